Background: an optimization exercise with open tools, aiming at small area, a short achievable clock period and few clock cycles. Do not read the settings as production practice. Where RTL was checked, it was by simulation tests only, not by an equivalence proof against the original. The runs stand in the order in which they began. Some may have run side by side, so a run need not build on the results above it, and the first need not be the original design. Not every run is shown, and edits may drop behaviour that the tests do not exercise. For runs 2 to 10, 15, 16, 24 and 25, only the layout was checked, not whether the RTL still works. Power and IR drop assume default switching activity.

[flow/config.mk]
export PLATFORM = sky130hd
export DESIGN_NAME = med_filter
export DESIGN_NICKNAME = med_filter
export VERILOG_FILES = /design/flow/design.v
export SDC_FILE = /design/flow/constraint.sdc
export NUM_CORES = 4
export LEC_CHECK = 0
export CAP_MARGIN = 20
export CORE_MARGIN = 2
export CORE_UTILIZATION = 40
export SLEW_MARGIN = 20
[flow/constraint.sdc]
create_clock -name core_clock -period 4.5 [get_ports {clk}]
set_input_delay 0.9000 -clock core_clock [delete_from_list [all_inputs] [get_ports {clk}]]
set_output_delay 0.9000 -clock core_clock [all_outputs]
set_load 0.01 [all_outputs]
[flow/design.v]
`timescale 1ns / 1ps
module arrange(
    output reg [7:0] max,
    output reg [7:0] med,
    output reg [7:0] min,
    input [7:0] a,
    input [7:0] b,
    input [7:0] c,
    input clk
    );
	 always @(posedge clk) begin
	       if ( a<=b && b<=c ) begin  
			     min<=a;
				  med<=b;
			     max<=c;
			 end
	       if ( a>=b && b<=c && a<=c ) begin  
			     min<=b;
			     med<=a;
			     max<=c;
			 end
	       if ( a<=b && b>=c && a>=c ) begin   
			    min<=c;
				 med<=a;
			    max<=b;
			 end
	       if ( a>=b && b>=c ) begin   
			     min<=c;
				  med<=b;
				  max<=a;
			 end
	       if ( a>=b && b<=c && a>=c ) begin   
              min<=b;
              med<=c;
              max<=a;
			 end
	       if ( a<=b && b>=c && a<=c ) begin  
			     min<=a;
			     med<=c;
			     max<=b;
			 end
	 end
endmodule
`timescale 1ns / 1ps
module med_filter(
    output  [7:0] out,
    output reg out_valid,
    output reg [15:0] addr_med,
    output reg finished,
    output reg [15:0] addr_im,
    input  [7:0] dout_im,
    input start,
    input rst,
    input clk
    );
	reg [7:0] matrix [0:2][0:2];
	reg [1:0] row_matrix;
	reg [1:0] row_matrix1;
	reg [1:0] row_matrix2;
	reg [7:0] col1, col2;
	reg rd1, rd2;
	reg [7:0] row,col;
	reg start_flag;
	reg win_valid, a_valid, s1_valid, s2_valid;
	reg [7:0] a11,a12,a13,a21,a22,a23,a31,a32,a33;
	wire [7:0] maxr1,maxr2,maxr3,medr1,medr2,medr3,minr1,minr2,minr3;
   wire [7:0] maxc1,maxc2,maxc3,medc1,medc2,medc3,minc1,minc2,minc3;
   always @(posedge clk) begin
     if ( rst ) begin
        start_flag<=0;
        addr_im<=0;
        finished<=0;
        rd1<=0;
        rd2<=0;
        win_valid<=0;
        a_valid<=0;
        s1_valid<=0;
        s2_valid<=0;
        out_valid<=0;
     end
     else begin
       if ( start && !start_flag ) begin
          start_flag<=1;
          finished<=0;
          row<=0;
          col<=0;
          row_matrix<=0;
          addr_med<=16'hFFFF;
       end
       rd1<=0;
       if( start_flag==1 ) begin
	    row_matrix<=row_matrix+1;
		 row_matrix1<=row_matrix;
		 col1<=col;
		 rd1<=1;
		 addr_im<=224*(row+row_matrix)+col;
		 if( row_matrix==2 ) begin 
		     row_matrix<=0;
		     col<=col+1;
			  if ( col==223) begin 
		     row<=row+1;
			  col<=0;
			  if ( row==221 ) start_flag<=0;
		     end
		 end
       end
       rd2<=rd1;
       row_matrix2<=row_matrix1;
       col2<=col1;
       if ( rd2 ) begin
	    matrix[row_matrix2][2]<=dout_im;
		 matrix[row_matrix2][1]<=matrix[row_matrix2][2];
	    matrix[row_matrix2][0]<=matrix[row_matrix2][1];
       end
       win_valid<= rd2 && row_matrix2==2 && col2>=2;
       a_valid<=win_valid;
       if ( win_valid ) begin
         a11<=matrix[0][0];
         a12<=matrix[0][1];
			a13<=matrix[0][2];
			a21<=matrix[1][0];
			a22<=matrix[1][1];
			a23<=matrix[1][2];
			a31<=matrix[2][0];
			a32<=matrix[2][1];
			a33<=matrix[2][2];
       end
       s1_valid<=a_valid;
       s2_valid<=s1_valid;
       out_valid<=s2_valid;
       if ( s2_valid ) addr_med<=addr_med+1;
       if ( out_valid && addr_med==16'd49283 ) finished<=1;
     end
   end
arrange r1(maxr1,medr1,minr1,a11,a12,a13,clk);
arrange r2(maxr2,medr2,minr2,a21,a22,a23,clk);
arrange r3(maxr3,medr3,minr3,a31,a32,a33,clk);
arrange c1(maxc1,medc1,minc1,minr1,minr2,minr3,clk);
arrange c2(maxc2,medc2,minc2,medr1,medr2,medr3,clk);
arrange c3(maxc3,medc3,minc3,maxr1,maxr2,maxr3,clk);
arrange total(,out,,minc3,medc2,maxc1,clk);
endmodule
[flow/run.sh]
#!/bin/bash
# synth_recipe.tcl (not shown) runs the flow's synth.tcl, then flattens the netlist and writes it again
# the make line also repeats each setting of config.mk as NAME=value (left out here)
make -C /OpenROAD-flow-scripts/flow DESIGN_CONFIG=/design/flow/config.mk WORK_HOME=/design/flow/orfs CLKGATE_MAP_FILE= SYNTH_SCRIPT=/design/flow/synth_recipe.tcl finish
==> results.tsv, run 1 <==
metric	value	unit
hold depth	0	
Mapped Area	0.0244	mm2
element type at the critical path end	flop	
startpoint types	flop	
worst setup slack after layout	405	ps
# diodes	0	
largest net degree at the start of global routing	73	
root buffer cell	clkbuf_16	
io pins	53	
FF-to-FF End	addr_im[14]	
post-CTS setup buffer count	0	
Clock Power Share	0.384	
area leader, netlist	edfxtp_1	
Resized cells post-CTS	0	
Worst-Margin Slew	1010	ps
combinational share of power	0.159	
RSZ-0062 raised after global routing	false	
worst-skew pair later-pin latency	590	ps
PortBufs	52	
Die ar.	0.0630	mm2
share of cells above drive strength 1	0.104	
register bit total from synthesis	381	
storage element area	0.0112	mm2
Max Clock Freq	244	MHz
drt initial violations	1666	
vias in the first global route	17900	
Critical Path AT	4530	ps
P per Cell Area	325	mW/mm2
DR vias/cell	5.71	
Final Critical Period	4090	ps
core area	0.0604	mm2
placed wire-length estimate	50.3	mm
Remaining DRCs	0	
CP most frequent cell	fa_1	
nets	2570	
initial antenna violation count	0	
Via Count	18100	
dpl ws	427	ps
Top reg by flops	matrix	
fin util	0.457	
Worst EP required	4940	ps
Synth area leaders	edfxtp_1 44%, ha_1 10%, mux4_2 6.1%, mux2i_1 5.0%, nand2_1 3.4%	
Die Wd	251	um
switching portion of total power	0.266	
Post-Place Cells	3088	
share of the synthesized area in the top cell type	0.438	
multi-input combinational cell area	0.0126	mm2
skew final	39.6	ps
Mapped Cells	2204	
setup_tns	0	ps
Max Slew Vio Count	0	
Remaining Overflow, GRT	0	
post-synthesis sequential area ratio	0.459	
gpl congestion	0.930	
ys flop type	edfxtp_1	
R2R Setup Slk	410	ps
Largest register FFs	128	
Area growth, synth to finish	13.0	%
Setup-failing EPs final	0	
Worst Path Max Fanout	6	
Psw	2.38	mW
CTS clk-pin slew, worst paths	60	ps
slowest stage delay, CP	480	ps
worst-case clock buffer depth	3	
max_cap viols	0	
Worst Reg2Reg Path Length in Cells	15	
worst hold path type	flop to flop	
worst r2r src	row[0]	
Post-CTS Hold Buffers	0	
H-tree levels	2	
Finished Layout Cells	3167	
Internal	6.58	mW
number of fill cells in the layout	5633	
Hold Startpoint	col1[5]	
run status	no timing/DRC/antenna violations	
Peak VDD IR	0.000234	V
global-route wire length before repair	105	mm
Worst slew margin	0.325	
Final Hold Fails	0	
crit-path cells	ha_1 -> fa_1 -> xor2_1 -> buf_4 -> fa_1 -> ha_1 -> fa_1 -> a211oi_1 -> o21bai_1 -> a21oi_1 -> xor2_1 -> nor3_1 -> xnor2_1 -> mux2i_1 -> nor2_1	
Leak	11.4	nW
DR pass1 iterations	7	
Syn Area/Cell	11.1	um2
Routed Antenna Nets	0	
Flop pwr share	0.457	
final wirelength	67.3	mm
CP max-delay cell	edfxtp_1	
Initial Utilization	0.404	
Final period util	0.910	
GRT Util Overall	0.213	
DIE HEIGHT	251	um
Netlist cell types	76	
total CTS buffers	44	
crit path kind	flop to flop	
Top Registers	matrix x128, addr_im x16, addr_med x16	
Worst Hold End	col2[5]	
number of synthesized flops with an enable pin	356	
cell row count	90	
clk sinks	381	
async set-reset flop share out of synthesis	0	
Synth warnings	2	
CTS tree	yes	
WL per Instance	21.2	um
-- worst max-delay path: cells and delay by family (launching register included) --
| kind | cells | cell delay, ps |
|---|---|---|
| fa+ha+maj | 5 | 1790 |
| xor+xnor | 3 | 630 |
| compound gates | 3 | 590 |
| flops | 1 | 480 |
| buf+inv | 1 | 170 |
| simple gates | 2 | 160 |
| mux | 1 | 140 |
-- cell type report --
class / count / area share
Sequential cell: 381 / 0.406
Inverter: 167 / 0.0227
Timing Repair Buffer: 89 / 0.0294
Multi-Input combinational cell: 1669 / 0.457
Clock buffer: 49 / 0.0414
Tap cell: 782 / 0.0355
Clock inverter: 30 / 0.00812
-- worst max-delay path by stage --
stage | startpoint | cells past startpoint | slack [ps] | to
2_1_floorplan | row[0] | 15 | 680 | addr_im[14]
4_1_cts | row[0] | 15 | 380 | addr_im[15]
5_1_grt | row[0] | 15 | 40 | addr_im[15]
3_3_place_gp | row[0] | 15 | 430 | addr_im[15]
3_5_place_dp | row[0] | 15 | 430 | addr_im[14]
6_report | row[0] | 15 | 410 | addr_im[14]
-- layout by cell type (no fill, tap or decap), drive strengths merged, types with 18 or more instances in the layout --
master,netlist,layout
a211oi,18,18
edfxtp,356,356
dfxtp,25,25
nor2b,35,35
nand4,41,41
xor2,20,20
clkdlybuf4s50,0,52
nor2,158,158
o21a,18,18
clkbuf,64,49
nand2,223,223
conb,1,104
a21oi,121,121
mux2,45,45
xnor2,25,25
mux4,66,66
buf,26,37
o31ai,24,24
o21ai,138,138
a31oi,22,22
ha,199,199
inv,167,171
mux2i,123,123
nand3,49,49
a22oi,31,31
a21o,32,32
clkinv,0,18
-- stage by stage --
step           area, um2  hold WS (ps)  power (mW)
5_1_grt            27600           425        9.35
6_report           27600           418        8.96
4_1_cts            27600           420        9.04
3_3_place_gp       26200           401        5.56
3_5_place_dp       26200           406        5.59
2_1_floorplan      24800           400        5.17
-- cell usage after synthesis, drive strengths merged, types with 31 or more instances --
cell    count
a21o       32
a21oi     121
a22oi      31
clkbuf     64
edfxtp    356
ha        199
inv       167
mux2       45
mux2i     123
mux4       66
nand2     223
nand3      49
nand4      41
nor2      158
nor2b      35
o21ai     138
-- logic make-up (layout without fill, tap and decap cells) --
kind of cell	count (synthesis)	after routing	synth area share
simple gates	592	592	0.111
flops	381	381	0.459
mux	234	234	0.132
buf+inv	257	335	0.0414
xor+xnor	45	45	0.0162
compound gates	487	487	0.132
fa+ha+maj	207	207	0.109
other cells	1	104	0.000154
-- per-layer routing --
metal / share of wire / vias up / GRT usage
met5: 0 / - / 0
met4: 0.045 / 0 / 0.0932
met3: 0.067 / 150 / 0.0347
met2: 0.48 / 725 / 0.361
met1: 0.41 / 8739 / 0.270
li1: - / 8465 / -
-- power groups by stage --
stage / sequential [mW] / combinational [mW] / clock (mW)
finish: 4.10 / 1.42 / 3.44
global route: 4.11 / 1.59 / 3.65
detailed placement: 4.17 / 1.41 / 0
global placement: 4.17 / 1.39 / 0
CTS: 4.10 / 1.42 / 3.52
floorplan: 4.15 / 1.02 / 0
Testbench counts, summed over its fixed seeds: cycles 1,790,304.
==> run 2, diff against run 1 <==
==> flow/design.v (replaced) <==
`timescale 1ns / 1ps
module arrange(
    output [7:0] max,
    output [7:0] med,
    output [7:0] min,
    input [7:0] a,
    input [7:0] b,
    input [7:0] c
    );
    wire x = a < b;
    wire y = a < c;
    wire z = b < c;
    assign max = (!x && !y) ? a : (!z ? b : c);
    assign min = ( x &&  y) ? a : ( z ? b : c);
    assign med = (x ^ y) ? a : ((x ^ z) ? c : b);
endmodule
`timescale 1ns / 1ps
module med_filter(
    output reg [7:0] out,
    output reg out_valid,
    output reg [15:0] addr_med,
    output reg finished,
    output reg [15:0] addr_im,
    input  [7:0] dout_im,
    input start,
    input rst,
    input clk
    );
   reg        running;
   reg [2:0]  ri;       
   reg [7:0]  rc;       
   reg [5:0]  rb;       
   wire col_end  = (ri == 3'd7);
   wire row_end  = (rc == 8'd223);
   wire band_end = (rb == 6'd36);
   always @(posedge clk) begin
      if (rst || (start && !running)) begin
         running <= !rst;
         ri <= 0;
         rc <= 0;
         rb <= 0;
         addr_im <= 0;
      end else if (running) begin
         ri <= ri + 3'd1;
         if (!col_end) begin
            addr_im <= addr_im + 16'd224;
         end else if (!row_end) begin
            rc <= rc + 8'd1;
            addr_im <= addr_im - 16'd1567;    
         end else begin
            rc <= 0;
            rb <= rb + 6'd1;
            addr_im <= addr_im - 16'd447;     
            if (band_end) running <= 0;
         end
      end
   end
   wire       rv = running && (ri[2] || ri[1]) && (rc[7:1] != 0);
   wire [1:0] rf = !rv ? 2'd0 : (ri != 3'd2) ? 2'd1 : (rc != 8'd2) ? 2'd2 : 2'd3;
   reg  [1:0] f1, f2, f3, f4;
   always @(posedge clk) begin
      if (rst) begin
         f1 <= 0; f2 <= 0; f3 <= 0; f4 <= 0;
      end else begin
         f1 <= rf; f2 <= f1; f3 <= f2; f4 <= f3;
      end
   end
   reg [7:0] p [0:16];
   integer k;
   always @(posedge clk) begin
      p[0] <= dout_im;
      for (k = 1; k <= 16; k = k + 1) p[k] <= p[k-1];
   end
   wire [7:0] smax, smed, smin;
   arrange srow(.max(smax), .med(smed), .min(smin), .a(p[0]), .b(p[8]), .c(p[16]));
   reg [7:0] lo1, lo2, lo3, md1, md2, md3, hi1, hi2, hi3;
   always @(posedge clk) begin
      lo1 <= smin; lo2 <= lo1; lo3 <= lo2;
      md1 <= smed; md2 <= md1; md3 <= md2;
      hi1 <= smax; hi2 <= hi1; hi3 <= hi2;
   end
   wire lx = lo1 < lo2, ly = lo1 < lo3;
   wire mx = md1 < md2, my = md1 < md3;
   wire hx = hi1 < hi2, hy = hi1 < hi3;
   reg  lz, mz, hz;
   reg [7:0] lmax, mmed, hmin;
   always @(posedge clk) begin
      lz <= lx; mz <= mx; hz <= hx;
      lmax <= (!lx && !ly) ? lo1 : (!lz ? lo2 : lo3);
      hmin <= ( hx &&  hy) ? hi1 : ( hz ? hi2 : hi3);
      mmed <= (mx ^ my) ? md1 : ((mx ^ mz) ? md3 : md2);
   end
   wire [7:0] fmed;
   arrange sfin(.max(), .med(fmed), .min(), .a(lmax), .b(mmed), .c(hmin));
   always @(posedge clk) begin
      out <= fmed;
   end
   always @(posedge clk) begin
      if (rst) begin
         out_valid <= 0;
         finished <= 0;
      end else begin
         out_valid <= (f4 != 0);
         if (start && !running) begin
            finished <= 0;
            addr_med <= 16'hFFFF;
         end else if (f4 != 0) begin
            addr_med <= addr_med + ((f4 == 2'd3) ? 16'd1 :
                                    (f4 == 2'd2) ? 16'hFBAB : 16'd222);   
            if (addr_med == 16'd49061) finished <= 1;
         end
      end
   end
endmodule
==> run 2 against run 1 <==
  * Utilization increased by 2.3 points
  * Area after synthesis down 51%
  * Maximum frequency is 37% higher
  * Worst hold slack lost 94 ps
  * Highest routed layer unchanged
  * Combinational power rose by 61%
  * Largest power group unchanged
==> results.tsv, run 2 <==
metric	value	unit
initial antenna violation count	0	
crit-path cells	ha_1 -> nand2_1 -> or3_1 -> ha_1 -> nand4_1 -> o21ai_0 -> a21oi_1 -> o31ai_1 -> o21ai_0 -> a21oi_1	
Synth warnings	3	
Die ar.	0.0310	mm2
Worst Path Max Fanout	7	
slowest stage delay, CP	490	ps
Worst slew margin	0.473	
Peak VDD IR	0.000333	V
Netlist cell types	69	
Final period util	0.664	
design area	0.0139	mm2
fin util	0.480	
PortBufs	52	
Fin Hold WS	323	ps
Top Registers	p x136, addr_im x16, addr_med x16	
top cells by count, synth	287 x dfxtp_1, 114 x ha_1, 91 x inv_1	
Worst EP required	4930	ps
DIE HEIGHT	176	um
final wirelength	22.5	mm
Flop pwr share	0.409	
element type at the critical path end	flop	
DR vias/cell	4.89	
number of synthesized flops with an enable pin	16	
post-CTS setup buffer count	0	
Remaining Overflow, GRT	0	
skew final	27.0	ps
Final Critical Period	2990	ps
crit path kind	flop to flop	
Syn Area/Cell	10.5	um2
worst-case clock buffer depth	3	
switching portion of total power	0.302	
Post-CTS Hold Buffers	0	
# diodes	0	
share of the synthesized area in the top cell type	0.485	
drt initial violations	379	
Power, Total	8.37	mW
DR pass1 iterations	5	
Max Slew Vio Count	0	
Max Clock Freq	335	MHz
startpoint types	flop	
Remaining DRCs	0	
core area	0.0289	mm2
Critical Path AT	3410	ps
async set-reset flop share out of synthesis	0	
RSZ-0062 raised after global routing	false	
setup_tns	0	ps
Setup-failing EPs final	0	
register bit total from synthesis	303	
multi-input combinational cell area	0.00518	mm2
post-synthesis sequential area ratio	0.526	
Clock Power Share	0.319	
total CTS buffers	34	
largest net degree at the start of global routing	27	
Initial Utilization	0.409	
most frequent cells in the layout	287 x dfxtp_1, 114 x ha_1, 91 x inv_1	
Placed Area	0.0128	mm2
io pins	53	
max_cap viols	0	
CTS tree	yes	
commonest non-fill, non-tap cell in the layout	dfxtp_1	
ys flop type	dfxtp_1	
CP max-delay cell	or3_1	
Crit path buffers/inverters	0	
GRT Util Overall	0.148	
run status	no timing/DRC/antenna violations	
placed wire-length estimate	15.9	mm
WL per Instance	14.0	um
Synth area leaders	dfxtp_1 49%, ha_1 12%, edfxtp_1 4.1%, inv_1 2.9%, nand2_1 2.8%	
combinational share of power	0.272	
Area growth, synth to finish	17.3	%
H-tree levels	2	
worst-skew pair later-pin latency	520	ps
nets	1321	
share of cells above drive strength 1	0.0893	
Final Hold Fails	0	
Internal	5.85	mW
cell row count	62	
Worst-Margin Slew	785	ps
cell with the most instances after synthesis	dfxtp_1	
Top reg by flops	p	
number of fill cells in the layout	2613	
Mapped Cells	1126	
Mapped Area	0.0118	mm2
Routed Antenna Nets	0	
worst hold path type	flop to flop	
Psw	2.52	mW
clk sinks	303	
Resized cells post-CTS	0	
crit-path leading delay family	compound AO/OA/AOI/OAI gates	
Die Wd	176	um
P per Cell Area	603	mW/mm2
root buffer cell	clkbuf_16	
Via Count	7851	
gpl congestion	0.838	
global-route wire length before repair	37.8	mm
vias in the first global route	7588	
storage element area	0.00623	mm2
area leader, netlist	dfxtp_1	
Leak	5.98	nW
CTS clk-pin slew, worst paths	60	ps
Largest register FFs	136	
[run 2: worst paths after layout]
kind / startpoint / end / slack, ps / cells after the start
setup / recovery: rc[1] / addr_im[15] / 1510 / 10
hold / removal: p[10][3] / p[11][3] / 320 / 0
setup reg to reg: rc[1] / addr_im[15] / 1510 / 10
hold reg to reg: p[10][3] / p[11][3] / 320 / 0
[run 2: metal layers]
layer,GRT usage,vias up,routed length (um)
met4,0.0503,0,506
met1,0.210,3609,11400
met2,0.230,104,9900
met3,0.0248,49,695
li1,-,4089,-
met5,0,-,0
[run 2: power by group through the flow]
stage,sequential (mW),clock [mW],combinational [mW]
after floorplan,3.37,0,1.79
after global placement,3.48,0,2.25
after detailed placement,3.49,0,2.28
after CTS,3.43,2.76,2.29
after global routing,3.48,2.87,2.57
final,3.42,2.67,2.28
[run 2: final cells by class]
class	count	share of cell area
Sequential cell	303	0.448
Multi-Input combinational cell	708	0.373
Clock buffer	47	0.0685
Timing Repair Buffer	57	0.0402
Tap cell	384	0.0346
Inverter	91	0.0246
Clock inverter	14	0.0110
[run 2: cell families after synthesis]
| kind of cell | after synthesis | share of synthesized area |
|---|---|---|
| buf+inv | 115 | 0.0372 |
| compound gates | 243 | 0.143 |
| flops | 303 | 0.526 |
| mux | 38 | 0.0347 |
| simple gates | 283 | 0.114 |
| fa+ha+maj | 115 | 0.122 |
| xor+xnor | 29 | 0.0230 |
[run 2: stage by stage]
stage / setup slack [ps] / std cells
2_1_floorplan: 1940 / 1126
3_3_place_gp: 1690 / 1543
3_5_place_dp: 1560 / 1543
4_1_cts: 1540 / 1604
5_1_grt: 1250 / 1604
6_report: 1510 / 1604
==> run 3, diff against run 2 <==
--- a/flow/config.mk
+++ b/flow/config.mk
@@ -8,4 +8,5 @@
 export CAP_MARGIN = 20
 export CORE_MARGIN = 2
 export CORE_UTILIZATION = 40
+export SETUP_SLACK_MARGIN = 2.0
 export SLEW_MARGIN = 20
==> run 3 against run 2 <==
  * Still clean on timing, DRC and antenna
  * Clock-buffer cell count decreased by 12
  * Total power increased by 0.86%
  * Via count grew 1.8%
  * Area after synthesis stayed put
  * Clock power about the same
  * First-iteration DRC count increased by 6.9%
  * Non-clock buffer count is 18 higher
  * Clock skew fell by 10 ps
  * Routed wire length up 0.72%
  * Worst hold slack better by 1.0 ps
  * Cell count rose by 0.94%
  * Flip-flop and latch count unchanged
  * Largest power group unchanged
  * Highest routed layer unchanged
==> results.tsv, run 3 <==
metric	value	unit
run status	no timing/DRC/antenna violations	
Mapped Area	0.0118	mm2
Worst Path Max Fanout	5	
area leader, netlist	dfxtp_1	
Adder-Cell Fraction of Synth Area	0.122	
setup_tns	0	ps
share of the synthesized area in the top cell type	0.485	
Worst Reg2Reg Path Length in Cells	11	
Netlist cell types	69	
PortBufs	52	
Synth warnings	3	
CTS clk-pin slew, worst paths	60	ps
Max Clock Freq	400	MHz
Internal	5.89	mW
skew final	16.9	ps
async set-reset flop share out of synthesis	0	
crit path kind	flop to flop	
initial antenna violation count	0	
Die ar.	0.0310	mm2
ys flop type	dfxtp_1	
global-route wire length before repair	38.1	mm
multi-input combinational cell area	0.00536	mm2
Flop pwr share	0.406	
Clock Power Share	0.317	
register bit total from synthesis	303	
io pins	53	
WL per Instance	14.0	um
number of synthesized flops with an enable pin	16	
Worst Setup SP	rc[1]	
largest net degree at the start of global routing	28	
core area	0.0289	mm2
Peak VDD IR	0.000371	V
worst hold path type	flop to flop	
DR pass1 iterations	5	
switching portion of total power	0.303	
worst-case clock buffer depth	3	
multiplexer share of the synthesized area	0.0347	
RSZ-0062 raised after global routing	true	
nets	1336	
Remaining Overflow, GRT	0	
post-synthesis sequential area ratio	0.526	
storage element area	0.00625	mm2
Final Hold Fails	0	
commonest non-fill, non-tap cell in the layout	dfxtp_1	
Synth area leaders	dfxtp_1 49%, ha_1 12%, edfxtp_1 4.1%, inv_1 2.9%, nand2_1 2.8%	
number of fill cells in the layout	2630	
share of cells above drive strength 1	0.146	
P per Cell Area	593	mW/mm2
element type at the critical path end	flop	
Power, Total	8.44	mW
vias in the first global route	7744	
drt initial violations	405	
combinational share of power	0.278	
Post-CTS Hold Buffers	0	
Psw	2.56	mW
simple-gate share of the synthesized area	0.114	
root buffer cell	clkbuf_16	
total CTS buffers	31	
Setup-failing EPs final	0	
Final Critical Period	2500	ps
largest family of logic cells by synthesized area	compound AO/OA/AOI/OAI gates	
Final period util	0.555	
Syn Area/Cell	10.5	um2
GRT Util Overall	0.147	
placed wire-length estimate	15.9	mm
Post-Place Cells	1541	
DR vias/cell	4.94	
startpoint types	flop	
Worst slew margin	0.462	
Largest register FFs	136	
Die Wd	176	um
worst-skew pair later-pin latency	560	ps
Setup crit end	addr_im[11]	
most frequent cells in the layout	271 x dfxtp_1, 105 x ha_1, 90 x inv_1	
final wirelength	22.7	mm
CTS tree	yes	
DIE HEIGHT	176	um
Mapped Cells	1126	
Via Count	7990	
FF-to-FF End	addr_im[11]	
Remaining DRCs	0	
clk sinks	303	
Routed Antenna Nets	0	
cell row count	62	
worst r2r src	rc[1]	
Initial Utilization	0.409	
post-synthesis compound-gate area fraction	0.143	
Worst EP required	4990	ps
Finished Layout Cells	1619	
Top Registers	p x136, addr_im x16, addr_med x16	
Leak	6.10	nW
max_cap viols	0	
cell with the most instances after synthesis	dfxtp_1	
top cells by count, synth	287 x dfxtp_1, 114 x ha_1, 91 x inv_1	
Fin Hold WS	324	ps
Worst-Margin Slew	808	ps
fin util	0.492	
Top reg by flops	p	
gpl congestion	0.811	
Area growth, synth to finish	20.3	%
H-tree levels	1	
Critical Path AT	2990	ps
# diodes	0	
R2R Setup Slk	2000	ps
Post-Synth XOR/XNOR Area	0.0230	
Max Slew Vio Count	0	
[run 3: cell types whose count changed in the layout (fill, tap and decap cells not counted), moves of 5 or more]
cell and change:
dfxtp_2 +15, clkbuf_1 -9, ha_1 -9, o21ai_1 +6, ha_2 +5, buf_4 +16
dfxtp_1 -16, o21ai_0 -7
[run 3: critical path: stages, from the launching register on]
cell     delay, ps
dfxtp_4        380
ha_4           140
nand2_2         40
or3_4          430
inv_4           90
ha_4           200
a21o_1         170
a21o_1         220
nand2_2        110
o31ai_4         80
or4_1          520
nand2_1         60
[run 3: worst min-delay path by stage]
| stage | start | cells past startpoint | slack [ps] | endpoint |
|---|---|---|---|---|
| detailed placement | p[12][0] | 0 | 310 | p[13][0] |
| finish | p[13][2] | 0 | 320 | p[14][2] |
| CTS | p[13][2] | 0 | 330 | p[14][2] |
| global placement | p[14][3] | 0 | 310 | p[15][3] |
| floorplan | p[9][0] | 0 | 310 | p[10][0] |
| global route | p[12][0] | 0 | 330 | p[13][0] |
[run 3: kinds of logic (layout without fill, tap and decap cells)]
logic type | Yosys count | after routing
AOI/OAI and AO/OA | 243 | 243
DFF | 303 | 303
and+or+nand+nor | 283 | 283
adders and majority gates | 115 | 115
xor gates and xnor gates | 29 | 29
buffers and inverters | 115 | 224
muxes | 38 | 38
[run 3: final cells by class]
| cell class | instances | area share |
|---|---|---|
| Clock buffer | 35 | 0.0591 |
| Clock inverter | 23 | 0.0184 |
| Inverter | 91 | 0.0242 |
| Multi-Input combinational cell | 708 | 0.376 |
| Sequential cell | 303 | 0.439 |
| Tap cell | 384 | 0.0337 |
| Timing Repair Buffer | 75 | 0.0498 |
[run 3: what timing repair did]
item	in CTS	in global routing
pin swaps	7	21
gates resized for setup	23	41
setup endpoints to repair	47	77
buffers inserted	5	15
[run 3: per-layer routing]
layer	global-route usage	wire length, um	share of wire
met4	0.0427	444	0.020
met1	0.202	11000	0.49
met5	0	0	0
met2	0.241	10400	0.46
met3	0.0224	822	0.036
[run 3: power by group through the flow]
stage          clock (mW)  sequential (mW)  combinational [mW]
2_1_floorplan           0             3.37                1.79
5_1_grt              2.86             3.48                2.66
3_5_place_dp            0             3.49                2.28
3_3_place_gp            0             3.48                2.24
6_report             2.67             3.42                2.34
4_1_cts              2.75             3.43                2.31
[run 3: metrics by stage]
stage	setup slack (ps)	instance area, um2
CTS	1990	14000
global placement	1460	12800
floorplan	2020	11900
global route	1900	14200
finish	2000	14200
detailed placement	1430	12800
==> run 4, diff against run 3 <==
--- a/flow/design.v
+++ b/flow/design.v
@@ -29,29 +29,25 @@
    reg        running;
    reg [2:0]  ri;       
    reg [7:0]  rc;       
-   reg [5:0]  rb;       
+   reg        lastc;    
    wire col_end  = (ri == 3'd7);
-   wire row_end  = (rc == 8'd223);
-   wire band_end = (rb == 6'd36);
+   wire last_rd  = (addr_im == 16'd50175);    
    always @(posedge clk) begin
       if (rst || (start && !running)) begin
          running <= !rst;
          ri <= 0;
          rc <= 0;
-         rb <= 0;
+         lastc <= 0;
          addr_im <= 0;
       end else if (running) begin
          ri <= ri + 3'd1;
-         if (!col_end) begin
-            addr_im <= addr_im + 16'd224;
-         end else if (!row_end) begin
-            rc <= rc + 8'd1;
-            addr_im <= addr_im - 16'd1567;    
-         end else begin
-            rc <= 0;
-            rb <= rb + 6'd1;
-            addr_im <= addr_im - 16'd447;     
-            if (band_end) running <= 0;
+         addr_im <= addr_im + (!col_end ? 16'd224 :           
+                               !lastc   ? 16'hF9E1 :         
+                                          16'hFE41);         
+         if (col_end) begin
+            rc <= lastc ? 8'd0 : rc + 8'd1;
+            lastc <= (rc == 8'd222);
+            if (last_rd) running <= 0;
          end
       end
    end
--- a/flow/config.mk
+++ b/flow/config.mk
@@ -7,6 +7,7 @@
 export LEC_CHECK = 0
 export CAP_MARGIN = 20
 export CORE_MARGIN = 2
-export CORE_UTILIZATION = 40
-export SETUP_SLACK_MARGIN = 2.0
+export CORE_UTILIZATION = 60
+export CTS_BUF_LIST = sky130_fd_sc_hd__clkbuf_4 sky130_fd_sc_hd__clkbuf_8
+export SETUP_SLACK_MARGIN = 2.5
 export SLEW_MARGIN = 20
==> run 4 against run 3 <==
  * Via count increased by 7.6%
  * Worst setup slack got worse by 42 ps
  * Worst hold slack got worse by 20 ps
  * Total power increased by 8.6%
  * Area after synthesis decreased by 2.7%
  * Critical path type unchanged
==> results.tsv, run 4 <==
metric	value	unit
run status	no timing/DRC/antenna violations	
Die Wd	143	um
Placed Area	0.0125	mm2
Via Count	8599	
CTS clk-pin slew, worst paths	70	ps
crit path kind	flop to flop	
ys flop type	dfxtp_1	
Synth warnings	3	
post-synthesis sequential area ratio	0.532	
Final Hold Fails	0	
Mapped Area	0.0115	mm2
Setup-failing EPs final	0	
dpl ws	1240	ps
clk sinks	298	
worst setup slack after layout	1960	ps
core area	0.0188	mm2
top cells by count, synth	282 x dfxtp_1, 110 x ha_1, 88 x nor2_1	
Leak	6.84	nW
worst-skew pair later-pin latency	580	ps
P per Cell Area	590	mW/mm2
Fin Hold WS	304	ps
CP most frequent cell	ha_4	
final wirelength	26.5	mm
Initial Utilization	0.614	
DR pass1 iterations	5	
gpl congestion	0.846	
design area	0.0155	mm2
Max Clock Freq	394	MHz
Crit path buffers/inverters	1	
setup_tns	0	ps
placed wire-length estimate	14.7	mm
Remaining Overflow, GRT	0	
cell row count	50	
share of the synthesized area in the top cell type	0.490	
number of fill cells in the layout	1098	
# diodes	0	
worst-case clock buffer depth	3	
crit-path cells	ha_4 -> ha_4 -> and2_4 -> inv_8 -> ha_4 -> nand4_1 -> a311oi_2 -> nand4_1 -> a211oi_2 -> mux2_4	
share of cells above drive strength 1	0.395	
CTS tree	yes	
async set-reset flop share out of synthesis	0	
number of synthesized flops with an enable pin	16	
Final period util	0.565	
Syn Area/Cell	10.5	um2
drt initial violations	515	
Critical Path AT	2990	ps
most frequent cells in the layout	221 x dfxtp_1, 81 x ha_1, 77 x nor2_1, 77 x buf_4, 66 x nand2_1	
commonest non-fill, non-tap cell in the layout	dfxtp_1	
area leader, netlist	dfxtp_1	
Peak VDD IR	0.000379	V
Worst slew margin	0.615	
total CTS buffers	46	
worst hold path type	flop to flop	
PortBufs	52	
Post-Place Cells	1363	
Die ar.	0.0203	mm2
Routed Antenna Nets	0	
DR vias/cell	5.51	
Worst EP required	4950	ps
crit-path leading delay family	compound AO/OA/AOI/OAI gates	
Final Critical Period	2540	ps
DIE HEIGHT	143	um
slowest stage delay, CP	350	ps
Finished Layout Cells	1561	
initial antenna violation count	0	
skew final	32.5	ps
Largest register FFs	136	
RSZ-0062 raised after global routing	true	
global-route wire length before repair	40.0	mm
Max Slew Vio Count	0	
Mapped Cells	1102	
Remaining DRCs	0	
startpoint types	flop	
fin util	0.828	
register bit total from synthesis	298	
Top Registers	p x136, addr_im x16, addr_med x16	
element type at the critical path end	flop	
nets	1411	
io pins	53	
Worst-Margin Slew	571	ps
CP max-delay cell	dfxtp_2	
Synth area leaders	dfxtp_1 49%, ha_1 12%, edfxtp_1 4.2%, nor2_1 2.9%, o21ai_0 2.7%	
GRT Util Overall	0.244	
Power, Total	9.17	mW
Worst Path Max Fanout	5	
max_cap viols	0	
Area growth, synth to finish	34.9	%
Netlist cell types	60	
WL per Instance	17.0	um
H-tree levels	2	
vias in the first global route	8417	
root buffer cell	clkbuf_8	
cell with the most instances after synthesis	dfxtp_1	
largest net degree at the start of global routing	28	
Top reg by flops	p	
-- run 4: cell families after synthesis --
kind of cell,synth area share
muxes,0.0342
DFF,0.532
adders and majority gates,0.119
buffers and inverters,0.0356
AOI/OAI and AO/OA,0.129
and+or+nand+nor,0.117
xor gates and xnor gates,0.0328
-- run 4: layout make-up --
type                    instances  area (um2)  share of cell area
inverters                      80         315              0.0203
clock buffers                  69         887              0.0571
flip-flops and latches        298        6250               0.402
well taps                     234         293              0.0188
clock inverters                16         181              0.0117
multi-input cells             698        6160               0.397
repair buffers                166        1450              0.0933
-- run 4: timing repair --
action / in CTS / in global routing
buffers inserted: 86 / 24
endpoints found under the setup margin: 155 / 100
pin swaps: 67 / 53
gates cloned: 1 / 2
hold buffers: 0 / 0
gates resized for setup: 357 / 142
-- run 4: layer usage --
metal / vias to the layer above / routed length [um] / global-route usage
li1: 4197 / - / -
met1: 4108 / 11900 / 0.316
met2: 227 / 12700 / 0.411
met3: 67 / 1160 / 0.0454
met4: 0 / 723 / 0.0881
met5: - / 0 / 0
-- run 4: power by group --
| group | total (mW) | switching (mW) | internal [mW] | leakage [nW] |
|---|---|---|---|---|
| Clock | 2.51 | 1.06 | 1.45 | 0.558 |
| Combinational | 3.21 | 1.52 | 1.69 | 3.76 |
| Sequential | 3.44 | 0.347 | 3.10 | 2.53 |
| Total | 9.17 | 2.93 | 6.24 | 6.84 |
-- run 4: path summary, 6_finish.rpt --
kind         startpoint          end  slack (ps)  cells after the start
max               ri[0]  addr_im[15]        1960                     10
min             p[7][1]      p[8][1]         300                      0
max reg2reg       ri[0]  addr_im[15]        1960                     10
min reg2reg     p[7][1]      p[8][1]         300                      0
==> run 5, diff against run 4 <==
--- a/flow/config.mk
+++ b/flow/config.mk
@@ -7,7 +7,6 @@
 export LEC_CHECK = 0
 export CAP_MARGIN = 20
 export CORE_MARGIN = 2
-export CORE_UTILIZATION = 60
-export CTS_BUF_LIST = sky130_fd_sc_hd__clkbuf_4 sky130_fd_sc_hd__clkbuf_8
+export CORE_UTILIZATION = 40
 export SETUP_SLACK_MARGIN = 2.5
 export SLEW_MARGIN = 20
==> run 5 against run 4 <==
  * Clock-buffer cell count is 25 lower
  * Die area is 48% higher
  * Utilization is 28 points lower
  * Largest power group unchanged
  * Synthesized cell count stayed put
  * Sequential share of layout area is 0.48 points lower
  * Cell count is 8.2% higher
  * Via count is 2.5% lower
  * Critical path type unchanged
  * Routed wire length is 5.2% lower
==> results.tsv, run 5 <==
metric	value	unit
Mapped Cells	1102	
placed wire-length estimate	15.4	mm
cell with the most instances after synthesis	dfxtp_1	
startpoint types	flop	
Final Hold Fails	0	
clk sinks	298	
async set-reset flop share out of synthesis	0	
drt initial violations	523	
vias in the first global route	8151	
register bit total from synthesis	298	
Top reg by flops	p	
worst-case clock buffer depth	3	
most frequent cells in the layout	223 x dfxtp_1, 89 x buf_4, 83 x ha_1	
Post-CTS Hold Buffers	0	
Max Slew Vio Count	0	
DR pass1 iterations	5	
cell row count	62	
Mapped Area	0.0115	mm2
initial antenna violation count	0	
Initial Utilization	0.403	
PortBufs	52	
Top Registers	p x136, addr_im x16, addr_med x16	
Post-Place Cells	1513	
Remaining DRCs	0	
CTS tree	yes	
Die Wd	174	um
# diodes	0	
Peak VDD IR	0.000404	V
Final period util	0.552	
Fin Hold WS	318	ps
post-synthesis sequential area ratio	0.532	
worst hold path type	flop to flop	
setup_tns	0	ps
share of the synthesized area in the top cell type	0.490	
total CTS buffers	30	
Leak	6.81	nW
Final Critical Period	2490	ps
Routed Antenna Nets	0	
top cells by count, synth	282 x dfxtp_1, 110 x ha_1, 88 x nor2_1	
worst-skew pair later-pin latency	540	ps
run status	no timing/DRC/antenna violations	
final wirelength	25.1	mm
area leader, netlist	dfxtp_1	
Area growth, synth to finish	36.6	%
io pins	53	
largest net degree at the start of global routing	28	
H-tree levels	1	
GRT Util Overall	0.161	
ys flop type	dfxtp_1	
element type at the critical path end	flop	
share of cells above drive strength 1	0.369	
RSZ-0062 raised after global routing	true	
Setup-failing EPs final	0	
Critical Path AT	2910	ps
nets	1403	
Worst Path Max Fanout	5	
Max Clock Freq	402	MHz
P per Cell Area	597	mW/mm2
Worst slew margin	0.644	
Via Count	8388	
Netlist cell types	60	
Synth warnings	3	
fin util	0.551	
DR vias/cell	4.97	
WL per Instance	14.9	um
Finished Layout Cells	1689	
global-route wire length before repair	40.4	mm
Largest register FFs	136	
DIE HEIGHT	174	um
Worst EP required	4920	ps
Worst-Margin Slew	532	ps
commonest non-fill, non-tap cell in the layout	dfxtp_1	
skew final	17.8	ps
crit path kind	flop to flop	
Synth area leaders	dfxtp_1 49%, ha_1 12%, edfxtp_1 4.2%, nor2_1 2.9%, o21ai_0 2.7%	
CTS clk-pin slew, worst paths	60	ps
root buffer cell	clkbuf_16	
number of synthesized flops with an enable pin	16	
gpl congestion	0.824	
core area	0.0285	mm2
max_cap viols	0	
Syn Area/Cell	10.5	um2
Die ar.	0.0302	mm2
Remaining Overflow, GRT	0	
[run 5: final cells by class]
type | count | area, um2
inverter | 80 | 308
clock buffer | 44 | 917
clock inverter | 11 | 129
sequential | 298 | 6250
fill | 2535 | 12800
multi-input combinational | 698 | 6180
timing repair buffer | 174 | 1470
tap | 384 | 480
[run 5: what timing repair did]
| item | CTS | global route |
|---|---|---|
| pin swaps | 81 | 71 |
| resized for setup | 361 | 116 |
| cloned | 1 | 3 |
| endpoints found under the setup margin | 155 | 108 |
| endpoints found under the hold margin | 0 | 0 |
| setup buffers | 88 | 29 |
[run 5: kinds of logic (layout without fill, tap and decap cells)]
group	Yosys count	after routing	synth area share
compound gates	222	222	0.129
flops	298	298	0.532
fa+ha+maj	110	110	0.119
mux	37	37	0.0342
buf+inv	107	309	0.0356
xor+xnor	41	41	0.0328
simple gates	287	288	0.117
[run 5: critical path, cell delays in order, from the launching register on]
cell and delay (ps):
dfxtp_4 360, ha_4 140, ha_4 150, and2_4 170
inv_6 40, ha_4 260, nand4_1 140, a311oi_4 330
nand4_1 200, a211oi_2 250, mux2_4 310
[run 5: worst paths after layout]
path / from / endpoint / slack, ps / cells past startpoint
max: ri[0] / addr_im[15] / 2010 / 10
min reg2reg: p[12][4] / p[13][4] / 320 / 0
min: p[12][4] / p[13][4] / 320 / 0
max reg2reg: ri[0] / addr_im[15] / 2010 / 10
[run 5: report_power, final]
part / leakage (nW) / internal, mW / total (mW) / switching, mW
combinational: 3.77 / 1.79 / 3.40 / 1.61
clock: 0.512 / 1.53 / 2.55 / 1.02
sequential: 2.53 / 3.09 / 3.45 / 0.356
[run 5: per-layer routing]
metal | vias up | routed length (um) | global-route usage
met5 | - | 0 | 0
met3 | 49 | 896 | 0.0248
met4 | 0 | 577 | 0.0431
li1 | 4186 | - | -
met1 | 4005 | 11500 | 0.213
met2 | 148 | 12100 | 0.276
[run 5: per-stage QoR]
stage                     setup slack, ps  area [um2]  total power [mW]
after detailed placement             1260       12700              5.67
final                                2010       15700              9.40
after global routing                 1890       15700              9.95
after floorplan                      2010       11800              5.03
after CTS                            2000       15100              8.96
after global placement               1300       12700              5.62
==> run 6, diff against run 5 <==
--- a/flow/design.v
+++ b/flow/design.v
@@ -30,7 +30,7 @@
    reg [2:0]  ri;       
    reg [7:0]  rc;       
    reg        lastc;    
-   wire col_end  = (ri == 3'd7);
+   reg        col_end;  
    wire last_rd  = (addr_im == 16'd50175);    
    always @(posedge clk) begin
       if (rst || (start && !running)) begin
@@ -38,9 +38,11 @@
          ri <= 0;
          rc <= 0;
          lastc <= 0;
+         col_end <= 0;
          addr_im <= 0;
       end else if (running) begin
          ri <= ri + 3'd1;
+         col_end <= (ri == 3'd6);
          addr_im <= addr_im + (!col_end ? 16'd224 :           
                                !lastc   ? 16'hF9E1 :         
                                           16'hFE41);         
--- a/flow/config.mk
+++ b/flow/config.mk
@@ -8,5 +8,5 @@
 export CAP_MARGIN = 20
 export CORE_MARGIN = 2
 export CORE_UTILIZATION = 40
-export SETUP_SLACK_MARGIN = 2.5
+export SETUP_SLACK_MARGIN = 2.3
 export SLEW_MARGIN = 20
==> run 6 against run 5 <==
  * Still clean
  * Sequential power down 1%
  * Clock skew down 8.5 ps
  * Worst setup slack better by 200 ps
  * Area after synthesis up 1.5%
  * Non-clock buffer count down 54
  * Clock-buffer cell count down 10
  * Combinational power down about 20%
  * Worst hold slack worse by 2.5 ps
  * Maximum frequency up 8.6%
  * Flip-flop and latch count up 1
  * Register-to-register slack better by 200 ps
  * Critical endpoint is now addr_med[14]
  * Largest cell class unchanged
==> results.tsv, run 6 <==
metric	value	unit
run status	no timing/DRC/antenna violations	
register bit total from synthesis	299	
element type at the critical path end	flop	
hold depth	0	
async set-reset flop share out of synthesis	0	
share of cells above drive strength 1	0.224	
setup_tns	0	ps
Worst slew margin	0.625	
Remaining Overflow, GRT	0	
slowest stage delay, CP	400	ps
PortBufs	52	
GRT Util Overall	0.151	
gpl congestion	0.833	
post-synthesis sequential area ratio	0.526	
drt initial violations	430	
area leader, netlist	dfxtp_1	
final wirelength	23.2	mm
Final Hold Fails	0	
Worst Hold End	p[8][1]	
Leak	6.46	nW
WL per Instance	13.8	um
max_cap viols	0	
nets	1382	
worst hold path type	flop to flop	
number of fill cells in the layout	2532	
largest net degree at the start of global routing	32	
Final period util	0.508	
Top Registers	p x136, addr_im x16, addr_med x16	
Via Count	8139	
most frequent cells in the layout	239 x dfxtp_1, 106 x nand2_1, 87 x inv_1, 87 x ha_1, 69 x nor2_1	
clk sinks	299	
Final Critical Period	2290	ps
Worst-Margin Slew	561	ps
top cells by count, synth	283 x dfxtp_1, 107 x nand2_1, 105 x ha_1	
initial antenna violation count	0	
Finished Layout Cells	1675	
GR Util met3	0.0255	
Die ar.	0.0306	mm2
core area	0.0288	mm2
CP max-delay cell	edfxtp_1	
CTS clk-pin slew, worst paths	60	ps
# diodes	0	
io pins	53	
commonest non-fill, non-tap cell in the layout	dfxtp_1	
share of the synthesized area in the top cell type	0.485	
CTS tree	yes	
ys flop type	dfxtp_1	
Netlist cell types	71	
busiest grt layer	met2	
H-tree levels	1	
Max Slew Vio Count	0	
crit-path leading delay family	simple AND/OR/NAND/NOR gates	
cell with the most instances after synthesis	dfxtp_1	
Worst Reg2Reg Path Length in Cells	10	
DIE HEIGHT	175	um
Top reg by flops	p	
Peak VDD IR	0.000339	V
R2R Setup Slk	2210	ps
Syn Area/Cell	10.2	um2
Setup-failing EPs final	0	
Synth warnings	3	
Max Clock Freq	437	MHz
Initial Utilization	0.406	
Worst EP required	4920	ps
Critical Path AT	2710	ps
Mapped Area	0.0117	mm2
Mapped Cells	1143	
worst-case clock buffer depth	3	
worst-skew pair later-pin latency	560	ps
Worst Path Max Fanout	5	
RSZ-0062 raised after global routing	true	
placed wire-length estimate	15.5	mm
FF-to-FF End	addr_med[14]	
skew final	9.31	ps
cell row count	62	
Post-Place Cells	1550	
number of synthesized flops with an enable pin	16	
P per Cell Area	598	mW/mm2
DR pass1 iterations	6	
vias in the first global route	7848	
Crit path buffers/inverters	1	
Post-CTS Hold Buffers	0	
crit path kind	flop to flop	
global routing met2 resource utilization	0.249	
met1 usage	0.206	
Hold Startpoint	p[7][1]	
DR vias/cell	4.86	
total CTS buffers	31	
startpoint types	flop	
Die Wd	175	um
global-route wire length before repair	38.4	mm
root buffer cell	clkbuf_16	
worst r2r src	addr_med[1]	
Synth area leaders	dfxtp_1 48%, ha_1 11%, edfxtp_1 4.1%, nand2_1 3.4%, inv_1 3.1%	
Area growth, synth to finish	27.0	%
Remaining DRCs	0	
Routed Antenna Nets	0	
crit-path cells	buf_6 -> xor2_2 -> ha_4 -> nor3_4 -> o221ai_2 -> a311oi_2 -> nor3b_2 -> o2bb2ai_4 -> or3b_1 -> nand4_1	
Largest register FFs	136	
==> run 6: worst register-to-register path, delay by kind of cell, from the launching register on <==
family	cells	cell delay, ps
flops	1	400
xor+xnor	1	180
compound gates	3	570
buf+inv	1	150
fa+ha+maj	1	180
simple gates	4	670
==> run 6: repair_timing <==
action / CTS / global route
setup endpoints to repair: 135 / 86
hold endpoints to repair: 0 / 0
resized for setup: 140 / 73
pin swaps: 28 / 49
buffers inserted: 39 / 27
cloned: 1 / 0
==> run 6: worst max-delay path by stage <==
stage,start,to,slack (ps),cells past startpoint
6_report,addr_med[1],addr_med[14],2210,10
3_3_place_gp,start,addr_med[12],1380,3
5_1_grt,addr_med[1],addr_med[14],2050,10
3_5_place_dp,start,addr_med[6],1300,3
2_1_floorplan,f4[1],addr_med[14],2140,12
4_1_cts,addr_med[1],addr_med[14],2130,10
==> run 6: power by group <==
part | switching (mW) | internal, mW | leakage, nW
clock | 1.07 | 1.66 | 0.547
combinational | 1.36 | 1.37 | 3.39
sequential | 0.312 | 3.10 | 2.53
==> run 6: cells by family after synthesis <==
logic type      Yosys count  share of synthesized area
flops                   299                      0.526
simple gates            294                      0.120
compound gates          229                      0.124
buf+inv                 127                     0.0415
fa+ha+maj               108                      0.115
xor+xnor                 46                     0.0361
mux                      40                     0.0372
==> run 6: stage by stage <==
stage	util	hold WS (ps)	total power [mW]	area (um2)	setup WS, ps
global route	0.516	320	9.45	14800	2050
finish	0.516	316	8.88	14800	2210
detailed placement	0.440	312	5.46	12700	1300
floorplan	-	310	4.85	11800	2140
CTS	0.499	317	8.67	14400	2130
global placement	0.440	310	5.44	12700	1380
==> run 6: layout make-up <==
cell class                 count  area (um2)  area share
inverter                      96         368      0.0248
timing repair buffer         120        1030      0.0693
sequential                   299        6230       0.419
multi-input combinational    718        5610       0.378
tap                          384         480      0.0324
clock buffer                  34         807      0.0544
clock inverter                24         327      0.0220
==> run 6: layer usage <==
metal	vias up	share of wire	wire length, um
met5	-	0	0
met4	0	0.016	380
met3	36	0.036	838
met2	109	0.47	10800
met1	3800	0.48	11100
li1	4194	-	-
==> run 7, diff against run 6 <==
--- a/flow/design.v
+++ b/flow/design.v
@@ -1,4 +1,13 @@
 `timescale 1ns / 1ps
+module lt8(output y, input [7:0] a, input [7:0] b);
+    wire [7:0] g = ~a & b;
+    wire [7:0] l = ~a | b;
+    wire [3:0] g2 = {g[7] | l[7] & g[6], g[5] | l[5] & g[4], g[3] | l[3] & g[2], g[1] | l[1] & g[0]};
+    wire [3:0] l2 = {l[7] & l[6], l[5] & l[4], l[3] & l[2], l[1] & l[0]};
+    wire [1:0] g4 = {g2[3] | l2[3] & g2[2], g2[1] | l2[1] & g2[0]};
+    wire       l4 = l2[3] & l2[2];
+    assign y = g4[1] | l4 & g4[0];
+endmodule
 module arrange(
     output [7:0] max,
     output [7:0] med,
@@ -7,9 +16,10 @@
     input [7:0] b,
     input [7:0] c
     );
-    wire x = a < b;
-    wire y = a < c;
-    wire z = b < c;
+    wire x, y, z;
+    lt8 cx(x, a, b);
+    lt8 cy(y, a, c);
+    lt8 cz(z, b, c);
     assign max = (!x && !y) ? a : (!z ? b : c);
     assign min = ( x &&  y) ? a : ( z ? b : c);
     assign med = (x ^ y) ? a : ((x ^ z) ? c : b);
@@ -77,9 +87,10 @@
       md1 <= smed; md2 <= md1; md3 <= md2;
       hi1 <= smax; hi2 <= hi1; hi3 <= hi2;
    end
-   wire lx = lo1 < lo2, ly = lo1 < lo3;
-   wire mx = md1 < md2, my = md1 < md3;
-   wire hx = hi1 < hi2, hy = hi1 < hi3;
+   wire lx, ly, mx, my, hx, hy;
+   lt8 clx(lx, lo1, lo2), cly(ly, lo1, lo3);
+   lt8 cmx(mx, md1, md2), cmy(my, md1, md3);
+   lt8 chx(hx, hi1, hi2), chy(hy, hi1, hi3);
    reg  lz, mz, hz;
    reg [7:0] lmax, mmed, hmin;
    always @(posedge clk) begin
@@ -99,14 +110,12 @@
          finished <= 0;
       end else begin
          out_valid <= (f4 != 0);
-         if (start && !running) begin
-            finished <= 0;
-            addr_med <= 16'hFFFF;
-         end else if (f4 != 0) begin
-            addr_med <= addr_med + ((f4 == 2'd3) ? 16'd1 :
-                                    (f4 == 2'd2) ? 16'hFBAB : 16'd222);   
-            if (addr_med == 16'd49061) finished <= 1;
-         end
+         if (start && !running) finished <= 0;
+         else if (f4 != 0 && addr_med == 16'd49061) finished <= 1;
       end
+      if (start && !running) addr_med <= 16'hFFFF;
+      else addr_med <= addr_med + ((f4 == 2'd0) ? 16'd0 :
+                                   (f4 == 2'd3) ? 16'd1 :
+                                   (f4 == 2'd2) ? 16'hFBAB : 16'd222);   
    end
 endmodule
==> run 7 against run 6 <==
  * Via count fell by 3.6%
  * Register-to-register slack got worse by 760 ps
  * Clock power fell by 8.4%
  * Cell count fell by 6.1%
  * Worst setup slack got worse by 760 ps
  * Combinational power rose by 3%
  * Total power fell by 2.0%
  * Synthesized cell count fell by 6.8%
  * Maximum frequency fell by 25%
  * Clock-buffer cell count rose by 1
  * Critical path type unchanged
  * Critical endpoint is now md1[1]
  * Largest power group unchanged
==> results.tsv, run 7 <==
metric	value	unit
commonest non-fill, non-tap cell in the layout	dfxtp_1	
largest net degree at the start of global routing	28	
cell row count	60	
max_cap viols	0	
worst hold path type	flop to flop	
element type at the critical path end	flop	
CTS tree	yes	
placed wire-length estimate	14.6	mm
DR vias/cell	4.99	
Netlist cell types	76	
Worst EP required	4990	ps
worst-skew pair later-pin latency	560	ps
worst-case clock buffer depth	3	
Synth warnings	3	
clk sinks	299	
Largest register FFs	136	
Via Count	7849	
Leak	6.07	nW
core area	0.0270	mm2
crit path kind	flop to flop	
Worst-Margin Slew	662	ps
skew final	14.6	ps
Final Hold Fails	0	
Critical Path AT	3540	ps
Final period util	0.678	
Routed Antenna Nets	0	
Peak VDD IR	0.000334	V
Syn Area/Cell	10.4	um2
Remaining Overflow, GRT	0	
io pins	53	
number of synthesized flops with an enable pin	0	
ys flop type	dfxtp_1	
DIE HEIGHT	170	um
register bit total from synthesis	299	
Mapped Cells	1065	
Max Clock Freq	328	MHz
Area growth, synth to finish	32.9	%
drt initial violations	314	
setup_tns	0	ps
Final Critical Period	3050	ps
startpoint types	flop	
Worst Path Max Fanout	8	
fin util	0.544	
gpl congestion	0.829	
Worst slew margin	0.558	
total CTS buffers	30	
top cells by count, synth	299 x dfxtp_1, 79 x nor2_1, 77 x nand2_1	
Top reg by flops	p	
initial antenna violation count	0	
root buffer cell	clkbuf_16	
GRT Util Overall	0.152	
Synth area leaders	dfxtp_1 54%, mux2i_1 5.0%, maj3_1 3.1%, ha_1 2.9%, nor2_1 2.7%	
Die Wd	170	um
DR pass1 iterations	7	
Initial Utilization	0.409	
run status	no timing/DRC/antenna violations	
Die ar.	0.0290	mm2
PortBufs	52	
vias in the first global route	7503	
Max Slew Vio Count	0	
H-tree levels	1	
P per Cell Area	592	mW/mm2
share of cells above drive strength 1	0.290	
Mapped Area	0.0111	mm2
WL per Instance	14.3	um
post-synthesis sequential area ratio	0.542	
global-route wire length before repair	36.5	mm
nets	1246	
area leader, netlist	dfxtp_1	
CTS clk-pin slew, worst paths	60	ps
RSZ-0062 raised after global routing	true	
async set-reset flop share out of synthesis	0	
Top Registers	p x136, addr_im x16, addr_med x16	
Remaining DRCs	0	
final wirelength	22.5	mm
# diodes	0	
share of the synthesized area in the top cell type	0.542	
Setup-failing EPs final	0	
most frequent cells in the layout	255 x dfxtp_1, 68 x nor2_1, 67 x inv_1	
cell with the most instances after synthesis	dfxtp_1	
## run 7: changes by cell type in the layout (fill, tap and decap cells not counted), moves of 14 or more
| cell | delta |
|---|---|
| mux2i_1 | +29 |
| a21o_1 | -15 |
| nand2_1 | -42 |
| maj3_2 | +25 |
| dfxtp_4 | +14 |
| dfxtp_2 | -14 |
| maj3_1 | +17 |
| inv_1 | -20 |
| o21ai_0 | -30 |
| ha_1 | -74 |
| edfxtp_1 | -16 |
| a21oi_1 | -21 |
| dfxtp_1 | +16 |
| mux2_2 | -15 |
## run 7: cell type report
type / instances / area [um2]
timing repair buffer: 139 / 1300
tap: 341 / 427
clock inverter: 19 / 209
multi-input combinational: 667 / 5550
fill: 2411 / 12300
clock buffer: 35 / 820
inverter: 72 / 279
sequential: 299 / 6100
## run 7: worst max-delay path, cell delays in order, from the launching register on
cell	delay, ps
dfxtp_2	320
nor2b_4	120
maj3_2	290
maj3_2	300
maj3_2	300
maj3_2	290
maj3_2	300
a21o_1	160
maj3_2	310
ha_4	330
buf_8	140
nand2_1	50
o21ai_1	70
## run 7: per-stage QoR
| step | hold slack (ps) | worst slack [ps] | cell area (um2) | instances | power, mW |
|---|---|---|---|---|---|
| final | 324 | 1450 | 14700 | 1572 | 8.70 |
| after global routing | 330 | 1340 | 14700 | 1572 | 9.15 |
| after CTS | 327 | 1460 | 14000 | 1537 | 8.34 |
| after detailed placement | 312 | 1150 | 12100 | 1435 | 5.27 |
| after global placement | 310 | 1340 | 12100 | 1435 | 5.25 |
| after floorplan | 310 | 1530 | 11300 | 1065 | 4.78 |
## run 7: worst paths after layout
kind	startpoint	end	slack, ps	depth (start not counted)
worst min-delay path	p[2][5]	p[3][5]	320	0
worst min register to register	p[2][5]	p[3][5]	320	0
worst max-delay path	p[16][0]	md1[1]	1450	12
worst max register to register	p[16][0]	md1[1]	1450	12
## run 7: routing by layer
| layer | share of wire | track usage | wire (um) |
|---|---|---|---|
| met5 | 0 | 0 | 0 |
| met4 | 0.014 | 0.0379 | 324 |
| met3 | 0.036 | 0.0263 | 805 |
| met2 | 0.47 | 0.258 | 10600 |
| met1 | 0.48 | 0.202 | 10800 |
## run 7: what timing repair did
action	in CTS	in global routing
hold buffers	0	0
resized for setup	177	107
gates cloned	0	0
pin swaps	39	51
endpoints found under the setup margin	130	94
setup buffers	48	35
## run 7: where the power goes
group | switching (mW) | internal [mW] | leakage (nW)
clock network | 1.07 | 1.44 | 0.501
registers | 0.331 | 3.04 | 2.51
logic | 1.26 | 1.55 | 3.06
total | 2.67 | 6.03 | 6.07
## run 7: cell families (layout without fill, tap and decap cells)
group	after synthesis	in the layout	synth area share
AND/OR/NAND/NOR	281	281	0.124
XOR/XNOR	49	49	0.0429
adder cells (fa/ha/maj)	71	71	0.0714
buffers and inverters	99	265	0.0338
AO/OA/AOI/OAI	198	198	0.122
flip-flops	299	299	0.542
multiplexers	68	68	0.0641
==> run 8, diff against run 7 <==
==> flow/flow/run.sh (new file) <==
#!/bin/bash
# Standard ORFS layout, with unrestricted resizing and plain buffers on the ports.
set -euo pipefail
bash standard.sh MATCH_CELL_FOOTPRINT=0 "BUFFER_PORTS_ARGS=-buffer_cell sky130_fd_sc_hd__buf_2" finish > standard.log 2>&1
==> flow/standard.sh (new file) <==
#!/bin/bash
# synth_recipe.tcl (not shown) runs the flow's synth.tcl, then flattens the netlist and writes it again
# the make line also repeats each setting of config.mk as NAME=value (left out here)
make -C /OpenROAD-flow-scripts/flow DESIGN_CONFIG=/design/flow/config.mk WORK_HOME=/design/flow/orfs CLKGATE_MAP_FILE= SYNTH_SCRIPT=/design/flow/synth_recipe.tcl "${@:-finish}"
removed: flow/run.sh
==> run 8 against run 7 <==
  * Die area did not move
  * First-iteration DRC count increased by 33%
  * Clock skew grew 3.0 ps
  * Sequential power about the same
  * Combinational power is 6% lower
  * Utilization is 2.0 points lower
  * Critical path type unchanged
  * Critical endpoint is now md1[0]
==> results.tsv, run 8 <==
metric	value	unit
run status	no timing/DRC/antenna violations	
area leader, netlist	dfxtp_1	
CTS clk-pin slew, worst paths	60	ps
DR vias/cell	4.99	
root buffer cell	clkbuf_16	
async set-reset flop share out of synthesis	0	
P per Cell Area	600	mW/mm2
Via Count	7763	
Worst slew margin	0.571	
Netlist cell types	76	
WL per Instance	14.3	um
number of fill cells in the layout	2369	
Setup-failing EPs final	0	
worst-case clock buffer depth	3	
Syn Area/Cell	10.4	um2
FF-to-FF End	md1[0]	
Worst Hold End	p[16][1]	
cell row count	60	
drt initial violations	417	
GRT Util Overall	0.149	
Remaining Overflow, GRT	0	
global routing met2 resource utilization	0.241	
global-route wire length before repair	35.7	mm
largest net degree at the start of global routing	28	
clk sinks	299	
gpl congestion	0.831	
Power, Total	8.49	mW
crit path kind	flop to flop	
skew final	17.5	ps
io pins	53	
design area	0.0142	mm2
top cells by count, synth	299 x dfxtp_1, 79 x nor2_1, 77 x nand2_1	
R2R Setup Slk	1450	ps
vias in the first global route	7208	
Max Clock Freq	327	MHz
Initial Utilization	0.409	
Synth area leaders	dfxtp_1 54%, mux2i_1 5.0%, maj3_1 3.1%, ha_1 2.9%, nor2_1 2.7%	
Worst Path Max Fanout	8	
Largest register FFs	136	
Routed Antenna Nets	0	
element type at the critical path end	flop	
Placed Area	0.0118	mm2
post-synthesis sequential area ratio	0.542	
core area	0.0270	mm2
Mapped Cells	1065	
Mapped Area	0.0111	mm2
worst-skew pair later-pin latency	570	ps
met1 usage	0.205	
placed wire-length estimate	14.3	mm
Peak VDD IR	0.000383	V
share of cells above drive strength 1	0.295	
worst r2r src	p[16][0]	
H-tree levels	1	
cell with the most instances after synthesis	dfxtp_1	
GR Util met3	0.0263	
most frequent cells in the layout	271 x dfxtp_1, 77 x nor2_1, 68 x nand2_1	
DR pass1 iterations	5	
ys flop type	dfxtp_1	
storage element area	0.00604	mm2
Top reg by flops	p	
Remaining DRCs	0	
share of the synthesized area in the top cell type	0.542	
setup_tns	0	ps
number of synthesized flops with an enable pin	0	
max_cap viols	0	
Hold Startpoint	p[15][1]	
busiest grt layer	met2	
Synth warnings	3	
Area growth, synth to finish	28.0	%
commonest non-fill, non-tap cell in the layout	dfxtp_1	
CTS tree	yes	
Worst EP required	4950	ps
worst hold path type	flop to flop	
Die ar.	0.0290	mm2
Final Hold Fails	0	
Top Registers	p x136, addr_im x16, addr_med x16	
Final period util	0.679	
hold depth	0	
Critical Path AT	3500	ps
Die Wd	170	um
Leak	5.86	nW
total CTS buffers	30	
RSZ-0062 raised after global routing	true	
Final Critical Period	3050	ps
Worst-Margin Slew	642	ps
Post-CTS Hold Buffers	0	
Max Slew Vio Count	0	
final wirelength	22.3	mm
startpoint types	flop	
PortBufs	52	
DIE HEIGHT	170	um
initial antenna violation count	0	
Worst Reg2Reg Path Length in Cells	12	
register bit total from synthesis	299	
# diodes	0	
nets	1229	
multi-input combinational cell area	0.00546	mm2
fin util	0.524	
[run 8: layer usage]
| metal | part of all wire | vias to the layer above |
|---|---|---|
| met5 | 0 | - |
| met4 | 0.016 | 0 |
| met3 | 0.041 | 31 |
| met2 | 0.46 | 135 |
| met1 | 0.48 | 3638 |
| li1 | - | 3959 |
[run 8: per-stage QoR]
stage | setup WS (ps) | hold slack [ps] | cells
6_report | 1450 | 317 | 1556
5_1_grt | 1320 | 325 | 1556
4_1_cts | 1430 | 321 | 1537
3_5_place_dp | 1240 | 312 | 1434
3_3_place_gp | 1350 | 310 | 1434
2_1_floorplan | 1540 | 310 | 1065
[run 8: cell type report]
cell class                      instances  share of cell area
Inverter                               72              0.0199
Multi-Input combinational cell        667               0.386
Timing Repair Buffer                  122              0.0648
Sequential cell                       299               0.427
Clock buffer                           45              0.0663
Tap cell                              341              0.0301
Clock inverter                         10             0.00628
[run 8: what timing repair did]
action	4_1_cts	5_1_grt
endpoints found under the setup margin	103	79
pin swaps	34	51
resized for setup	105	88
buffers inserted	48	19
[run 8: cells by family (layout without fill, tap and decap cells)]
logic type               after synthesis  count (layout)  share of synthesized area
XOR/XNOR                              49              49                     0.0429
multiplexers                          68              68                     0.0641
AND/OR/NAND/NOR                      281             281                      0.124
buffers and inverters                 99             249                     0.0338
AO/OA/AOI/OAI                        198             198                      0.122
flip-flops                           299             299                      0.542
adder cells (fa/ha/maj)               71              71                     0.0714
[run 8: worst max path at each step]
stage                  start      endpoint  cells past startpoint
CTS                 p[16][0]        md1[0]                     12
finish              p[16][0]        md1[0]                     12
floorplan              f4[0]  addr_med[12]                     16
global placement       f4[1]  addr_med[12]                     12
detailed placement     f4[1]  addr_med[12]                     12
global route        p[16][0]        md1[2]                     12
[run 8: where the power goes]
group | switching, mW | internal [mW]
combinational | 1.22 | 1.44
clock | 1.03 | 1.45
sequential | 0.324 | 3.04
total | 2.57 | 5.92
[run 8: critical path, cell delays in order, from the launching register on]
cell,delay [ps]
dfxtp_2,320
nor2b_4,110
maj3_2,290
maj3_2,300
maj3_2,300
maj3_2,290
maj3_2,310
a21o_1,170
maj3_2,320
ha_4,290
buf_8,150
nand2_1,60
o21ai_1,50
==> run 9, diff against run 8 <==
--- a/flow/design.v
+++ b/flow/design.v
@@ -65,12 +65,17 @@
    end
    wire       rv = running && (ri[2] || ri[1]) && (rc[7:1] != 0);
    wire [1:0] rf = !rv ? 2'd0 : (ri != 3'd2) ? 2'd1 : (rc != 8'd2) ? 2'd2 : 2'd3;
-   reg  [1:0] f1, f2, f3, f4;
+   reg  [1:0] f1, f2, f3;
+   reg        n_row, n_col, n_band;    
    always @(posedge clk) begin
       if (rst) begin
-         f1 <= 0; f2 <= 0; f3 <= 0; f4 <= 0;
+         f1 <= 0; f2 <= 0; f3 <= 0;
+         n_row <= 0; n_col <= 0; n_band <= 0;
       end else begin
-         f1 <= rf; f2 <= f1; f3 <= f2; f4 <= f3;
+         f1 <= rf; f2 <= f1; f3 <= f2;
+         n_row  <= (f3 == 2'd1);
+         n_col  <= (f3 == 2'd2);
+         n_band <= (f3 == 2'd3);
       end
    end
    reg [7:0] p [0:16];
@@ -109,13 +114,13 @@
          out_valid <= 0;
          finished <= 0;
       end else begin
-         out_valid <= (f4 != 0);
+         out_valid <= n_row || n_col || n_band;
          if (start && !running) finished <= 0;
-         else if (f4 != 0 && addr_med == 16'd49061) finished <= 1;
+         else if (n_row && addr_med == 16'd49061) finished <= 1;    
       end
       if (start && !running) addr_med <= 16'hFFFF;
-      else addr_med <= addr_med + ((f4 == 2'd0) ? 16'd0 :
-                                   (f4 == 2'd3) ? 16'd1 :
-                                   (f4 == 2'd2) ? 16'hFBAB : 16'd222);   
+      else addr_med <= addr_med + (({16{n_row}}  & 16'd222)  |
+                                   ({16{n_col}}  & 16'hFBAB) |     
+                                   ({16{n_band}} & 16'd1));
    end
 endmodule
==> flow/flow/run.sh (replaced) <==
#!/bin/bash
# Standard ORFS layout, except: no full/half-adder cell extraction in synthesis
# (ABC maps the comparators freely), unrestricted resizing, plain port buffers.
set -euo pipefail
bash standard.sh ADDER_MAP_FILE= MATCH_CELL_FOOTPRINT=0 "BUFFER_PORTS_ARGS=-buffer_cell sky130_fd_sc_hd__buf_2" finish > standard.log 2>&1
--- a/flow/config.mk
+++ b/flow/config.mk
@@ -8,5 +8,5 @@
 export CAP_MARGIN = 20
 export CORE_MARGIN = 2
 export CORE_UTILIZATION = 40
-export SETUP_SLACK_MARGIN = 2.3
+export SETUP_SLACK_MARGIN = 2.6
 export SLEW_MARGIN = 20
==> run 9 against run 8 <==
  * Synthesized cell count up 7.5%
  * Sequential share of layout area down 3.5 points
  * Flip-flop and latch count is 1 higher
  * Global-route usage increased by 3.7 points
  * Cell count increased by 12%
  * Clock skew up 3.3 ps
  * Maximum frequency up 14%
  * Routed wire length increased by 26%
  * Total power fell by 2.0%
  * Worst hold slack is essentially flat
  * Worst setup slack improved by 380 ps
  * Register-to-register slack better by 380 ps
  * Critical path type unchanged
==> results.tsv, run 9 <==
metric	value	unit
run status	no timing/DRC/antenna violations	
crit path kind	flop to flop	
Worst slew margin	0.671	
Worst Path Max Fanout	7	
Largest register FFs	136	
global-route wire length before repair	44.3	mm
slowest stage delay, CP	360	ps
Psw	2.51	mW
async set-reset flop share out of synthesis	0	
P per Cell Area	524	mW/mm2
CP max-delay cell	maj3_2	
largest net degree at the start of global routing	25	
Final Critical Period	2670	ps
crit-path cells	nand2b_4 -> maj3_2 -> maj3_2 -> a32oi_4 -> a21oi_4 -> buf_6 -> o21ai_4 -> buf_6 -> mux2i_4 -> a222oi_1	
Top Registers	p x136, addr_im x16, addr_med x16	
number of synthesized flops with an enable pin	0	
R2R Setup Slk	1830	ps
max_cap viols	0	
worst-case clock buffer depth	3	
H-tree levels	1	
design area	0.0159	mm2
Post-Place Cells	1535	
crit-path leading delay family	compound AO/OA/AOI/OAI gates	
Critical Path AT	3100	ps
register bit total from synthesis	300	
Worst EP required	4920	ps
Setup-failing EPs final	0	
Remaining DRCs	0	
cell row count	61	
combinational share of power	0.297	
ys flop type	dfxtp_1	
Final Hold Fails	0	
Power, Total	8.32	mW
Post-CTS Hold Buffers	0	
Mapped Cells	1145	
skew final	20.8	ps
# diodes	0	
nets	1354	
final wirelength	28.0	mm
Clock Power Share	0.304	
Die ar.	0.0293	mm2
gpl congestion	0.930	
Synth warnings	3	
Routed Antenna Nets	0	
Netlist cell types	81	
DIE HEIGHT	171	um
post-synthesis sequential area ratio	0.537	
commonest non-fill, non-tap cell in the layout	dfxtp_1	
vias in the first global route	8767	
DR vias/cell	5.18	
CTS tree	yes	
Finished Layout Cells	1745	
worst hold path type	flop to flop	
share of the synthesized area in the top cell type	0.537	
CTS clk-pin slew, worst paths	70	ps
total CTS buffers	30	
element type at the critical path end	flop	
Top reg by flops	p	
Remaining Overflow, GRT	0	
top cells by count, synth	300 x dfxtp_1, 91 x inv_1, 84 x nor2_1	
Initial Utilization	0.405	
core area	0.0276	mm2
Final period util	0.594	
share of cells above drive strength 1	0.413	
switching portion of total power	0.302	
setup_tns	0	ps
initial antenna violation count	0	
Max Clock Freq	374	MHz
RSZ-0062 raised after global routing	true	
clk sinks	300	
drt initial violations	702	
worst-skew pair later-pin latency	560	ps
Peak VDD IR	0.000362	V
area leader, netlist	dfxtp_1	
cell with the most instances after synthesis	dfxtp_1	
PortBufs	52	
Internal	5.81	mW
most frequent cells in the layout	225 x dfxtp_1, 109 x buf_4, 82 x inv_1	
Area growth, synth to finish	42.0	%
DR pass1 iterations	6	
Die Wd	171	um
WL per Instance	16.1	um
GRT Util Overall	0.186	
Synth area leaders	dfxtp_1 54%, maj3_1 3.4%, a21oi_1 3.1%, inv_1 3.1%, nor2_1 2.8%	
io pins	53	
placed wire-length estimate	16.0	mm
startpoint types	flop	
Mapped Area	0.0112	mm2
Crit path buffers/inverters	2	
fin util	0.575	
root buffer cell	clkbuf_16	
Max Slew Vio Count	0	
Placed Area	0.0120	mm2
Syn Area/Cell	9.77	um2
Worst-Margin Slew	491	ps
Flop pwr share	0.399	
number of fill cells in the layout	2302	
Leak	6.47	nW
Via Count	9044	
run 9: cell count changes in the layout (fill, tap and decap cells not counted), moves of 11 or more:
cell	before	now
buf_2	52	17
nor3_1	16	32
nand3_1	9	20
a21oi_2	11	26
buf_6	19	77
dfxtp_1	271	225
buf_4	45	109
xor2_1	10	23
mux2i_1	43	20
ha_1	12	0
inv_1	67	82
dfxtp_4	8	49
run 9: logic make-up after synthesis:
logic type,count (synthesis),synth area share
compound gates,250,0.152
flops,300,0.537
simple gates,322,0.143
buf+inv,138,0.0482
fa+ha+maj,51,0.0471
mux,34,0.0311
xor+xnor,50,0.0412
run 9: worst register-to-register path: stages, from the launching register on:
cell and delay (ps):
dfxtp_4 350, nand2b_4 130, maj3_2 290, maj3_2 360, a32oi_4 330, a21oi_4 120
buf_6 140, o21ai_4 240, buf_6 160, mux2i_4 100, a222oi_1 320
run 9: power by group through the flow:
stage | Sequential, mW | Clock, mW | Combinational (mW)
floorplan | 3.27 | 0 | 1.36
global placement | 3.36 | 0 | 1.64
detailed placement | 3.36 | 0 | 1.66
CTS | 3.31 | 2.60 | 2.17
global route | 3.37 | 2.72 | 2.65
finish | 3.32 | 2.53 | 2.47
run 9: stage by stage:
stage	setup WS, ps	hold slack (ps)
global route	1740	325
CTS	1890	319
finish	1830	317
floorplan	2080	310
detailed placement	1690	312
global placement	1800	310
run 9: final timing paths:
| path | from | to | cells past startpoint |
|---|---|---|---|
| worst max-delay path | p[0][0] | md1[1] | 10 |
| worst min-delay path | p[7][0] | p[8][0] | 0 |
| worst max register to register | p[0][0] | md1[1] | 10 |
| worst min register to register | p[7][0] | p[8][0] | 0 |
run 9: per-layer routing:
metal | part of all wire | global-route usage | vias up
met2 | 0.48 | 0.305 | 248
met3 | 0.043 | 0.0281 | 73
met5 | 0 | 0 | -
met1 | 0.45 | 0.248 | 4312
met4 | 0.032 | 0.0700 | 0
li1 | - | - | 4411
run 9: timing repair:
action / 4_1_cts / 5_1_grt
gates resized for setup: 314 / 134
hold endpoints to repair: 0 / 0
setup endpoints to repair: 121 / 126
pin swaps: 90 / 79
buffers inserted: 119 / 35
run 9: layout make-up:
type                    count  area (um2)  area share
flip-flops and latches    300        6220       0.392
multi-input cells         707        5860       0.369
repair buffers            213        1960       0.123
clock buffers              40         808      0.0509
well taps                 378         473      0.0298
inverters                  91         353      0.0222
clock inverters            16         211      0.0133
==> run 10, diff against run 9 <==
--- a/flow/config.mk
+++ b/flow/config.mk
@@ -8,5 +8,5 @@
 export CAP_MARGIN = 20
 export CORE_MARGIN = 2
 export CORE_UTILIZATION = 40
-export SETUP_SLACK_MARGIN = 2.6
+export SETUP_SLACK_MARGIN = 2.3
 export SLEW_MARGIN = 20
==> run 10 against run 9 <==
  * Synthesized cell count unchanged
  * Worst hold slack lost 4.1 ps
  * Sequential power hardly changed
  * Critical endpoint is now md1[0]
  * Largest power group unchanged
  * Worst setup slack got worse by 29 ps
  * Total power fell by 0.87%
==> results.tsv, run 10 <==
metric	value	unit
run status	no timing/DRC/antenna violations	
element type at the critical path end	flop	
P per Cell Area	581	mW/mm2
Largest register FFs	136	
switching portion of total power	0.295	
drt initial violations	472	
dpl ws	1510	ps
DR pass1 iterations	6	
largest net degree at the start of global routing	25	
Mapped Cells	1145	
# diodes	0	
clk sinks	300	
CTS clk-pin slew, worst paths	70	ps
Placed Area	0.0119	mm2
cell row count	61	
max_cap viols	0	
combinational share of power	0.265	
Internal	5.82	mW
root buffer cell	clkbuf_16	
Worst EP required	4910	ps
Setup-failing EPs final	0	
Die Wd	171	um
share of the synthesized area in the top cell type	0.537	
Final Critical Period	2700	ps
setup_tns	0	ps
GRT Util Overall	0.162	
DIE HEIGHT	171	um
placed wire-length estimate	15.5	mm
register bit total from synthesis	300	
Routed Antenna Nets	0	
worst setup slack after layout	1800	ps
Psw	2.43	mW
Power, Total	8.25	mW
worst-skew pair later-pin latency	560	ps
Synth area leaders	dfxtp_1 54%, maj3_1 3.4%, a21oi_1 3.1%, inv_1 3.1%, nor2_1 2.8%	
Area growth, synth to finish	27.0	%
Syn Area/Cell	9.77	um2
share of cells above drive strength 1	0.278	
startpoint types	flop	
most frequent cells in the layout	258 x dfxtp_1, 87 x inv_1, 81 x nor2_1	
design area	0.0142	mm2
Top Registers	p x136, addr_im x16, addr_med x16	
Max Clock Freq	370	MHz
Via Count	8395	
Remaining Overflow, GRT	0	
io pins	53	
WL per Instance	14.5	um
crit path kind	flop to flop	
Top reg by flops	p	
Initial Utilization	0.405	
Remaining DRCs	0	
area leader, netlist	dfxtp_1	
nets	1258	
gpl congestion	0.873	
CTS tree	yes	
ys flop type	dfxtp_1	
Post-Place Cells	1535	
H-tree levels	1	
Clock Power Share	0.334	
Mapped Area	0.0112	mm2
Peak VDD IR	0.000361	V
PortBufs	52	
Finished Layout Cells	1650	
initial antenna violation count	0	
Post-CTS Hold Buffers	0	
post-synthesis sequential area ratio	0.537	
cell with the most instances after synthesis	dfxtp_1	
Worst-Margin Slew	690	ps
number of fill cells in the layout	2497	
Die ar.	0.0293	mm2
core area	0.0276	mm2
Leak	5.76	nW
Max Slew Vio Count	0	
Fin Hold WS	313	ps
Netlist cell types	81	
vias in the first global route	7857	
skew final	21.4	ps
worst hold path type	flop to flop	
fin util	0.514	
worst-case clock buffer depth	3	
async set-reset flop share out of synthesis	0	
Flop pwr share	0.401	
commonest non-fill, non-tap cell in the layout	dfxtp_1	
RSZ-0062 raised after global routing	true	
Worst slew margin	0.540	
Critical Path AT	3120	ps
global-route wire length before repair	39.2	mm
final wirelength	24.0	mm
DR vias/cell	5.09	
number of synthesized flops with an enable pin	0	
top cells by count, synth	300 x dfxtp_1, 91 x inv_1, 84 x nor2_1	
Worst Path Max Fanout	6	
Final period util	0.600	
Synth warnings	3	
total CTS buffers	31	
Final Hold Fails	0	
run 10: cell count changes in the layout (fill, tap and decap cells not counted), moves of 8 or more:
| cell | change |
|---|---|
| a21oi_2 | -14 |
| dfxtp_1 | +33 |
| nor2_1 | +8 |
| a21oi_1 | +20 |
| buf_6 | -68 |
| buf_2 | +35 |
| o21ai_0 | +16 |
| buf_4 | -59 |
| o21ai_2 | -12 |
| dfxtp_4 | -33 |
run 10: cell type report:
cell class	count	area, um2	area share
Tap cell	378	473	0.0333
Inverter	91	345	0.0243
Sequential cell	300	6100	0.429
Multi-Input combinational cell	707	5320	0.375
Timing Repair Buffer	116	827	0.0582
Clock inverter	20	307	0.0216
Clock buffer	38	832	0.0586
run 10: kinds of logic (layout without fill, tap and decap cells):
kind of cell               after synthesis  count (layout)  synth area share
muxes                                   34              34            0.0311
and+or+nand+nor                        322             322             0.143
AOI/OAI and AO/OA                      250             250             0.152
adders and majority gates               51              51            0.0471
buffers and inverters                  138             265            0.0482
xor gates and xnor gates                50              50            0.0412
DFF                                    300             300             0.537
run 10: path summary, 6_finish.rpt:
check / start / end / slack, ps / cells after the start
hold reg to reg: p[4][7] / p[5][7] / 310 / 0
setup / recovery: p[0][0] / md1[0] / 1800 / 9
setup reg to reg: p[0][0] / md1[0] / 1800 / 9
hold / removal: p[4][7] / p[5][7] / 310 / 0
run 10: worst max-delay path: stages (launching register included):
cell      delay, ps
dfxtp_4         340
nand2b_4        130
maj3_2          300
maj3_2          380
a32oi_4         310
buf_6           150
a31oi_4         130
o21ai_4         250
mux2i_4         120
a222oi_1        430
run 10: metal layers:
layer  vias up  global-route usage  wire (um)
li1       4216                   -          -
met1      3940               0.229      11700
met2       198               0.257      10800
met3        41              0.0242        994
met4         0              0.0479        457
met5         -                   0          0
run 10: power groups by stage:
stage / logic [mW] / registers [mW] / clock network [mW]
global placement: 1.62 / 3.36 / 0
detailed placement: 1.64 / 3.36 / 0
CTS: 2.00 / 3.31 / 2.82
floorplan: 1.34 / 3.27 / 0
finish: 2.18 / 3.31 / 2.75
global route: 2.36 / 3.36 / 2.94
run 10: timing repair:
item                       4_1_cts  5_1_grt
buffers inserted                39       17
resized for setup              115       84
pin swaps                       34       30
cloned                           0        1
setup endpoints to repair       85       72
==> run 11, diff against run 10 <==
--- a/flow/design.v
+++ b/flow/design.v
@@ -1,13 +1,4 @@
 `timescale 1ns / 1ps
-module lt8(output y, input [7:0] a, input [7:0] b);
-    wire [7:0] g = ~a & b;
-    wire [7:0] l = ~a | b;
-    wire [3:0] g2 = {g[7] | l[7] & g[6], g[5] | l[5] & g[4], g[3] | l[3] & g[2], g[1] | l[1] & g[0]};
-    wire [3:0] l2 = {l[7] & l[6], l[5] & l[4], l[3] & l[2], l[1] & l[0]};
-    wire [1:0] g4 = {g2[3] | l2[3] & g2[2], g2[1] | l2[1] & g2[0]};
-    wire       l4 = l2[3] & l2[2];
-    assign y = g4[1] | l4 & g4[0];
-endmodule
 module arrange(
     output [7:0] max,
     output [7:0] med,
@@ -16,10 +7,9 @@
     input [7:0] b,
     input [7:0] c
     );
-    wire x, y, z;
-    lt8 cx(x, a, b);
-    lt8 cy(y, a, c);
-    lt8 cz(z, b, c);
+    wire x = a < b;
+    wire y = a < c;
+    wire z = b < c;
     assign max = (!x && !y) ? a : (!z ? b : c);
     assign min = ( x &&  y) ? a : ( z ? b : c);
     assign med = (x ^ y) ? a : ((x ^ z) ? c : b);
@@ -92,10 +82,9 @@
       md1 <= smed; md2 <= md1; md3 <= md2;
       hi1 <= smax; hi2 <= hi1; hi3 <= hi2;
    end
-   wire lx, ly, mx, my, hx, hy;
-   lt8 clx(lx, lo1, lo2), cly(ly, lo1, lo3);
-   lt8 cmx(mx, md1, md2), cmy(my, md1, md3);
-   lt8 chx(hx, hi1, hi2), chy(hy, hi1, hi3);
+   wire lx = lo1 < lo2, ly = lo1 < lo3;
+   wire mx = md1 < md2, my = md1 < md3;
+   wire hx = hi1 < hi2, hy = hi1 < hi3;
    reg  lz, mz, hz;
    reg [7:0] lmax, mmed, hmin;
    always @(posedge clk) begin
==> run 11 against run 10 <==
  * Area after synthesis fell by 1.9%
  * Synthesized cell count fell by 4.5%
  * Sequential share of layout area rose by 1.1 points
  * Clock-buffer cell count rose by 1
  * Largest power group unchanged
  * Non-clock buffer count fell by 8
  * First-iteration DRC count rose by 5.3%
  * Global-route usage fell by 0.93 points
  * Clock power fell by 11%
  * Via count fell by 5.4%
  * Combinational power fell by 12%
  * Flip-flop and latch count did not move
==> results.tsv, run 11 <==
metric	value	unit
cell with the most instances after synthesis	dfxtp_1	
final wirelength	22.2	mm
nets	1206	
largest net degree at the start of global routing	22	
startpoint types	flop	
Top Registers	p x136, addr_im x16, addr_med x16	
ys flop type	dfxtp_1	
Remaining DRCs	0	
global-route wire length before repair	36.7	mm
PortBufs	52	
Largest register FFs	136	
Netlist cell types	74	
placed wire-length estimate	14.5	mm
Critical Path AT	3150	ps
Placed Area	0.0117	mm2
Remaining Overflow, GRT	0	
top cells by count, synth	300 x dfxtp_1, 84 x nor2_1, 78 x inv_1	
Worst-Margin Slew	757	ps
Die ar.	0.0288	mm2
root buffer cell	clkbuf_16	
Worst Path Max Fanout	7	
Worst slew margin	0.495	
Fin Hold WS	324	ps
run status	no timing/DRC/antenna violations	
element type at the critical path end	flop	
Synth area leaders	dfxtp_1 55%, mux2i_1 3.6%, nor2_1 2.9%, inv_1 2.7%, nand2_1 2.6%	
Syn Area/Cell	10.0	um2
Synth warnings	3	
Mapped Cells	1094	
worst hold path type	flop to flop	
Top reg by flops	p	
setup_tns	0	ps
cell row count	60	
clk sinks	300	
gpl congestion	0.826	
DIE HEIGHT	170	um
Initial Utilization	0.407	
H-tree levels	1	
Area growth, synth to finish	25.7	%
# diodes	0	
WL per Instance	14.3	um
share of cells above drive strength 1	0.275	
crit path kind	flop to flop	
Peak VDD IR	0.000384	V
share of the synthesized area in the top cell type	0.547	
initial antenna violation count	0	
Max Clock Freq	376	MHz
vias in the first global route	7389	
Via Count	7942	
post-synthesis sequential area ratio	0.547	
Post-CTS Hold Buffers	0	
design area	0.0138	mm2
skew final	6.15	ps
most frequent cells in the layout	265 x dfxtp_1, 78 x nor2_1, 75 x inv_1	
Leak	5.66	nW
Max Slew Vio Count	0	
drt initial violations	497	
RSZ-0062 raised after global routing	true	
area leader, netlist	dfxtp_1	
Final Hold Fails	0	
max_cap viols	0	
register bit total from synthesis	300	
CTS clk-pin slew, worst paths	60	ps
commonest non-fill, non-tap cell in the layout	dfxtp_1	
async set-reset flop share out of synthesis	0	
Die Wd	170	um
Setup-failing EPs final	0	
worst-case clock buffer depth	3	
io pins	53	
Mapped Area	0.0110	mm2
worst-skew pair later-pin latency	560	ps
GRT Util Overall	0.153	
Final Critical Period	2660	ps
core area	0.0270	mm2
Power, Total	7.67	mW
Routed Antenna Nets	0	
Final period util	0.591	
number of synthesized flops with an enable pin	0	
total CTS buffers	30	
CTS tree	yes	
DR pass1 iterations	8	
P per Cell Area	556	mW/mm2
Worst EP required	5000	ps
DR vias/cell	5.10	
run 11: cell count changes in the layout (fill, tap and decap cells not counted), sizes merged, moves of 7 or more:
cell,before,now
a21oi,71,57
buf,116,108
inv,94,78
maj3,51,36
mux2i,28,43
nor2b,34,27
nor3,38,15
run 11: area by class of cell:
cell class	count	area, um2
repair buffers	108	777
clock buffers	39	805
inverters	79	303
multi-input cells	675	5210
clock inverters	14	185
repair inverters	1	5.00
flip-flops and latches	300	6080
fillers	2397	13200
well taps	341	427
run 11: cell families (layout without fill, tap and decap cells):
logic type,after synthesis,after routing,share of synthesized area
buffers and inverters,119,241,0.0408
AND/OR/NAND/NOR,301,301,0.135
AO/OA/AOI/OAI,230,230,0.145
multiplexers,51,51,0.0509
adder cells (fa/ha/maj),36,36,0.0347
XOR/XNOR,57,57,0.0462
flip-flops,300,300,0.547
run 11: worst max-delay path, stage by stage, from the launching register on:
cell     delay, ps
dfxtp_2        330
nor2b_4        120
maj3_2         300
maj3_2         310
maj3_2         310
maj3_2         330
a31o_4         260
and2_4         170
mux2i_4        240
o221a_1        230
run 11: layer usage:
| metal | track usage | part of all wire | vias up |
|---|---|---|---|
| met3 | 0.0240 | 0.041 | 35 |
| li1 | - | - | 4022 |
| met4 | 0.0442 | 0.022 | 0 |
| met2 | 0.239 | 0.44 | 155 |
| met5 | 0 | 0 | - |
| met1 | 0.219 | 0.49 | 3730 |
run 11: timing repair:
item                                    in CTS  in global routing
pin swaps                                   29                 30
endpoints found under the setup margin      83                 87
buffers inserted                            35                 18
gates cloned                                 0                  1
resized for setup                           98                 82
run 11: path summary, 6_finish.rpt:
check / startpoint / end / slack (ps) / cells past startpoint
setup / recovery: hmin[0] / out[1] / 1840 / 9
hold / removal: p[4][6] / p[5][6] / 320 / 0
setup reg to reg: hmin[0] / out[1] / 1840 / 9
hold reg to reg: p[4][6] / p[5][6] / 320 / 0
run 11: where the power goes:
group | leakage [nW] | switching, mW | total [mW] | internal (mW)
Combinational | 2.66 | 0.923 | 1.92 | 0.997
Clock | 0.480 | 1.02 | 2.46 | 1.44
Sequential | 2.51 | 0.280 | 3.29 | 3.01
Total | 5.66 | 2.22 | 7.67 | 5.45
run 11: stage by stage:
| step | util | setup WS (ps) | cells |
|---|---|---|---|
| 2_1_floorplan | - | 1950 | 1094 |
| 3_3_place_gp | 0.435 | 1590 | 1450 |
| 3_5_place_dp | 0.435 | 1490 | 1450 |
| 4_1_cts | 0.493 | 1810 | 1538 |
| 5_1_grt | 0.512 | 1750 | 1557 |
| 6_report | 0.512 | 1840 | 1557 |
Testbench counts for the RTL of run 11, summed over its fixed seeds: cycles 795,708.
==> run 12, diff against run 11 <==
==> flow/flow/run.sh (replaced) <==
#!/bin/bash
# Standard ORFS layout, with unrestricted resizing and plain buffers on the ports.
set -euo pipefail
bash standard.sh MATCH_CELL_FOOTPRINT=0 "BUFFER_PORTS_ARGS=-buffer_cell sky130_fd_sc_hd__buf_2" finish > standard.log 2>&1
==> run 12 against run 11 <==
  * Critical path depth grew 1
  * Global-route usage shrank 0.46 points
  * First-iteration DRC count shrank 27%
  * Clock power grew 5%
  * Flip-flop and latch count is the same
  * Critical endpoint is now addr_im[15]
  * Clock-buffer cell count shrank 5
  * Synthesized cell count shrank 0.91%
  * Worst hold slack gained 1.6 ps
  * Register-to-register slack gained 400 ps
  * Critical path type unchanged
  * Die area grew 3.6%
  * Cell count grew 2.4%
  * Combinational power grew 35%
==> results.tsv, run 12 <==
metric	value	unit
root buffer cell	clkbuf_16	
post-synthesis sequential area ratio	0.528	
clk sinks	300	
share of cells above drive strength 1	0.248	
Top Registers	p x136, addr_im x16, addr_med x16	
H-tree levels	1	
Peak VDD IR	0.000373	V
GRT Util Overall	0.148	
Leak	6.33	nW
Hold Startpoint	p[2][1]	
worst-skew pair later-pin latency	560	ps
dpl ws	1940	ps
Area growth, synth to finish	23.9	%
Worst Hold End	p[3][1]	
final wirelength	22.4	mm
Syn Area/Cell	10.5	um2
drt initial violations	365	
Via Count	7736	
element type at the critical path end	flop	
fin util	0.505	
Synth warnings	3	
DIE HEIGHT	173	um
placed wire-length estimate	15.0	mm
register bit total from synthesis	300	
CTS tree	yes	
vias in the first global route	7546	
Placed Area	0.0121	mm2
io pins	53	
run status	no timing/DRC/antenna violations	
design area	0.0141	mm2
Largest register FFs	136	
Final Critical Period	2260	ps
Worst Reg2Reg Path Length in Cells	10	
total CTS buffers	30	
P per Cell Area	607	mW/mm2
worst setup slack after layout	2240	ps
Max Slew Vio Count	0	
CP max-delay cell	dfxtp_4	
share of the synthesized area in the top cell type	0.528	
Synth area leaders	dfxtp_1 53%, ha_1 12%, inv_1 2.8%, nor2_1 2.6%, a21o_1 2.6%	
Worst Path Max Fanout	5	
startpoint types	flop	
Worst EP required	4950	ps
max_cap viols	0	
Mapped Area	0.0114	mm2
Die Wd	173	um
Post-CTS Hold Buffers	0	
hold depth	0	
ys flop type	dfxtp_1	
PortBufs	52	
cell with the most instances after synthesis	dfxtp_1	
Power, Total	8.55	mW
Critical Path AT	2700	ps
CTS clk-pin slew, worst paths	70	ps
FF-to-FF End	addr_im[15]	
DR vias/cell	4.85	
initial antenna violation count	0	
Initial Utilization	0.407	
Worst Setup SP	col_end	
# diodes	0	
area leader, netlist	dfxtp_1	
Setup-failing EPs final	0	
Worst slew margin	0.664	
Routed Antenna Nets	0	
Max Clock Freq	443	MHz
crit-path cells	and2_4 -> inv_6 -> ha_4 -> and4_1 -> a221o_1 -> o211a_1 -> o21ai_2 -> nor2_1 -> a31oi_1 -> mux2_2	
skew final	8.87	ps
number of synthesized flops with an enable pin	0	
DR pass1 iterations	5	
global-route wire length before repair	37.2	mm
nets	1318	
most frequent cells in the layout	267 x dfxtp_1, 96 x ha_1, 79 x inv_1	
commonest non-fill, non-tap cell in the layout	dfxtp_1	
largest net degree at the start of global routing	31	
Netlist cell types	68	
RSZ-0062 raised after global routing	true	
crit path kind	flop to flop	
Remaining DRCs	0	
Final Hold Fails	0	
Worst-Margin Slew	504	ps
Top reg by flops	p	
worst-case clock buffer depth	3	
top cells by count, synth	300 x dfxtp_1, 113 x ha_1, 85 x inv_1	
R2R Setup Slk	2240	ps
async set-reset flop share out of synthesis	0	
Die ar.	0.0298	mm2
gpl congestion	0.828	
setup_tns	0	ps
WL per Instance	14.0	um
worst r2r src	col_end	
Mapped Cells	1084	
worst hold path type	flop to flop	
cell row count	61	
Final period util	0.501	
core area	0.0279	mm2
Remaining Overflow, GRT	0	
slowest stage delay, CP	360	ps
-- run 12: cell types whose count changed after synthesis, sizes merged, moves of 9 or more --
cell and change:
ha +113, maj3 -36, a21o +32, mux2i -26
clkbuf -22, nor2b -18, o21ai +17, xnor2 -14
mux2 +11, nand3 -10, a222oi -9, xor2 -9
-- run 12: kinds of logic after synthesis --
kind of cell / Yosys count / synth area share
AO/OA/AOI/OAI: 222 / 0.129
XOR/XNOR: 34 / 0.0291
adder cells (fa/ha/maj): 114 / 0.126
buffers and inverters: 107 / 0.0361
flip-flops: 300 / 0.528
multiplexers: 36 / 0.0349
AND/OR/NAND/NOR: 271 / 0.117
-- run 12: where the power goes --
| part | internal (mW) | switching (mW) | leakage (nW) | total, mW |
|---|---|---|---|---|
| clock network | 1.53 | 1.07 | 0.516 | 2.59 |
| logic | 1.30 | 1.29 | 3.30 | 2.59 |
| registers | 3.07 | 0.301 | 2.52 | 3.37 |
| total | 5.90 | 2.65 | 6.33 | 8.55 |
-- run 12: layer usage --
metal,part of all wire,global-route usage,vias to the layer above
li1,-,-,3985
met1,0.50,0.203,3601
met2,0.45,0.246,111
met3,0.030,0.0204,39
met4,0.025,0.0410,0
met5,0,0,-
-- run 12: repair_timing --
item                       in CTS  in global routing
setup endpoints to repair      60                 72
gates cloned                    1                  0
pin swaps                      26                 44
resized for setup              49                 85
setup buffers                  28                 15
-- run 12: worst max-delay path: cells and delay by family, from the launching register on --
family / cells / cell delay (ps)
buf+inv: 1 / 40
mux: 1 / 340
compound gates: 4 / 770
fa+ha+maj: 1 / 230
simple gates: 3 / 400
flops: 1 / 360
-- run 12: final cells by class --
type | instances | area, um2
inverters | 85 | 324
repair buffers | 98 | 649
well taps | 378 | 473
fillers | 2516 | 13800
multi-input cells | 678 | 5520
flip-flops and latches | 300 | 6060
clock buffers | 34 | 796
clock inverters | 21 | 274
-- run 12: worst max-delay path by stage --
stage                  endpoint  slack, ps  depth (start not counted)
floorplan           addr_im[15]       2210                         11
global placement         md1[6]       2070                          9
detailed placement       md1[2]       1940                          9
CTS                 addr_im[15]       2240                         10
global route        addr_im[15]       2120                         10
finish              addr_im[15]       2240                         10
-- run 12: through the flow --
stage,hold slack [ps],cells
detailed placement,312,1495
global placement,310,1495
global route,328,1594
floorplan,310,1084
CTS,325,1579
finish,325,1594
==> run 13, diff against run 12 <==
--- a/flow/config.mk
+++ b/flow/config.mk
@@ -8,5 +8,8 @@
 export CAP_MARGIN = 20
 export CORE_MARGIN = 2
 export CORE_UTILIZATION = 40
+export CTS_BUF_LIST = sky130_fd_sc_hd__clkbuf_16
+export CTS_CLUSTER_DIAMETER = 80
+export CTS_CLUSTER_SIZE = 25
 export SETUP_SLACK_MARGIN = 2.3
 export SLEW_MARGIN = 20
==> run 13 against run 12 <==
  * Worst hold slack lost 7.7 ps
  * Cell count shrank 1.9%
  * Sequential share of layout area grew 2.1 points
  * Design area shrank 4.7%
  * Utilization shrank 2.4 points
  * Clock power shrank 39%
  * Via count shrank 1.8%
  * Routed wire length shrank 1.9%
  * Flip-flop and latch count is the same
  * Area after synthesis is the same
  * Sequential power is essentially flat
  * Critical path type unchanged
  * Critical endpoint unchanged
==> results.tsv, run 13 <==
metric	value	unit
share of the synthesized area in the top cell type	0.528	
gpl congestion	0.828	
post-synthesis sequential area ratio	0.528	
core area	0.0279	mm2
async set-reset flop share out of synthesis	0	
Via Count	7600	
Max Clock Freq	440	MHz
crit path kind	flop to flop	
drt initial violations	407	
register bit total from synthesis	300	
clk sinks	300	
WL per Instance	14.0	um
Critical Path AT	2660	ps
ys flop type	dfxtp_1	
Mapped Cells	1084	
Netlist cell types	68	
Top Registers	p x136, addr_im x16, addr_med x16	
commonest non-fill, non-tap cell in the layout	dfxtp_1	
global routing met2 resource utilization	0.234	
Largest register FFs	136	
max_cap viols	0	
Setup-failing EPs final	0	
global-route wire length before repair	36.2	mm
DR vias/cell	4.86	
initial antenna violation count	0	
Peak VDD IR	0.000346	V
H-tree levels	1	
Worst EP required	4890	ps
Area growth, synth to finish	18.1	%
largest net degree at the start of global routing	31	
Synth area leaders	dfxtp_1 53%, ha_1 12%, inv_1 2.8%, nor2_1 2.6%, a21o_1 2.6%	
cell with the most instances after synthesis	dfxtp_1	
busiest grt layer	met2	
R2R Setup Slk	2230	ps
Top reg by flops	p	
vias in the first global route	7291	
PortBufs	52	
DR pass1 iterations	5	
number of fill cells in the layout	2610	
area leader, netlist	dfxtp_1	
Mapped Area	0.0114	mm2
nets	1305	
CTS tree	yes	
crit-path cells	and2_4 -> inv_6 -> ha_4 -> and4_1 -> a221o_1 -> o211a_1 -> o21ai_2 -> nor2_1 -> a31oi_1 -> mux2_2	
Worst-Margin Slew	488	ps
startpoint types	flop	
Final period util	0.505	
worst hold path type	flop to flop	
Die ar.	0.0298	mm2
CTS clk-pin slew, worst paths	90	ps
io pins	53	
worst-skew pair later-pin latency	510	ps
Initial Utilization	0.407	
P per Cell Area	562	mW/mm2
run status	no timing/DRC/antenna violations	
Remaining Overflow, GRT	0	
cell row count	61	
Worst slew margin	0.674	
Worst Path Max Fanout	5	
GR Util met3	0.0185	
CP max-delay cell	dfxtp_4	
# diodes	0	
root buffer cell	clkbuf_16	
fin util	0.481	
Leak	6.05	nW
share of cells above drive strength 1	0.217	
DIE HEIGHT	173	um
Routed Antenna Nets	0	
placed wire-length estimate	15.0	mm
Final Critical Period	2270	ps
number of synthesized flops with an enable pin	0	
Synth warnings	3	
element type at the critical path end	flop	
GRT Util Overall	0.145	
Remaining DRCs	0	
met1 usage	0.206	
Max Slew Vio Count	0	
top cells by count, synth	300 x dfxtp_1, 113 x ha_1, 85 x inv_1	
worst-case clock buffer depth	3	
final wirelength	21.9	mm
total CTS buffers	17	
slowest stage delay, CP	370	ps
most frequent cells in the layout	270 x dfxtp_1, 102 x ha_1, 81 x inv_1	
skew final	24.0	ps
Syn Area/Cell	10.5	um2
Die Wd	173	um
RSZ-0062 raised after global routing	true	
setup_tns	0	ps
Final Hold Fails	0	
## run 13: cell counts after synthesis
No cell type changed its count.
## run 13: layout make-up
cell class              count  area [um2]  share of cell area
clock buffers              17         425              0.0317
clock inverters             7        75.1             0.00559
inverters                  85         324              0.0241
multi-input cells         678        5420               0.403
flip-flops and latches    300        6060               0.451
well taps                 378         473              0.0352
repair buffers             98         666              0.0495
## run 13: metal layers
| layer | vias up | part of all wire |
|---|---|---|
| met5 | - | 0 |
| met4 | 0 | 0.017 |
| met3 | 32 | 0.034 |
| met2 | 110 | 0.44 |
| met1 | 3523 | 0.51 |
| li1 | 3935 | - |
## run 13: cell families after synthesis
group	share of synthesized area
XOR/XNOR	0.0291
multiplexers	0.0349
adder cells (fa/ha/maj)	0.126
buffers and inverters	0.0361
AND/OR/NAND/NOR	0.117
flip-flops	0.528
AO/OA/AOI/OAI	0.129
## run 13: report_power, final
| group | switching [mW] | internal (mW) |
|---|---|---|
| combinational | 1.28 | 1.32 |
| sequential | 0.294 | 3.07 |
| clock | 0.873 | 0.718 |
| total | 2.45 | 5.11 |
## run 13: worst paths after layout
check,start,to,depth (start not counted)
worst min-delay path,p[14][3],p[15][3],0
worst min register to register,p[14][3],p[15][3],0
worst max-delay path,col_end,addr_im[15],10
worst max register to register,col_end,addr_im[15],10
## run 13: per-stage QoR
stage | worst slack, ps | hold WS (ps) | instances | cell area [um2] | total power [mW]
6_report | 2230 | 318 | 1563 | 13400 | 7.56
5_1_grt | 2120 | 325 | 1563 | 13400 | 8.08
3_3_place_gp | 2070 | 310 | 1495 | 12100 | 5.33
2_1_floorplan | 2210 | 310 | 1084 | 11400 | 4.85
4_1_cts | 2210 | 318 | 1549 | 13000 | 7.20
3_5_place_dp | 1940 | 312 | 1495 | 12100 | 5.38
## run 13: what timing repair did
action / 4_1_cts / 5_1_grt
hold buffers: 0 / 0
gates resized for setup: 48 / 72
pin swaps: 24 / 34
cloned: 1 / 0
buffers inserted: 29 / 14
endpoints found under the setup margin: 58 / 75
## run 13: worst max-delay path, delay by kind of cell (launching register included)
family / cells / cell delay (ps)
flops: 1 / 370
buf+inv: 1 / 40
mux: 1 / 350
simple gates: 3 / 390
fa+ha+maj: 1 / 230
compound gates: 4 / 780
==> run 14, diff against run 13 <==
--- a/flow/config.mk
+++ b/flow/config.mk
@@ -8,8 +8,8 @@
 export CAP_MARGIN = 20
 export CORE_MARGIN = 2
 export CORE_UTILIZATION = 40
-export CTS_BUF_LIST = sky130_fd_sc_hd__clkbuf_16
-export CTS_CLUSTER_DIAMETER = 80
-export CTS_CLUSTER_SIZE = 25
+export CTS_BUF_LIST = sky130_fd_sc_hd__clkbuf_8
+export CTS_CLUSTER_DIAMETER = 60
+export CTS_CLUSTER_SIZE = 16
 export SETUP_SLACK_MARGIN = 2.3
 export SLEW_MARGIN = 20
==> run 14 against run 13 <==
  * Register-to-register slack lost 20 ps
  * Combinational power barely moved
  * Global-route usage is 0.13 points higher
  * Critical path type unchanged
  * Via count increased by 1.1%
  * Still clean on timing, DRC and antenna
==> results.tsv, run 14 <==
metric	value	unit
Area growth, synth to finish	19.0	%
GRT Util Overall	0.146	
crit-path leading delay family	compound AO/OA/AOI/OAI gates	
worst hold path type	flop to flop	
fin util	0.485	
max_cap viols	0	
Remaining Overflow, GRT	0	
final wirelength	22.3	mm
largest net degree at the start of global routing	31	
slowest stage delay, CP	370	ps
commonest non-fill, non-tap cell in the layout	dfxtp_1	
setup_tns	0	ps
share of cells above drive strength 1	0.229	
Top Registers	p x136, addr_im x16, addr_med x16	
DR pass1 iterations	5	
Finished Layout Cells	1577	
Crit path buffers/inverters	1	
placed wire-length estimate	15.0	mm
dpl ws	1940	ps
Final period util	0.509	
Mapped Cells	1084	
Worst-Margin Slew	499	ps
Peak VDD IR	0.000325	V
drt initial violations	402	
Remaining DRCs	0	
cell row count	61	
Worst EP required	4970	ps
share of the synthesized area in the top cell type	0.528	
CTS clk-pin slew, worst paths	100	ps
Final Critical Period	2290	ps
cell with the most instances after synthesis	dfxtp_1	
io pins	53	
Top reg by flops	p	
Worst Path Max Fanout	5	
number of synthesized flops with an enable pin	0	
Worst slew margin	0.667	
crit-path cells	and2_4 -> inv_6 -> ha_4 -> and4_1 -> a221o_1 -> o211a_1 -> o21ai_2 -> nor2_1 -> a31oi_1 -> mux2_2	
GR Util met3	0.0235	
initial antenna violation count	0	
gpl congestion	0.828	
clk sinks	300	
nets	1310	
Die ar.	0.0298	mm2
Synth area leaders	dfxtp_1 53%, ha_1 12%, inv_1 2.8%, nor2_1 2.6%, a21o_1 2.6%	
element type at the critical path end	flop	
Internal	5.21	mW
Final Hold Fails	0	
PortBufs	52	
Synth warnings	3	
Largest register FFs	136	
design area	0.0135	mm2
register bit total from synthesis	300	
WL per Instance	14.2	um
worst setup slack after layout	2210	ps
Die Wd	173	um
area leader, netlist	dfxtp_1	
total CTS buffers	27	
Netlist cell types	68	
most frequent cells in the layout	270 x dfxtp_1, 100 x ha_1, 82 x inv_1	
Placed Area	0.0121	mm2
H-tree levels	1	
Fin Hold WS	324	ps
run status	no timing/DRC/antenna violations	
Mapped Area	0.0114	mm2
Via Count	7681	
startpoint types	flop	
Power, Total	7.75	mW
met1 usage	0.204	
root buffer cell	clkbuf_8	
Clock Power Share	0.226	
Critical Path AT	2760	ps
global routing met2 resource utilization	0.235	
Max Slew Vio Count	0	
async set-reset flop share out of synthesis	0	
ys flop type	dfxtp_1	
Routed Antenna Nets	0	
DR vias/cell	4.87	
CP max-delay cell	dfxtp_4	
global-route wire length before repair	36.5	mm
multi-input combinational cell area	0.00546	mm2
Post-Place Cells	1495	
worst-case clock buffer depth	3	
CTS tree	yes	
Max Clock Freq	437	MHz
number of fill cells in the layout	2578	
Leak	6.10	nW
Flop pwr share	0.434	
RSZ-0062 raised after global routing	true	
Setup-failing EPs final	0	
DIE HEIGHT	173	um
busiest grt layer	met2	
P per Cell Area	572	mW/mm2
# diodes	0	
worst-skew pair later-pin latency	590	ps
Syn Area/Cell	10.5	um2
skew final	19.5	ps
core area	0.0279	mm2
crit path kind	flop to flop	
post-synthesis sequential area ratio	0.528	
Post-CTS Hold Buffers	0	
switching portion of total power	0.327	
Initial Utilization	0.407	
top cells by count, synth	300 x dfxtp_1, 113 x ha_1, 85 x inv_1	
Psw	2.54	mW
storage element area	0.00606	mm2
vias in the first global route	7402	
combinational share of power	0.341	
-- run 14: cell counts after synthesis --
No cell type changed its count.
-- run 14: cell families (layout without fill, tap and decap cells) --
| logic type | after synthesis | in the layout | share of synthesized area |
|---|---|---|---|
| AOI/OAI and AO/OA | 222 | 223 | 0.129 |
| xor gates and xnor gates | 34 | 34 | 0.0291 |
| adders and majority gates | 114 | 114 | 0.126 |
| buffers and inverters | 107 | 221 | 0.0361 |
| DFF | 300 | 300 | 0.528 |
| muxes | 36 | 36 | 0.0349 |
| and+or+nand+nor | 271 | 271 | 0.117 |
-- run 14: final timing paths --
path | from | endpoint | slack, ps | depth (start not counted)
setup / recovery | col_end | addr_im[15] | 2210 | 10
hold / removal | p[3][0] | p[4][0] | 320 | 0
setup reg to reg | col_end | addr_im[15] | 2210 | 10
hold reg to reg | p[3][0] | p[4][0] | 320 | 0
-- run 14: layout make-up --
class / count / area share
Sequential cell: 300 / 0.447
Multi-Input combinational cell: 678 / 0.403
Timing Repair Buffer: 93 / 0.0464
Tap cell: 378 / 0.0349
Clock buffer: 27 / 0.0274
Inverter: 85 / 0.0239
Clock inverter: 16 / 0.0164
-- run 14: power by group through the flow --
stage / sequential (mW) / combinational (mW) / clock (mW)
after global placement: 3.41 / 1.92 / 0
final: 3.36 / 2.64 / 1.75
after global routing: 3.42 / 2.93 / 1.93
after detailed placement: 3.41 / 1.97 / 0
after floorplan: 3.31 / 1.55 / 0
after CTS: 3.35 / 2.19 / 1.82
-- run 14: worst register-to-register path, cell delays in order, from the launching register on --
cell,delay (ps)
dfxtp_4,370
and2_4,160
inv_6,40
ha_4,230
and4_1,190
a221o_1,320
o211a_1,170
o21ai_2,130
nor2_1,50
a31oi_1,160
mux2_2,340
-- run 14: per-layer routing --
layer,vias to the layer above,part of all wire
met4,0,0.018
met2,121,0.44
met3,40,0.039
met1,3562,0.50
li1,3958,-
met5,-,0
-- run 14: what timing repair did --
item | 4_1_cts | 5_1_grt
setup endpoints to repair | 62 | 73
pin swaps | 26 | 35
gates cloned | 1 | 0
resized for setup | 50 | 77
buffers inserted | 27 | 11
==> run 15, diff against run 14 <==
--- a/flow/design.v
+++ b/flow/design.v
@@ -33,14 +33,19 @@
    reg        col_end;  
    wire last_rd  = (addr_im == 16'd50175);    
    always @(posedge clk) begin
+      if (rst)
+         running <= 0;
+      else if (start && !running)
+         running <= 1;
+      else if (col_end && last_rd)
+         running <= 0;
       if (rst || (start && !running)) begin
-         running <= !rst;
          ri <= 0;
          rc <= 0;
          lastc <= 0;
          col_end <= 0;
          addr_im <= 0;
-      end else if (running) begin
+      end else begin
          ri <= ri + 3'd1;
          col_end <= (ri == 3'd6);
          addr_im <= addr_im + (!col_end ? 16'd224 :           
@@ -49,7 +54,6 @@
          if (col_end) begin
             rc <= lastc ? 8'd0 : rc + 8'd1;
             lastc <= (rc == 8'd222);
-            if (last_rd) running <= 0;
          end
       end
    end
--- a/flow/config.mk
+++ b/flow/config.mk
@@ -8,8 +8,8 @@
 export CAP_MARGIN = 20
 export CORE_MARGIN = 2
 export CORE_UTILIZATION = 40
-export CTS_BUF_LIST = sky130_fd_sc_hd__clkbuf_8
-export CTS_CLUSTER_DIAMETER = 60
-export CTS_CLUSTER_SIZE = 16
+export CTS_BUF_LIST = sky130_fd_sc_hd__clkbuf_16
+export CTS_CLUSTER_DIAMETER = 80
+export CTS_CLUSTER_SIZE = 25
 export SETUP_SLACK_MARGIN = 2.3
 export SLEW_MARGIN = 20
==> run 15 against run 14 <==
  * Area after synthesis rose by 0.15%
  * Routed wire length fell by 0.73%
  * Global-route usage barely moved
  * Sequential power rose by 1%
  * Non-clock buffer count fell by 6
  * Combinational power fell by 7%
  * Clock power fell by 9.7%
  * Worst setup slack got worse by 130 ps
  * Clock skew fell by 8.5 ps
  * Sequential share of layout area rose by 0.36 points
  * Highest routed layer unchanged
==> results.tsv, run 15 <==
metric	value	unit
run status	no timing/DRC/antenna violations	
initial antenna violation count	0	
number of fill cells in the layout	2565	
top cells by count, synth	300 x dfxtp_1, 113 x ha_1, 85 x inv_1	
Syn Area/Cell	10.2	um2
CP max-delay cell	or4_4	
DIE HEIGHT	173	um
Remaining DRCs	0	
Worst slew margin	0.563	
Critical Path AT	2790	ps
multi-input combinational cell area	0.00554	mm2
DR pass1 iterations	5	
Post-Place Cells	1523	
Peak VDD IR	0.000280	V
storage element area	0.00607	mm2
Leak	5.95	nW
Synth warnings	3	
Area growth, synth to finish	18.0	%
slowest stage delay, CP	430	ps
Top Registers	p x136, addr_im x16, addr_med x16	
commonest non-fill, non-tap cell in the layout	dfxtp_1	
vias in the first global route	7304	
setup_tns	0	ps
Finished Layout Cells	1577	
Internal	4.98	mW
CTS clk-pin slew, worst paths	100	ps
switching portion of total power	0.332	
register bit total from synthesis	300	
clk sinks	300	
cell with the most instances after synthesis	dfxtp_1	
WL per Instance	14.1	um
Psw	2.47	mW
worst-skew pair later-pin latency	500	ps
largest net degree at the start of global routing	26	
post-synthesis sequential area ratio	0.527	
share of cells above drive strength 1	0.214	
GRT Util Overall	0.146	
nets	1322	
total CTS buffers	16	
Max Slew Vio Count	0	
Synth area leaders	dfxtp_1 53%, ha_1 12%, a21oi_1 3.4%, o21ai_0 2.9%, inv_1 2.8%	
max_cap viols	0	
most frequent cells in the layout	265 x dfxtp_1, 100 x ha_1, 81 x nor2_1	
Remaining Overflow, GRT	0	
Worst Path Max Fanout	3	
core area	0.0279	mm2
Mapped Area	0.0114	mm2
CTS tree	yes	
Mapped Cells	1113	
Final Critical Period	2410	ps
DR vias/cell	4.90	
Die ar.	0.0299	mm2
Die Wd	173	um
Largest register FFs	136	
RSZ-0062 raised after global routing	true	
root buffer cell	clkbuf_16	
Post-CTS Hold Buffers	0	
Flop pwr share	0.458	
H-tree levels	1	
ys flop type	dfxtp_1	
crit path kind	flop to flop	
Top reg by flops	p	
share of the synthesized area in the top cell type	0.527	
Initial Utilization	0.408	
final wirelength	22.2	mm
Final period util	0.537	
gpl congestion	0.838	
number of synthesized flops with an enable pin	0	
skew final	11.0	ps
# diodes	0	
combinational share of power	0.329	
drt initial violations	328	
placed wire-length estimate	15.4	mm
worst-case clock buffer depth	3	
io pins	53	
Worst EP required	4880	ps
Netlist cell types	71	
Clock Power Share	0.213	
element type at the critical path end	flop	
design area	0.0135	mm2
cell row count	61	
startpoint types	flop	
P per Cell Area	554	mW/mm2
global-route wire length before repair	36.4	mm
Placed Area	0.0121	mm2
PortBufs	52	
Routed Antenna Nets	0	
Final Hold Fails	0	
Via Count	7732	
async set-reset flop share out of synthesis	0	
crit-path cells	or2_4 -> ha_4 -> a21o_1 -> and4_4 -> or4_4 -> a32oi_2 -> a21oi_1 -> or3b_1	
Max Clock Freq	414	MHz
area leader, netlist	dfxtp_1	
Setup-failing EPs final	0	
worst hold path type	flop to flop	
Worst-Margin Slew	655	ps
run 15: cell count changes after synthesis, sizes merged, moves of 6 or more:
cell    previous run  this run
o31a               7         0
nand2b            27        10
a21o              39        23
a221oi            10         0
nand2             70        83
xnor2             16        10
nor3              11        35
a21oi             52        80
run 15: worst max-delay path, delay by kind of cell (launching register included):
kind,cells,cell delay (ps)
compound gates,3,480
fa+ha+maj,1,210
flops,1,350
simple gates,4,1240
run 15: layout make-up:
class,count,share of cell area
flip-flops and latches,300,0.451
multi-input cells,707,0.412
repair buffers,87,0.0422
well taps,378,0.0352
clock buffers,17,0.0316
inverters,85,0.0240
clock inverters,3,0.00428
run 15: repair_timing:
item | in CTS | in global routing
setup buffers | 25 | 9
resized for setup | 54 | 119
gates cloned | 0 | 0
pin swaps | 12 | 27
setup endpoints to repair | 73 | 56
run 15: worst paths after layout:
kind	from	end	cells past startpoint	slack, ps
setup / recovery	n_row	addr_med[15]	8	2090
hold / removal	p[15][3]	p[16][3]	0	320
setup reg to reg	n_row	addr_med[15]	8	2090
hold reg to reg	p[15][3]	p[16][3]	0	320
run 15: stage by stage:
| step | total power [mW] | setup WS [ps] | util | hold slack [ps] |
|---|---|---|---|---|
| final | 7.45 | 2090 | 0.482 | 320 |
| after global routing | 7.96 | 2000 | 0.482 | 326 |
| after CTS | 7.20 | 2070 | 0.464 | 325 |
| after detailed placement | 5.44 | 1820 | 0.432 | 312 |
| after global placement | 5.40 | 1840 | 0.432 | 310 |
| after floorplan | 4.92 | 2130 | - | 310 |
run 15: logic make-up after synthesis:
kind of cell / synth area share
mux: 0.0382
flops: 0.527
xor+xnor: 0.0209
buf+inv: 0.0357
simple gates: 0.130
fa+ha+maj: 0.126
compound gates: 0.123
run 15: power groups by stage:
stage	Clock [mW]	Combinational [mW]	Sequential (mW)
detailed placement	0	1.97	3.46
finish	1.58	2.45	3.41
floorplan	0	1.59	3.32
CTS	1.65	2.15	3.40
global placement	0	1.94	3.46
global route	1.74	2.76	3.47
run 15: per-layer routing:
metal  vias up  track usage  wire length (um)
li1       4012            -                 -
met1      3560        0.204             10900
met2       132        0.239             10100
met3        28       0.0182               846
met4         0       0.0357               400
met5         -            0                 0
==> run 16, diff against run 15 <==
--- a/flow/config.mk
+++ b/flow/config.mk
@@ -5,6 +5,7 @@
 export SDC_FILE = /design/flow/constraint.sdc
 export NUM_CORES = 4
 export LEC_CHECK = 0
+export ABC_AREA = 1
 export CAP_MARGIN = 20
 export CORE_MARGIN = 2
 export CORE_UTILIZATION = 40
==> run 16 against run 15 <==
  * Still clean
  * Total power fell by 5.2%
  * Critical path depth up 3
  * Non-clock buffer count shrank 28
  * Maximum frequency increased by 11%
  * Area after synthesis grew 2.7%
  * First-iteration DRC count grew 40%
  * Cell count grew 13%
  * Global-route usage down 0.24 points
  * Register-to-register slack improved by 240 ps
  * Worst hold slack hardly changed
  * Flip-flop and latch count did not move
  * Combinational power fell by 12%
  * Critical path type unchanged
  * Critical endpoint is now md1[0]
==> results.tsv, run 16 <==
metric	value	unit
Remaining Overflow, GRT	0	
worst-case clock buffer depth	3	
post-synthesis sequential area ratio	0.513	
R2R Setup Slk	2320	ps
gpl congestion	0.872	
Worst slew margin	0.682	
vias in the first global route	7732	
startpoint types	flop	
Final Critical Period	2180	ps
Die Wd	175	um
Psw	2.49	mW
fin util	0.451	
skew final	23.4	ps
Worst Hold End	p[8][7]	
cell row count	62	
Flop pwr share	0.472	
Worst Reg2Reg Path Length in Cells	11	
global-route wire length before repair	36.7	mm
CTS tree	yes	
max_cap viols	0	
worst r2r src	p[0][5]	
Via Count	8415	
Post-CTS Hold Buffers	0	
number of fill cells in the layout	2787	
Routed Antenna Nets	0	
setup_tns	0	ps
number of synthesized flops with an enable pin	0	
DR vias/cell	4.71	
CTS clk-pin slew, worst paths	90	ps
worst hold path type	flop to flop	
io pins	53	
Max Slew Vio Count	0	
ys flop type	dfxtp_1	
Top Registers	p x136, addr_im x16, addr_med x16	
placed wire-length estimate	16.6	mm
Largest register FFs	136	
storage element area	0.00602	mm2
Mapped Area	0.0117	mm2
clk sinks	300	
top cells by count, synth	300 x dfxtp_1, 244 x nand2_1, 190 x inv_1	
total CTS buffers	17	
switching portion of total power	0.353	
Netlist cell types	45	
share of the synthesized area in the top cell type	0.513	
area leader, netlist	dfxtp_1	
Worst Path Max Fanout	8	
Critical Path AT	2560	ps
# diodes	0	
drt initial violations	459	
Final period util	0.483	
Setup-failing EPs final	0	
H-tree levels	1	
Mapped Cells	1335	
run status	no timing/DRC/antenna violations	
final wirelength	21.9	mm
PortBufs	52	
multi-input combinational cell area	0.00491	mm2
Hold Startpoint	p[7][7]	
Leak	6.35	nW
combinational share of power	0.306	
commonest non-fill, non-tap cell in the layout	dfxtp_1	
Synth warnings	3	
share of cells above drive strength 1	0.110	
worst-skew pair later-pin latency	500	ps
Initial Utilization	0.407	
crit path kind	flop to flop	
initial antenna violation count	0	
Area growth, synth to finish	10.8	%
RSZ-0062 raised after global routing	true	
FF-to-FF End	md1[0]	
hold depth	0	
DR pass1 iterations	5	
GRT Util Overall	0.143	
root buffer cell	clkbuf_16	
Remaining DRCs	0	
register bit total from synthesis	300	
cell with the most instances after synthesis	dfxtp_1	
Peak VDD IR	0.000320	V
Top reg by flops	p	
DIE HEIGHT	175	um
Syn Area/Cell	8.77	um2
most frequent cells in the layout	293 x dfxtp_1, 243 x nand2_1, 190 x inv_1	
Die ar.	0.0307	mm2
worst setup slack after layout	2320	ps
P per Cell Area	544	mW/mm2
core area	0.0288	mm2
element type at the critical path end	flop	
largest net degree at the start of global routing	35	
Power, Total	7.06	mW
Synth area leaders	dfxtp_1 51%, ha_1 12%, nand2_1 7.8%, inv_1 6.1%, nand3_1 4.9%	
Worst EP required	4880	ps
Final Hold Fails	0	
Clock Power Share	0.223	
WL per Instance	12.3	um
Worst-Margin Slew	475	ps
async set-reset flop share out of synthesis	0	
nets	1524	
dpl ws	1850	ps
Max Clock Freq	460	MHz
Internal	4.57	mW
==> run 16: changes by cell type in the layout (fill, tap and decap cells not counted), moves of 23 or more <==
cell     previous run  this run
nand3_1            14       113
nand2_1            74       243
dfxtp_1           265       293
dfxtp_2            28         5
inv_1              80       190
==> run 16: worst max path at each step <==
stage                  start      endpoint  slack [ps]  cells after the start
global route           n_row  addr_med[12]        2210                      9
finish               p[0][5]        md1[0]        2320                     11
global placement       start         rc[3]        1950                      7
CTS                  p[8][5]        md1[0]        2300                     12
detailed placement     start         rc[3]        1850                      7
floorplan           p[16][1]        md1[0]        2490                     12
==> run 16: worst max-delay path: stages (launching register included) <==
cell and delay [ps]:
dfxtp_1 470, ha_1 300, nand2_1 80, a21oi_1 60, nor2_1 100, nand2_1 110, inv_1 70, nand2_1 130
ha_4 350, clkinvlp_4 170, nand3_1 140, nand2_1 80
==> run 16: through the flow <==
stage / hold slack (ps) / instances / area, um2
2_1_floorplan: 310 / 1335 / 11700
3_3_place_gp: 310 / 1758 / 12400
3_5_place_dp: 312 / 1758 / 12400
4_1_cts: 320 / 1782 / 12900
5_1_grt: 323 / 1788 / 13000
6_report: 320 / 1788 / 13000
==> run 16: logic make-up after synthesis <==
| logic type | after synthesis | share of synthesized area |
|---|---|---|
| compound gates | 207 | 0.0994 |
| xor+xnor | 3 | 0.00224 |
| fa+ha+maj | 114 | 0.122 |
| buf+inv | 212 | 0.0711 |
| flops | 300 | 0.513 |
| simple gates | 499 | 0.192 |
==> run 16: power by group through the flow <==
stage	Combinational, mW	Sequential, mW	Clock (mW)
floorplan	1.67	3.30	0
global placement	2.08	3.39	0
detailed placement	2.14	3.40	0
CTS	2.15	3.34	1.65
global route	2.52	3.39	1.74
finish	2.16	3.33	1.57
==> run 16: routing by layer <==
layer,GRT usage,vias up,routed length [um]
li1,-,4476,-
met1,0.200,3715,10900
met2,0.230,188,9540
met3,0.0215,36,953
met4,0.0410,0,539
met5,0,-,0
==> run 16: area by class of cell <==
| class | count | share of cell area |
|---|---|---|
| multi-input combinational | 823 | 0.379 |
| timing repair buffer | 59 | 0.0241 |
| tap | 384 | 0.0370 |
| inverter | 198 | 0.0576 |
| clock buffer | 17 | 0.0328 |
| clock inverter | 7 | 0.00598 |
| sequential | 300 | 0.464 |
==> run 16: repair_timing <==
action | CTS | global route
cloned | 0 | 0
setup endpoints to repair | 26 | 33
buffers inserted | 0 | 6
pin swaps | 0 | 2
gates resized for setup | 5 | 15
==> run 17, diff against run 16 <==
--- a/flow/design.v
+++ b/flow/design.v
@@ -31,6 +31,8 @@
    reg [7:0]  rc;       
    reg        lastc;    
    reg        col_end;  
+   reg        ce_col;   
+   reg        ce_band;  
    wire last_rd  = (addr_im == 16'd50175);    
    always @(posedge clk) begin
       if (rst)
@@ -44,13 +46,16 @@
          rc <= 0;
          lastc <= 0;
          col_end <= 0;
+         ce_col <= 0;
+         ce_band <= 0;
          addr_im <= 0;
       end else begin
          ri <= ri + 3'd1;
          col_end <= (ri == 3'd6);
-         addr_im <= addr_im + (!col_end ? 16'd224 :           
-                               !lastc   ? 16'hF9E1 :         
-                                          16'hFE41);         
+         ce_col  <= (ri == 3'd6) && !lastc;
+         ce_band <= (ri == 3'd6) && lastc;
+         addr_im <= addr_im + {{5{col_end}}, ce_band, ce_band, ce_col, !ce_band, 1'b1,
+                               !ce_band, 4'b0000, col_end};
          if (col_end) begin
             rc <= lastc ? 8'd0 : rc + 8'd1;
             lastc <= (rc == 8'd222);
@@ -61,15 +66,19 @@
    wire [1:0] rf = !rv ? 2'd0 : (ri != 3'd2) ? 2'd1 : (rc != 8'd2) ? 2'd2 : 2'd3;
    reg  [1:0] f1, f2, f3;
    reg        n_row, n_col, n_band;    
+   reg        n_rc, n_cb;              
    always @(posedge clk) begin
       if (rst) begin
          f1 <= 0; f2 <= 0; f3 <= 0;
          n_row <= 0; n_col <= 0; n_band <= 0;
+         n_rc <= 0; n_cb <= 0;
       end else begin
          f1 <= rf; f2 <= f1; f3 <= f2;
          n_row  <= (f3 == 2'd1);
          n_col  <= (f3 == 2'd2);
          n_band <= (f3 == 2'd3);
+         n_rc   <= (f3 == 2'd1) || (f3 == 2'd2);
+         n_cb   <= (f3 == 2'd2) || (f3 == 2'd3);
       end
    end
    reg [7:0] p [0:16];
@@ -112,8 +121,7 @@
          else if (n_row && addr_med == 16'd49061) finished <= 1;    
       end
       if (start && !running) addr_med <= 16'hFFFF;
-      else addr_med <= addr_med + (({16{n_row}}  & 16'd222)  |
-                                   ({16{n_col}}  & 16'hFBAB) |     
-                                   ({16{n_band}} & 16'd1));
+      else addr_med <= addr_med + {{5{n_col}}, 1'b0, n_col, n_col, n_rc, n_row, n_col,
+                                   n_row, n_rc, n_row, n_rc, n_cb};
    end
 endmodule
--- a/flow/config.mk
+++ b/flow/config.mk
@@ -5,7 +5,6 @@
 export SDC_FILE = /design/flow/constraint.sdc
 export NUM_CORES = 4
 export LEC_CHECK = 0
-export ABC_AREA = 1
 export CAP_MARGIN = 20
 export CORE_MARGIN = 2
 export CORE_UTILIZATION = 40
==> run 17 against run 16 <==
  * Still clean on timing, DRC and antenna
  * Clock-buffer cell count unchanged
  * Synthesized cell count down 20%
  * Maximum frequency shrank 7.6%
  * Flip-flop and latch count grew 4
  * Critical path depth shrank 3
  * Combinational power rose by 19%
  * First-iteration DRC count fell by 33%
==> results.tsv, run 17 <==
metric	value	unit
Netlist cell types	58	
drt initial violations	307	
Leak	6.02	nW
Remaining Overflow, GRT	0	
max_cap viols	0	
Final Hold Fails	0	
element type at the critical path end	flop	
post-synthesis sequential area ratio	0.539	
P per Cell Area	568	mW/mm2
gpl congestion	0.840	
area leader, netlist	dfxtp_1	
worst-skew pair later-pin latency	520	ps
Max Clock Freq	425	MHz
largest net degree at the start of global routing	26	
cell row count	61	
Setup-failing EPs final	0	
worst-case clock buffer depth	3	
global-route wire length before repair	35.4	mm
io pins	53	
Remaining DRCs	0	
multiplexer share of the synthesized area	0.0401	
Area growth, synth to finish	19.0	%
simple-gate share of the synthesized area	0.111	
Top Registers	p x136, addr_im x16, addr_med x16	
number of synthesized flops with an enable pin	0	
Post-Synth XOR/XNOR Area	0.0319	
core area	0.0278	mm2
DR vias/cell	4.82	
cell with the most instances after synthesis	dfxtp_1	
Largest register FFs	136	
Die Wd	172	um
root buffer cell	clkbuf_16	
worst hold path type	flop to flop	
Worst-Margin Slew	762	ps
ys flop type	dfxtp_1	
run status	no timing/DRC/antenna violations	
top cells by count, synth	304 x dfxtp_1, 118 x ha_1, 88 x inv_1	
largest family of logic cells by synthesized area	adder cells	
Peak VDD IR	0.000333	V
Worst slew margin	0.492	
startpoint types	flop	
PortBufs	52	
Final period util	0.523	
Syn Area/Cell	10.6	um2
Crit path buffers/inverters	1	
DR pass1 iterations	4	
crit path kind	flop to flop	
final wirelength	21.6	mm
share of cells above drive strength 1	0.217	
Worst Path Max Fanout	8	
setup_tns	0	ps
Worst EP required	4910	ps
share of the synthesized area in the top cell type	0.539	
RSZ-0062 raised after global routing	true	
Initial Utilization	0.406	
H-tree levels	1	
fin util	0.483	
placed wire-length estimate	15.1	mm
total CTS buffers	17	
initial antenna violation count	0	
register bit total from synthesis	304	
Synth area leaders	dfxtp_1 54%, ha_1 13%, inv_1 2.9%, o21ai_0 2.5%, nand2_1 2.5%	
Critical Path AT	2760	ps
GRT Util Overall	0.146	
crit-path cells	inv_2 -> ha_4 -> a2111oi_4 -> nor3_2 -> or4_4 -> or3_4 -> a21oi_1 -> nor3_1	
Routed Antenna Nets	0	
DIE HEIGHT	172	um
Mapped Area	0.0113	mm2
crit-path leading delay family	simple AND/OR/NAND/NOR gates	
Die ar.	0.0296	mm2
post-synthesis compound-gate area fraction	0.110	
Synth warnings	3	
slowest stage delay, CP	490	ps
commonest non-fill, non-tap cell in the layout	dfxtp_1	
async set-reset flop share out of synthesis	0	
vias in the first global route	7240	
CP max-delay cell	or4_4	
Max Slew Vio Count	0	
Final Critical Period	2350	ps
most frequent cells in the layout	264 x dfxtp_1, 107 x ha_1, 85 x inv_1	
CTS clk-pin slew, worst paths	90	ps
skew final	21.5	ps
Mapped Cells	1067	
Top reg by flops	p	
# diodes	0	
nets	1288	
CTS tree	yes	
WL per Instance	14.0	um
clk sinks	304	
number of fill cells in the layout	2554	
Via Count	7421	
Adder-Cell Fraction of Synth Area	0.133	
Fin Hold WS	317	ps
==> run 17: cell types whose count changed after synthesis, sizes merged, moves of 18 or more <==
| cell | previous run | this run |
|---|---|---|
| a21o | 5 | 27 |
| a21oi | 94 | 56 |
| inv | 198 | 88 |
| mux2 | 0 | 18 |
| mux2i | 0 | 25 |
| nand2 | 269 | 76 |
| nand3 | 115 | 11 |
| o21ai | 80 | 57 |
| xnor2 | 2 | 20 |
| xor2 | 1 | 19 |
==> run 17: timing repair <==
| item | 4_1_cts | 5_1_grt |
|---|---|---|
| setup buffers | 15 | 22 |
| resized for setup | 58 | 107 |
| hold buffers | 0 | 0 |
| pin swaps | 18 | 38 |
| setup endpoints to repair | 69 | 72 |
==> run 17: layout make-up <==
cell class              count  area, um2  share of cell area
repair buffers             89        607              0.0452
well taps                 378        473              0.0352
clock inverters             7       75.1             0.00559
inverters                  88        330              0.0246
flip-flops and latches    304       6160               0.459
multi-input cells         658       5350               0.399
clock buffers              17        425              0.0317
==> run 17: kinds of logic after synthesis <==
group | count (synthesis)
AOI/OAI and AO/OA | 196
xor gates and xnor gates | 39
adders and majority gates | 119
buffers and inverters | 105
DFF | 304
muxes | 43
and+or+nand+nor | 261
==> run 17: per-layer routing <==
metal | track usage | part of all wire
met1 | 0.206 | 0.50
met5 | 0 | 0
met4 | 0.0395 | 0.022
met3 | 0.0211 | 0.036
met2 | 0.235 | 0.44
==> run 17: power by group <==
group / leakage (nW) / internal [mW] / switching, mW / total (mW)
Combinational: 3.22 / 1.27 / 1.31 / 2.58
Sequential: 2.55 / 3.10 / 0.345 / 3.45
Clock: 0.248 / 0.713 / 0.879 / 1.59
Total: 6.02 / 5.08 / 2.54 / 7.62
==> run 17: worst paths after layout <==
check	startpoint	endpoint	slack [ps]	cells past startpoint
setup / recovery	hmin[1]	out[5]	2150	8
hold / removal	p[4][4]	p[5][4]	320	0
setup reg to reg	hmin[1]	out[5]	2150	8
hold reg to reg	p[4][4]	p[5][4]	320	0
==> run 17: worst reg2reg max path: cells and delay by family (launching register included) <==
family / cells / cell delay (ps)
flops: 1 / 350
fa+ha+maj: 1 / 220
compound gates: 2 / 550
simple gates: 4 / 1090
buf+inv: 1 / 50
==> run 17: through the flow <==
| step | worst slack, ps | area, um2 | instances | total power, mW |
|---|---|---|---|---|
| 2_1_floorplan | 2320 | 11300 | 1067 | 4.82 |
| 3_3_place_gp | 1950 | 12000 | 1480 | 5.29 |
| 3_5_place_dp | 1910 | 12000 | 1480 | 5.33 |
| 4_1_cts | 2180 | 12900 | 1519 | 7.25 |
| 5_1_grt | 2070 | 13400 | 1541 | 8.15 |
| 6_report | 2150 | 13400 | 1541 | 7.62 |
Testbench counts for the RTL of run 17, summed over its fixed seeds: cycles 795,708.
==> run 18, diff against run 17 <==
--- a/flow/config.mk
+++ b/flow/config.mk
@@ -5,6 +5,7 @@
 export SDC_FILE = /design/flow/constraint.sdc
 export NUM_CORES = 4
 export LEC_CHECK = 0
+export ABC_AREA = 1
 export CAP_MARGIN = 20
 export CORE_MARGIN = 2
 export CORE_UTILIZATION = 40
==> run 18 against run 17 <==
  * Sequential share of layout area is 0.62 points higher
  * Worst setup slack better by 280 ps
  * Largest power group unchanged
  * Largest cell class unchanged
  * Sequential power fell by 2%
  * Flip-flop and latch count unchanged
==> results.tsv, run 18 <==
metric	value	unit
Leak	6.37	nW
DIE HEIGHT	176	um
CTS tree	yes	
GRT Util Overall	0.143	
Largest register FFs	136	
setup_tns	0	ps
max_cap viols	0	
Worst EP required	4890	ps
drt initial violations	415	
worst hold path type	flop to flop	
number of fill cells in the layout	2896	
CP most frequent cell	nand2_1	
Post-CTS Hold Buffers	0	
Crit path buffers/inverters	3	
Worst Reg2Reg Path Length in Cells	12	
Routed Antenna Nets	0	
Max Slew Vio Count	0	
RSZ-0062 raised after global routing	true	
placed wire-length estimate	16.7	mm
worst-skew pair later-pin latency	490	ps
slowest stage delay, CP	390	ps
hold depth	0	
post-synthesis compound-gate area fraction	0.102	
crit-path cells	inv_1 -> ha_1 -> nand2_1 -> a21oi_1 -> nor2_1 -> nand2_1 -> inv_1 -> nand2_2 -> ha_4 -> clkinvlp_4 -> nand3_1 -> nand2_1	
nets	1547	
core area	0.0294	mm2
element type at the critical path end	flop	
Final period util	0.462	
global-route wire length before repair	37.3	mm
Max Clock Freq	481	MHz
run status	no timing/DRC/antenna violations	
Post-Synth XOR/XNOR Area	0.00369	
ys flop type	dfxtp_1	
Synth area leaders	dfxtp_1 51%, ha_1 12%, nand2_1 7.7%, inv_1 5.9%, nand3_1 4.7%	
P per Cell Area	545	mW/mm2
Initial Utilization	0.403	
DR vias/cell	4.71	
DR pass1 iterations	5	
crit-path leading delay family	adder cells	
Mapped Area	0.0119	mm2
share of the synthesized area in the top cell type	0.513	
Top Registers	p x136, addr_im x16, addr_med x16	
Final Critical Period	2080	ps
most frequent cells in the layout	300 x dfxtp_1, 243 x nand2_1, 185 x inv_1	
Die ar.	0.0310	mm2
post-synthesis sequential area ratio	0.513	
vias in the first global route	7876	
Top reg by flops	p	
CP max-delay cell	dfxtp_1	
register bit total from synthesis	304	
skew final	16.8	ps
Adder-Cell Fraction of Synth Area	0.126	
largest net degree at the start of global routing	35	
crit path kind	flop to flop	
Area growth, synth to finish	10.4	%
largest family of logic cells by synthesized area	simple AND/OR/NAND/NOR gates	
Synth warnings	3	
Worst-Margin Slew	827	ps
Final Hold Fails	0	
Mapped Cells	1357	
Peak VDD IR	0.000406	V
final wirelength	22.1	mm
H-tree levels	1	
root buffer cell	clkbuf_16	
Worst Path Max Fanout	8	
Remaining DRCs	0	
Critical Path AT	2460	ps
gpl congestion	0.857	
Post-Place Cells	1786	
clk sinks	304	
async set-reset flop share out of synthesis	0	
cell row count	63	
Crit path depth	12	
total CTS buffers	17	
area leader, netlist	dfxtp_1	
startpoint types	flop	
Netlist cell types	46	
CTS clk-pin slew, worst paths	90	ps
top cells by count, synth	304 x dfxtp_1, 243 x nand2_1, 187 x inv_1	
Die Wd	176	um
Syn Area/Cell	8.74	um2
fin util	0.445	
cell with the most instances after synthesis	dfxtp_1	
# diodes	0	
Finished Layout Cells	1811	
Remaining Overflow, GRT	0	
multiplexer share of the synthesized area	0	
commonest non-fill, non-tap cell in the layout	dfxtp_1	
Via Count	8533	
WL per Instance	12.2	um
PortBufs	52	
worst-case clock buffer depth	3	
number of synthesized flops with an enable pin	0	
share of cells above drive strength 1	0.0985	
Worst slew margin	0.448	
io pins	53	
simple-gate share of the synthesized area	0.186	
Power, Total	7.14	mW
initial antenna violation count	0	
Setup-failing EPs final	0	
## run 18: changes by cell type after synthesis, sizes merged, moves of 25 or more
cell | previous run | this run
a21oi | 56 | 106
mux2i | 25 | 0
inv | 88 | 195
nand3 | 11 | 113
nand2 | 76 | 266
o21ai | 57 | 85
## run 18: per-layer routing
metal | vias up | global-route usage | part of all wire
met2 | 125 | 0.234 | 0.45
met1 | 3874 | 0.201 | 0.50
li1 | 4513 | - | -
met4 | 0 | 0.0334 | 0.014
met5 | - | 0 | 0
met3 | 21 | 0.0207 | 0.040
## run 18: worst paths after layout
path,slack (ps),from,endpoint
max,2420,p[8][7],md1[5]
min reg2reg,320,p[1][2],p[2][2]
max reg2reg,2420,p[8][7],md1[5]
min,320,p[1][2],p[2][2]
## run 18: report_power, final
part / total (mW) / switching, mW / internal, mW / leakage, nW
logic: 2.15 / 1.36 / 0.787 / 3.58
registers: 3.37 / 0.274 / 3.10 / 2.54
clock network: 1.62 / 0.850 / 0.765 / 0.244
## run 18: logic make-up (layout without fill, tap and decap cells)
group	after synthesis	count (layout)
adders and majority gates	119	119
buffers and inverters	209	273
AOI/OAI and AO/OA	216	216
and+or+nand+nor	504	504
DFF	304	304
xor gates and xnor gates	5	5
## run 18: worst reg2reg max path, stage by stage, from the launching register on
cell and delay [ps]:
dfxtp_1 390, inv_1 90, ha_1 290, nand2_1 90
a21oi_1 40, nor2_1 80, nand2_1 110, inv_1 90
nand2_2 100, ha_4 310, clkinvlp_4 180, nand3_1 130
nand2_1 70
## run 18: layout make-up
cell class              instances  area [um2]  share of cell area
repair buffers                 54         275              0.0210
well taps                     390         488              0.0373
clock inverters                 6        82.6             0.00631
flip-flops and latches        304        6090               0.465
multi-input cells             844        4990               0.381
inverters                     196         742              0.0567
clock buffers                  17         425              0.0325
## run 18: timing repair
action                                  in CTS  in global routing
endpoints found under the setup margin      15                 29
buffers inserted                             0                  2
gates resized for setup                      2                 10
pin swaps                                    0                  1
## run 18: per-stage QoR
step	instance area, um2	setup slack [ps]	hold WS, ps
2_1_floorplan	11900	2480	310
6_report	13100	2420	318
3_5_place_dp	12500	2010	312
4_1_cts	13000	2290	310
3_3_place_gp	12500	2070	310
5_1_grt	13100	2260	318
==> run 19, diff against run 18 <==
--- a/flow/config.mk
+++ b/flow/config.mk
@@ -12,5 +12,5 @@
 export CTS_BUF_LIST = sky130_fd_sc_hd__clkbuf_16
 export CTS_CLUSTER_DIAMETER = 80
 export CTS_CLUSTER_SIZE = 25
-export SETUP_SLACK_MARGIN = 2.3
+export SETUP_SLACK_MARGIN = 2.7
 export SLEW_MARGIN = 20
==> run 19 against run 18 <==
  * Via count rose by 4.2%
  * Largest power group unchanged
  * Die area unchanged
  * Utilization up 5.0 points
  * First-iteration DRC count is 36% higher
  * Synthesized cell count stayed put
  * Clock-buffer cell count up 2
  * Routed wire length increased by 11%
  * Non-clock buffer count is 48 higher
  * Combinational power is 22% higher
  * Area after synthesis unchanged
==> results.tsv, run 19 <==
metric	value	unit
Synth warnings	3	
Synth area leaders	dfxtp_1 51%, ha_1 12%, nand2_1 7.7%, inv_1 5.9%, nand3_1 4.7%	
Die Wd	176	um
Post-Place Cells	1786	
worst-case clock buffer depth	3	
Top reg by flops	p	
P per Cell Area	533	mW/mm2
ys flop type	dfxtp_1	
Worst Setup SP	p[8][5]	
share of cells above drive strength 1	0.252	
WL per Instance	13.1	um
Max Slew Vio Count	0	
async set-reset flop share out of synthesis	0	
Die ar.	0.0310	mm2
cell with the most instances after synthesis	dfxtp_1	
Critical Path AT	2410	ps
post-synthesis sequential area ratio	0.513	
DR pass1 iterations	7	
cell row count	63	
final wirelength	24.4	mm
area leader, netlist	dfxtp_1	
Routed Antenna Nets	0	
worst hold path type	flop to flop	
H-tree levels	1	
register bit total from synthesis	304	
Remaining Overflow, GRT	0	
vias in the first global route	8186	
CTS tree	yes	
Final Hold Fails	0	
placed wire-length estimate	16.7	mm
largest net degree at the start of global routing	35	
Setup-failing EPs final	0	
Crit path buffers/inverters	3	
Leak	6.84	nW
Final Critical Period	1980	ps
crit path kind	flop to flop	
Netlist cell types	46	
Max Clock Freq	504	MHz
Top Registers	p x136, addr_im x16, addr_med x16	
PortBufs	52	
design area	0.0146	mm2
setup_tns	0	ps
CTS clk-pin slew, worst paths	90	ps
top cells by count, synth	304 x dfxtp_1, 243 x nand2_1, 187 x inv_1	
worst r2r src	p[8][5]	
root buffer cell	clkbuf_16	
Post-CTS Hold Buffers	0	
nets	1602	
slowest stage delay, CP	380	ps
skew final	23.7	ps
Worst EP required	4920	ps
total CTS buffers	18	
Placed Area	0.0125	mm2
Mapped Area	0.0119	mm2
clk sinks	304	
RSZ-0062 raised after global routing	true	
max_cap viols	0	
startpoint types	flop	
fin util	0.496	
Area growth, synth to finish	22.9	%
Remaining DRCs	0	
global-route wire length before repair	38.8	mm
crit-path cells	inv_1 -> ha_1 -> nand2_1 -> a21oi_1 -> nor2_1 -> nand2_1 -> inv_1 -> nand2_2 -> ha_4 -> clkinvlp_4 -> o21ai_0	
Finished Layout Cells	1868	
crit-path leading delay family	adder cells	
number of synthesized flops with an enable pin	0	
commonest non-fill, non-tap cell in the layout	dfxtp_1	
run status	no timing/DRC/antenna violations	
# diodes	0	
Fin Hold WS	313	ps
DR vias/cell	4.76	
core area	0.0294	mm2
Syn Area/Cell	8.74	um2
io pins	53	
Worst Path Max Fanout	9	
initial antenna violation count	0	
GRT Util Overall	0.151	
number of fill cells in the layout	2739	
Hold Startpoint	p[5][4]	
share of the synthesized area in the top cell type	0.513	
Worst-Margin Slew	488	ps
worst-skew pair later-pin latency	510	ps
most frequent cells in the layout	225 x dfxtp_1, 221 x nand2_1, 173 x inv_1	
gpl congestion	0.834	
Mapped Cells	1357	
CP max-delay cell	dfxtp_2	
Worst slew margin	0.674	
Final period util	0.441	
Largest register FFs	136	
Via Count	8890	
Initial Utilization	0.403	
DIE HEIGHT	176	um
element type at the critical path end	flop	
drt initial violations	563	
Peak VDD IR	0.000286	V
[run 19: cell types whose count changed in the layout (fill, tap and decap cells not counted), moves of 17 or more]
| cell | previous run | this run |
|---|---|---|
| ha_4 | 2 | 21 |
| a21oi_1 | 98 | 77 |
| nand2_2 | 20 | 37 |
| nand2_1 | 243 | 221 |
| buf_4 | 2 | 44 |
| ha_1 | 116 | 96 |
| buf_2 | 52 | 14 |
| dfxtp_1 | 300 | 225 |
| o21ai_1 | 5 | 29 |
| buf_6 | 0 | 41 |
| o21ai_0 | 78 | 51 |
| a21oi_2 | 7 | 24 |
| dfxtp_2 | 4 | 67 |
[run 19: final timing paths]
| check | to | slack (ps) | cells after the start |
|---|---|---|---|
| worst max-delay path | hi1[1] | 2520 | 11 |
| worst max register to register | hi1[1] | 2520 | 11 |
| worst min-delay path | p[6][4] | 310 | 0 |
| worst min register to register | p[6][4] | 310 | 0 |
[run 19: worst register-to-register path, delay by kind of cell (launching register included)]
kind,cells,cell delay (ps)
AOI/OAI and AO/OA,2,360
DFF,1,380
adders and majority gates,2,520
and+or+nand+nor,4,330
buffers and inverters,3,340
[run 19: area by class of cell]
type	instances	area [um2]	area share
clock inverters	7	95.1	0.00652
repair inverters	1	7.51	0.000515
inverters	196	759	0.0521
multi-input cells	849	5610	0.385
repair buffers	102	922	0.0633
clock buffers	19	475	0.0326
well taps	390	488	0.0335
flip-flops and latches	304	6210	0.426
[run 19: per-stage QoR]
step                worst slack [ps]  total power [mW]
global route                    2450              8.40
global placement                2050              5.51
floorplan                       2710              5.02
finish                          2520              7.76
CTS                             2550              7.38
detailed placement              2010              5.56
[run 19: logic make-up after synthesis]
family,synth area share
compound gates,0.102
xor+xnor,0.00369
fa+ha+maj,0.126
buf+inv,0.0691
flops,0.513
simple gates,0.186
[run 19: what timing repair did]
action / 4_1_cts / 5_1_grt
setup endpoints to repair: 92 / 121
gates cloned: 1 / 5
gates resized for setup: 146 / 153
pin swaps: 17 / 33
buffers inserted: 39 / 11
[run 19: where the power goes]
part / total, mW / switching, mW / internal (mW)
registers: 3.42 / 0.300 / 3.12
clock network: 1.73 / 0.921 / 0.804
logic: 2.62 / 1.59 / 1.02
[run 19: routing by layer]
metal	part of all wire	up-vias	wire, um	track usage
met5	0	-	0	0
met4	0.021	0	505	0.0410
met3	0.039	41	946	0.0215
met2	0.46	150	11200	0.250
met1	0.48	4043	11700	0.206
li1	-	4656	-	-
==> run 20, diff against run 19 <==
--- a/flow/config.mk
+++ b/flow/config.mk
@@ -12,5 +12,5 @@
 export CTS_BUF_LIST = sky130_fd_sc_hd__clkbuf_16
 export CTS_CLUSTER_DIAMETER = 80
 export CTS_CLUSTER_SIZE = 25
-export SETUP_SLACK_MARGIN = 2.7
+export SETUP_SLACK_MARGIN = 2.5
 export SLEW_MARGIN = 20
==> run 20 against run 19 <==
  * Largest cell class unchanged
  * Clock skew fell by 5.5 ps
  * Critical path type is now flop to output pin
  * Flip-flop and latch count did not move
  * Die area did not move
  * Combinational power fell by 16%
  * Still clean
  * Area after synthesis did not move
  * Total power fell by 8.0%
  * Design area fell by 9.3%
  * Clock-buffer cell count fell by 2
==> results.tsv, run 20 <==
metric	value	unit
share of the synthesized area in the top cell type	0.513	
Final Hold Fails	0	
Power, Total	7.14	mW
clk sinks	304	
PortBufs	52	
worst-skew pair later-pin latency	490	ps
worst-case clock buffer depth	3	
total CTS buffers	17	
Worst slew margin	0.638	
skew final	18.2	ps
DR pass1 iterations	7	
number of fill cells in the layout	2868	
global-route wire length before repair	37.5	mm
crit-path cells	buf_2	
async set-reset flop share out of synthesis	0	
crit path kind	flop to output pin	
register bit total from synthesis	304	
GRT Util Overall	0.144	
P per Cell Area	540	mW/mm2
Crit path buffers/inverters	1	
Finished Layout Cells	1819	
Synth area leaders	dfxtp_1 51%, ha_1 12%, nand2_1 7.7%, inv_1 5.9%, nand3_1 4.7%	
Clock Power Share	0.220	
CP max-delay cell	dfxtp_2	
Max Clock Freq	511	MHz
number of synthesized flops with an enable pin	0	
initial antenna violation count	0	
Max Slew Vio Count	0	
Routed Antenna Nets	0	
area leader, netlist	dfxtp_1	
CTS clk-pin slew, worst paths	90	ps
placed wire-length estimate	16.8	mm
io pins	53	
Netlist cell types	46	
Psw	2.53	mW
element type at the critical path end	output pin	
final wirelength	22.5	mm
CTS tree	yes	
combinational share of power	0.307	
Leak	6.41	nW
Initial Utilization	0.403	
startpoint types	flop	
Largest register FFs	136	
share of cells above drive strength 1	0.120	
drt initial violations	421	
top cells by count, synth	304 x dfxtp_1, 243 x nand2_1, 187 x inv_1	
Worst-Margin Slew	539	ps
crit-path leading delay family	flip-flops	
DR vias/cell	4.71	
Worst Path Max Fanout	8	
Flop pwr share	0.474	
RSZ-0062 raised after global routing	true	
Area growth, synth to finish	11.5	%
Top reg by flops	p	
switching portion of total power	0.354	
cell with the most instances after synthesis	dfxtp_1	
core area	0.0294	mm2
# diodes	0	
Mapped Cells	1357	
Post-Place Cells	1786	
Remaining Overflow, GRT	0	
Remaining DRCs	0	
root buffer cell	clkbuf_16	
Via Count	8569	
Syn Area/Cell	8.74	um2
Critical Path AT	1060	ps
Die ar.	0.0310	mm2
vias in the first global route	7922	
most frequent cells in the layout	288 x dfxtp_1, 241 x nand2_1, 184 x inv_1	
nets	1554	
Peak VDD IR	0.000378	V
H-tree levels	1	
commonest non-fill, non-tap cell in the layout	dfxtp_1	
setup_tns	0	ps
WL per Instance	12.4	um
run status	no timing/DRC/antenna violations	
Setup-failing EPs final	0	
DIE HEIGHT	176	um
Synth warnings	3	
worst hold path type	flop to flop	
post-synthesis sequential area ratio	0.513	
slowest stage delay, CP	410	ps
Die Wd	176	um
largest net degree at the start of global routing	35	
cell row count	63	
Internal	4.61	mW
Worst EP required	3600	ps
Final Critical Period	1960	ps
Mapped Area	0.0119	mm2
Top Registers	p x136, addr_im x16, addr_med x16	
ys flop type	dfxtp_1	
Final period util	0.435	
gpl congestion	0.865	
max_cap viols	0	
## run 20: cell families (layout without fill, tap and decap cells)
logic type	after synthesis	after routing	synth area share
buffers and inverters	209	281	0.0691
AOI/OAI and AO/OA	216	216	0.102
DFF	304	304	0.513
adders and majority gates	119	119	0.126
xor gates and xnor gates	5	5	0.00369
and+or+nand+nor	504	504	0.186
## run 20: final cells by class
class	instances	area, um2	share of cell area
clock buffer	17	425	0.0322
clock inverter	7	61.3	0.00464
inverter	196	747	0.0565
multi-input combinational	844	5050	0.382
sequential	304	6110	0.463
tap	390	488	0.0369
timing repair buffer	60	328	0.0248
timing repair inverter	1	5.00	0.000379
## run 20: final timing paths
kind,from,to,slack [ps],cells after the start
setup / recovery,addr_im[6],addr_im[6],2540,1
hold reg to reg,p[7][7],p[8][7],320,0
hold / removal,p[7][7],p[8][7],320,0
setup reg to reg,p[16][7],lo1[3],2550,9
## run 20: per-layer routing
metal | GRT usage | part of all wire
met4 | 0.0272 | 0.012
met2 | 0.237 | 0.45
met3 | 0.0168 | 0.035
met1 | 0.204 | 0.50
met5 | 0 | 0
## run 20: power groups by stage
stage          Clock [mW]  Sequential (mW)  Combinational [mW]
2_1_floorplan           0             3.34                1.68
3_3_place_gp            0             3.44                2.07
3_5_place_dp            0             3.45                2.12
4_1_cts              1.63             3.39                2.15
5_1_grt              1.73             3.43                2.58
6_report             1.57             3.38                2.19
## run 20: what timing repair did
item,4_1_cts,5_1_grt
cloned,0,1
pin swaps,0,6
buffers inserted,0,8
gates resized for setup,14,46
hold buffers,0,0
setup endpoints to repair,34,48
## run 20: metrics by stage
stage / area, um2 / setup slack (ps) / hold slack, ps / util
floorplan: 11900 / 2610 / 310 / -
finish: 13200 / 2540 / 322 / 0.450
detailed placement: 12500 / 2060 / 312 / 0.426
global placement: 12500 / 2050 / 310 / 0.426
global route: 13200 / 2390 / 328 / 0.450
CTS: 13100 / 2490 / 328 / 0.444
==> run 21, diff against run 20 <==
--- a/flow/config.mk
+++ b/flow/config.mk
@@ -12,5 +12,5 @@
 export CTS_BUF_LIST = sky130_fd_sc_hd__clkbuf_16
 export CTS_CLUSTER_DIAMETER = 80
 export CTS_CLUSTER_SIZE = 25
-export SETUP_SLACK_MARGIN = 2.5
+export SETUP_SLACK_MARGIN = 2.6
 export SLEW_MARGIN = 20
==> run 21 against run 20 <==
  * Via count increased by 2.1%
  * Flip-flop and latch count unchanged
  * Clock skew up 0.98 ps
  * Clock-buffer cell count unchanged
  * Worst hold slack lost 1.9 ps
  * Synthesized cell count stayed put
  * Critical endpoint is now lo1[2]
  * Highest routed layer unchanged
  * Still clean
==> results.tsv, run 21 <==
metric	value	unit
RSZ-0062 raised after global routing	true	
number of fill cells in the layout	2795	
DIE HEIGHT	176	um
Initial Utilization	0.403	
drt initial violations	549	
Synth warnings	3	
Critical Path AT	2370	ps
ys flop type	dfxtp_1	
Top reg by flops	p	
worst hold path type	flop to flop	
slowest stage delay, CP	370	ps
largest net degree at the start of global routing	35	
crit-path leading delay family	adder cells	
area leader, netlist	dfxtp_1	
Mapped Cells	1357	
Worst EP required	4870	ps
final wirelength	23.4	mm
Remaining DRCs	0	
initial antenna violation count	0	
Peak VDD IR	0.000377	V
Via Count	8750	
global-route wire length before repair	38.5	mm
setup_tns	0	ps
clk sinks	304	
cell with the most instances after synthesis	dfxtp_1	
placed wire-length estimate	16.8	mm
CTS tree	yes	
Netlist cell types	46	
CP max-delay cell	dfxtp_4	
Top Registers	p x136, addr_im x16, addr_med x16	
io pins	53	
post-synthesis sequential area ratio	0.513	
run status	no timing/DRC/antenna violations	
gpl congestion	0.865	
commonest non-fill, non-tap cell in the layout	dfxtp_1	
Syn Area/Cell	8.74	um2
DR pass1 iterations	5	
Max Clock Freq	501	MHz
most frequent cells in the layout	247 x dfxtp_1, 226 x nand2_1, 180 x inv_1	
Synth area leaders	dfxtp_1 51%, ha_1 12%, nand2_1 7.7%, inv_1 5.9%, nand3_1 4.7%	
Area growth, synth to finish	16.8	%
Crit path buffers/inverters	2	
cell row count	63	
Die ar.	0.0310	mm2
startpoint types	flop	
worst-case clock buffer depth	3	
total CTS buffers	17	
Worst-Margin Slew	478	ps
crit path kind	flop to flop	
P per Cell Area	531	mW/mm2
Remaining Overflow, GRT	0	
top cells by count, synth	304 x dfxtp_1, 243 x nand2_1, 187 x inv_1	
Final Critical Period	2000	ps
Max Slew Vio Count	0	
async set-reset flop share out of synthesis	0	
CTS clk-pin slew, worst paths	90	ps
core area	0.0294	mm2
DR vias/cell	4.72	
# diodes	0	
max_cap viols	0	
Post-Place Cells	1786	
PortBufs	52	
Post-CTS Hold Buffers	0	
Finished Layout Cells	1854	
WL per Instance	12.6	um
Leak	6.66	nW
Die Wd	176	um
crit-path cells	buf_6 -> ha_1 -> nand2_1 -> nand2_1 -> nand2_1 -> nand2_2 -> a21oi_4 -> ha_4 -> buf_6 -> a21oi_1 -> o21ai_1 -> o21ai_1	
nets	1589	
vias in the first global route	8101	
skew final	19.2	ps
Routed Antenna Nets	0	
worst-skew pair later-pin latency	490	ps
H-tree levels	1	
register bit total from synthesis	304	
GRT Util Overall	0.148	
element type at the critical path end	flop	
fin util	0.471	
Largest register FFs	136	
Final Hold Fails	0	
share of cells above drive strength 1	0.193	
Worst Path Max Fanout	6	
number of synthesized flops with an enable pin	0	
Final period util	0.444	
Worst slew margin	0.681	
share of the synthesized area in the top cell type	0.513	
Mapped Area	0.0119	mm2
Setup-failing EPs final	0	
CP most frequent cell	nand2_1	
root buffer cell	clkbuf_16	
[run 21: area by class of cell]
type	count	area, um2	area share
repair inverters	1	7.51	0.000542
repair buffers	94	734	0.0530
clock buffers	17	425	0.0307
inverters	196	751	0.0542
clock inverters	7	61.3	0.00443
flip-flops and latches	304	6180	0.446
multi-input cells	845	5200	0.376
well taps	390	488	0.0352
[run 21: cell families (layout without fill, tap and decap cells)]
group                    after synthesis  after routing  share of synthesized area
flip-flops                           304            304                      0.513
XOR/XNOR                               5              5                    0.00369
AND/OR/NAND/NOR                      504            505                      0.186
adder cells (fa/ha/maj)              119            119                      0.126
AO/OA/AOI/OAI                        216            216                      0.102
buffers and inverters                209            315                     0.0691
[run 21: through the flow]
stage          hold WS, ps  area, um2  setup WS (ps)  power [mW]
2_1_floorplan          310      11900           2610        5.02
3_3_place_gp           310      12500           2050        5.51
3_5_place_dp           312      12500           2060        5.57
4_1_cts                325      13400           2600        7.19
5_1_grt                328      13900           2410        7.96
6_report               320      13900           2500        7.36
[run 21: final timing paths]
| path | cells after the start | slack [ps] | end | startpoint |
|---|---|---|---|---|
| max | 12 | 2500 | lo1[2] | p[0][1] |
| min | 0 | 320 | p[8][4] | p[7][4] |
| max reg2reg | 12 | 2500 | lo1[2] | p[0][1] |
| min reg2reg | 0 | 320 | p[8][4] | p[7][4] |
[run 21: per-layer routing]
metal  vias to the layer above  routed length [um]  global-route usage
met4                         0                 287              0.0272
met2                       166               10700               0.246
met3                        25                 910              0.0170
met5                         -                   0                   0
li1                       4613                   -                   -
met1                      3946               11500               0.209
[run 21: where the power goes]
| group | switching [mW] | internal [mW] |
|---|---|---|
| logic | 1.47 | 0.937 |
| registers | 0.284 | 3.10 |
| clock network | 0.856 | 0.710 |
| total | 2.61 | 4.75 |
[run 21: repair_timing]
| action | CTS | global route |
|---|---|---|
| pin swaps | 6 | 13 |
| cloned | 1 | 1 |
| setup buffers | 18 | 24 |
| setup endpoints to repair | 71 | 91 |
| gates resized for setup | 93 | 92 |
| hold endpoints to repair | 0 | 0 |
==> run 22, diff against run 21 <==
--- a/flow/config.mk
+++ b/flow/config.mk
@@ -8,9 +8,10 @@
 export ABC_AREA = 1
 export CAP_MARGIN = 20
 export CORE_MARGIN = 2
-export CORE_UTILIZATION = 40
+export CORE_UTILIZATION = 55
 export CTS_BUF_LIST = sky130_fd_sc_hd__clkbuf_16
 export CTS_CLUSTER_DIAMETER = 80
 export CTS_CLUSTER_SIZE = 25
-export SETUP_SLACK_MARGIN = 2.6
+export PLACE_DENSITY = 0.7
+export SETUP_SLACK_MARGIN = 2.5
 export SLEW_MARGIN = 20
==> run 22 against run 21 <==
  * Clock-buffer cell count unchanged
  * Worst hold slack improved by 4.8 ps
  * Largest cell class unchanged
  * Highest routed layer unchanged
  * Sequential power hardly changed
  * First-iteration DRC count rose by 12%
  * Synthesized cell count unchanged
  * Register-to-register slack got worse by 30 ps
  * Routed wire length down 2.6%
  * Worst setup slack lost 30 ps
  * Maximum frequency fell by 1.5%
  * Total power shrank 2.6%
==> results.tsv, run 22 <==
metric	value	unit
run status	no timing/DRC/antenna violations	
nets	1553	
RSZ-0062 raised after global routing	true	
Worst Reg2Reg Path Length in Cells	12	
DIE HEIGHT	151	um
Area growth, synth to finish	10.6	%
crit-path cells	inv_1 -> ha_1 -> nand2_1 -> nand2_1 -> nand2_1 -> nand2_2 -> nand2_1 -> nand2_2 -> ha_4 -> clkinvlp_4 -> nand3_2 -> nand2_2	
Hold Startpoint	p[14][1]	
Final Critical Period	2030	ps
largest net degree at the start of global routing	35	
Top Registers	p x136, addr_im x16, addr_med x16	
Largest register FFs	136	
Initial Utilization	0.562	
worst hold path type	flop to flop	
CP most frequent cell	nand2_1	
drt initial violations	613	
Final Hold Fails	0	
total CTS buffers	17	
placed wire-length estimate	16.5	mm
Setup crit end	md1[3]	
async set-reset flop share out of synthesis	0	
root buffer cell	clkbuf_16	
Synth warnings	3	
slowest stage delay, CP	410	ps
Remaining DRCs	0	
final wirelength	22.8	mm
Mapped Cells	1357	
Die ar.	0.0228	mm2
commonest non-fill, non-tap cell in the layout	dfxtp_1	
WL per Instance	13.4	um
Critical Path AT	2430	ps
worst-case clock buffer depth	3	
DR vias/cell	5.07	
Final period util	0.451	
Worst-Margin Slew	540	ps
element type at the critical path end	flop	
R2R Setup Slk	2470	ps
area leader, netlist	dfxtp_1	
P per Cell Area	547	mW/mm2
H-tree levels	1	
cell row count	53	
multi-input combinational cell area	0.00508	mm2
Peak VDD IR	0.000396	V
skew final	23.1	ps
worst r2r src	p[8][1]	
CTS clk-pin slew, worst paths	90	ps
Worst slew margin	0.638	
Die Wd	151	um
Max Slew Vio Count	0	
Adder-Cell Fraction of Synth Area	0.126	
Syn Area/Cell	8.74	um2
multiplexer share of the synthesized area	0	
max_cap viols	0	
startpoint types	flop	
Top reg by flops	p	
number of fill cells in the layout	1811	
vias in the first global route	8078	
post-synthesis compound-gate area fraction	0.102	
Worst Setup SP	p[8][1]	
setup_tns	0	ps
CTS tree	yes	
Setup-failing EPs final	0	
cell with the most instances after synthesis	dfxtp_1	
GRT Util Overall	0.202	
Worst EP required	4910	ps
DR pass1 iterations	5	
register bit total from synthesis	304	
share of the synthesized area in the top cell type	0.513	
top cells by count, synth	304 x dfxtp_1, 243 x nand2_1, 187 x inv_1	
Max Clock Freq	493	MHz
global-route wire length before repair	37.7	mm
number of synthesized flops with an enable pin	0	
initial antenna violation count	0	
worst-skew pair later-pin latency	510	ps
Netlist cell types	46	
storage element area	0.00612	mm2
simple-gate share of the synthesized area	0.186	
Worst Path Max Fanout	8	
Via Count	8632	
ys flop type	dfxtp_1	
PortBufs	52	
crit path kind	flop to flop	
core area	0.0211	mm2
io pins	53	
# diodes	0	
largest family of logic cells by synthesized area	simple AND/OR/NAND/NOR gates	
Routed Antenna Nets	0	
share of cells above drive strength 1	0.131	
gpl congestion	0.915	
FF-to-FF End	md1[3]	
Power, Total	7.17	mW
clk sinks	304	
Post-Synth XOR/XNOR Area	0.00369	
Mapped Area	0.0119	mm2
post-synthesis sequential area ratio	0.513	
CP max-delay cell	dfxtp_1	
Leak	6.41	nW
most frequent cells in the layout	281 x dfxtp_1, 237 x nand2_1, 183 x inv_1	
Remaining Overflow, GRT	0	
Synth area leaders	dfxtp_1 51%, ha_1 12%, nand2_1 7.7%, inv_1 5.9%, nand3_1 4.7%	
## run 22: cell counts after synthesis
No cell type changed its count.
## run 22: routing by layer
layer	GRT usage	part of all wire
met5	0	0
met4	0.0593	0.025
met3	0.0283	0.041
met2	0.328	0.44
met1	0.283	0.49
## run 22: where the power goes
group          total [mW]  internal [mW]  switching (mW)
logic                2.22          0.804            1.41
registers            3.37           3.10           0.274
clock network        1.58          0.711           0.867
total                7.17           4.61            2.55
## run 22: cell families after synthesis
kind of cell	after synthesis
and+or+nand+nor	504
buffers and inverters	209
DFF	304
xor gates and xnor gates	5
adders and majority gates	119
AOI/OAI and AO/OA	216
## run 22: how the worst min path moves through the flow
stage | end | slack (ps) | cells past startpoint
global placement | p[8][6] | 310 | 0
floorplan | p[10][0] | 310 | 0
CTS | p[10][7] | 320 | 0
finish | p[15][1] | 320 | 0
detailed placement | p[10][7] | 310 | 0
global route | p[15][1] | 330 | 0
## run 22: final cells by class
class                           count  share of cell area
Sequential cell                   304               0.467
Multi-Input combinational cell    844               0.387
Inverter                          196              0.0572
Clock buffer                       17              0.0324
Tap cell                          275              0.0262
Timing Repair Buffer               59              0.0239
Clock inverter                      7             0.00544
Timing Repair inverter              1            0.000382
## run 22: critical path: cells and delay by family, from the launching register on
kind / cells / cell delay (ps)
adder cells (fa/ha/maj): 2 / 570
AND/OR/NAND/NOR: 8 / 610
flip-flops: 1 / 410
buffers and inverters: 2 / 320
## run 22: what timing repair did
action | CTS | global route
setup endpoints to repair | 33 | 46
gates cloned | 0 | 1
pin swaps | 0 | 12
hold buffers | 0 | 0
gates resized for setup | 12 | 49
buffers inserted | 1 | 6
## run 22: stage by stage
step | hold WS [ps] | utilization | area [um2] | cells | worst slack (ps)
2_1_floorplan | 310 | - | 11900 | 1357 | 2610
3_3_place_gp | 310 | 0.587 | 12400 | 1671 | 2080
3_5_place_dp | 312 | 0.587 | 12400 | 1671 | 2040
4_1_cts | 325 | 0.613 | 12900 | 1696 | 2500
5_1_grt | 328 | 0.622 | 13100 | 1703 | 2350
6_report | 325 | 0.622 | 13100 | 1703 | 2470
==> run 23, diff against run 22 <==
--- a/flow/config.mk
+++ b/flow/config.mk
@@ -8,10 +8,9 @@
 export ABC_AREA = 1
 export CAP_MARGIN = 20
 export CORE_MARGIN = 2
-export CORE_UTILIZATION = 55
+export CORE_UTILIZATION = 40
 export CTS_BUF_LIST = sky130_fd_sc_hd__clkbuf_16
-export CTS_CLUSTER_DIAMETER = 80
-export CTS_CLUSTER_SIZE = 25
-export PLACE_DENSITY = 0.7
+export CTS_CLUSTER_DIAMETER = 100
+export CTS_CLUSTER_SIZE = 35
 export SETUP_SLACK_MARGIN = 2.5
 export SLEW_MARGIN = 20
==> run 23 against run 22 <==
  * Sequential share of layout area is 0.74 points lower
  * Routed wire length is 0.99% lower
  * Critical path type unchanged
  * Critical endpoint is now md1[1]
  * First-iteration DRC count is 28% lower
==> results.tsv, run 23 <==
metric	value	unit
Synth warnings	3	
slowest stage delay, CP	470	ps
fin util	0.453	
Setup-failing EPs final	0	
skew final	22.0	ps
clk sinks	304	
Die Wd	176	um
Remaining Overflow, GRT	0	
largest net degree at the start of global routing	36	
DIE HEIGHT	176	um
global-route wire length before repair	37.4	mm
drt initial violations	444	
worst setup slack after layout	2440	ps
GRT Util Overall	0.144	
Critical Path AT	2460	ps
Largest register FFs	136	
gpl congestion	0.865	
dpl ws	2060	ps
top cells by count, synth	304 x dfxtp_1, 243 x nand2_1, 187 x inv_1	
WL per Instance	12.4	um
DR pass1 iterations	5	
Worst Path Max Fanout	8	
Worst EP required	4910	ps
Final Critical Period	2060	ps
number of fill cells in the layout	2846	
number of synthesized flops with an enable pin	0	
share of the synthesized area in the top cell type	0.513	
Max Clock Freq	486	MHz
element type at the critical path end	flop	
H-tree levels	1	
Final Hold Fails	0	
Final period util	0.457	
final wirelength	22.6	mm
Via Count	8593	
Crit path buffers/inverters	2	
nets	1555	
worst hold path type	flop to flop	
vias in the first global route	7879	
total CTS buffers	14	
worst-case clock buffer depth	3	
Initial Utilization	0.403	
Top Registers	p x136, addr_im x16, addr_med x16	
# diodes	0	
CTS clk-pin slew, worst paths	120	ps
CTS tree	yes	
DR vias/cell	4.72	
initial antenna violation count	0	
Peak VDD IR	0.000367	V
worst-skew pair later-pin latency	500	ps
register bit total from synthesis	304	
area leader, netlist	dfxtp_1	
Fin Hold WS	315	ps
Leak	6.43	nW
Mapped Area	0.0119	mm2
crit-path leading delay family	adder cells	
placed wire-length estimate	16.8	mm
setup_tns	0	ps
PortBufs	52	
cell row count	63	
post-synthesis sequential area ratio	0.513	
io pins	53	
core area	0.0294	mm2
crit-path cells	ha_1 -> nand2_1 -> a21oi_1 -> nor2_1 -> nand2_2 -> inv_1 -> nand2_2 -> ha_4 -> clkinvlp_4 -> nand3_2 -> nand2_1	
CP max-delay cell	dfxtp_1	
run status	no timing/DRC/antenna violations	
multi-input combinational cell area	0.00511	mm2
share of cells above drive strength 1	0.138	
Power, Total	7.15	mW
storage element area	0.00612	mm2
ys flop type	dfxtp_1	
cell with the most instances after synthesis	dfxtp_1	
Worst-Margin Slew	560	ps
Die ar.	0.0310	mm2
Syn Area/Cell	8.74	um2
RSZ-0062 raised after global routing	true	
async set-reset flop share out of synthesis	0	
commonest non-fill, non-tap cell in the layout	dfxtp_1	
Remaining DRCs	0	
crit path kind	flop to flop	
most frequent cells in the layout	283 x dfxtp_1, 240 x nand2_1, 180 x inv_1	
Area growth, synth to finish	12.3	%
Worst slew margin	0.625	
Mapped Cells	1357	
max_cap viols	0	
Synth area leaders	dfxtp_1 51%, ha_1 12%, nand2_1 7.7%, inv_1 5.9%, nand3_1 4.7%	
P per Cell Area	537	mW/mm2
Max Slew Vio Count	0	
Netlist cell types	46	
startpoint types	flop	
Routed Antenna Nets	0	
Post-CTS Hold Buffers	0	
root buffer cell	clkbuf_16	
Top reg by flops	p	
-- run 23: per-layer routing --
layer	part of all wire	vias up	GRT usage
met5	0	-	0
met4	0.011	0	0.0269
met3	0.032	18	0.0172
met2	0.45	129	0.235
met1	0.50	3896	0.205
li1	-	4550	-
-- run 23: worst paths after layout --
check / cells past startpoint / slack, ps / end / startpoint
max: 11 / 2440 / md1[1] / p[0][7]
min: 0 / 310 / p[8][2] / p[7][2]
max reg2reg: 11 / 2440 / md1[1] / p[0][7]
min reg2reg: 0 / 310 / p[8][2] / p[7][2]
-- run 23: power breakdown --
part           internal [mW]  switching, mW  total (mW)
sequential              3.10          0.281        3.38
combinational          0.817           1.40        2.22
clock                  0.658          0.892        1.55
-- run 23: final cells by class --
class	instances	area share
clock buffer	15	0.0282
clock inverter	6	0.00723
inverter	196	0.0567
multi-input combinational	844	0.384
sequential	304	0.460
tap	390	0.0366
timing repair buffer	64	0.0275
timing repair inverter	1	0.000376
-- run 23: through the flow --
step / area, um2 / instances
2_1_floorplan: 11900 / 1357
4_1_cts: 13000 / 1808
5_1_grt: 13300 / 1820
3_5_place_dp: 12500 / 1786
3_3_place_gp: 12500 / 1786
6_report: 13300 / 1820
-- run 23: timing repair --
action	CTS	global route
setup buffers	1	11
pin swaps	0	20
resized for setup	13	86
setup endpoints to repair	34	49
cloned	0	1
hold endpoints to repair	0	0
-- run 23: cells by family (layout without fill, tap and decap cells) --
logic type	count (synthesis)	after routing	synth area share
and+or+nand+nor	504	504	0.186
DFF	304	304	0.513
AOI/OAI and AO/OA	216	216	0.102
buffers and inverters	209	282	0.0691
adders and majority gates	119	119	0.126
xor gates and xnor gates	5	5	0.00369
==> run 24, diff against run 23 <==
--- a/flow/design.v
+++ b/flow/design.v
@@ -1,4 +1,19 @@
 `timescale 1ns / 1ps
+module sel3(
+    output [7:0] max,
+    output [7:0] med,
+    output [7:0] min,
+    input [7:0] a,
+    input [7:0] b,
+    input [7:0] c,
+    input x,
+    input y,
+    input z
+    );
+    assign max = (!x && !y) ? a : (!z ? b : c);
+    assign min = ( x &&  y) ? a : ( z ? b : c);
+    assign med = (x ^ y) ? a : ((x ^ z) ? c : b);
+endmodule
 module arrange(
     output [7:0] max,
     output [7:0] med,
@@ -7,12 +22,8 @@
     input [7:0] b,
     input [7:0] c
     );
-    wire x = a < b;
-    wire y = a < c;
-    wire z = b < c;
-    assign max = (!x && !y) ? a : (!z ? b : c);
-    assign min = ( x &&  y) ? a : ( z ? b : c);
-    assign med = (x ^ y) ? a : ((x ^ z) ? c : b);
+    sel3 s(.max(max), .med(med), .min(min), .a(a), .b(b), .c(c),
+           .x(a < b), .y(a < c), .z(b < c));
 endmodule
 `timescale 1ns / 1ps
 module med_filter(
@@ -64,31 +75,38 @@
    end
    wire       rv = running && (ri[2] || ri[1]) && (rc[7:1] != 0);
    wire [1:0] rf = !rv ? 2'd0 : (ri != 3'd2) ? 2'd1 : (rc != 8'd2) ? 2'd2 : 2'd3;
-   reg  [1:0] f1, f2, f3;
+   reg  [1:0] f1, f2, f3, f4;
    reg        n_row, n_col, n_band;    
    reg        n_rc, n_cb;              
    always @(posedge clk) begin
       if (rst) begin
-         f1 <= 0; f2 <= 0; f3 <= 0;
+         f1 <= 0; f2 <= 0; f3 <= 0; f4 <= 0;
          n_row <= 0; n_col <= 0; n_band <= 0;
          n_rc <= 0; n_cb <= 0;
       end else begin
-         f1 <= rf; f2 <= f1; f3 <= f2;
-         n_row  <= (f3 == 2'd1);
-         n_col  <= (f3 == 2'd2);
-         n_band <= (f3 == 2'd3);
-         n_rc   <= (f3 == 2'd1) || (f3 == 2'd2);
-         n_cb   <= (f3 == 2'd2) || (f3 == 2'd3);
+         f1 <= rf; f2 <= f1; f3 <= f2; f4 <= f3;
+         n_row  <= (f4 == 2'd1);
+         n_col  <= (f4 == 2'd2);
+         n_band <= (f4 == 2'd3);
+         n_rc   <= (f4 == 2'd1) || (f4 == 2'd2);
+         n_cb   <= (f4 == 2'd2) || (f4 == 2'd3);
       end
    end
-   reg [7:0] p [0:16];
+   reg [7:0] p [0:17];
    integer k;
    always @(posedge clk) begin
       p[0] <= dout_im;
-      for (k = 1; k <= 16; k = k + 1) p[k] <= p[k-1];
+      for (k = 1; k <= 17; k = k + 1) p[k] <= p[k-1];
+   end
+   reg rx, ry, rz;
+   always @(posedge clk) begin
+      rx <= p[0] < p[8];
+      ry <= p[0] < p[16];
+      rz <= p[8] < p[16];
    end
    wire [7:0] smax, smed, smin;
-   arrange srow(.max(smax), .med(smed), .min(smin), .a(p[0]), .b(p[8]), .c(p[16]));
+   sel3 srow(.max(smax), .med(smed), .min(smin), .a(p[1]), .b(p[9]), .c(p[17]),
+             .x(rx), .y(ry), .z(rz));
    reg [7:0] lo1, lo2, lo3, md1, md2, md3, hi1, hi2, hi3;
    always @(posedge clk) begin
       lo1 <= smin; lo2 <= lo1; lo3 <= lo2;
--- a/flow/config.mk
+++ b/flow/config.mk
@@ -10,7 +10,7 @@
 export CORE_MARGIN = 2
 export CORE_UTILIZATION = 40
 export CTS_BUF_LIST = sky130_fd_sc_hd__clkbuf_16
-export CTS_CLUSTER_DIAMETER = 100
-export CTS_CLUSTER_SIZE = 35
-export SETUP_SLACK_MARGIN = 2.5
+export CTS_CLUSTER_DIAMETER = 80
+export CTS_CLUSTER_SIZE = 25
+export SETUP_SLACK_MARGIN = 2.7
 export SLEW_MARGIN = 20
==> run 24 against run 23 <==
  * Still clean on timing, DRC and antenna
  * Maximum frequency rose by 8.8%
  * Global-route usage grew 1.1 points
  * Sequential power up 4%
  * Area after synthesis is 1.1% higher
  * Clock power increased by about 10%
  * Via count up 2.0%
  * Critical path depth is 10 lower
  * Total power up 11%
  * Sequential share of layout area shrank 1.4 points
  * Flip-flop and latch count is 13 higher
  * Largest cell class unchanged
==> results.tsv, run 24 <==
metric	value	unit
Via Count	8768	
worst-skew pair later-pin latency	500	ps
Area growth, synth to finish	20.5	%
commonest non-fill, non-tap cell in the layout	dfxtp_1	
P per Cell Area	551	mW/mm2
total CTS buffers	18	
crit path kind	flop to output pin	
Leak	6.80	nW
FF-to-FF End	addr_med[14]	
Adder-Cell Fraction of Synth Area	0.125	
RSZ-0062 raised after global routing	true	
final wirelength	24.3	mm
Post-Synth XOR/XNOR Area	0.00365	
skew final	19.9	ps
top cells by count, synth	317 x dfxtp_1, 229 x nand2_1, 181 x inv_1	
Synth area leaders	dfxtp_1 53%, ha_1 12%, nand2_1 7.2%, inv_1 5.7%, a21oi_1 4.9%	
crit-path leading delay family	flip-flops	
Final Hold Fails	0	
Worst Path Max Fanout	3	
cell row count	63	
io pins	53	
Routed Antenna Nets	0	
number of synthesized flops with an enable pin	0	
Remaining DRCs	0	
element type at the critical path end	output pin	
Die ar.	0.0314	mm2
most frequent cells in the layout	259 x dfxtp_1, 206 x nand2_1, 179 x inv_1	
Worst-Margin Slew	587	ps
nets	1577	
CP max-delay cell	dfxtp_4	
initial antenna violation count	0	
Top Registers	p x144, addr_im x16, addr_med x16	
Max Clock Freq	529	MHz
Worst slew margin	0.603	
hold depth	0	
area leader, netlist	dfxtp_1	
root buffer cell	clkbuf_16	
Critical Path AT	990	ps
post-synthesis sequential area ratio	0.529	
DIE HEIGHT	177	um
async set-reset flop share out of synthesis	0	
largest family of logic cells by synthesized area	simple AND/OR/NAND/NOR gates	
H-tree levels	1	
Setup-failing EPs final	0	
Peak VDD IR	0.000356	V
GRT Util Overall	0.154	
gpl congestion	0.862	
placed wire-length estimate	17.0	mm
run status	no timing/DRC/antenna violations	
register bit total from synthesis	317	
post-synthesis compound-gate area fraction	0.105	
Mapped Cells	1337	
ys flop type	dfxtp_1	
Die Wd	177	um
slowest stage delay, CP	370	ps
DR vias/cell	4.76	
worst r2r src	addr_med[0]	
Largest register FFs	144	
Crit path depth	1	
CTS clk-pin slew, worst paths	100	ps
Worst Reg2Reg Path Length in Cells	10	
startpoint types	flop	
Worst EP required	3600	ps
Syn Area/Cell	8.97	um2
Max Slew Vio Count	0	
multiplexer share of the synthesized area	0	
Remaining Overflow, GRT	0	
Worst Setup SP	addr_im[12]	
R2R Setup Slk	2750	ps
Netlist cell types	50	
# diodes	0	
global-route wire length before repair	39.9	mm
setup_tns	0	ps
core area	0.0296	mm2
clk sinks	317	
Mapped Area	0.0120	mm2
vias in the first global route	8323	
Hold Startpoint	p[15][1]	
Post-CTS Hold Buffers	0	
Top reg by flops	p	
cell with the most instances after synthesis	dfxtp_1	
DR pass1 iterations	7	
Final period util	0.420	
PortBufs	52	
drt initial violations	530	
worst-case clock buffer depth	3	
Initial Utilization	0.406	
WL per Instance	13.2	um
Crit path buffers/inverters	1	
largest net degree at the start of global routing	26	
simple-gate share of the synthesized area	0.171	
Final Critical Period	1890	ps
max_cap viols	0	
Synth warnings	3	
share of the synthesized area in the top cell type	0.529	
CTS tree	yes	
Power, Total	7.96	mW
share of cells above drive strength 1	0.212	
worst hold path type	flop to flop	
crit-path cells	buf_6	
Worst Hold End	p[16][1]	
[run 24: changes by cell type after synthesis, moves of 6 or more]
cell | previous run | this run
clkbuf_1 | 4 | 10
nand2_1 | 243 | 229
a21oi_1 | 98 | 117
dfxtp_1 | 304 | 317
nand4_1 | 9 | 15
nand2_2 | 20 | 8
nand3_1 | 112 | 90
o21ai_0 | 78 | 54
inv_1 | 187 | 181
a22oi_1 | 0 | 11
[run 24: layout make-up]
class                           instances  area (um2)
Clock buffer                           19         475
Clock inverter                          6        72.6
Fill cell                            2735       15100
Inverter                              187         713
Multi-Input combinational cell        817        5350
Sequential cell                       317        6440
Tap cell                              390         488
Timing Repair Buffer                  105         901
Timing Repair inverter                  1        5.00
[run 24: how the worst max path moves through the flow]
stage                    to
2_1_floorplan  addr_med[14]
3_3_place_gp          rc[5]
3_5_place_dp          rc[5]
4_1_cts         addr_im[12]
5_1_grt         addr_im[12]
6_report        addr_im[12]
[run 24: stage by stage]
stage | std cells | cell area, um2 | worst slack, ps | hold slack, ps | utilization
after global routing | 1842 | 14400 | 2570 | 327 | 0.489
after global placement | 1762 | 12700 | 1930 | 310 | 0.428
after floorplan | 1337 | 12000 | 2700 | 310 | -
after CTS | 1829 | 13900 | 2580 | 326 | 0.470
after detailed placement | 1762 | 12700 | 1890 | 312 | 0.428
final | 1842 | 14400 | 2610 | 319 | 0.489
[run 24: cells by family (layout without fill, tap and decap cells)]
logic type                 after synthesis  in the layout
adders and majority gates              119            119
and+or+nand+nor                        467            468
xor gates and xnor gates                 5              5
buffers and inverters                  204            318
AOI/OAI and AO/OA                      225            225
DFF                                    317            317
[run 24: power breakdown]
| group | switching [mW] | internal (mW) | total, mW |
|---|---|---|---|
| Combinational | 1.63 | 1.09 | 2.72 |
| Clock | 0.915 | 0.791 | 1.71 |
| Sequential | 0.294 | 3.24 | 3.53 |
[run 24: layer usage]
| metal | track usage | part of all wire | wire, um |
|---|---|---|---|
| met1 | 0.220 | 0.49 | 11900 |
| met3 | 0.0185 | 0.035 | 852 |
| met4 | 0.0437 | 0.023 | 550 |
| met5 | 0 | 0 | 0 |
| met2 | 0.246 | 0.45 | 11000 |
[run 24: timing repair]
action / 4_1_cts / 5_1_grt
buffers inserted: 41 / 12
resized for setup: 108 / 105
hold endpoints to repair: 0 / 0
gates cloned: 1 / 1
endpoints found under the setup margin: 93 / 92
pin swaps: 7 / 17
==> run 25, diff against run 24 <==
--- a/flow/config.mk
+++ b/flow/config.mk
@@ -12,5 +12,5 @@
 export CTS_BUF_LIST = sky130_fd_sc_hd__clkbuf_16
 export CTS_CLUSTER_DIAMETER = 80
 export CTS_CLUSTER_SIZE = 25
-export SETUP_SLACK_MARGIN = 2.7
+export SETUP_SLACK_MARGIN = 2.5
 export SLEW_MARGIN = 20
==> run 25 against run 24 <==
  * Still clean
  * Via count is 3.0% lower
  * Non-clock buffer count is 46 lower
  * Critical path depth unchanged
  * Design area is 7.4% lower
  * Flip-flop and latch count stayed put
==> results.tsv, run 25 <==
metric	value	unit
run status	no timing/DRC/antenna violations	
Worst Path Max Fanout	3	
Worst Reg2Reg Path Length in Cells	11	
Final Hold Fails	0	
element type at the critical path end	output pin	
drt initial violations	485	
Area growth, synth to finish	11.6	%
register bit total from synthesis	317	
max_cap viols	0	
Routed Antenna Nets	0	
global-route wire length before repair	38.4	mm
worst-case clock buffer depth	3	
Leak	6.45	nW
Remaining DRCs	0	
GR Util met3	0.0215	
Critical Path AT	1070	ps
PortBufs	52	
skew final	14.2	ps
number of synthesized flops with an enable pin	0	
initial antenna violation count	0	
number of fill cells in the layout	2881	
Netlist cell types	50	
Peak VDD IR	0.000330	V
Max Clock Freq	508	MHz
met1 usage	0.213	
Worst-Margin Slew	572	ps
crit path kind	flop to output pin	
Top reg by flops	p	
GRT Util Overall	0.148	
worst setup slack after layout	2530	ps
DR vias/cell	4.74	
# diodes	0	
Top Registers	p x144, addr_im x16, addr_med x16	
vias in the first global route	8056	
CTS clk-pin slew, worst paths	90	ps
Largest register FFs	144	
CP max-delay cell	dfxtp_1	
DR pass1 iterations	5	
H-tree levels	1	
Remaining Overflow, GRT	0	
final wirelength	22.8	mm
Worst slew margin	0.618	
Mapped Cells	1337	
async set-reset flop share out of synthesis	0	
cell row count	63	
Synth warnings	3	
RSZ-0062 raised after global routing	true	
ys flop type	dfxtp_1	
Setup-failing EPs final	0	
Initial Utilization	0.406	
io pins	53	
Mapped Area	0.0120	mm2
Synth area leaders	dfxtp_1 53%, ha_1 12%, nand2_1 7.2%, inv_1 5.7%, a21oi_1 4.9%	
top cells by count, synth	317 x dfxtp_1, 229 x nand2_1, 181 x inv_1	
FF-to-FF End	mmed[2]	
placed wire-length estimate	17.0	mm
Die Wd	177	um
P per Cell Area	566	mW/mm2
Max Slew Vio Count	0	
share of the synthesized area in the top cell type	0.529	
worst-skew pair later-pin latency	510	ps
gpl congestion	0.850	
Final period util	0.437	
busiest grt layer	met2	
largest net degree at the start of global routing	26	
cell with the most instances after synthesis	dfxtp_1	
nets	1530	
global routing met2 resource utilization	0.234	
area leader, netlist	dfxtp_1	
core area	0.0296	mm2
startpoint types	flop	
Worst Setup SP	addr_im[11]	
Worst EP required	3600	ps
Setup crit end	addr_im[11]	
commonest non-fill, non-tap cell in the layout	dfxtp_1	
Post-CTS Hold Buffers	0	
Crit path buffers/inverters	1	
post-synthesis sequential area ratio	0.529	
total CTS buffers	18	
WL per Instance	12.7	um
crit-path cells	buf_2	
Crit path depth	1	
share of cells above drive strength 1	0.115	
worst hold path type	flop to flop	
Syn Area/Cell	8.97	um2
setup_tns	0	ps
Die ar.	0.0314	mm2
CTS tree	yes	
DIE HEIGHT	177	um
slowest stage delay, CP	400	ps
root buffer cell	clkbuf_16	
R2R Setup Slk	2630	ps
clk sinks	317	
Via Count	8509	
worst r2r src	md1[7]	
most frequent cells in the layout	298 x dfxtp_1, 221 x nand2_1, 180 x inv_1	
dpl ws	1940	ps
Final Critical Period	1970	ps
crit-path leading delay family	flip-flops	
[run 25: cell families after synthesis]
group	share of synthesized area
AND/OR/NAND/NOR	0.171
flip-flops	0.529
AO/OA/AOI/OAI	0.105
buffers and inverters	0.0660
adder cells (fa/ha/maj)	0.125
XOR/XNOR	0.00365
[run 25: power breakdown]
group	switching, mW	internal [mW]	total (mW)	leakage, nW
Clock	0.917	0.792	1.71	0.268
Combinational	1.47	0.885	2.36	3.52
Sequential	0.279	3.23	3.51	2.66
[run 25: area by class of cell]
class | count | area [um2] | share of cell area
repair buffers | 59 | 313 | 0.0234
repair inverters | 1 | 5.00 | 0.000374
inverters | 187 | 711 | 0.0531
clock inverters | 7 | 82.6 | 0.00617
multi-input cells | 816 | 4920 | 0.368
flip-flops and latches | 317 | 6380 | 0.477
well taps | 390 | 488 | 0.0365
clock buffers | 19 | 475 | 0.0355
[run 25: worst min path at each step]
stage / from / to / slack, ps / depth (start not counted)
after global placement: p[4][6] / p[5][6] / 310 / 0
after CTS: p[7][1] / p[8][1] / 320 / 0
after global routing: p[7][2] / p[8][2] / 330 / 0
after floorplan: p[10][0] / p[11][0] / 310 / 0
final: p[7][2] / p[8][2] / 320 / 0
after detailed placement: p[12][6] / p[13][6] / 310 / 0
[run 25: routing by layer]
metal,routed length [um],part of all wire
met1,11700,0.51
met2,9930,0.44
met3,810,0.035
met4,367,0.016
met5,0,0
[run 25: timing repair]
item	CTS	global route
gates resized for setup	10	35
buffers inserted	0	7
cloned	1	0
setup endpoints to repair	15	42
pin swaps	0	3
[run 25: worst register-to-register path: cells and delay by family (launching register included)]
kind                       cells  cell delay (ps)
DFF                            1              480
and+or+nand+nor                8              830
adders and majority gates      1              300
buffers and inverters          2              150
[run 25: per-stage QoR]
step           instances  power [mW]  utilization  cell area (um2)  hold slack (ps)
6_report            1796        7.57        0.453            13400              323
5_1_grt             1796        8.21        0.453            13400              330
4_1_cts             1789        7.50        0.448            13200              323
3_5_place_dp        1762        5.77        0.428            12600              312
3_3_place_gp        1762        5.70        0.428            12600              310
2_1_floorplan       1337        5.16            -            12000              310

==> static timing again, ports no longer ideal <==
No port has a modelled driver above. Below, the same layouts with a new extraction and two added sets of constraints. Step 1: set_driving_cell puts a clkbuf_16 on clk and a buf_2 on each other input, an assumption about the parent block. Step 2 adds t to the input delays and takes it off the output delays; t is the mean of the earliest and latest rising clock arrival at the registers after step 1. Input paths then give back, and output paths get back, about the clock's delay inside the block. a / b / c = ideal ports / drivers / drivers and shift; a / b = the first two.
run	t, ns	setup slack, ns	pins driven straight from the clock port
run 1	0.633	0.405 / 0.405 / 0.405	1
run 2	0.553	1.513 / 1.513 / 1.513	1
run 3	0.597	2.002 / 1.977 / 1.568	1
run 4	0.601	1.960 / 1.960 / 1.960	1
run 5	0.585	2.014 / 2.014 / 1.960	1
run 6	0.603	2.212 / 2.200 / 1.833	1
run 7	0.605	1.450 / 1.450 / 1.450	1
run 8	0.606	1.446 / 1.446 / 1.446	1
run 9	0.601	1.827 / 1.827 / 1.827	1
run 10	0.599	1.798 / 1.798 / 1.798	1
run 11	0.597	1.842 / 1.842 / 1.842	1
run 12	0.602	2.245 / 2.245 / 2.214	1
run 13	0.546	2.227 / 2.227 / 2.227	1
run 14	0.621	2.212 / 2.212 / 2.212	1
run 15	0.543	2.086 / 2.086 / 2.086	1
run 16	0.543	2.325 / 2.325 / 2.217	1
run 17	0.555	2.147 / 2.147 / 2.147	1
run 18	0.536	2.422 / 2.397 / 2.055	1
run 19	0.554	2.517 / 2.517 / 2.330	1
run 20	0.529	2.544 / 2.498 / 2.168	1
run 21	0.529	2.502 / 2.502 / 2.264	1
run 22	0.548	2.473 / 2.473 / 2.147	1
run 23	0.538	2.444 / 2.444 / 2.154	1
run 24	0.542	2.611 / 2.561 / 2.314	1
run 25	0.547	2.532 / 2.484 / 2.213	1
After both steps setup and hold are still met in every run listed. For run 3, which loses most, drivers alone change the setup slack by -0.025 ns; drivers and shift together by -0.434 ns.
